This is an optimization exercise on Yosys and OpenROAD, whose aim is small area, not a production implementation.
Only simulation tests tie the RTL to the original design; equivalence was not proved.
Order is by start time. A run may have started before the one above it ended, and the first run may already hold edits.
The series may have gaps, and a smaller design here may also do less where the tests do not look.
Power is estimated from default activity; no workload was simulated.

`design.v`:
```
module synchroniser (
	input clk,
	input rst,
	input in_data,
	output reg sync_data
);
	reg half_sync_data;
	always @(posedge clk) begin
		if (rst) begin
			half_sync_data <= 1'b0;
			sync_data <= 1'b0;
		end else begin
			half_sync_data <= in_data;
			sync_data <= half_sync_data;
		end
	end
endmodule 
module counter #(parameter n=1)
	(input clk, rst, reset_counter, in, output reg [n-1:0] out);
	always @(posedge clk) begin
		if (rst || reset_counter) out <= 0;
		else if (in) out <= out + 1'b1;
	end
endmodule 
`default_nettype none
module timer #(
	parameter CLK_PERIOD_ns = 20,  
	parameter TIMER_PERIOD_ms = 25,  
	parameter TIMER_PERIOD_us = 25_000,  
	parameter TIMER_PERIOD_ns = 25_000_000,  
	parameter TIMER_PERIOD_TYPE = "ms"
)
(
	input wire clk,
	input wire rst,
	input wire enable,
	input wire resetn,
	input wire sync_resetn,
	input wire start,
	output wire done
);
	localparam TIMER_PERIOD = get_timer_period(TIMER_PERIOD_TYPE);
	localparam MULTIPLIER = get_multiplier(TIMER_PERIOD_TYPE);
	localparam MAX_COUNT = (TIMER_PERIOD * MULTIPLIER / CLK_PERIOD_ns);  
	localparam
	IDLE = 0,
	COUNTING_DOWN = 1,
	STOPPED = 2;
	timer_base #(
		.MAX_COUNT(MAX_COUNT)
	)
	timer_inst (
		.clk(clk),
		.rst(rst),
		.enable(enable),
		.resetn(resetn),
		.sync_resetn(sync_resetn),
		.start(start),
		.done(done)
	);
	function [31:0] get_timer_period(
		input [15:0] type_str
		);
		case (type_str)
			"ms" : get_timer_period = TIMER_PERIOD_ms;
			"us" : get_timer_period = TIMER_PERIOD_us;
			"ns" : get_timer_period = TIMER_PERIOD_ns;
		default : get_timer_period = TIMER_PERIOD_ms;
		endcase
	endfunction
	function [31:0] get_multiplier(
		input [15:0] type_str
	);	
		case (type_str)
			"ms" : get_multiplier = 1_000_000;
			"us" : get_multiplier = 1_000;
			"ns" : get_multiplier = 1;
			default : get_multiplier = 1_000_000;
		endcase
	endfunction
endmodule
module timer_base #(
	parameter MAX_COUNT = 10
)
(
	input  wire clk,
	input  wire rst,
	input  wire enable,
	input  wire resetn,
	input  wire sync_resetn,
	input  wire start,
	output reg done
);
	localparam COUNTER_BITS = $clog2(MAX_COUNT);  
	localparam
		IDLE          = 2'b00,
		COUNTING_DOWN = 2'b01,
		STOPPED       = 2'b10;
	reg [1:0] state;
	reg [COUNTER_BITS : 0 ] count;
	always @(posedge clk) begin
		if (rst) begin
			state <= IDLE;
			count <= MAX_COUNT-1'b1;
		end
		else if (!resetn) begin
			state <= IDLE;
			count <= MAX_COUNT;
		end
		else if (enable) begin
			if (!sync_resetn) begin
				state <= IDLE;
				count <= MAX_COUNT - 1'b1;
			end else begin
				case (state)
					IDLE:
						if (start)
							state <= COUNTING_DOWN;
						else
							state <= IDLE;
					COUNTING_DOWN:
						if (count == 0)
							state <= STOPPED;
						else
							state <= COUNTING_DOWN;
					STOPPED:
						if (start)
							state <= COUNTING_DOWN;
						else
							state <= IDLE;
					default:
						state <= IDLE;
				endcase
				if (state == COUNTING_DOWN)
					count <= count - 1'b1;
				else if (state == STOPPED)
					count <= MAX_COUNT - 2'd2;  
				else
					count <= MAX_COUNT - 1'b1;
			end
		end
	end
	always@(*) done = (state == STOPPED);
endmodule
module debounce #(
	parameter CLK_PERIOD_ns = 20,
	parameter DEBOUNCE_TIME_ns = 30_000_000
)
(
	input wire clk,
	input wire rst,
	input wire enable,
	input wire resetn,
	input wire sig_i,
	output wire sig_o
);
	localparam TIMER_ADJUST = DEBOUNCE_TIME_ns + CLK_PERIOD_ns;  
	localparam ZERO_OFF = 2'b00, ZERO_ON = 2'b10; 
	localparam ONE_OFF = 2'b01, ONE_ON = 2'b11;
	wire sync_i;
	synchroniser sync(.clk(clk), .rst(rst), .in_data(sig_i), .sync_data(sync_i));
	reg [1:0] state;
	reg [1:0] next_state;
	wire timer_resetn;
	wire timer_start;
	wire done;
	always @(*)
		case(state)  
			ZERO_OFF : next_state = done ? ZERO_ON : (sync_i ? ONE_ON : ZERO_OFF);
			ZERO_ON  : next_state = sync_i ? ONE_OFF : ZERO_ON;
			ONE_OFF  : next_state = done ? ONE_ON : (sync_i ? ONE_OFF : ZERO_ON);
			ONE_ON   : next_state = sync_i ? ONE_ON : ZERO_OFF;
			default  : next_state = ZERO_ON;
		endcase
	always @(posedge clk) begin
		if (rst || !resetn) begin
			state <= ZERO_ON;
		end 
		else begin
			if (enable) begin
				state <= next_state;
			end
		end
	end
	assign timer_resetn = !((state == ZERO_ON) || (state == ONE_ON));
	assign timer_start = !done && ((state == ZERO_OFF) || (state == ONE_OFF));
	assign sig_o = (state == ZERO_OFF) || (state == ONE_ON);  
	timer #(
		.CLK_PERIOD_ns(CLK_PERIOD_ns),
		.TIMER_PERIOD_TYPE("ns"),
		.TIMER_PERIOD_ns(TIMER_ADJUST)
	)
	timer_inst (
		.clk(clk),
		.rst(rst),
		.enable(enable),
		.resetn(resetn),
		.sync_resetn(timer_resetn),
		.start(timer_start),
		.done(done)
	);
endmodule 
module falling_edge_detector #(
	parameter DEBOUNCE_TIME_ns = 30_000_000,
	parameter HOLD_TIME_ns = 1_500_000_000
) 
(input clk, rst, in, output out_press, hold_indicator);
	wire deb_in;
	debounce #(.DEBOUNCE_TIME_ns(DEBOUNCE_TIME_ns))
		deb(.clk(clk), .rst(rst), .enable(1'b1), .resetn(1'b1), .sig_i(in), .sig_o(deb_in));
	reg prev_press;  
	always @(posedge clk)
		if (rst) prev_press <= 1'b0;
		else prev_press <= deb_in;
	wire done_hold;
	timer #(
		.TIMER_PERIOD_TYPE("ns"),
		.TIMER_PERIOD_ns(HOLD_TIME_ns)
	)
	timer_hold(
		.clk(clk),
		.rst(rst),
		.enable(1'b1),
		.resetn(1'b1),
		.sync_resetn(deb_in),
		.start(deb_in),
		.done(done_hold)
	);
	reg hold_sig;  
	always @(posedge clk) begin
		if (rst) hold_sig <= 1'b0;
		else begin
		if (done_hold) hold_sig <= done_hold;
		if (out_press) hold_sig <= 1'b0;
		end
	end
	assign hold_indicator = hold_sig;
	assign out_press = (prev_press && !deb_in);
endmodule 
module enable_gen #(
	parameter ENABLE_CNT = 10
)
(
	input wire clk,
	input wire rst,
	input wire reset,
	input wire mode,
	output wire enable_out
);
	localparam size = $clog2(ENABLE_CNT) + 1;  
	wire [size-1:0] num_count;
	wire out_slow = (num_count == ENABLE_CNT);
	wire reset_counter = out_slow || !(reset);
	counter #(.n(size)) count(.clk(clk), .rst(rst), .reset_counter(reset_counter), .in(1'b1), .out(num_count));
	assign enable_out = mode ? 1'b1 : out_slow;
endmodule 
`default_nettype none
module instruction_splitter (
	input  wire [31:0] insruction,
	output wire [2:0]  command_group,
	output wire [2:0]  command,
	output wire        arg_type_1,
	output wire [7:0]  arg_1,
	output wire        arg_type_2,
	output wire [7:0]  arg_2,
	output wire [7:0]  address
);
	assign command_group	= insruction [31:29];
	assign command			= insruction [28:26];
	assign arg_type_1		= insruction    [25];
	assign arg_1			= insruction [24:17];
	assign arg_type_2		= insruction    [16];
	assign arg_2			= insruction  [15:8]; 
	assign address			= insruction   [7:0];
endmodule 
`default_nettype none
module controller (
	input wire [2:0] command_group,
	input wire [2:0] command,
	output reg [3:0] alu_op,
	output reg branch_select,
	output reg write_enable,
	output reg is_atc
);
	always @(*)
		case (command_group)
			3'b000 : begin
				write_enable = 1'b0;
				branch_select = 1'b0;
				is_atc = 1'b0;
				alu_op = 4'b0000;
			end
			3'b011 : begin
				write_enable = 1'b1;
				branch_select = 1'b0;
				is_atc = 1'b0;
				case (command)
					3'b000: alu_op = 4'b0000;
					3'b001: alu_op = 4'b0001;
					3'b010: alu_op = 4'b0010;
					default: alu_op = 4'b0000;
				endcase
			end
			3'b001 : begin
				write_enable = 1'b0;
				branch_select = 1'b1;
				is_atc = 1'b0;
				case (command)
					3'b000: alu_op = 4'b0011;
					3'b010 : alu_op = 4'b0100 ;
					3'b100: alu_op = 4'b0101;
					3'b101: alu_op = 4'b0110;
					3'b110: alu_op = 4'b0111;
					3'b111: alu_op = 4'b1000;
					default: alu_op = 4'b0000;
				endcase
			end
			3'b100 : begin
				write_enable = 1'b1;
				branch_select = 1'b0;
				is_atc = 1'b0;
				case (command)
					3'b000: alu_op = 4'b1001;
					3'b001: alu_op = 4'b1010;
					3'b010: alu_op = 4'b1011;
					3'b011: alu_op = 4'b1100;
					3'b100: alu_op = 4'b1101;
					3'b101 : alu_op = 4'b1110 ;
					3'b110: alu_op = 4'b1111;
					default: alu_op = 4'b0000;
				endcase
			end
			3'b010 : begin
				write_enable = 1'b0;
				branch_select = 1'b0;
				alu_op = 4'b0000;
				is_atc = 1'b1;
			end
			default: begin
				write_enable = 1'b0;
				branch_select = 1'b0;
				is_atc = 1'b0;
				alu_op = 4'b0000;
			end
		endcase
endmodule 
`default_nettype none
module alu (
	input wire [7:0] operand_a,
	input wire [7:0] operand_b,
	input wire [3:0] alu_op,
	output reg [7:0] result,
	output reg arithmetic_overflow,
	output reg shift_overflow
);
	wire [8:0] shift_left = {operand_a, 1'b0};
	wire [8:0] shift_right = {1'b0, operand_a};
	wire [8:0] unsigned_add = operand_a + operand_b;
	wire signed [8:0] signed_add = $signed(operand_a) + $signed(operand_b);
	wire [15:0] unsigned_mul = operand_a * operand_b;
	wire signed [15:0] signed_mul = $signed(operand_a) * $signed(operand_b);	
	always @(*)
		case (alu_op)
			4'b0000 : result = operand_a; 										  	 
			4'b0001 : result = shift_left[7:0]; 								  	 
			4'b0010 : result = shift_right[8:1]; 								  	 
			4'b0011	: result = 1'd1; 												  	 
			4'b0100 	: result = operand_a == operand_b; 						  	 
			4'b0101	: result = operand_a <  operand_b; 						  	 
			4'b0110	: result = $signed(operand_a) <  $signed(operand_b); 	 
			4'b0111	: result = operand_a <=  operand_b; 					  	 
			4'b1000	: result = $signed(operand_a) <= $signed(operand_b);	 
			4'b1001 : result = unsigned_add[7:0]; 								 
			4'b1010 : result = signed_add[7:0]; 									 
			4'b1011 : result = unsigned_mul[7:0]; 								 
			4'b1100 : result = signed_mul[7:0];  									 
			4'b1101 : result = operand_a & operand_b;							 
			4'b1110  : result = operand_a | operand_b; 							 
			4'b1111 : result = operand_a ^ operand_b; 							 
			default  : result = operand_a; 											 
		endcase
	always @(*) begin
		case (alu_op)
			4'b0001 : shift_overflow = shift_left[8];
			4'b0010 : shift_overflow = shift_right[0];
			default  : shift_overflow = 1'b0;
		endcase
	end
	always @(*) begin
		case (alu_op)
			4'b1001 : arithmetic_overflow = unsigned_add > 255;
			4'b1010 : arithmetic_overflow = signed_add > 127 || signed_add < -128;
			4'b1011 : arithmetic_overflow = unsigned_mul > 255;
			4'b1100 : arithmetic_overflow = signed_mul > 127 || signed_mul < -128;
			default  : arithmetic_overflow = 1'b0;
		endcase
	end
endmodule
`default_nettype none
module register_file (
	input wire clk,
	input wire rst,
	input wire enable,
	input wire resetn,
	input wire non_signed,
	input  wire [4:0] a_addr,
	output wire [7:0] a_data_out,
	input  wire [4:0] b_addr,
	input  wire [7:0] b_data_in,
	input  wire       b_wr_enable,
	output wire [7:0] b_data_out,
	input  wire [7:0] flag_inputs,
	input  wire is_atc,
	input  wire [2:0] atc_bit,
	output wire atc_out,
	input  wire [7:0] reg_din,
	output wire [7:0] reg_gout,
	output wire [7:0] reg_dout,
	output wire [7:0] reg_flag
);
	reg [7:0] reg_arr [0:31];
	assign a_data_out = reg_arr[a_addr];
	assign b_data_out = reg_arr[b_addr];
	assign atc_out = is_atc ? reg_arr[8'd31][atc_bit] : 1'b0;
	always @(posedge clk) begin : write_block
		integer i;
		if (rst || !resetn)
			for (i = 0; i < 32; i = i + 1)
				reg_arr[i] <= 0;
		else begin
			if (enable && b_wr_enable)
				reg_arr[b_addr] <= b_data_in;
			if (enable && is_atc)
				reg_arr[8'd31][atc_bit] <= 1'b0;
			for (i = 0; i < 7; i = i + 1)
				if (flag_inputs[i])
					reg_arr[8'd31][i] <= 1'b1;
			reg_arr[8'd28] <= reg_din;
			if (reg_arr[8'd29][7])
				reg_arr[8'd29][5] <= non_signed;
			if 		(reg_arr[8'd5] != 8'b1111_1111) reg_arr[8'd5] <= reg_arr[8'd5] + 1'b1;
			else if 	(reg_arr[8'd5] == 8'b1111_1111)	reg_arr[8'd5] <= 8'b0;
		end
	end
	assign reg_gout = reg_arr[8'd29];
	assign reg_dout = reg_arr[8'd30];
	assign reg_flag = reg_arr[8'd31];
endmodule
`default_nettype none
module instruction_pointer (
	input wire clk, rst, resetn, enable, 
	input wire alu_result, branch_select, atc_out,
	input wire non_signed,
	input wire dval,
	input wire [3:0] gpi,
	input wire 		  gpi_hold,
	input wire [7:0] address,
	output reg [7:0] instruction_pointer
);
	always @(posedge clk)
		if (rst || !resetn)
			instruction_pointer <= 8'd0;
		else if (enable && alu_result && branch_select)
			instruction_pointer <= address;
		else if (enable && atc_out)
			instruction_pointer <= address;
		else if (dval && gpi_hold)
			instruction_pointer <= 8'd90;
		else if (enable)
			instruction_pointer <= instruction_pointer + 1'b1;
		else
			instruction_pointer <= instruction_pointer;
endmodule 
`default_nettype none
module cpu (
	input wire clk,
	input wire rst,
	input wire enable,
	input wire resetn,
	input  wire [31:0] instruction,
	output wire [7:0] instruction_pointer,
	input wire [7:0] din,
	input wire [3:0] gpi,
	input wire 		  gpi_hold,
	output wire [7:0] reg_dout,
	output wire [7:0] reg_gout,
	output wire [7:0] reg_flag,
	output reg  		non_signed
);
	wire [2:0] command_group;
	wire [2:0] command;
	wire       arg_type_1;
	wire [7:0] arg_1;
	wire       arg_type_2;
	wire [7:0] arg_2;
	wire [7:0] address;
	instruction_splitter split(
		.insruction(instruction),
		.command_group(command_group),
		.command(command),
		.arg_type_1(arg_type_1),
		.arg_1(arg_1),
		.arg_type_2(arg_type_2),
		.arg_2(arg_2),
		.address(address)
	);
	wire [3:0] alu_op;
	wire branch_select;
	wire write_enable;
	wire is_atc;
	wire write_reg_enable = write_enable && (arg_type_2 == 1'b1);
	wire atc_out;
	wire [7:0] a_data_out;
	wire [7:0] b_data_out;	
	wire [7:0] operand_a = (arg_type_1 == 1'b1) ? a_data_out : arg_1;
	wire [7:0] operand_b = (arg_type_2 == 1'b1) ? b_data_out : arg_2;
	wire [7:0] alu_result;
	wire shift_overflow;
	wire arithmetic_overflow;	
	reg [7:0] flag_inputs;
	always @(*)
		flag_inputs = {2'b0, (shift_overflow), (arithmetic_overflow), gpi};
	always @(posedge clk) 
		if (rst || !resetn) non_signed <= 1'b0;
		else if (gpi_hold && gpi[1])
			non_signed <= !non_signed;
	controller control(
		.command_group(command_group),
		.command(command),
		.alu_op(alu_op),
		.branch_select(branch_select),
		.write_enable(write_enable),
		.is_atc(is_atc)
	);
	alu logic_calc(
		.operand_a(operand_a),
		.operand_b(operand_b),
		.alu_op(alu_op),
		.result(alu_result),
		.shift_overflow(shift_overflow),
		.arithmetic_overflow(arithmetic_overflow)
	);
	register_file register(
		.clk(clk), .rst(rst), .enable(enable), .resetn(resetn), 
		.non_signed(non_signed),
		.a_addr(arg_1), 
		.a_data_out(a_data_out),
		.b_addr(arg_2),
		.b_data_in(alu_result),
		.b_wr_enable(write_reg_enable),
		.b_data_out(b_data_out),
		.flag_inputs(flag_inputs),
		.is_atc(is_atc),
		.atc_bit(command),
		.atc_out(atc_out),
		.reg_din(din),
		.reg_gout(reg_gout),
		.reg_dout(reg_dout),
		.reg_flag(reg_flag)
	);
	instruction_pointer instruct(
		.clk(clk), .rst(rst), .enable(enable), .resetn(resetn), 
		.alu_result(alu_result), 
		.branch_select(branch_select), 
		.atc_out(atc_out),
		.non_signed(non_signed),
		.dval(reg_gout[7]),
		.gpi(gpi),
		.gpi_hold(gpi_hold),
		.address(address),
		.instruction_pointer(instruction_pointer)
	);
endmodule 
`default_nettype none
module instruction_memory (
	input wire [7:0] 	address,
	input 				non_signed,
	output reg [31:0] instruction
);
	always @(*)
		case (address)
			0  : instruction = set(8'd29, 0);
			1  : instruction = set(8'd4, 0);
			2  : instruction = set(8'd31, 0);
			3  : instruction = set(8'd30, 0);
			4  : instruction = set(8'd28, 0);
			5  : instruction = jmp(8'd6);
			6  : instruction = set(8'd29, 128);
			7  : instruction = acc(3'b000, 1'b1, 8'd4, 8'd29);
			8  : instruction = 32'd0;  
			9  : instruction = jmp(8'd84);
			10 : instruction = set(8'd29, 0);
			11 : instruction = mov(3'b000, 1'b1, 8'd28, 8'd30);
			12 : instruction = mov(3'b000, 1'b1, 8'd2, 8'd3);
			13 : instruction = mov(3'b000, 1'b1, 8'd1, 8'd2);
			14 : instruction = mov(3'b000, 1'b1, 8'd0, 8'd1);
			15 : instruction = mov(3'b000, 1'b1, 8'd30, 8'd0);
			16 : instruction = atc(3'd5, 8'd17);
			17 : instruction = {3'b001, 3'b010, 1'b1, 8'd4, 1'b0, 8'd8, 8'd23};
			18 : instruction = {3'b001, 3'b010, 1'b1, 8'd4, 1'b0, 8'd0, 8'd21};
			19 : instruction = mov(3'b001, 1'b1, 8'd4, 8'd4);
			20 : instruction = jmp(8'd6);
			21 : instruction = set(8'd4, 8'b0000_0001);
			22 : instruction = jmp(8'd6);
			23 : instruction = acc(3'b000, 1'b0, 8'b0010_0000, 8'd31);
			24 : instruction = jmp(8'd6);
			25 : instruction = set(8'd29, 0);
			26 : instruction = atc(3'd5, 8'd27);
			27 : instruction = mov(3'b000, 1'b1,  8'd1, 8'd0);
			28 : instruction = mov(3'b000, 1'b1,  8'd2, 8'd1);
			29 : instruction = mov(3'b000, 1'b1,  8'd3, 8'd2);
			30 : instruction = mov(3'b000, 1'b1,  8'd0, 8'd30);
			31 : instruction = mov(3'b010, 1'b1, 8'd4, 8'd4);
			32 : instruction = {3'b001, 3'b010, 1'b1, 8'd4, 1'b0, 8'd0, 8'd34};
			33 : instruction = jmp(8'd6);
			34 : instruction = set(8'd30, 0);
			35 : instruction = jmp(8'd6);
			36 : instruction = set(8'd29, 0);
			37 : instruction = {3'b001, 3'b110, 1'b1, 8'd4, 1'b0, 8'd1, 8'd6};
			38 : instruction = set(8'd31, 0);
			39 : instruction = acc(3'b001, 1'b1, 8'd0, 8'd1);
			40 : instruction = jmp(8'd27);
			41 : instruction = set(8'd29, 0);
			42 : instruction = set(8'd31, 0);
			43 : instruction = {3'b001, 3'b110, 1'b1, 8'd4, 1'b0, 8'd1, 8'd46};
			44 : instruction = acc(3'b011, 1'b1, 8'd0, 8'd1);
			45 : instruction = jmp(8'd27);
			46 : instruction = set(8'd0, 0);
			47 : instruction = set(8'd30, 0);
			48 : instruction = jmp(8'd6);
			49 : instruction = set(8'd29, 0);
			50 : instruction = {3'b001, 3'b110, 1'b1, 8'd4, 1'b0, 8'd1, 8'd6};
			51 : instruction = set(8'd31, 0);
			52 : instruction = acc(3'b000, 1'b1, 8'd0, 8'd1);
			53 : instruction = jmp(8'd27);
			54 : instruction = set(8'd29, 0);
			55 : instruction = set(8'd31, 0);
			56 : instruction = {3'b001, 3'b110, 1'b1, 8'd4, 1'b0, 8'd1, 8'd59};
			57 : instruction = acc(3'b010, 1'b1, 8'd0, 8'd1);
			58 : instruction = jmp(8'd27);
			59 : instruction = set(8'd0, 0);
			60 : instruction = set(8'd30, 0);
			61 : instruction = jmp(8'd6);
			62 : instruction = set(8'd29, 0);
			63 : instruction = mov(3'b000, 1'b1, 8'd5, 8'd30);
			64 : instruction = jmp(8'd10 + 8'd2);
			65 : instruction = set(8'd29, 0);
			66 : instruction = {3'b001, 3'b110, 1'b1, 8'd4, 1'b0, 8'd1, 8'd6};
			67 : instruction = mov(3'b000, 1'b1, 8'd0, 8'd30);
			68 : instruction = mov(3'b000, 1'b1, 8'd1, 8'd0);
			69 : instruction = mov(3'b000, 1'b1, 8'd2, 8'd1);
			70 : instruction = mov(3'b000, 1'b1, 8'd3, 8'd2);
			71 : instruction = {3'b001, 3'b010, 1'b0, 8'b0000_0100, 1'b1, 8'd4, 8'd75};
			72 : instruction = {3'b001, 3'b010, 1'b0, 8'b0000_1000, 1'b1, 8'd4, 8'd77};
			73 : instruction = mov(3'b000, 1'b1, 8'd30, 8'd1);
			74 : instruction = jmp(8'd78);
			75 : instruction = mov(3'b000, 1'b1, 8'd30, 8'd2);
			76 : instruction = jmp(8'd78);
			77 : instruction = mov(3'b000, 1'b1, 8'd30, 8'd3);
			78 : instruction = mov(3'b000, 1'b1, 8'd0, 8'd30);
			79 : instruction = atc(3'd5, 8'd80);
			80 : instruction = jmp(8'd6);
			81 : instruction = set(8'd29, 0);
			82 : instruction = set(8'd31, 0);
			83 : instruction = jmp(8'd6);
			84 : instruction = 32'd0;
			85 : instruction = atc(3'd3, 8'd10);
			86 : instruction = atc(3'd2, 8'd25 );
			87 : 	if (!non_signed)		instruction = atc(3'd1, 8'd36);
					else					instruction = atc(3'd1, 8'd49);
			88 : 	if (!non_signed)		instruction = atc(3'd0, 8'd41);
					else					instruction = atc(3'd0, 8'd54);
			89 : instruction = jmp(8'd84);
			90 : instruction = 32'd0;
			91 : instruction = atc(3'd3, 8'd62);
			92 : instruction = atc(3'd2, 8'd65);
			93 : instruction = atc(3'd1, 8'd84);
			94 : instruction = atc(3'd0, 8'd81);
			95 : instruction = jmp(8'd90);
			default : instruction = jmp(8'd6);
		endcase
		function [31:0] mov;
			input [2:0] op;
			input arg1_type;
			input [7:0] arg1;
			input [7:0] reg_num;
			mov = {3'b011, op, arg1_type, arg1, 1'b1, reg_num, 8'd0};
		endfunction
		function [31:0] set;
			input [7:0] reg_num;
			input [7:0] value;
			set = {3'b011, 3'b000, 1'b0, value, 1'b1, reg_num, 8'd0};
		endfunction
		function [31:0] jmp;
			input [7:0] addr;
			jmp = {3'b001, 3'b000, 9'd0, 9'd0, addr};
		endfunction
		function [31:0] atc;
			input [2:0] atc_bit;
			input [7:0] addr;
			atc = {3'b010, atc_bit, 9'd0, 9'd0, addr};
		endfunction
		function [31:0] acc;
			input [2:0] op;
			input num_type;
			input [7:0] num;
			input [7:0] reg_num;
			acc = {3'b100, op, num_type, num, 1'b1, reg_num, 8'd0};
		endfunction
endmodule 
`default_nettype none
module soc #(
	parameter DEBOUNCE_TIME_ns = 30_000_000,  
	parameter HOLD_TIME_ns = 1_500_000_000,
	parameter ENABLE_CNT = 2**23
)
(
    input   wire        clk,
    input   wire        rst,
    input   wire        resetn,  
    input   wire        turbo_mode,
    input   wire [3:0]  gpi,
    output  wire [5:0]  gpo,
    input   wire [7:0]  din,
    output  wire [7:0]  dout,
    output  wire        dval, 
    output  wire [3:0]  debug,
    output  wire [7:0]  ip,
	 output  wire        non_signed
);
	wire [31:0] instruction;
	wire [7:0] gout;
	wire [7:0] flag;
	wire [7:0] dsync;
	genvar i_SW;
	generate
		for (i_SW=0; i_SW<8; i_SW=i_SW+1) begin:SW_loop
			synchroniser sync_SW(.clk(clk), .rst(rst), .in_data(din[i_SW]), .sync_data(dsync[i_SW]));
		end
	endgenerate
	wire deb_resetn;
	debounce #(.DEBOUNCE_TIME_ns(DEBOUNCE_TIME_ns)) 
		deb_reset(.clk(clk), .rst(rst), .enable(1'b1), .resetn(1'b1), .sig_i(resetn), .sig_o(deb_resetn));
	wire deb_turbo_mode;
	debounce #(.DEBOUNCE_TIME_ns(DEBOUNCE_TIME_ns)) 
		deb_turb(.clk(clk), .rst(rst), .enable(1'b1), .resetn(deb_resetn), .sig_i(turbo_mode), .sig_o(deb_turbo_mode));
	wire [3:0] gpi_sync;
	wire [3:0] gpi_fall;
	wire [3:0] hold_indicator;
	wire		  gpi_hold = (hold_indicator != 4'd0);
	genvar i_KEY;
	generate
		for (i_KEY=0; i_KEY<4; i_KEY=i_KEY+1) begin:KEY_loop
			synchroniser sync_KEY(.clk(clk), .rst(rst), .in_data(gpi[i_KEY]), .sync_data(gpi_sync[i_KEY]));
			falling_edge_detector #(.DEBOUNCE_TIME_ns(DEBOUNCE_TIME_ns), .HOLD_TIME_ns(HOLD_TIME_ns))
				fall(.clk(clk), .rst(rst), 
					.in(gpi_sync[i_KEY]), 
					.out_press(gpi_fall[i_KEY]), 
					.hold_indicator(hold_indicator[i_KEY])
				);
		end
	endgenerate
	wire enabler;
	enable_gen #(ENABLE_CNT) 
	enable(.clk(clk), .rst(rst), .reset(deb_resetn), .mode(deb_turbo_mode), .enable_out(enabler));	
	reg [7:0] din_reg;
	always @(posedge clk)
		if (rst || !deb_resetn)
			din_reg <= 8'd0;
		else if (gpi_fall[3] && gout[7])
			din_reg <= dsync;
	instruction_memory rom (
		.address(ip), 
		.instruction(instruction),
		.non_signed(non_signed)
	);
	cpu core (
		.clk(clk),
		.rst(rst),
		.enable(enabler),
		.resetn(deb_resetn),
		.instruction(instruction),
		.din(din_reg),
		.gpi(gpi_fall),
		.gpi_hold(gpi_hold),
		.reg_flag(flag),
		.instruction_pointer(ip),
		.reg_dout(dout),
		.reg_gout(gout),
		.non_signed(non_signed)
	);
	assign dval = gout[7];
	assign debug[3] = enabler;
	assign debug[2] = flag[3'd5];
	assign debug[1] = flag[3'd4];
	assign debug[0] = gpi_hold;
	assign gpo[5:0] = gout[5:0];
endmodule 
`default_nettype none
module SSeg
(
	input  wire	[3:0] 	bin, 
	input  wire				neg, 
	input  wire			enable, 
	output reg	[6:0] 	segs
);
	always @(*)
		if (enable) begin
			if (neg) segs = 7'b011_1111;
			else begin
				case (bin)
					4'd0	: segs = 7'b100_0000;
					4'd1	: segs = 7'b111_1001;
					4'd2	: segs = 7'b010_0100;
					4'd3	: segs = 7'b011_0000;
					4'd4	: segs = 7'b001_1001;
					4'd5	: segs = 7'b001_0010;
					4'd6	: segs = 7'b000_0010;
					4'd7	: segs = 7'b111_1000;
					4'd8	: segs = 7'b000_0000;
					4'd9	: segs = 7'b001_1000;
					4'd10	: segs = 7'b000_1000;
					4'd11	: segs = 7'b000_0011;
					4'd12	: segs = 7'b100_0110;
					4'd13	: segs = 7'b010_0001;
					4'd14	: segs = 7'b000_0110;
					4'd15	: segs = 7'b000_1110;
				endcase
			end
		end
		else segs = 7'b111_1111;
endmodule 
module snum_to_sseg
(
	input [7:0] x, 
	input neg, enable_in, 
	output reg [7:0] xo, 
	output eno, 
	output [6:0] segs
);
	wire [3:0] digit = x % 4'd10;
	wire n_sign = neg && !x;
	assign eno = !((!neg && x<10) || (neg && n_sign)) && enable_in;  
	always @(*)
		xo = x / 4'd10;
	SSeg converter(.bin(digit), .neg(n_sign), .enable(enable_in), .segs(segs));
endmodule 
module disp_decimal (
	input signed [7:0] value,
	input enable,
	input non_signed,
	output [6:0] disp_dec0,
	output [6:0] disp_dec1,
	output [6:0] disp_dec2,
	output [6:0] disp_dec3
);
	wire [7:0] x_val = non_signed ? value : $signed(value);
	wire neg = x_val[7] && !non_signed;
	wire [7:0] x0 = neg ? -x_val : x_val;
	wire [7:0] x1, x2, x3;  
	wire en1, en2, en3;  
	snum_to_sseg digit0 (
		.x(x0),
		.neg(neg), .enable_in(enable),
		.xo(x1),
		.eno(en1),
		.segs(disp_dec0)
	);
	snum_to_sseg digit1 (
		.x(x1),
		.neg(neg), .enable_in(en1),
		.xo(x2),
		.eno(en2),
		.segs(disp_dec1)
	);
	snum_to_sseg digit2 (
		.x(x2),
		.neg(neg), .enable_in(en2),
		.xo(x3),
		.eno(en3),
		.segs(disp_dec2)
	);
	snum_to_sseg digit3 (
		.x(x3),
		.neg(neg), .enable_in(en3),
		.xo(),
		.eno(),
		.segs(disp_dec3)
	);
endmodule 
module disp_hex
(
	input wire [7:0] instruct_pointer,
	output wire [6:0] disp_hex0,
	output wire [6:0] disp_hex1
);
	SSeg hex_dig0(.bin(instruct_pointer[3:0]), .neg(1'b0), .enable(1'b1), .segs(disp_hex0));
	SSeg hex_dig1(.bin(instruct_pointer[7:4]), .neg(1'b0), .enable(1'b1), .segs(disp_hex1));
endmodule 
`default_nettype none
module top (
	input	wire		CLOCK_50,
	input	wire		rst,
    input 	wire [9:0] 	SW,         
    input 	wire [3:0] 	KEY,        
    output 	wire [9:0] 	LEDR,      
    output 	wire [6:0] 	HEX0,      
    output 	wire [6:0] 	HEX1,
    output 	wire [6:0] 	HEX2,
    output 	wire [6:0] 	HEX3,
    output 	wire [6:0] 	HEX4,
    output 	wire [6:0] 	HEX5
);
	wire [7:0] soc_d_out;
	wire 		  soc_d_val;
	wire [7:0] soc_ip;
	wire 		  non_signed;
	soc #(
		.DEBOUNCE_TIME_ns(1280),
		.HOLD_TIME_ns(20480),
		.ENABLE_CNT(32)
	) system_on_chip (
		.clk(CLOCK_50), 
		.rst(rst),
		.resetn(~SW[9]), 
		.turbo_mode(SW[8]), 
		.gpi(~KEY[3:0]), 
		.gpo(LEDR[5:0]), 
		.din(SW[7:0]), 
		.debug(LEDR[9:6]),
		.dout(soc_d_out),
		.dval(soc_d_val),
		.ip(soc_ip),
		.non_signed(non_signed)
	);
	disp_decimal dec (
		.value(soc_d_out),
		.enable(soc_d_val),
		.non_signed(non_signed),
		.disp_dec0(HEX0),
		.disp_dec1(HEX1),
		.disp_dec2(HEX2),
		.disp_dec3(HEX3)
	);
	disp_hex hex (
		.instruct_pointer(soc_ip),
		.disp_hex0(HEX4),
		.disp_hex1(HEX5)
	);
endmodule 
```
`run.sh`:
```
#!/bin/bash
# synth_recipe.tcl (not shown) runs the flow's synth.tcl, then flattens the netlist and writes it again
# the make line also repeats each setting of config.mk as NAME=value (left out here)
make -C /OpenROAD-flow-scripts/flow DESIGN_CONFIG=/design/flow/config.mk WORK_HOME=/design/flow/orfs CLKGATE_MAP_FILE= SYNTH_SCRIPT=/design/flow/synth_recipe.tcl finish
```
`config.mk`:
```
export PLATFORM = sky130hd
export DESIGN_NAME = top
export DESIGN_NICKNAME = top
export VERILOG_FILES = /design/flow/design.v
export SDC_FILE = /design/flow/constraint.sdc
export NUM_CORES = 4
export LEC_CHECK = 0
export CAP_MARGIN = 20
export CORE_MARGIN = 2
export CORE_UTILIZATION = 40
export SLEW_MARGIN = 20
```
`constraint.sdc`:
```
create_clock -name core_clock -period 12.0 [get_ports {CLOCK_50}]
set_input_delay 2.4000 -clock core_clock [delete_from_list [all_inputs] [get_ports {CLOCK_50}]]
set_output_delay 2.4000 -clock core_clock [all_outputs]
set_load 0.01 [all_outputs]
```
==> flow_summary.html, run 1 <==
<table>
<tr><th>Metric</th><th>Value</th></tr>
<tr><th colspan="2">Outcome</th></tr>
<tr><td>Status</td><td>complete, no violations</td></tr>
<tr><th colspan="2">Power</th></tr>
<tr><td>Leakage power of the design</td><td>between 10 and 15 nW</td></tr>
<tr><td>Worst-case vdd ir drop</td><td>~110 uV</td></tr>
<tr><td>Final Total Pwr</td><td>roughly 3.4 mW</td></tr>
<tr><td>Pwr Density</td><td>111 nW/um^2</td></tr>
<tr><th colspan="2">Cells and area</th></tr>
<tr><td>Area of all placed cells without fillers</td><td>~31,000 sq um</td></tr>
<tr><td>Share of layout cells above drive strength 1</td><td>5.60%</td></tr>
<tr><td>Largest register FFs</td><td>around 190</td></tr>
<tr><td>Final #Nets</td><td>around 3,700</td></tr>
<tr><td>Biggest registers after layout</td><td>system_on_chip.core.register.reg_arr x186, system_on_chip.KEY_loop.fall.timer_hold.timer_inst.count x44, system_on_chip.KEY_loop.fall.deb.timer_inst.timer_inst.count x32</td></tr>
<tr><td>Register bank with the most flops</td><td>system_on_chip.core.register.reg_arr</td></tr>
<tr><td>Core Util, Final</td><td>44.6%</td></tr>
<tr><td>Post-route insts no fill</td><td>4,388</td></tr>
<tr><td>Layout Area Growth over Synthesis</td><td>10.9%</td></tr>
<tr><td>Antenna diode count</td><td>0</td></tr>
<tr><th colspan="2">Worst setup path</th></tr>
<tr><td>Max FO, Critical Path</td><td>12</td></tr>
<tr><td>Crit. End Element</td><td>output pin</td></tr>
<tr><td>Cells on worst reg2reg path</td><td>35</td></tr>
<tr><td>Worst Path Class, Setup</td><td>reg -&gt; out</td></tr>
<tr><td>Endpoint arrival time on the critical path</td><td>8.42 ns</td></tr>
<tr><td>Critical path required time</td><td>9.60 ns</td></tr>
<tr><td>Launching element type of the critical path</td><td>flop</td></tr>
<tr><th colspan="2">Logic synthesis</th></tr>
<tr><td>Number of unique standard cell types used by synthesis</td><td>between 100 and 150</td></tr>
<tr><td>Cells after Synth</td><td>3,371</td></tr>
<tr><td>Largest cells by area after synthesis</td><td>edfxtp_1 (19%), dfxtp_1 (15%), nand2_1 (7.6%)</td></tr>
<tr><td>Seq/Total Area, Yosys</td><td>34.3%</td></tr>
<tr><td>Largest area contributor in the netlist</td><td>edfxtp_1</td></tr>
<tr><td>Post-synth EDFFs</td><td>roughly 180</td></tr>
<tr><td>Async set-or-reset flop fraction in the synthesized netlist</td><td>0%</td></tr>
<tr><td>Synth Cell Area</td><td>28,000 sq um</td></tr>
<tr><td>Top cell type's share of synthesized area</td><td>19.1%</td></tr>
<tr><td>Post-synthesis average cell area</td><td>8.31 sq um</td></tr>
<tr><td>Yosys reg bits</td><td>~400</td></tr>
<tr><td>Primary FF master, synth</td><td>dfxtp_1</td></tr>
<tr><td>Most frequent cell after synthesis</td><td>nand2_1</td></tr>
<tr><td>YS warnings</td><td>18</td></tr>
<tr><td>Most common library cells after synthesis</td><td>nand2_1 (565), inv_1 (324), nor2_1 (293)</td></tr>
<tr><th colspan="2">Global route</th></tr>
<tr><td>Overflow left after global routing</td><td>0</td></tr>
<tr><td>Wire length of the first global-routing pass</td><td>about 130,000 um</td></tr>
<tr><td>Largest net degree at the start of global routing</td><td>77</td></tr>
<tr><td>Antenna violations before repair</td><td>2</td></tr>
<tr><td>Overall routing resource usage</td><td>22.1%</td></tr>
<tr><td>Vias in the first global route</td><td>around 23,000</td></tr>
<tr><th colspan="2">Floorplan</th></tr>
<tr><td>Die ar.</td><td>approximately 72,000 sq um</td></tr>
<tr><td>Number of core rows</td><td>97</td></tr>
<tr><td>Io pins</td><td>just under 70</td></tr>
<tr><td>Initial core utilization</td><td>between 40% and 50%</td></tr>
<tr><td>Chip Width</td><td>269 um</td></tr>
<tr><td>Core Region</td><td>69,700 sq um</td></tr>
<tr><td>Die H</td><td>around 270 um</td></tr>
<tr><th colspan="2">Placed design</th></tr>
<tr><td>Placer Congestion</td><td>around 0.95</td></tr>
<tr><td>Post-placement cell count</td><td>between 4,000 and 5,000</td></tr>
<tr><td>Buffers added on ports</td><td>61</td></tr>
<tr><td>Dpl cell area</td><td>29,700 sq um</td></tr>
<tr><td>Dpl hpwl</td><td>57,800 um</td></tr>
<tr><td>Worst slack after detailed placement</td><td>around 1.5 ns</td></tr>
<tr><th colspan="2">Clocking</th></tr>
<tr><td>Insertion delay to the later sink of the worst-skew pair</td><td>around 0.59 ns</td></tr>
<tr><td>TritonCTS sink count</td><td>between 300 and 400</td></tr>
<tr><td>Hold buffers post-CTS</td><td>0</td></tr>
<tr><td>CTS tree</td><td>built</td></tr>
<tr><td>Max Root-Sink Buffers</td><td>3</td></tr>
<tr><td>Total of cells resized after clock tree synthesis</td><td>0</td></tr>
<tr><td>Buffers inserted during post-CTS setup optimization</td><td>0</td></tr>
<tr><td>H-tree depth</td><td>2</td></tr>
<tr><td>Inserted Clock Buffers</td><td>44</td></tr>
<tr><td>Clock tree root driver cell</td><td>clkbuf_16</td></tr>
<tr><td>Clock input transition at the sequential cells of the worst setup and hold paths</td><td>0.06 ns</td></tr>
<tr><th colspan="2">Routing</th></tr>
<tr><td>Total via count in the routed design</td><td>between 20,000 and 25,000</td></tr>
<tr><td>ANT nets after route</td><td>0</td></tr>
<tr><td>Drt first pass iters</td><td>8</td></tr>
<tr><td>Routed wire per std cell</td><td>around 18 um</td></tr>
<tr><td>Number of DRC violations after detailed-routing iteration 0</td><td>about 2,000</td></tr>
<tr><td>DRC violations left</td><td>0</td></tr>
<tr><td>Post-Route WL</td><td>roughly 80,000 um</td></tr>
<tr><td>Vias per cell</td><td>roughly 5.5</td></tr>
<tr><th colspan="2">STA</th></tr>
<tr><td>Final worst path period need</td><td>between 10 and 15 ns</td></tr>
<tr><td>Worst hold margin</td><td>~0.43 ns</td></tr>
<tr><td>Final Hold Viols</td><td>0</td></tr>
<tr><td>Worst Setup Slack, final</td><td>between 1 and 1.5 ns</td></tr>
<tr><td>Achievable frequency</td><td>0.0924 GHz</td></tr>
<tr><td>Count of final max-slew check failures</td><td>0</td></tr>
<tr><td>Final worst-path cycle share</td><td>90.2%</td></tr>
<tr><td>Post-route setup TNS</td><td>0 ns</td></tr>
<tr><td>Final setup violation count</td><td>0</td></tr>
<tr><td>Worst-case headroom to the max-slew limit</td><td>a little over an eighth</td></tr>
<tr><td>Measured slew at the worst slew-check pin</td><td>about 1.3 ns</td></tr>
<tr><td>RSZ-0062 raised after global routing</td><td>false</td></tr>
<tr><td>Clk_skew</td><td>about 0.027 ns</td></tr>
<tr><th colspan="2">Min path</th></tr>
<tr><td>Path class of the lowest-slack min-delay path</td><td>reg -&gt; reg</td></tr>
<tr><td>Cells on Worst Hold Path</td><td>1</td></tr>
<tr><th colspan="2">Run</th></tr>
<tr><td>Max-cap violations</td><td>0</td></tr>
</table>
## layout by cell type, fill, tap and decap left out, drive strengths merged, types with 15 or more instances in the layout
cell / n
nand2: 566
inv: 329
nor2: 293
dfxtp: 213
edfxtp: 178
ha: 163
nand3: 134
o21ai: 133
a21oi: 131
conb: 96
fa: 87
xnor2: 69
nor2b: 65
clkbuf: 63
nor3: 62
clkdlybuf4s50: 60
buf: 56
and3: 54
a311oi: 45
nor4: 45
o22ai: 40
xor2: 39
mux2i: 35
nand2b: 32
a31oi: 30
and2: 29
a211oi: 25
or3: 24
o21a: 20
o211ai: 18
nand3b: 18
or4: 18
nor4b: 18
o221ai: 17
nor3b: 17
a21o: 15
## cell families (layout without fill, tap and decap cells)
| group | count (synthesis) | after routing | synth area share, % |
|---|---|---|---|
| simple gates | 1422 | 1422 | 24.2 |
| compound gates | 612 | 612 | 14.9 |
| buf+inv | 540 | 523 | 7.96 |
| flops | 391 | 391 | 34.3 |
| fa+ha+maj | 250 | 250 | 13.5 |
| xor+xnor | 108 | 108 | 3.40 |
| mux | 46 | 46 | 1.75 |
| other cells | 2 | 96 | 0.0268 |
## critical path, cell delays in order (launching register included)
cell	delay [ns]
edfxtp_1	0.55
inv_1	0.25
ha_1	0.30
nor3b_2	0.54
a21oi_1	0.16
xnor2_1	0.37
inv_1	0.17
ha_1	0.43
nand2_1	0.07
a2bb2oi_1	0.62
a211oi_1	0.13
nor2b_1	0.58
xnor2_1	0.26
ha_1	0.29
a31oi_2	0.41
xnor2_1	0.31
nand2_1	0.13
a21boi_2	0.48
xor2_1	0.34
ha_1	0.36
mux2_2	0.25
o221ai_1	0.11
o21ai_1	0.18
clkdlybuf4s50_1	0.56
## worst paths after layout
check | slack [ns] | startpoint | to
max | 1.18 | system_on_chip.core.register.reg_arr[30][0] | HEX0[3]
min | 0.43 | system_on_chip.KEY_loop[1].sync_KEY.sync_data | flop
max reg2reg | 1.35 | flop | system_on_chip.core.register.reg_arr[31][4]
min reg2reg | 0.43 | system_on_chip.KEY_loop[1].sync_KEY.sync_data | flop
## final cells by class
cell class | count | area, sq um
Clock inverter | 16 | 170
Tap cell | 940 | 1180
Clock buffer | 63 | 1250
Timing Repair Buffer | 116 | 1040
Inverter | 328 | 1230
Multi-Input combinational cell | 2534 | 16600
Sequential cell | 391 | 9610
Fill cell | 6997 | 38600
## power by group
group	switching (mW)	leakage [nW]	internal (mW)
clock	0.558	0.693	0.774
combinational	0.365	8.14	0.226
sequential	0.0499	3.70	1.47
total	0.973	12.5	2.47
## layer usage
| metal | vias up | GRT usage, % | routed length [um] |
|---|---|---|---|
| met1 | 11300 | 30.1 | 35000 |
| li1 | 11600 | - | - |
| met4 | 2 | 8.47 | 3130 |
| met2 | 885 | 35.7 | 35800 |
| met3 | 192 | 2.76 | 5540 |
| met5 | - | 0 | 20 |
==> run 2: changes to the inputs <==
==> design.v (replaced) <==
`default_nettype none
module debounce (
	input  wire clk,
	input  wire rst,
	input  wire in,
	output reg  v
);
	reg [6:0] c;
	always @(posedge clk)
		if (rst) begin
			v <= 1'b0;
			c <= 7'd0;
		end else if (c == 7'd0) begin
			if (in != v) c <= 7'd1;
		end else if (c == 7'd67) begin
			v <= ~v;
			c <= 7'd0;
		end else if (in == v)
			c <= 7'd0;
		else
			c <= c + 7'd1;
endmodule
module keyhold (
	input  wire clk,
	input  wire rst,
	input  wire v,
	output wire press,
	output wire hold
);
	reg [10:0] h;
	always @(posedge clk)
		if (rst || !v) h <= 11'd0;
		else if (h != 11'd1026) h <= h + 11'd1;
	assign press = (h != 11'd0) && !v;
	assign hold  = (h == 11'd1026);
endmodule
`default_nettype none
module sseg7 (input wire [3:0] d, output reg [6:0] s);
	always @(*)
		case (d)
			4'd0 : s = 7'b100_0000;
			4'd1 : s = 7'b111_1001;
			4'd2 : s = 7'b010_0100;
			4'd3 : s = 7'b011_0000;
			4'd4 : s = 7'b001_1001;
			4'd5 : s = 7'b001_0010;
			4'd6 : s = 7'b000_0010;
			4'd7 : s = 7'b111_1000;
			4'd8 : s = 7'b000_0000;
			4'd9 : s = 7'b001_1000;
			4'd10: s = 7'b000_1000;
			4'd11: s = 7'b000_0011;
			4'd12: s = 7'b100_0110;
			4'd13: s = 7'b010_0001;
			4'd14: s = 7'b000_0110;
			default: s = 7'b000_1110;
		endcase
endmodule
module disp_decimal (
	input  wire [7:0] value,
	input  wire       enable,
	input  wire       non_signed,
	output wire [6:0] disp_dec0,
	output wire [6:0] disp_dec1,
	output wire [6:0] disp_dec2,
	output wire [6:0] disp_dec3
);
	wire       neg = value[7] && !non_signed;
	wire [7:0] mag = neg ? -value : value;
	wire [3:0] u = mag % 8'd10;
	wire [3:0] t = (mag / 8'd10) % 8'd10;
	wire [3:0] hd = mag / 8'd100;
	wire ge10  = mag >= 8'd10;
	wire ge100 = mag >= 8'd100;
	wire [6:0] su, st, sh;
	sseg7 e0 (.d(u),  .s(su));
	sseg7 e1 (.d(t),  .s(st));
	sseg7 e2 (.d(hd), .s(sh));
	localparam [6:0] BLANK = 7'b111_1111, MINUS = 7'b011_1111;
	assign disp_dec0 = !enable ? BLANK : su;
	assign disp_dec1 = !enable ? BLANK : neg ? (ge10 ? st : MINUS) : (ge10 ? st : BLANK);
	assign disp_dec2 = !enable ? BLANK : neg ? (ge100 ? sh : ge10 ? MINUS : BLANK) : (ge100 ? sh : BLANK);
	assign disp_dec3 = (enable && neg && ge100) ? MINUS : BLANK;
endmodule
`default_nettype none
module top (
	input	wire		CLOCK_50,
	input	wire		rst,
	input 	wire [9:0] 	SW,
	input 	wire [3:0] 	KEY,
	output 	wire [9:0] 	LEDR,
	output 	wire [6:0] 	HEX0,
	output 	wire [6:0] 	HEX1,
	output 	wire [6:0] 	HEX2,
	output 	wire [6:0] 	HEX3,
	output 	wire [6:0] 	HEX4,
	output 	wire [6:0] 	HEX5
);
	wire clk = CLOCK_50;
	reg [7:0] sw_s1, sw_s2;
	always @(posedge clk) begin
		sw_s1 <= SW[7:0];
		sw_s2 <= sw_s1;
	end
	reg [3:0] k1, k2, k3, k4;
	always @(posedge clk)
		if (rst) begin
			k1 <= 4'd0; k2 <= 4'd0; k3 <= 4'd0; k4 <= 4'd0;
		end else begin
			k1 <= ~KEY; k2 <= k1; k3 <= k2; k4 <= k3;
		end
	reg r9a, r9b, t8a, t8b;
	always @(posedge clk)
		if (rst) begin
			r9a <= 1'b0; r9b <= 1'b0; t8a <= 1'b0; t8b <= 1'b0;
		end else begin
			r9a <= ~SW[9]; r9b <= r9a; t8a <= SW[8]; t8b <= t8a;
		end
	wire dresetn;           
	wire turbo;
	debounce deb_r (.clk(clk), .rst(rst), .in(r9b), .v(dresetn));
	wire crst = rst || !dresetn;
	debounce deb_t (.clk(clk), .rst(crst), .in(t8b), .v(turbo));
	wire [3:0] kv, fall, hold;
	genvar i;
	generate
		for (i = 0; i < 4; i = i + 1) begin : key
			debounce deb (.clk(clk), .rst(rst), .in(k4[i]), .v(kv[i]));
			keyhold  kh  (.clk(clk), .rst(rst), .v(kv[i]), .press(fall[i]), .hold(hold[i]));
		end
	endgenerate
	wire hold_any = |hold;
	reg [5:0] ecnt;
	wire eslow = (ecnt == 6'd32);
	always @(posedge clk)
		if (crst || eslow) ecnt <= 6'd0;
		else ecnt <= ecnt + 6'd1;
	wire en = turbo || eslow;
	reg [6:0] ip;
	reg [7:0] r0, r1, r2, r3, dout, rnd, dinp, dreg;
	reg [3:0] size;        
	reg [5:0] flag;        
	reg       gout7, gout5, g7, ns;
	wire [8:0]  sum  = r0 + r1;
	wire        uadd_ovf = sum[8];
	wire        sadd_ovf = (r0[7] == r1[7]) && (sum[7] != r0[7]);
	wire [15:0] prod = r0 * r1;
	wire        umul_ovf = |prod[15:8];
	wire [7:0]  shi  = prod[15:8] - (r0[7] ? r1 : 8'd0) - (r1[7] ? r0 : 8'd0);
	wire        smul_ovf = (shi != {8{prod[7]}});
	wire aovf = (ip == 7'd39 && sadd_ovf) || (ip == 7'd52 && uadd_ovf) ||
	            (ip == 7'd44 && smul_ovf) || (ip == 7'd57 && umul_ovf);
	wire sovf = (ip == 7'd31) && size[0];
	wire sz_le1 = (size[3:1] == 3'd0);
	wire sz_0   = (size == 4'd0);
	reg       jt;           
	reg [6:0] tgt;
	reg       atc;          
	reg [2:0] abit;
	always @(*) begin
		jt = 1'b0; tgt = 7'd6; atc = 1'b0; abit = 3'd0;
		case (ip)
			7'd5 : begin jt = 1'b1; tgt = 7'd6; end
			7'd9 : begin jt = 1'b1; tgt = 7'd84; end
			7'd16: begin atc = 1'b1; abit = 3'd5; jt = flag[5]; tgt = 7'd17; end
			7'd17: begin jt = size[3]; tgt = 7'd23; end
			7'd18: begin jt = sz_0; tgt = 7'd21; end
			7'd20, 7'd22, 7'd24, 7'd33, 7'd35, 7'd61, 7'd80, 7'd83:
			       begin jt = 1'b1; tgt = 7'd6; end
			7'd26: begin atc = 1'b1; abit = 3'd5; jt = flag[5]; tgt = 7'd27; end
			7'd32: begin jt = sz_0; tgt = 7'd34; end
			7'd37, 7'd50, 7'd66: begin jt = sz_le1; tgt = 7'd6; end
			7'd40, 7'd45, 7'd53, 7'd58: begin jt = 1'b1; tgt = 7'd27; end
			7'd43: begin jt = sz_le1; tgt = 7'd46; end
			7'd48: begin jt = 1'b1; tgt = 7'd6; end
			7'd56: begin jt = sz_le1; tgt = 7'd59; end
			7'd64: begin jt = 1'b1; tgt = 7'd12; end
			7'd71: begin jt = size[2]; tgt = 7'd75; end
			7'd72: begin jt = size[3]; tgt = 7'd77; end
			7'd74, 7'd76: begin jt = 1'b1; tgt = 7'd78; end
			7'd79: begin atc = 1'b1; abit = 3'd5; jt = flag[5]; tgt = 7'd80; end
			7'd85: begin atc = 1'b1; abit = 3'd3; jt = flag[3]; tgt = 7'd10; end
			7'd86: begin atc = 1'b1; abit = 3'd2; jt = flag[2]; tgt = 7'd25; end
			7'd87: begin atc = 1'b1; abit = 3'd1; jt = flag[1]; tgt = ns ? 7'd49 : 7'd36; end
			7'd88: begin atc = 1'b1; abit = 3'd0; jt = flag[0]; tgt = ns ? 7'd54 : 7'd41; end
			7'd89: begin jt = 1'b1; tgt = 7'd84; end
			7'd91: begin atc = 1'b1; abit = 3'd3; jt = flag[3]; tgt = 7'd62; end
			7'd92: begin atc = 1'b1; abit = 3'd2; jt = flag[2]; tgt = 7'd65; end
			7'd93: begin atc = 1'b1; abit = 3'd1; jt = flag[1]; tgt = 7'd84; end
			7'd94: begin atc = 1'b1; abit = 3'd0; jt = flag[0]; tgt = 7'd81; end
			7'd95: begin jt = 1'b1; tgt = 7'd90; end
			default: ;
		endcase
	end
	always @(posedge clk)
		if (crst) ip <= 7'd0;
		else if (en && jt) ip <= tgt;
		else if (gout7 && hold_any) ip <= 7'd90;
		else if (en) ip <= ip + 7'd1;
	always @(posedge clk)
		if (crst) begin
			r0 <= 8'd0; r1 <= 8'd0; r2 <= 8'd0; r3 <= 8'd0;
			dout <= 8'd0; size <= 4'd0;
		end else if (en)
			case (ip)
				7'd1 : size <= 4'd0;
				7'd3, 7'd34, 7'd47, 7'd60: dout <= 8'd0;
				7'd11: dout <= dinp;
				7'd12: r3 <= r2;
				7'd13: r2 <= r1;
				7'd14: r1 <= r0;
				7'd15: r0 <= dout;
				7'd19: size <= {size[2:0], 1'b0};
				7'd21: size <= 4'd1;
				7'd27, 7'd68: r0 <= r1;
				7'd28, 7'd69: r1 <= r2;
				7'd29, 7'd70: r2 <= r3;
				7'd30, 7'd67, 7'd78: dout <= r0;
				7'd31: size <= {1'b0, size[3:1]};
				7'd39, 7'd52: r1 <= sum[7:0];
				7'd44, 7'd57: r1 <= prod[7:0];
				7'd46, 7'd59: r0 <= 8'd0;
				7'd63: dout <= rnd;
				7'd73: r1 <= dout;
				7'd75: r2 <= dout;
				7'd77: r3 <= dout;
				default: ;
			endcase
	reg [5:0] flag_n;
	always @(*) begin
		flag_n = flag;
		if (en) begin
			case (ip)
				7'd2, 7'd38, 7'd42, 7'd51, 7'd55, 7'd82: flag_n = 6'd0;
				7'd23: flag_n[5] = ~flag[5];
				default: ;
			endcase
			if (atc) flag_n[abit] = 1'b0;
		end
		flag_n = flag_n | {sovf, aovf, fall};
	end
	always @(posedge clk)
		if (crst) flag <= 6'd0;
		else flag <= flag_n;
	wire gclr = en && (ip == 7'd0 || ip == 7'd10 || ip == 7'd25 || ip == 7'd36 ||
	                   ip == 7'd41 || ip == 7'd49 || ip == 7'd54 || ip == 7'd62 ||
	                   ip == 7'd65 || ip == 7'd81);
	wire gset = en && (ip == 7'd6);
	always @(posedge clk)
		if (crst) begin
			gout7 <= 1'b0; gout5 <= 1'b0; g7 <= 1'b0;
		end else begin
			if (gclr || gset) begin
				gout7 <= gset; g7 <= 1'b0; gout5 <= 1'b0;
			end
			if (en && ip == 7'd7) g7 <= 1'b1;
			if (gout7) gout5 <= ns;
		end
	always @(posedge clk)
		if (crst) begin
			rnd <= 8'd0; dinp <= 8'd0; dreg <= 8'd0; ns <= 1'b0;
		end else begin
			rnd  <= rnd + 8'd1;
			dinp <= dreg;
			if (fall[3] && gout7) dreg <= sw_s2;
			if (hold_any && fall[1]) ns <= ~ns;
		end
	assign LEDR[5:0] = {gout5, 1'b0, size & {4{g7}}};
	assign LEDR[6] = hold_any;
	assign LEDR[7] = flag[4];
	assign LEDR[8] = flag[5];
	assign LEDR[9] = en;
	disp_decimal dec (
		.value(dout), .enable(gout7), .non_signed(ns),
		.disp_dec0(HEX0), .disp_dec1(HEX1), .disp_dec2(HEX2), .disp_dec3(HEX3)
	);
	sseg7 hx0 (.d(ip[3:0]), .s(HEX4));
	sseg7 hx1 (.d({1'b0, ip[6:4]}), .s(HEX5));
endmodule
==> run 2 against run 1 <==
Net effect:
- still clean on timing, DRC and antenna
- core utilization rose by 0.49 points
- register-to-register slack improved by 3.7 ns
- global-route usage fell by 2.8 points
- synthesized area fell by 42%
- die area fell by 41%
- critical path type unchanged
- largest cell class unchanged
==> flow_summary.html, run 2 <==
<table>
<tr><th>Metric</th><th>Value</th></tr>
<tr><th colspan="2">Logic synthesis</th></tr>
<tr><td>Largest area contributor in the netlist</td><td>dfxtp_1</td></tr>
<tr><td>Cells after Synth</td><td>1,994 (-41%)</td></tr>
<tr><td>Post-synthesis average cell area</td><td>8.16 sq um (-1.9%)</td></tr>
<tr><td>Synth Cell Area</td><td>16,300 sq um (-42%)</td></tr>
<tr><td>Top cell type's share of synthesized area</td><td>28.7% (+9.6 points)</td></tr>
<tr><td>Post-synth EDFFs</td><td>0 (-100%)</td></tr>
<tr><td>Primary FF master, synth</td><td>dfxtp_1</td></tr>
<tr><td>Async set-or-reset flop fraction in the synthesized netlist</td><td>0% (unchanged)</td></tr>
<tr><td>YS warnings</td><td>4 (-14)</td></tr>
<tr><td>Yosys reg bits</td><td>233 (-40%)</td></tr>
<tr><td>Largest cells by area after synthesis</td><td>dfxtp_1 (29%), ha_1 (9.0%), nor2_1 (6.2%)</td></tr>
<tr><td>Seq/Total Area, Yosys</td><td>28.7% (-5.6 points)</td></tr>
<tr><td>Number of unique standard cell types used by synthesis</td><td>102 (-8.9%)</td></tr>
<tr><td>Most frequent cell after synthesis</td><td>nor2_1</td></tr>
<tr><td>Most common library cells after synthesis</td><td>nor2_1 (267), dfxtp_1 (233), inv_1 (147)</td></tr>
<tr><th colspan="2">Routing</th></tr>
<tr><td>ANT nets after route</td><td>0 (unchanged)</td></tr>
<tr><td>Vias per cell</td><td>5.53 (+0.94%)</td></tr>
<tr><td>Routed wire per std cell</td><td>16.1 um (-11%)</td></tr>
<tr><td>DRC violations left</td><td>0 (unchanged)</td></tr>
<tr><td>Number of DRC violations after detailed-routing iteration 0</td><td>1,008 (-50%)</td></tr>
<tr><td>Drt first pass iters</td><td>7 (-1)</td></tr>
<tr><td>Post-Route WL</td><td>41,000 um (-49%)</td></tr>
<tr><td>Total via count in the routed design</td><td>14,000 (-42%)</td></tr>
<tr><th colspan="2">Clocking</th></tr>
<tr><td>H-tree depth</td><td>1 (-1)</td></tr>
<tr><td>Inserted Clock Buffers</td><td>26 (-41%)</td></tr>
<tr><td>TritonCTS sink count</td><td>233 (-40%)</td></tr>
<tr><td>CTS tree</td><td>built</td></tr>
<tr><td>Clock input transition at the sequential cells of the worst setup and hold paths</td><td>0.06 ns (about the same)</td></tr>
<tr><td>Insertion delay to the later sink of the worst-skew pair</td><td>0.55 ns (-0.04 ns)</td></tr>
<tr><td>Clock tree root driver cell</td><td>clkbuf_16</td></tr>
<tr><td>Total of cells resized after clock tree synthesis</td><td>0 (unchanged)</td></tr>
<tr><td>Hold buffers post-CTS</td><td>0 (unchanged)</td></tr>
<tr><td>Buffers inserted during post-CTS setup optimization</td><td>0 (unchanged)</td></tr>
<tr><td>Max Root-Sink Buffers</td><td>3 (unchanged)</td></tr>
<tr><th colspan="2">Global route</th></tr>
<tr><td>Met3 capacity usage during global routing</td><td>2.60% (-0.16 points)</td></tr>
<tr><td>Largest net degree at the start of global routing</td><td>70 (-9.1%)</td></tr>
<tr><td>Vias in the first global route</td><td>13,200 (-43%)</td></tr>
<tr><td>Met1 Usage GRT</td><td>26.6% (-3.5 points)</td></tr>
<tr><td>Overall routing resource usage</td><td>19.2% (-2.8 points)</td></tr>
<tr><td>Met2 Usage GRT</td><td>31.2% (-4.5 points)</td></tr>
<tr><td>Wire length of the first global-routing pass</td><td>67,400 um (-47%)</td></tr>
<tr><td>Antenna violations before repair</td><td>0 (-2)</td></tr>
<tr><td>Top Usage Layer GRT</td><td>met2</td></tr>
<tr><td>Overflow left after global routing</td><td>0 (unchanged)</td></tr>
<tr><th colspan="2">STA</th></tr>
<tr><td>Worst Setup Slack, final</td><td>2.26 ns (+1.08 ns)</td></tr>
<tr><td>Final worst path period need</td><td>9.74 ns (-1.08 ns)</td></tr>
<tr><td>Worst-case headroom to the max-slew limit</td><td>30.8% (+18 points)</td></tr>
<tr><td>Count of final max-slew check failures</td><td>0 (unchanged)</td></tr>
<tr><td>RSZ-0062 raised after global routing</td><td>false</td></tr>
<tr><td>Measured slew at the worst slew-check pin</td><td>1.04 ns (-0.251 ns)</td></tr>
<tr><td>Worst hold margin</td><td>0.326 ns (-0.109 ns)</td></tr>
<tr><td>Achievable frequency</td><td>0.103 GHz (+11%)</td></tr>
<tr><td>Post-route setup TNS</td><td>0 ns (unchanged)</td></tr>
<tr><td>Final Hold Viols</td><td>0 (unchanged)</td></tr>
<tr><td>Clk_skew</td><td>0.0260 ns (-0.00116 ns)</td></tr>
<tr><td>Final worst-path cycle share</td><td>81.2% (-9.0 points)</td></tr>
<tr><td>Final setup violation count</td><td>0 (unchanged)</td></tr>
<tr><th colspan="2">Cells and area</th></tr>
<tr><td>Final #Nets</td><td>2,174 (-41%)</td></tr>
<tr><td>Biggest registers after layout</td><td>key.kh.h x44, key.deb.c x28</td></tr>
<tr><td>Layout Area Growth over Synthesis</td><td>10.7%</td></tr>
<tr><td>Largest register FFs</td><td>44 (-76%)</td></tr>
<tr><td>Leading cell types in the layout, fill and taps excluded</td><td>nor2_1 (265), dfxtp_1 (233), inv_1 (147), nand2_1 (125), ha_1 (117)</td></tr>
<tr><td>Commonest non-fill, non-tap cell in the layout</td><td>nor2_1</td></tr>
<tr><td>Antenna diode count</td><td>0 (unchanged)</td></tr>
<tr><td>Register bank with the most flops</td><td>key.kh.h</td></tr>
<tr><td>Post-route insts no fill</td><td>2,540 (-42%)</td></tr>
<tr><td>Share of layout cells above drive strength 1</td><td>5.56% (-0.039 points)</td></tr>
<tr><th colspan="2">Floorplan</th></tr>
<tr><td>Die ar.</td><td>42,300 sq um (-41%)</td></tr>
<tr><td>Io pins</td><td>68 (unchanged)</td></tr>
<tr><td>Initial core utilization</td><td>40.7% (+0.52 points)</td></tr>
<tr><td>Die H</td><td>206 um (-23%)</td></tr>
<tr><td>Core Region</td><td>39,900 sq um (-43%)</td></tr>
<tr><td>Chip Width</td><td>206 um (-23%)</td></tr>
<tr><td>Number of core rows</td><td>73 (-25%)</td></tr>
<tr><th colspan="2">Outcome</th></tr>
<tr><td>Status</td><td>complete, no violations</td></tr>
<tr><th colspan="2">Worst setup path</th></tr>
<tr><td>Launching element type of the critical path</td><td>flop</td></tr>
<tr><td>Max FO, Critical Path</td><td>13 (+1)</td></tr>
<tr><td>Crit. End Element</td><td>output pin</td></tr>
<tr><td>Critical path required time</td><td>9.60 ns (about the same)</td></tr>
<tr><td>Worst Path Class, Setup</td><td>reg -&gt; out</td></tr>
<tr><td>Endpoint arrival time on the critical path</td><td>7.34 ns (-1.08 ns)</td></tr>
<tr><th colspan="2">Placed design</th></tr>
<tr><td>Post-placement cell count</td><td>2,494 (-42%)</td></tr>
<tr><td>Dpl hpwl</td><td>29,700 um (-49%)</td></tr>
<tr><td>Placer Congestion</td><td>0.944 (-1.1%)</td></tr>
<tr><td>Worst slack after detailed placement</td><td>2.86 ns (+1.38 ns)</td></tr>
<tr><td>Buffers added on ports</td><td>59 (-3.3%)</td></tr>
<tr><th colspan="2">Run</th></tr>
<tr><td>Max-cap violations</td><td>0 (unchanged)</td></tr>
<tr><th colspan="2">Min path</th></tr>
<tr><td>Path class of the lowest-slack min-delay path</td><td>reg -&gt; reg</td></tr>
</table>
[run 2: changes by cell type after synthesis, moves of 36 or more]
cell      change
ha_1         -46
and2_1       +39
nand2_1     -440
fa_1         -43
clkbuf_1     -56
o21ai_0      -54
nand3_1      -71
edfxtp_1    -178
inv_1       -177
nor2b_1      -36
[run 2: through the flow]
stage	area, sq um	util, %
2_1_floorplan	16300	-
4_1_cts	18000	45.1
5_1_grt	18000	45.1
3_3_place_gp	17100	42.9
6_report	18000	45.1
3_5_place_dp	17100	42.9
[run 2: cell families after synthesis]
group | after synthesis | synth area share (%)
xor gates and xnor gates | 119 | 6.59
AOI/OAI and AO/OA | 423 | 18.0
buffers and inverters | 261 | 6.84
adders and majority gates | 162 | 14.5
DFF | 233 | 28.7
muxes | 37 | 2.30
and+or+nand+nor | 757 | 23.1
other | 2 | 0.0462
[run 2: area by class of cell]
| cell class | count | area, sq um |
|---|---|---|
| Fill cell | 3961 | 21900 |
| Multi-Input combinational cell | 1506 | 10500 |
| Sequential cell | 233 | 4660 |
| Clock buffer | 34 | 731 |
| Timing Repair Buffer | 76 | 718 |
| Tap cell | 525 | 657 |
| Inverter | 154 | 581 |
| Clock inverter | 12 | 135 |
[run 2: path summary, 6_finish.rpt]
path	depth (start not counted)	to	slack, ns	start
worst max-delay path	24	HEX1[0]	2.26	dout[0]
worst max register to register	27	flag[4]	5.05	r0[1]
worst min register to register	0	sw_s2[7]	0.33	sw_s1[7]
worst min-delay path	0	sw_s2[7]	0.33	sw_s1[7]
[run 2: critical path, cell delays in order (launching register included)]
cell,delay [ns]
dfxtp_1,0.64
inv_1,0.30
ha_1,0.33
nor4b_4,0.16
a22o_1,0.26
or2_4,0.34
ha_1,0.47
nor2_1,0.12
a32oi_4,0.32
nand2_2,0.15
inv_2,0.14
o211ai_1,0.19
o21ai_0,0.27
and4_1,0.46
nand2_1,0.12
o21ai_0,0.14
and3_1,0.17
a21oi_1,0.04
ha_1,0.22
nand2_1,0.06
o32ai_1,0.10
a211oi_2,0.64
mux2_2,0.41
a22oi_1,0.18
clkdlybuf4s50_1,0.56
[run 2: per-layer routing]
metal / up-vias / wire length (um)
li1: 6940 / -
met1: 6648 / 18900
met2: 375 / 18800
met3: 72 / 2270
met4: 0 / 971
met5: - / 0
Power of run 2 is not shown: the default activity estimate is doubtful for this run.
==> run 3: changes to the inputs <==
--- a/design.v
+++ b/design.v
@@ -5,56 +5,45 @@
 	input  wire in,
 	output reg  v
 );
-	reg [6:0] c;
-	always @(posedge clk)
-		if (rst) begin
-			v <= 1'b0;
-			c <= 7'd0;
-		end else if (c == 7'd0) begin
-			if (in != v) c <= 7'd1;
-		end else if (c == 7'd67) begin
-			v <= ~v;
-			c <= 7'd0;
-		end else if (in == v)
-			c <= 7'd0;
-		else
-			c <= c + 7'd1;
+	reg  [6:0] c;
+	wire       done = c[5] & c[4] & c[3] & c[1];    
+	wire       run  = !rst && (in != v) && !done;
+	always @(posedge clk) begin
+		c <= run ? {c[5:0], ~(c[6] ^ c[0])} : 7'd0;
+		v <= !rst && (v ^ done);
+	end
 endmodule
 module keyhold (
 	input  wire clk,
 	input  wire rst,
 	input  wire v,
 	output wire press,
-	output wire hold
-);
-	reg [10:0] h;
-	always @(posedge clk)
-		if (rst || !v) h <= 11'd0;
-		else if (h != 11'd1026) h <= h + 11'd1;
-	assign press = (h != 11'd0) && !v;
-	assign hold  = (h == 11'd1026);
+	output reg  hold
+);
+	reg  [10:0] h;
+	reg         prev;
+	wire        on  = !rst && v;
+	wire        hit = h[10] & h[8] & h[6] & h[5] & h[3] & h[2] & h[1] & h[0];  
+	always @(posedge clk) begin
+		h    <= on ? {h[9:0], ~(h[10] ^ h[8])} : 11'd0;
+		prev <= on;
+		hold <= on && (hold || hit);
+	end
+	assign press = prev && !v;
 endmodule
 `default_nettype none
-module sseg7 (input wire [3:0] d, output reg [6:0] s);
-	always @(*)
-		case (d)
-			4'd0 : s = 7'b100_0000;
-			4'd1 : s = 7'b111_1001;
-			4'd2 : s = 7'b010_0100;
-			4'd3 : s = 7'b011_0000;
-			4'd4 : s = 7'b001_1001;
-			4'd5 : s = 7'b001_0010;
-			4'd6 : s = 7'b000_0010;
-			4'd7 : s = 7'b111_1000;
-			4'd8 : s = 7'b000_0000;
-			4'd9 : s = 7'b001_1000;
-			4'd10: s = 7'b000_1000;
-			4'd11: s = 7'b000_0011;
-			4'd12: s = 7'b100_0110;
-			4'd13: s = 7'b010_0001;
-			4'd14: s = 7'b000_0110;
-			default: s = 7'b000_1110;
-		endcase
+module sseg7 (input wire [3:0] d, output wire [6:0] s);
+	wire [15:0] oh = 16'd1 << d;
+	assign s[0] = |(oh & 16'h2812);
+	assign s[1] = |(oh & 16'hd860);
+	assign s[2] = |(oh & 16'hd004);
+	assign s[3] = |(oh & 16'h8692);
+	assign s[4] = |(oh & 16'h02ba);
+	assign s[5] = |(oh & 16'h208e);
+	assign s[6] = |(oh & 16'h1083);
+endmodule
+module add3(input wire [3:0] i, output wire [3:0] o);
+  assign o = (i >= 4'd5) ? i + 4'd3 : i;
 endmodule
 module disp_decimal (
 	input  wire [7:0] value,
@@ -67,19 +56,27 @@
 );
 	wire       neg = value[7] && !non_signed;
 	wire [7:0] mag = neg ? -value : value;
-	wire [3:0] u = mag % 8'd10;
-	wire [3:0] t = (mag / 8'd10) % 8'd10;
-	wire [3:0] hd = mag / 8'd100;
-	wire ge10  = mag >= 8'd10;
-	wire ge100 = mag >= 8'd100;
+	wire [3:0] a1,a2,a3,a4,a5,a6,a7;
+	add3 m1(.i({1'b0,mag[7:5]}), .o(a1));
+	add3 m2(.i({a1[2:0],mag[4]}), .o(a2));
+	add3 m3(.i({a2[2:0],mag[3]}), .o(a3));
+	add3 m4(.i({a3[2:0],mag[2]}), .o(a4));
+	add3 m5(.i({a4[2:0],mag[1]}), .o(a5));
+	add3 m6(.i({1'b0,a1[3],a2[3],a3[3]}), .o(a6));
+	add3 m7(.i({a6[2:0],a4[3]}), .o(a7));
+	wire [3:0] u = {a5[2:0], mag[0]};
+	wire [3:0] t = {a7[2:0], a5[3]};
+	wire [1:0] hd = {a6[3], a7[3]};
+	wire ge10  = |hd || |t;
+	wire ge100 = |hd;
 	wire [6:0] su, st, sh;
 	sseg7 e0 (.d(u),  .s(su));
 	sseg7 e1 (.d(t),  .s(st));
-	sseg7 e2 (.d(hd), .s(sh));
+	assign sh = hd[1] ? 7'b010_0100 : 7'b111_1001;
 	localparam [6:0] BLANK = 7'b111_1111, MINUS = 7'b011_1111;
 	assign disp_dec0 = !enable ? BLANK : su;
-	assign disp_dec1 = !enable ? BLANK : neg ? (ge10 ? st : MINUS) : (ge10 ? st : BLANK);
-	assign disp_dec2 = !enable ? BLANK : neg ? (ge100 ? sh : ge10 ? MINUS : BLANK) : (ge100 ? sh : BLANK);
+	assign disp_dec1 = !enable ? BLANK : (ge10 ? st : neg ? MINUS : BLANK);
+	assign disp_dec2 = !enable ? BLANK : ge100 ? sh : (neg && ge10) ? MINUS : BLANK;
 	assign disp_dec3 = (enable && neg && ge100) ? MINUS : BLANK;
 endmodule
 `default_nettype none
@@ -131,10 +128,10 @@
 	endgenerate
 	wire hold_any = |hold;
 	reg [5:0] ecnt;
-	wire eslow = (ecnt == 6'd32);
+	wire eslow = ecnt[3] & ecnt[2] & ecnt[1];
 	always @(posedge clk)
 		if (crst || eslow) ecnt <= 6'd0;
-		else ecnt <= ecnt + 6'd1;
+		else ecnt <= {ecnt[4:0], ~(ecnt[5] ^ ecnt[0])};
 	wire en = turbo || eslow;
 	reg [6:0] ip;
 	reg [7:0] r0, r1, r2, r3, dout, rnd, dinp, dreg;
==> run 3 against run 2 <==
Net effect:
- sequential share of layout area up 3.8 points
- design area shrank 15%
- still clean on timing, DRC and antenna
- routed wire length is 16% lower
- register-to-register slack lost 0.81 ns
- worst hold slack better by 0.0012 ns
==> flow_summary.html, run 3 <==
<table>
<tr><th>Metric</th><th>Value</th></tr>
<tr><th colspan="2">Worst setup path</th></tr>
<tr><td>Crit. End Element</td><td>output pin</td></tr>
<tr><td>Launching element type of the critical path</td><td>flop</td></tr>
<tr><td>Max FO, Critical Path</td><td>15 (+2)</td></tr>
<tr><td>Critical Path Start</td><td>dout[0]</td></tr>
<tr><td>Critical path required time</td><td>9.60 ns (about the same)</td></tr>
<tr><td>Critical R2R Launch</td><td>r0[2]</td></tr>
<tr><td>Worst Path Class, Setup</td><td>reg -&gt; out</td></tr>
<tr><td>Endpoint arrival time on the critical path</td><td>8.71 ns (+1.37 ns)</td></tr>
<tr><th colspan="2">Global route</th></tr>
<tr><td>Vias in the first global route</td><td>10,900 (-17%)</td></tr>
<tr><td>Largest net degree at the start of global routing</td><td>77 (+10%)</td></tr>
<tr><td>Antenna violations before repair</td><td>0 (unchanged)</td></tr>
<tr><td>Wire length of the first global-routing pass</td><td>56,500 um (-16%)</td></tr>
<tr><td>Overall routing resource usage</td><td>19.0% (-0.22 points)</td></tr>
<tr><td>Overflow left after global routing</td><td>0 (unchanged)</td></tr>
<tr><th colspan="2">Logic synthesis</th></tr>
<tr><td>Post-synth EDFFs</td><td>0 (unchanged)</td></tr>
<tr><td>Primary FF master, synth</td><td>dfxtp_1</td></tr>
<tr><td>Most frequent cell after synthesis</td><td>dfxtp_1</td></tr>
<tr><td>Most common library cells after synthesis</td><td>dfxtp_1 (227), nor2_1 (154), and2_1 (136)</td></tr>
<tr><td>Largest cells by area after synthesis</td><td>dfxtp_1 (33%), ha_1 (6.7%), fa_1 (6.4%)</td></tr>
<tr><td>Synth Cell Area</td><td>13,800 sq um (-15%)</td></tr>
<tr><td>Largest area contributor in the netlist</td><td>dfxtp_1</td></tr>
<tr><td>Seq/Total Area, Yosys</td><td>33.0% (+4.3 points)</td></tr>
<tr><td>Yosys reg bits</td><td>227 (-2.6%)</td></tr>
<tr><td>Cells after Synth</td><td>1,608 (-19%)</td></tr>
<tr><td>Async set-or-reset flop fraction in the synthesized netlist</td><td>0% (unchanged)</td></tr>
<tr><td>Number of unique standard cell types used by synthesis</td><td>99 (-2.9%)</td></tr>
<tr><td>Post-synthesis average cell area</td><td>8.57 sq um (+5.0%)</td></tr>
<tr><td>YS warnings</td><td>3 (-1)</td></tr>
<tr><td>Top cell type's share of synthesized area</td><td>33.0% (+4.3 points)</td></tr>
<tr><th colspan="2">Clocking</th></tr>
<tr><td>Clock tree root driver cell</td><td>clkbuf_16</td></tr>
<tr><td>Clock input transition at the sequential cells of the worst setup and hold paths</td><td>0.06 ns (about the same)</td></tr>
<tr><td>Buffers inserted during post-CTS setup optimization</td><td>0 (unchanged)</td></tr>
<tr><td>CTS tree</td><td>built</td></tr>
<tr><td>H-tree depth</td><td>1 (unchanged)</td></tr>
<tr><td>Total of cells resized after clock tree synthesis</td><td>0 (unchanged)</td></tr>
<tr><td>Inserted Clock Buffers</td><td>24 (-7.7%)</td></tr>
<tr><td>Max Root-Sink Buffers</td><td>3 (unchanged)</td></tr>
<tr><td>TritonCTS sink count</td><td>227 (-2.6%)</td></tr>
<tr><td>Hold buffers post-CTS</td><td>0 (unchanged)</td></tr>
<tr><td>Insertion delay to the later sink of the worst-skew pair</td><td>0.52 ns (-0.03 ns)</td></tr>
<tr><th colspan="2">Floorplan</th></tr>
<tr><td>Chip Width</td><td>190 um (-7.8%)</td></tr>
<tr><td>Initial core utilization</td><td>40.9% (+0.13 points)</td></tr>
<tr><td>Core Region</td><td>33,700 sq um (-16%)</td></tr>
<tr><td>Number of core rows</td><td>67 (-8.2%)</td></tr>
<tr><td>Die ar.</td><td>35,900 sq um (-15%)</td></tr>
<tr><td>Io pins</td><td>68 (unchanged)</td></tr>
<tr><td>Die H</td><td>190 um (-7.8%)</td></tr>
<tr><th colspan="2">STA</th></tr>
<tr><td>Final worst path period need</td><td>11.11 ns (+1.37 ns)</td></tr>
<tr><td>Final setup violation count</td><td>0 (unchanged)</td></tr>
<tr><td>Achievable frequency</td><td>0.0900 GHz (-12%)</td></tr>
<tr><td>RSZ-0062 raised after global routing</td><td>false</td></tr>
<tr><td>Clk_skew</td><td>0.0175 ns (-0.00853 ns)</td></tr>
<tr><td>Post-route setup TNS</td><td>0 ns (unchanged)</td></tr>
<tr><td>Final worst-path cycle share</td><td>92.6% (+11 points)</td></tr>
<tr><td>Measured slew at the worst slew-check pin</td><td>1.02 ns (-0.0128 ns)</td></tr>
<tr><td>Final Hold Viols</td><td>0 (unchanged)</td></tr>
<tr><td>Worst-case headroom to the max-slew limit</td><td>31.7% (+0.85 points)</td></tr>
<tr><td>Count of final max-slew check failures</td><td>0 (unchanged)</td></tr>
<tr><th colspan="2">Placed design</th></tr>
<tr><td>Buffers added on ports</td><td>59 (unchanged)</td></tr>
<tr><td>Dpl hpwl</td><td>24,700 um (-17%)</td></tr>
<tr><td>Placer Congestion</td><td>0.931 (-1.4%)</td></tr>
<tr><th colspan="2">Min path</th></tr>
<tr><td>Launch point of the worst hold path</td><td>sw_s1[2]</td></tr>
<tr><td>Path class of the lowest-slack min-delay path</td><td>reg -&gt; reg</td></tr>
<tr><th colspan="2">Routing</th></tr>
<tr><td>Number of DRC violations after detailed-routing iteration 0</td><td>971 (-3.7%)</td></tr>
<tr><td>Routed wire per std cell</td><td>16.7 um (+3.3%)</td></tr>
<tr><td>ANT nets after route</td><td>0 (unchanged)</td></tr>
<tr><td>Total via count in the routed design</td><td>11,300 (-19%)</td></tr>
<tr><td>DRC violations left</td><td>0 (unchanged)</td></tr>
<tr><td>Vias per cell</td><td>5.49 (-0.57%)</td></tr>
<tr><td>Post-Route WL</td><td>34,400 um (-16%)</td></tr>
<tr><td>Drt first pass iters</td><td>6 (-1)</td></tr>
<tr><th colspan="2">Cells and area</th></tr>
<tr><td>Leading cell types in the layout, fill and taps excluded</td><td>dfxtp_1 (227), nor2_1 (153), and2_1 (136), nand2_1 (116), inv_1 (98)</td></tr>
<tr><td>Commonest non-fill, non-tap cell in the layout</td><td>dfxtp_1</td></tr>
<tr><td>Biggest registers after layout</td><td>key.kh.h x44, key.deb.c x28</td></tr>
<tr><td>Final #Nets</td><td>1,738 (-20%)</td></tr>
<tr><td>Antenna diode count</td><td>0 (unchanged)</td></tr>
<tr><td>Largest register FFs</td><td>44 (unchanged)</td></tr>
<tr><td>Share of layout cells above drive strength 1</td><td>5.32% (-0.24 points)</td></tr>
<tr><td>Register bank with the most flops</td><td>key.kh.h</td></tr>
<tr><td>Layout Area Growth over Synthesis</td><td>11.2%</td></tr>
<tr><th colspan="2">Outcome</th></tr>
<tr><td>Status</td><td>complete, no violations</td></tr>
<tr><th colspan="2">Run</th></tr>
<tr><td>Max-cap violations</td><td>0 (unchanged)</td></tr>
</table>
[run 3: cell count changes in the layout (fill, tap and decap cells not counted), sizes merged, moves of 12 or more]
cell,change
a21oi,-21
inv,-53
o211ai,-12
and3,-27
o21ai,-27
nand3,-30
xor2,-24
and2,+71
ha,-43
xnor2,-34
nand2,-12
nor2,-115
[run 3: path summary, 6_finish.rpt]
check / end / slack [ns] / cells after the start
worst max-delay path: HEX1[3] / 0.89 / 27
worst min register to register: sw_s2[2] / 0.33 / 0
worst min-delay path: sw_s2[2] / 0.33 / 0
worst max register to register: flag[4] / 4.24 / 29
[run 3: cell type report]
class	instances	area (sq um)
tap	448	561
multi-input combinational	1180	8410
clock inverter	6	73.8
timing repair buffer	70	673
inverter	101	379
fill	3317	18400
sequential	227	4540
clock buffer	33	674
[run 3: layer usage]
metal  part of all wire (%)  track usage [%]
met1                     46             26.4
met2                     44             30.5
met3                    6.7             3.12
met4                    2.4             5.34
met5                      0                0
[run 3: logic make-up after synthesis]
family | Yosys count | share of synthesized area (%)
AOI/OAI and AO/OA | 358 | 18.2
xor gates and xnor gates | 61 | 4.03
DFF | 227 | 33.0
other | 2 | 0.0545
muxes | 32 | 2.48
and+or+nand+nor | 602 | 22.8
adders and majority gates | 119 | 13.2
buffers and inverters | 207 | 6.29
[run 3: critical path: stages, from the launching register on]
cell             delay, ns
dfxtp_1               0.64
clkinv_1              0.40
ha_1                  0.32
nor3b_2               0.19
a22oi_1               0.29
nand2_1               0.17
a21oi_1               0.21
ha_1                  0.30
nor2b_1               0.22
a211o_1               0.20
a21oi_1               0.10
a31oi_2               0.34
ha_1                  0.27
nand2b_1              0.16
or4_1                 0.51
o311ai_0              0.14
a211oi_2              0.14
ha_1                  0.24
nand2b_1              0.21
and2_1                0.22
mux2i_4               0.26
ha_1                  0.32
or2_2                 0.30
o221ai_1              0.81
nand2b_1              0.23
mux2_1                0.35
nand4_1               0.09
clkdlybuf4s50_1       0.54
[run 3: metrics by stage]
step / utilization [%] / hold WS [ns] / worst slack, ns / area (sq um) / instances
floorplan: - / 0.310 / 3.52 / 13800 / 1614
global placement: 43.2 / 0.313 / 1.85 / 14600 / 2026
detailed placement: 43.2 / 0.315 / 1.49 / 14600 / 2026
CTS: 45.4 / 0.328 / 0.905 / 15300 / 2065
global route: 45.4 / 0.335 / 0.263 / 15300 / 2065
finish: 45.4 / 0.327 / 0.892 / 15300 / 2065
Power of run 3 is not shown: the default activity estimate is doubtful for this run.
==> run 4: changes to the inputs <==
==> flow/run.sh (new file) <==
#!/bin/bash
# Own layout flow: the standard synthesis, then the combinational logic of
# its netlist re-mapped by ABC for area (registers untouched: same cells, same
# names), then the standard layout from floorplan to finish.
set -euo pipefail
WORK=$(pwd)
R=$WORK/orfs/results/$FLOW_PLATFORM/top/base
YOSYS=$FLOW_HOME/../tools/install/yosys/bin/yosys

bash standard.sh synth > $WORK/flow_synth.log 2>&1
cp $R/1_2_yosys.v $WORK/std_synth.v
RESYN_IN=$WORK/std_synth.v RESYN_OUT=$WORK/resynth.v \
RESYN_LIB=$FLOW_HOME/platforms/$FLOW_PLATFORM/lib/sky130_fd_sc_hd__tt_025C_1v80.lib \
RESYN_SCRIPT=$WORK/flow/abc.script \
	$YOSYS -c $WORK/flow/resynth.tcl > $WORK/flow_resynth.log 2>&1
cp $WORK/resynth.v $R/1_2_yosys.v
rm -f $R/1_synth.odb $R/1_synth.sdc
bash standard.sh > $WORK/flow_layout.log 2>&1
==> flow/abc.script (new file) <==
strash
ifraig
dc2
dch -f
map -a
strash
dch -f
amap
==> flow/resynth.tcl (new file) <==
set lib $::env(RESYN_LIB)
yosys read_liberty -ignore_miss_func -ignore_miss_dir $lib
yosys read_verilog $::env(RESYN_IN)
yosys hierarchy -top top
# keep the registers as they are; dissolve every other cell into logic
yosys setattr -mod -set keep_hierarchy 1 sky130_fd_sc_hd__df*
yosys flatten
yosys opt -purge
yosys abc -liberty $lib -script $::env(RESYN_SCRIPT) -dont_use *probe* -dont_use *lpflow* -dont_use *clkbuf* -dont_use *clkinv* -dont_use *dly*
yosys opt_clean -purge
yosys hilomap -singleton -hicell sky130_fd_sc_hd__conb_1 HI -locell sky130_fd_sc_hd__conb_1 LO
yosys insbuf -buf sky130_fd_sc_hd__buf_4 A X
yosys splitnets
yosys opt_clean -purge
yosys rename -enumerate
yosys select top
yosys tee -o $::env(RESYN_OUT).stat stat -liberty $lib
yosys write_verilog -noattr -noexpr -nohex -nodec -selected $::env(RESYN_OUT)
==> standard.sh (new file) <==
#!/bin/bash
# synth_recipe.tcl (not shown) runs the flow's synth.tcl, then flattens the netlist and writes it again
# the make line also repeats each setting of config.mk as NAME=value (left out here)
make -C /OpenROAD-flow-scripts/flow DESIGN_CONFIG=/design/flow/config.mk WORK_HOME=/design/flow/orfs CLKGATE_MAP_FILE= SYNTH_SCRIPT=/design/flow/synth_recipe.tcl "${@:-finish}"
removed: run.sh
==> run 4 against run 3 <==
Net effect:
- still clean
- clock skew shrank 0.0049 ns
- critical path depth shrank 5
- non-clock buffer count up 1
- synthesized cell count grew 5.0%
- worst hold slack worse by 0.0030 ns
- critical path type unchanged
- largest cell class unchanged
==> flow_summary.html, run 4 <==
<table>
<tr><th>Metric</th><th>Value</th></tr>
<tr><th colspan="2">Global route</th></tr>
<tr><td>Overall routing resource usage</td><td>23.3% (+4.3 points)</td></tr>
<tr><td>Largest net degree at the start of global routing</td><td>65 (-16%)</td></tr>
<tr><td>Overflow left after global routing</td><td>0 (unchanged)</td></tr>
<tr><td>Vias in the first global route</td><td>11,300 (+3.6%)</td></tr>
<tr><td>Wire length of the first global-routing pass</td><td>58,500 um (+3.4%)</td></tr>
<tr><td>Antenna violations before repair</td><td>0 (unchanged)</td></tr>
<tr><th colspan="2">Worst setup path</th></tr>
<tr><td>Crit-path max cell delay</td><td>0.66 ns (-0.15 ns)</td></tr>
<tr><td>Endpoint arrival time on the critical path</td><td>6.49 ns (-2.22 ns)</td></tr>
<tr><td>Critical R2R Launch</td><td>r1[3]</td></tr>
<tr><td>Critical path's slowest cell</td><td>a2111oi_0</td></tr>
<tr><td>Top delay family on crit path</td><td>compound AO/OA/AOI/OAI gates</td></tr>
<tr><td>Worst Path Class, Setup</td><td>reg -&gt; out</td></tr>
<tr><td>Reg2reg end</td><td>flag[4]</td></tr>
<tr><td>Worst path buffer plus inverter count</td><td>5 (+3)</td></tr>
<tr><td>Crit-path cells</td><td>inv_1 -&gt; nor2_1 -&gt; inv_1 -&gt; nor2_1 -&gt; nor2_1 -&gt; a21oi_1 -&gt; inv_1 -&gt; nor2_1 -&gt; inv_1 -&gt; a221oi_1 -&gt; nor2_1 -&gt; o21ai_0 -&gt; nand2_1 -&gt; a22oi_1 -&gt; o21ai_0 -&gt; nor2_1 -&gt; nor4_1 -&gt; a2111oi_0 -&gt; nand2_1 -&gt; o21ai_0 -&gt; o21bai_1 -&gt; clkdlybuf4s50_1</td></tr>
<tr><td>Crit. End Element</td><td>output pin</td></tr>
<tr><td>Reg2reg setup slack</td><td>4.87 ns (+0.63 ns)</td></tr>
<tr><td>CP endpoint</td><td>HEX0[0]</td></tr>
<tr><td>Critical path required time</td><td>9.60 ns (about the same)</td></tr>
<tr><td>Launching element type of the critical path</td><td>flop</td></tr>
<tr><td>Logic depth of the worst setup path including buffers</td><td>22 (-19%)</td></tr>
<tr><td>Cell repeated most along the worst path</td><td>nor2_1</td></tr>
<tr><td>Critical Path Start</td><td>dout[7]</td></tr>
<tr><td>Cells on worst reg2reg path</td><td>41 (+41%)</td></tr>
<tr><td>Max FO, Critical Path</td><td>8 (-7)</td></tr>
<tr><th colspan="2">Routing</th></tr>
<tr><td>Total via count in the routed design</td><td>12,100 (+6.8%)</td></tr>
<tr><td>Drt first pass iters</td><td>6 (unchanged)</td></tr>
<tr><td>ANT nets after route</td><td>0 (unchanged)</td></tr>
<tr><td>DRC violations left</td><td>0 (unchanged)</td></tr>
<tr><td>Routed wire per std cell</td><td>16.7 um (+0.37%)</td></tr>
<tr><td>Post-Route WL</td><td>36,500 um (+6.0%)</td></tr>
<tr><td>Number of DRC violations after detailed-routing iteration 0</td><td>981 (+1.0%)</td></tr>
<tr><td>Vias per cell</td><td>5.55 (+1.1%)</td></tr>
<tr><th colspan="2">Floorplan</th></tr>
<tr><td>Number of core rows</td><td>62 (-7.5%)</td></tr>
<tr><td>Core Region</td><td>28,800 sq um (-15%)</td></tr>
<tr><td>Initial core utilization</td><td>40.8% (-0.048 points)</td></tr>
<tr><td>Die H</td><td>175 um (-7.5%)</td></tr>
<tr><td>Chip Width</td><td>175 um (-7.5%)</td></tr>
<tr><td>Die ar.</td><td>30,800 sq um (-14%)</td></tr>
<tr><td>Io pins</td><td>68 (unchanged)</td></tr>
<tr><th colspan="2">Cells and area</th></tr>
<tr><td>Largest register FFs</td><td>44 (unchanged)</td></tr>
<tr><td>Final #Nets</td><td>1,795 (+3.3%)</td></tr>
<tr><td>Leading cell types in the layout, fill and taps excluded</td><td>nor2_1 (442), dfxtp_1 (227), inv_1 (190), nand2_1 (138), o21ai_0 (128)</td></tr>
<tr><td>Commonest non-fill, non-tap cell in the layout</td><td>nor2_1</td></tr>
<tr><td>Register bank with the most flops</td><td>key.kh.h</td></tr>
<tr><td>Biggest registers after layout</td><td>key.kh.h x44, key.deb.c x28</td></tr>
<tr><td>Layout Area Growth over Synthesis</td><td>16.8%</td></tr>
<tr><td>Antenna diode count</td><td>0 (unchanged)</td></tr>
<tr><td>Share of layout cells above drive strength 1</td><td>3.06% (-2.3 points)</td></tr>
<tr><th colspan="2">STA</th></tr>
<tr><td>Post-route setup TNS</td><td>0 ns (unchanged)</td></tr>
<tr><td>RSZ-0062 raised after global routing</td><td>false</td></tr>
<tr><td>Final worst-path cycle share</td><td>74.1% (-18 points)</td></tr>
<tr><td>Clk_skew</td><td>0.0126 ns (-0.00490 ns)</td></tr>
<tr><td>Final worst path period need</td><td>8.89 ns (-2.22 ns)</td></tr>
<tr><td>Final setup violation count</td><td>0 (unchanged)</td></tr>
<tr><td>Achievable frequency</td><td>0.112 GHz (+25%)</td></tr>
<tr><td>Measured slew at the worst slew-check pin</td><td>1.05 ns (+0.0207 ns)</td></tr>
<tr><td>Count of final max-slew check failures</td><td>0 (unchanged)</td></tr>
<tr><td>Worst-case headroom to the max-slew limit</td><td>29.6% (-2.1 points)</td></tr>
<tr><td>Final Hold Viols</td><td>0 (unchanged)</td></tr>
<tr><th colspan="2">Clocking</th></tr>
<tr><td>H-tree depth</td><td>1 (unchanged)</td></tr>
<tr><td>Max Root-Sink Buffers</td><td>3 (unchanged)</td></tr>
<tr><td>Total of cells resized after clock tree synthesis</td><td>0 (unchanged)</td></tr>
<tr><td>Clock input transition at the sequential cells of the worst setup and hold paths</td><td>0.06 ns (about the same)</td></tr>
<tr><td>TritonCTS sink count</td><td>227 (unchanged)</td></tr>
<tr><td>Buffers inserted during post-CTS setup optimization</td><td>0 (unchanged)</td></tr>
<tr><td>Inserted Clock Buffers</td><td>25 (+4.2%)</td></tr>
<tr><td>Hold buffers post-CTS</td><td>0 (unchanged)</td></tr>
<tr><td>CTS tree</td><td>built</td></tr>
<tr><td>Insertion delay to the later sink of the worst-skew pair</td><td>0.53 ns (about the same)</td></tr>
<tr><td>Clock tree root driver cell</td><td>clkbuf_16</td></tr>
<tr><th colspan="2">Min path</th></tr>
<tr><td>Path class of the lowest-slack min-delay path</td><td>reg -&gt; reg</td></tr>
<tr><th colspan="2">Logic synthesis</th></tr>
<tr><td>Synth Cell Area</td><td>11,700 sq um (-15%)</td></tr>
<tr><td>YS warnings</td><td>3 (unchanged)</td></tr>
<tr><td>Cells after Synth</td><td>1,688 (+5.0%)</td></tr>
<tr><td>Post-synthesis average cell area</td><td>6.96 sq um (-19%)</td></tr>
<tr><th colspan="2">Placed design</th></tr>
<tr><td>Dpl hpwl</td><td>27,600 um (+12%)</td></tr>
<tr><td>Placer Congestion</td><td>0.972 (+4.5%)</td></tr>
<tr><td>Buffers added on ports</td><td>59 (unchanged)</td></tr>
<tr><th colspan="2">Run</th></tr>
<tr><td>Max-cap violations</td><td>0 (unchanged)</td></tr>
<tr><th colspan="2">Outcome</th></tr>
<tr><td>Status</td><td>complete, no violations</td></tr>
</table>
## run 4: final cells by class
type / count / area (sq um)
Fill cell: 2931 / 15100
Tap cell: 384 / 480
Timing Repair Buffer: 71 / 681
Multi-Input combinational cell: 1263 / 6420
Clock buffer: 34 / 709
Clock inverter: 11 / 166
Inverter: 191 / 717
Sequential cell: 227 / 4540
## run 4: per-layer routing
metal	global-route usage (%)	up-vias	wire length, um
met5	0	-	0
met4	8.06	0	1200
met3	4.07	95	2760
met2	38.2	472	16300
met1	30.9	5487	16200
li1	-	6059	-
## run 4: how the worst min path moves through the flow
stage              from        to  slack, ns  cells past startpoint
6_report       sw_s1[0]  sw_s2[0]       0.32                      0
5_1_grt        sw_s1[0]  sw_s2[0]       0.33                      0
4_1_cts        sw_s1[0]  sw_s2[0]       0.32                      0
3_5_place_dp   sw_s1[0]  sw_s2[0]       0.31                      0
3_3_place_gp   sw_s1[7]  sw_s2[7]       0.31                      0
2_1_floorplan  sw_s1[0]  sw_s2[0]       0.31                      0
## run 4: metrics by stage
stage / hold slack [ns] / cells / setup slack (ns) / util (%) / instance area [sq um]
global placement: 0.312 / 2136 / 4.04 / 44.6 / 12800
CTS: 0.324 / 2181 / 3.18 / 47.7 / 13700
finish: 0.324 / 2181 / 3.11 / 47.7 / 13700
detailed placement: 0.312 / 2136 / 3.79 / 44.6 / 12800
floorplan: 0.310 / 1694 / 5.24 / - / 11800
global route: 0.329 / 2181 / 2.51 / 47.7 / 13700
## run 4: worst reg2reg max path: cells and delay by family (launching register included)
kind	cells	cell delay, ns
AOI/OAI and AO/OA	17	3.32
and+or+nand+nor	22	2.86
DFF	1	0.50
buffers and inverters	2	0.34
Power of run 4 is not shown: the default activity estimate is doubtful for this run.
==> run 5: changes to the inputs <==
--- a/design.v
+++ b/design.v
@@ -3,11 +3,13 @@
 	input  wire clk,
 	input  wire rst,
 	input  wire in,
-	output reg  v
+	output reg  v,
+	output wire rel         
 );
 	reg  [6:0] c;
 	wire       done = c[5] & c[4] & c[3] & c[1];    
 	wire       run  = !rst && (in != v) && !done;
+	assign rel = run && v;
 	always @(posedge clk) begin
 		c <= run ? {c[5:0], ~(c[6] ^ c[0])} : 7'd0;
 		v <= !rst && (v ^ done);
@@ -94,11 +96,6 @@
 	output 	wire [6:0] 	HEX5
 );
 	wire clk = CLOCK_50;
-	reg [7:0] sw_s1, sw_s2;
-	always @(posedge clk) begin
-		sw_s1 <= SW[7:0];
-		sw_s2 <= sw_s1;
-	end
 	reg [3:0] k1, k2, k3, k4;
 	always @(posedge clk)
 		if (rst) begin
@@ -115,14 +112,14 @@
 		end
 	wire dresetn;           
 	wire turbo;
-	debounce deb_r (.clk(clk), .rst(rst), .in(r9b), .v(dresetn));
+	debounce deb_r (.clk(clk), .rst(rst), .in(r9b), .v(dresetn), .rel());
 	wire crst = rst || !dresetn;
-	debounce deb_t (.clk(clk), .rst(crst), .in(t8b), .v(turbo));
-	wire [3:0] kv, fall, hold;
+	debounce deb_t (.clk(clk), .rst(crst), .in(t8b), .v(turbo), .rel());
+	wire [3:0] kv, fall, hold, krel;
 	genvar i;
 	generate
 		for (i = 0; i < 4; i = i + 1) begin : key
-			debounce deb (.clk(clk), .rst(rst), .in(k4[i]), .v(kv[i]));
+			debounce deb (.clk(clk), .rst(rst), .in(k4[i]), .v(kv[i]), .rel(krel[i]));
 			keyhold  kh  (.clk(clk), .rst(rst), .v(kv[i]), .press(fall[i]), .hold(hold[i]));
 		end
 	endgenerate
@@ -134,17 +131,46 @@
 		else ecnt <= {ecnt[4:0], ~(ecnt[5] ^ ecnt[0])};
 	wire en = turbo || eslow;
 	reg [6:0] ip;
-	reg [7:0] r0, r1, r2, r3, dout, rnd, dinp, dreg;
+	reg [7:0] r0, r1, r2, r3, dout, rnd, dinp, swz;
+	reg       dld;
 	reg [3:0] size;        
 	reg [5:0] flag;        
 	reg       gout7, gout5, g7, ns;
+	always @(posedge clk)
+		if (krel[3]) swz <= SW[7:0];
 	wire [8:0]  sum  = r0 + r1;
 	wire        uadd_ovf = sum[8];
 	wire        sadd_ovf = (r0[7] == r1[7]) && (sum[7] != r0[7]);
-	wire [15:0] prod = r0 * r1;
-	wire        umul_ovf = |prod[15:8];
-	wire [7:0]  shi  = prod[15:8] - (r0[7] ? r1 : 8'd0) - (r1[7] ? r0 : 8'd0);
-	wire        smul_ovf = (shi != {8{prod[7]}});
+	reg  [7:0] mh, ml;
+	reg  [3:0] mst;
+	reg        muo;
+	wire       mwr = en && (ip == 7'd14 || ip == 7'd15 || ip == 7'd27 || ip == 7'd28 ||
+	                        ip == 7'd39 || ip == 7'd44 || ip == 7'd46 || ip == 7'd52 ||
+	                        ip == 7'd57 || ip == 7'd59 || ip == 7'd68 || ip == 7'd69 ||
+	                        ip == 7'd73);
+	wire       mshift = !mst[3];
+	wire       mcor   = mst[3] && !mst[1];        
+	wire       mbit   = r1[mst[2:0]];
+	wire       selA   = mshift ? mbit : (mst[0] ? r1[7] : 1'b0);
+	wire       selB   = !mshift && !mst[0] && r0[7];
+	wire [7:0] maddend = {8{!mshift}} ^ ({8{selA}} & r0 | {8{selB}} & r1);
+	wire [8:0] madd   = {1'b0, mh} + {1'b0, maddend} + {8'd0, !mshift};
+	always @(posedge clk)
+		if (crst || mwr) begin
+			mst <= 4'd0;
+			mh  <= 8'd0;
+		end else if (mshift) begin
+			mst <= mst + 4'd1;
+			mh  <= madd[8:1];
+			ml  <= {madd[0], ml[7:1]};
+		end else if (mcor) begin
+			mst <= mst + 4'd1;
+			mh  <= madd[7:0];
+			if (!mst[0]) muo <= (mh != 8'd0);
+		end
+	wire [7:0] prod_lo  = ml;
+	wire       umul_ovf = muo;
+	wire       smul_ovf = (mh != {8{ml[7]}});
 	wire aovf = (ip == 7'd39 && sadd_ovf) || (ip == 7'd52 && uadd_ovf) ||
 	            (ip == 7'd44 && smul_ovf) || (ip == 7'd57 && umul_ovf);
 	wire sovf = (ip == 7'd31) && size[0];
@@ -215,7 +241,7 @@
 				7'd30, 7'd67, 7'd78: dout <= r0;
 				7'd31: size <= {1'b0, size[3:1]};
 				7'd39, 7'd52: r1 <= sum[7:0];
-				7'd44, 7'd57: r1 <= prod[7:0];
+				7'd44, 7'd57: r1 <= prod_lo;
 				7'd46, 7'd59: r0 <= 8'd0;
 				7'd63: dout <= rnd;
 				7'd73: r1 <= dout;
@@ -255,11 +281,11 @@
 		end
 	always @(posedge clk)
 		if (crst) begin
-			rnd <= 8'd0; dinp <= 8'd0; dreg <= 8'd0; ns <= 1'b0;
+			rnd <= 8'd0; dinp <= 8'd0; dld <= 1'b0; ns <= 1'b0;
 		end else begin
 			rnd  <= rnd + 8'd1;
-			dinp <= dreg;
-			if (fall[3] && gout7) dreg <= sw_s2;
+			dld  <= fall[3] && gout7;
+			if (dld) dinp <= swz;
 			if (hold_any && fall[1]) ns <= ~ns;
 		end
 	assign LEDR[5:0] = {gout5, 1'b0, size & {4{g7}}};
==> flow/abc.script (replaced) <==
strash
&get -n
&deepsyn -T 60
&put
dch -f
amap
==> flow/resynth.tcl (replaced) <==
set lib $::env(RESYN_LIB)
yosys read_liberty -ignore_miss_func -ignore_miss_dir $lib
yosys read_verilog $::env(RESYN_IN)
yosys hierarchy -top top
# keep the registers as they are; dissolve every other cell into logic
yosys setattr -mod -set keep_hierarchy 1 sky130_fd_sc_hd__df* sky130_fd_sc_hd__edf* sky130_fd_sc_hd__sdf* sky130_fd_sc_hd__sedf* sky130_fd_sc_hd__dl*
yosys flatten
yosys opt -purge
yosys abc -liberty $lib -script $::env(RESYN_SCRIPT) -dont_use *probe* -dont_use *lpflow* -dont_use *clkbuf* -dont_use *clkinv* -dont_use *dly*
yosys opt_clean -purge
yosys hilomap -hicell sky130_fd_sc_hd__conb_1 HI -locell sky130_fd_sc_hd__conb_1 LO
yosys insbuf -buf sky130_fd_sc_hd__buf_1 A X
yosys splitnets
yosys opt_clean -purge
yosys rename -enumerate
yosys select top
yosys tee -o $::env(RESYN_OUT).stat stat -liberty $lib
yosys write_verilog -noattr -noexpr -nohex -nodec -selected $::env(RESYN_OUT)
==> run 5 against run 4 <==
Net effect:
- routed wire length decreased by 20%
- die area decreased by 14%
- highest routed layer unchanged
- worst hold slack improved by 0.11 ns
- still clean
- design area decreased by 13%
- fmax increased by 10%
- first-iteration DRC count decreased by 11%
==> flow_summary.html, run 5 <==
<table>
<tr><th>Metric</th><th>Value</th></tr>
<tr><th colspan="2">Clocking</th></tr>
<tr><td>Inserted Clock Buffers</td><td>25 (unchanged)</td></tr>
<tr><td>H-tree depth</td><td>1 (unchanged)</td></tr>
<tr><td>Hold buffers post-CTS</td><td>0 (unchanged)</td></tr>
<tr><td>Clock tree root driver cell</td><td>clkbuf_16</td></tr>
<tr><td>Clock input transition at the sequential cells of the worst setup and hold paths</td><td>0.06 ns (about the same)</td></tr>
<tr><td>CTS tree</td><td>built</td></tr>
<tr><td>TritonCTS sink count</td><td>233 (+2.6%)</td></tr>
<tr><td>Total of cells resized after clock tree synthesis</td><td>0 (unchanged)</td></tr>
<tr><td>Buffers inserted during post-CTS setup optimization</td><td>0 (unchanged)</td></tr>
<tr><td>Insertion delay to the later sink of the worst-skew pair</td><td>0.52 ns (about the same)</td></tr>
<tr><td>Max Root-Sink Buffers</td><td>3 (unchanged)</td></tr>
<tr><th colspan="2">STA</th></tr>
<tr><td>Measured slew at the worst slew-check pin</td><td>1.09 ns (+0.0419 ns)</td></tr>
<tr><td>Post-route setup TNS</td><td>0 ns (unchanged)</td></tr>
<tr><td>Final setup violation count</td><td>0 (unchanged)</td></tr>
<tr><td>Final Hold Viols</td><td>0 (unchanged)</td></tr>
<tr><td>Worst-case headroom to the max-slew limit</td><td>26.7% (-2.8 points)</td></tr>
<tr><td>Final worst path period need</td><td>8.06 ns (-0.833 ns)</td></tr>
<tr><td>Final worst-path cycle share</td><td>67.1% (-6.9 points)</td></tr>
<tr><td>Count of final max-slew check failures</td><td>0 (unchanged)</td></tr>
<tr><td>RSZ-0062 raised after global routing</td><td>false</td></tr>
<tr><td>Clk_skew</td><td>0.0213 ns (+0.00866 ns)</td></tr>
<tr><td>Achievable frequency</td><td>0.124 GHz (+10%)</td></tr>
<tr><th colspan="2">Floorplan</th></tr>
<tr><td>Die ar.</td><td>26,500 sq um (-14%)</td></tr>
<tr><td>Initial core utilization</td><td>40.4% (-0.44 points)</td></tr>
<tr><td>Io pins</td><td>68 (unchanged)</td></tr>
<tr><td>Die H</td><td>163 um (-7.2%)</td></tr>
<tr><td>Chip Width</td><td>163 um (-7.2%)</td></tr>
<tr><td>Core Region</td><td>25,000 sq um (-13%)</td></tr>
<tr><td>Number of core rows</td><td>58 (-6.5%)</td></tr>
<tr><th colspan="2">Cells and area</th></tr>
<tr><td>Biggest registers after layout</td><td>key.kh.h x44, key.deb.c x28</td></tr>
<tr><td>Register bank with the most flops</td><td>key.kh.h</td></tr>
<tr><td>Layout Area Growth over Synthesis</td><td>18.9%</td></tr>
<tr><td>Share of layout cells above drive strength 1</td><td>3.92% (+0.86 points)</td></tr>
<tr><td>Leading cell types in the layout, fill and taps excluded</td><td>nor2_1 (262), dfxtp_1 (216), inv_1 (181), o21ai_0 (100), nand2_1 (74)</td></tr>
<tr><td>Fill cell count</td><td>2,500 (-15%)</td></tr>
<tr><td>Combined flip-flop and latch cell area</td><td>4830 sq um (+6.4%)</td></tr>
<tr><td>Largest register FFs</td><td>44 (unchanged)</td></tr>
<tr><td>Commonest non-fill, non-tap cell in the layout</td><td>nor2_1</td></tr>
<tr><td>Antenna diode count</td><td>0 (unchanged)</td></tr>
<tr><td>Final #Nets</td><td>1,377 (-23%)</td></tr>
<tr><td>Combined area of the multi-input logic cells</td><td>4520 sq um (-30%)</td></tr>
<tr><th colspan="2">Routing</th></tr>
<tr><td>Number of DRC violations after detailed-routing iteration 0</td><td>877 (-11%)</td></tr>
<tr><td>Vias per cell</td><td>5.50 (-0.91%)</td></tr>
<tr><td>DRC violations left</td><td>0 (unchanged)</td></tr>
<tr><td>Post-Route WL</td><td>29,100 um (-20%)</td></tr>
<tr><td>Routed wire per std cell</td><td>17.0 um (+1.9%)</td></tr>
<tr><td>Total via count in the routed design</td><td>9,400 (-22%)</td></tr>
<tr><td>ANT nets after route</td><td>0 (unchanged)</td></tr>
<tr><td>Drt first pass iters</td><td>8 (+2)</td></tr>
<tr><th colspan="2">Worst setup path</th></tr>
<tr><td>Critical path required time</td><td>9.60 ns (about the same)</td></tr>
<tr><td>Endpoint arrival time on the critical path</td><td>5.66 ns (-0.83 ns)</td></tr>
<tr><td>Crit. End Element</td><td>output pin</td></tr>
<tr><td>Worst Path Class, Setup</td><td>reg -&gt; out</td></tr>
<tr><td>Launching element type of the critical path</td><td>flop</td></tr>
<tr><td>Max FO, Critical Path</td><td>7 (-1)</td></tr>
<tr><th colspan="2">Logic synthesis</th></tr>
<tr><td>Synth Cell Area</td><td>10,100 sq um (-14%)</td></tr>
<tr><td>Post-synthesis average cell area</td><td>7.91 sq um (+14%)</td></tr>
<tr><td>YS warnings</td><td>3 (unchanged)</td></tr>
<tr><td>Cells after Synth</td><td>1,275 (-24%)</td></tr>
<tr><th colspan="2">Global route</th></tr>
<tr><td>Wire length of the first global-routing pass</td><td>46,700 um (-20%)</td></tr>
<tr><td>Vias in the first global route</td><td>8,730 (-23%)</td></tr>
<tr><td>Overflow left after global routing</td><td>0 (unchanged)</td></tr>
<tr><td>Largest net degree at the start of global routing</td><td>43 (-34%)</td></tr>
<tr><td>Met3 capacity usage during global routing</td><td>3.06% (-1.0 points)</td></tr>
<tr><td>Met2 Usage GRT</td><td>34.4% (-3.8 points)</td></tr>
<tr><td>Antenna violations before repair</td><td>0 (unchanged)</td></tr>
<tr><td>Met1 Usage GRT</td><td>30.6% (-0.24 points)</td></tr>
<tr><td>Top Usage Layer GRT</td><td>met2</td></tr>
<tr><td>Overall routing resource usage</td><td>21.8% (-1.5 points)</td></tr>
<tr><th colspan="2">Outcome</th></tr>
<tr><td>Status</td><td>complete, no violations</td></tr>
<tr><th colspan="2">Placed design</th></tr>
<tr><td>Dpl hpwl</td><td>21,500 um (-22%)</td></tr>
<tr><td>Buffers added on ports</td><td>59 (unchanged)</td></tr>
<tr><td>Placer Congestion</td><td>0.966 (-0.66%)</td></tr>
<tr><th colspan="2">Run</th></tr>
<tr><td>Max-cap violations</td><td>0 (unchanged)</td></tr>
<tr><th colspan="2">Min path</th></tr>
<tr><td>Path class of the lowest-slack min-delay path</td><td>reg -&gt; reg</td></tr>
</table>
run 5: critical path: stages, from the launching register on:
cell,delay [ns]
dfxtp_1,0.34
inv_1,0.20
nor2_1,0.10
inv_1,0.16
nor2_1,0.07
a21oi_1,0.21
a21oi_1,0.11
a31oi_1,0.14
o21ai_0,0.23
inv_1,0.23
nor2_1,0.07
a21oi_1,0.22
inv_1,0.09
nor3_1,0.25
nor2_1,0.13
inv_1,0.15
o22ai_1,0.11
nor2_1,0.11
a21oi_1,0.06
a221oi_1,0.58
inv_1,0.24
nor2_1,0.17
or2_0,0.20
nand2_1,0.10
nand3_1,0.11
a21boi_0,0.18
clkdlybuf4s50_1,0.55
run 5: stage by stage:
step / worst slack (ns) / cell area [sq um] / cells / util (%) / hold slack [ns]
6_report: 3.94 / 12000 / 1708 / 48.0 / 0.430
5_1_grt: 3.36 / 12000 / 1708 / 48.0 / 0.448
4_1_cts: 3.97 / 12000 / 1708 / 48.0 / 0.434
2_1_floorplan: 5.65 / 10100 / 1275 / - / 0.413
3_5_place_dp: 4.56 / 11100 / 1664 / 44.6 / 0.421
3_3_place_gp: 4.66 / 11100 / 1664 / 44.6 / 0.417
run 5: final cells by class:
class,instances,share of cell area [%]
Sequential cell,233,40.3
Tap cell,330,3.44
Inverter,181,5.67
Clock inverter,9,0.918
Multi-Input combinational cell,848,37.7
Timing Repair Buffer,72,5.74
Clock buffer,35,6.21
run 5: final timing paths:
path | start | end | slack, ns | cells past startpoint
worst min-delay path | r9a | r9b | 0.43 | 1
worst min register to register | r9a | r9b | 0.43 | 1
worst max-delay path | ns | HEX0[0] | 3.94 | 26
worst max register to register | ip[1] | mh[7] | 6.80 | 13
run 5: metal layers:
layer | up-vias | share of wire [%]
met5 | - | 0
met4 | 0 | 3.2
met3 | 77 | 7.1
met2 | 384 | 43
met1 | 4302 | 46
li1 | 4637 | -
Power of run 5 is not shown: the default activity estimate is doubtful for this run.
==> run 6: changes to the inputs <==
--- a/design.v
+++ b/design.v
@@ -106,10 +106,13 @@
 	reg r9a, r9b, t8a, t8b;
 	always @(posedge clk)
 		if (rst) begin
-			r9a <= 1'b0; r9b <= 1'b0; t8a <= 1'b0; t8b <= 1'b0;
+			r9a <= 1'b0; r9b <= 1'b0;
 		end else begin
-			r9a <= ~SW[9]; r9b <= r9a; t8a <= SW[8]; t8b <= t8a;
+			r9a <= ~SW[9]; r9b <= r9a;
 		end
+	always @(posedge clk) begin
+		t8a <= SW[8]; t8b <= t8a;
+	end
 	wire dresetn;           
 	wire turbo;
 	debounce deb_r (.clk(clk), .rst(rst), .in(r9b), .v(dresetn), .rel());
@@ -223,7 +226,6 @@
 	always @(posedge clk)
 		if (crst) begin
 			r0 <= 8'd0; r1 <= 8'd0; r2 <= 8'd0; r3 <= 8'd0;
-			dout <= 8'd0; size <= 4'd0;
 		end else if (en)
 			case (ip)
 				7'd1 : size <= 4'd0;
==> flow/run.sh (replaced) <==
#!/bin/bash
# Own layout flow: the standard synthesis; then the combinational logic of
# its netlist re-mapped by ABC for area, with every register kept as it is
# (same cell, same name); then the standard layout from floorplan to
# finish, with a clock tree of smaller buffers. If the re-mapped netlist cannot
# be proven equal to the standard one, the standard netlist is laid out.
set -euo pipefail
WORK=$(pwd)
R=$WORK/orfs/results/$FLOW_PLATFORM/top/base
YOSYS=$FLOW_HOME/../tools/install/yosys/bin/yosys
export RESYN_LIB=$FLOW_HOME/platforms/$FLOW_PLATFORM/lib/sky130_fd_sc_hd__tt_025C_1v80.lib
export RESYN_MAP=$WORK/cellmap.v

bash standard.sh synth > $WORK/flow_synth.log 2>&1
cp $R/1_2_yosys.v $WORK/std_synth.v

# Three ABC runs with different seeds; the smallest netlist that is proven
# equal to the standard one is laid out.
python3 $WORK/flow/genmap.py $RESYN_LIB $RESYN_MAP > $WORK/flow_genmap.log 2>&1 || true
resyn() {
	local k=$1
	RESYN_IN=$WORK/std_synth.v RESYN_OUT=$WORK/resynth$k.raw.v RESYN_SCRIPT=$WORK/flow/abc$k.script \
		$YOSYS -c $WORK/flow/resynth.tcl > $WORK/flow_resynth$k.log 2>&1 &&
	python3 $WORK/flow/fixports.py $WORK/resynth$k.raw.v $WORK/resynth$k.v > $WORK/flow_fixports$k.log 2>&1 &&
	EQ_GOLD=$WORK/std_synth.v EQ_GATE=$WORK/resynth$k.v \
		$YOSYS -c $WORK/flow/eqv.tcl > $WORK/flow_equiv$k.log 2>&1 &&
	grep "Chip area" $WORK/resynth$k.raw.v.stat | awk '{print $NF}' > $WORK/resynth$k.area
}
for k in 0 1 2; do resyn $k & done
wait || true
best=""; bestarea=""
for k in 0 1 2; do
	if [[ -s $WORK/resynth$k.area ]]; then
		a=$(cat $WORK/resynth$k.area)
		if [[ -z "$best" ]] || python3 -c "import sys; sys.exit(0 if $a < $bestarea else 1)"; then
			best=$k; bestarea=$a
		fi
	fi
done
if [[ -n "$best" ]]; then
	echo "using re-mapped netlist $best, area $bestarea" > $WORK/flow_choice.log
	cp $WORK/resynth$best.v $R/1_2_yosys.v
	rm -f $R/1_synth.odb $R/1_synth.sdc
else
	echo "re-mapping failed; using the standard netlist" > $WORK/flow_choice.log
fi

# Clock tree of clkbuf_4 without dummy loads; the port buffers that the
# standard flow adds are buf_1 cells (the resizer upsizes them if needed).
CTS="CTS_ARGS=$(cat $WORK/flow/cts_args)"
BUFP="BUFFER_PORTS_ARGS=-inputs -outputs -buffer_cell sky130_fd_sc_hd__buf_1"
bash standard.sh "$CTS" "$BUFP" finish > $WORK/flow_layout.log 2>&1
==> flow/abc0.script (new file) <==
strash
&get -n
&deepsyn -T 60 -S 1
&put
dch -f
amap
==> flow/abc1.script (new file) <==
strash
&get -n
&deepsyn -T 60 -S 8
&put
dch -f
amap
==> flow/abc2.script (new file) <==
strash
&get -n
&deepsyn -T 60 -S 15
&put
dch -f
amap
==> flow/cts_args (new file) <==
-sink_clustering_enable -repair_clock_nets -buf_list sky130_fd_sc_hd__clkbuf_4 -root_buf sky130_fd_sc_hd__clkbuf_4 -dont_use_dummy_load
==> flow/eqv.tcl (new file) <==
# Prove the re-mapped netlist equal to the standard one (same registers).
set lib $::env(RESYN_LIB)
yosys read_liberty -ignore_miss_func -ignore_miss_dir $lib
yosys read_verilog $::env(EQ_GOLD)
yosys rename top gold
yosys read_verilog $::env(EQ_GATE)
yosys rename top gate
yosys hierarchy -check
yosys flatten
yosys opt_clean
yosys equiv_make gold gate eq
yosys hierarchy -top eq
yosys equiv_simple -seq 2
yosys equiv_induct -seq 2
yosys equiv_status -assert
==> flow/fixports.py (new file) <==
# Connect output ports straight to their drivers in a Yosys-written netlist:
# "assign PORT = {...};" lines become net renames, buffers (a net that drives
# several port bits) and tie cells (constant port bits).
import re, sys
src, dst = sys.argv[1], sys.argv[2]
txt = open(src).read()
m = re.search(r'module\s+top\s*\((.*?)\);', txt, re.S)
widths = {}
for d in re.finditer(r'^\s*(input|output)\s+(?:\[(\d+):(\d+)\]\s+)?(\w+)\s*;', txt, re.M):
    hi = int(d.group(2)) if d.group(2) else 0
    widths[d.group(4)] = (d.group(1), hi)
def items(rhs):
    rhs = rhs.strip()
    if rhs.startswith('{'):
        rhs = rhs[1:-1]
    out = []
    for it in [x.strip() for x in rhs.split(',')]:
        c = re.fullmatch(r"(\d+)'([bh])([0-9a-fA-F]+)", it)
        if c:
            n = int(c.group(1)); v = int(c.group(3), 2 if c.group(2) == 'b' else 16)
            out += [("const", (v >> k) & 1) for k in reversed(range(n))]
        else:
            out.append(("net", it))
    return out
renames = {}; extra = []; k = 0
def bitname(port, i, hi):
    return f"{port}[{i}]" if hi > 0 or widths[port][1] > 0 else port
lines = []
for line in txt.split('\n'):
    a = re.fullmatch(r'\s*assign\s+(\w+)\s*=\s*(.+?)\s*;\s*', line)
    if not a:
        lines.append(line); continue
    port, rhs = a.group(1), a.group(2)
    assert port in widths and widths[port][0] == 'output', line
    hi = widths[port][1]
    its = items(rhs)
    assert len(its) == hi + 1, line
    for pos, (kind, v) in enumerate(its):
        bit = bitname(port, hi - pos, hi)
        k += 1
        if kind == 'const':
            pin = 'HI' if v else 'LO'
            extra.append(f"  sky130_fd_sc_hd__conb_1 tieport_{k} (.{pin}({bit}));")
        elif re.fullmatch(r'_\d+_', v) and v not in renames:
            renames[v] = bit
        else:
            extra.append(f"  sky130_fd_sc_hd__buf_1 portbuf_{k} (.A({renames.get(v, v)}), .X({bit}));")
body = '\n'.join(lines)
for old, new in renames.items():
    body = re.sub(r'^\s*wire\s+' + re.escape(old) + r'\s*;\s*\n', '', body, flags=re.M)
    body = re.sub(r'(?<![\w\\$])' + re.escape(old) + r'(?!\w)', new, body)
body = body.replace('endmodule', '\n'.join(extra) + '\nendmodule', 1)
assert 'assign' not in body
assert not re.search(r"\(\s*\d+'[bh][01]+\s*\)", body), 'constant pin connection left'
open(dst, 'w').write(body)
print('renamed', len(renames), 'extra cells', len(extra))
==> flow/genmap.py (new file) <==
# Write a Yosys techmap file giving every combinational cell of the liberty
# file its logic function: genmap.py LIB OUT
import re,sys
lib=open(sys.argv[1]).read()
cells=re.split(r'\n\s*cell\s*\(\s*"?',lib)[1:]
out=[]
for c in cells:
    name=re.match(r'([\w]+)',c).group(1)
    if re.search(r'\b(ff|latch|statetable)\s*\(',c): continue
    pins=[]
    for m in re.finditer(r'\n\s*pin\s*\(\s*"?(\w+)"?\s*\)\s*\{',c):
        body=c[m.end():]
        # find end of pin group by brace matching
        depth=1;i=0
        while depth>0:
            if body[i]=='{':depth+=1
            elif body[i]=='}':depth-=1
            i+=1
        body=body[:i]
        d=re.search(r'direction\s*:\s*"?(\w+)"?',body)
        f=re.search(r'\bfunction\s*:\s*"([^"]*)"',body)
        tri=re.search(r'three_state',body)
        pins.append((m.group(1),d.group(1) if d else None,f.group(1) if f else None,bool(tri)))
    outs=[p for p in pins if p[1]=='output']
    ins=[p for p in pins if p[1]=='input']
    if not outs or any(p[2] is None or p[3] for p in outs): continue
    if 'lpflow' in name or 'probe' in name: continue
    def conv(e):
        e=e.replace('!','~').replace('+','|')
        e=re.sub(r"(\w+)'",r"~\1",e)
        return e
    ports=[p[0] for p in ins]+[p[0] for p in outs]
    s=f"module {name}({', '.join(ports)});\n"
    for p in ins: s+=f"  input {p[0]};\n"
    for p in outs: s+=f"  output {p[0]};\n  assign {p[0]} = {conv(p[2])};\n"
    s+="endmodule\n"
    out.append(s)
open(sys.argv[2],'w').write('\n'.join(out))
print(len(out))
==> flow/resynth.tcl (replaced) <==
set lib $::env(RESYN_LIB)
yosys read_liberty -lib -ignore_miss_dir $lib
yosys read_verilog $::env(RESYN_IN)
yosys hierarchy -top top
# every combinational cell becomes plain logic; registers stay as they are
yosys techmap -map $::env(RESYN_MAP)
yosys techmap
yosys opt -purge
yosys abc -liberty $lib -script $::env(RESYN_SCRIPT) -dont_use *probe* -dont_use *lpflow* -dont_use *clkbuf* -dont_use *clkinv* -dont_use *dly*
yosys rename -enumerate
yosys opt_clean -purge
yosys splitnets
yosys opt_clean -purge
yosys rename -enumerate
yosys tee -o $::env(RESYN_OUT).stat stat -liberty $lib
yosys write_verilog -noattr -noexpr -nohex -nodec $::env(RESYN_OUT)
removed: flow/abc.script
==> run 6 against run 5 <==
Net effect:
- register-to-register slack worse by 0.12 ns
- synthesized area up 0.52%
- first-iteration DRC count up 11%
- fmax down 4.1%
- sequential share of layout area up 3.4 points
- global-route usage up 0.68 points
- non-clock buffer count up 2
- count of clock-buffer cells in the layout up 25
- routed wire length up 3.0%
- critical endpoint is now HEX0[2]
- largest cell class unchanged
- highest routed layer unchanged
==> flow_summary.html, run 6 <==
<table>
<tr><th>Metric</th><th>Value</th></tr>
<tr><th colspan="2">Worst setup path</th></tr>
<tr><td>Critical path required time</td><td>9.60 ns (about the same)</td></tr>
<tr><td>Cell repeated most along the worst path</td><td>inv_1</td></tr>
<tr><td>Worst path buffer plus inverter count</td><td>9 (+2)</td></tr>
<tr><td>Worst Path Class, Setup</td><td>reg -&gt; out</td></tr>
<tr><td>Crit. End Element</td><td>output pin</td></tr>
<tr><td>Max FO, Critical Path</td><td>10 (+3)</td></tr>
<tr><td>Endpoint arrival time on the critical path</td><td>6.00 ns (+0.34 ns)</td></tr>
<tr><td>Top delay family on crit path</td><td>compound AO/OA/AOI/OAI gates</td></tr>
<tr><td>Critical path's slowest cell</td><td>edfxtp_1</td></tr>
<tr><td>Launching element type of the critical path</td><td>flop</td></tr>
<tr><td>Crit-path max cell delay</td><td>0.61 ns (+0.03 ns)</td></tr>
<tr><th colspan="2">Routing</th></tr>
<tr><td>DRC violations left</td><td>0 (unchanged)</td></tr>
<tr><td>Vias per cell</td><td>5.57 (+1.2%)</td></tr>
<tr><td>Routed wire per std cell</td><td>17.3 um (+1.8%)</td></tr>
<tr><td>Drt first pass iters</td><td>8 (unchanged)</td></tr>
<tr><td>Post-Route WL</td><td>29,900 um (+3.0%)</td></tr>
<tr><td>ANT nets after route</td><td>0 (unchanged)</td></tr>
<tr><td>Number of DRC violations after detailed-routing iteration 0</td><td>977 (+11%)</td></tr>
<tr><td>Total via count in the routed design</td><td>9,624 (+2.4%)</td></tr>
<tr><th colspan="2">Floorplan</th></tr>
<tr><td>Die H</td><td>163 um (+0.25%)</td></tr>
<tr><td>Number of core rows</td><td>58 (unchanged)</td></tr>
<tr><td>Core Region</td><td>25,000 sq um (+0.29%)</td></tr>
<tr><td>Initial core utilization</td><td>40.5% (+0.093 points)</td></tr>
<tr><td>Die ar.</td><td>26,600 sq um (+0.51%)</td></tr>
<tr><td>Io pins</td><td>68 (unchanged)</td></tr>
<tr><td>Chip Width</td><td>163 um (+0.25%)</td></tr>
<tr><th colspan="2">Cells and area</th></tr>
<tr><td>Fill cell count</td><td>2,599 (+4.0%)</td></tr>
<tr><td>Layout Area Growth over Synthesis</td><td>11.8%</td></tr>
<tr><td>Commonest non-fill, non-tap cell in the layout</td><td>nor2_1</td></tr>
<tr><td>Core Util, Final</td><td>45.2% (-2.8 points)</td></tr>
<tr><td>Leading cell types in the layout, fill and taps excluded</td><td>nor2_1 (256), dfxtp_1 (204), inv_1 (192), nand2_1 (93), o21ai_0 (84)</td></tr>
<tr><td>Share of layout cells above drive strength 1</td><td>5.37% (+1.4 points)</td></tr>
<tr><td>Final #Nets</td><td>1,415 (+2.8%)</td></tr>
<tr><td>Largest register FFs</td><td>44 (unchanged)</td></tr>
<tr><td>Register bank with the most flops</td><td>key.kh.h</td></tr>
<tr><td>Biggest registers after layout</td><td>key.kh.h x44, key.deb.c x28</td></tr>
<tr><th colspan="2">Global route</th></tr>
<tr><td>Vias in the first global route</td><td>9,010 (+3.2%)</td></tr>
<tr><td>Overflow left after global routing</td><td>0 (unchanged)</td></tr>
<tr><td>Overall routing resource usage</td><td>22.5% (+0.68 points)</td></tr>
<tr><td>Antenna violations before repair</td><td>1 (+1)</td></tr>
<tr><td>Wire length of the first global-routing pass</td><td>47,200 um (+1.2%)</td></tr>
<tr><td>Largest net degree at the start of global routing</td><td>47 (+9.3%)</td></tr>
<tr><th colspan="2">Clocking</th></tr>
<tr><td>H-tree depth</td><td>2 (+1)</td></tr>
<tr><td>Clock tree root driver cell</td><td>clkbuf_4</td></tr>
<tr><td>Insertion delay to the later sink of the worst-skew pair</td><td>0.71 ns (+0.19 ns)</td></tr>
<tr><td>Max Root-Sink Buffers</td><td>3 (unchanged)</td></tr>
<tr><td>Inserted Clock Buffers</td><td>60 (+140%)</td></tr>
<tr><td>TritonCTS sink count</td><td>233 (unchanged)</td></tr>
<tr><td>Hold buffers post-CTS</td><td>0 (unchanged)</td></tr>
<tr><td>Clock input transition at the sequential cells of the worst setup and hold paths</td><td>0.06 ns (about the same)</td></tr>
<tr><td>Total of cells resized after clock tree synthesis</td><td>0 (unchanged)</td></tr>
<tr><td>CTS tree</td><td>built</td></tr>
<tr><td>Buffers inserted during post-CTS setup optimization</td><td>0 (unchanged)</td></tr>
<tr><th colspan="2">Outcome</th></tr>
<tr><td>Status</td><td>complete, no violations</td></tr>
<tr><th colspan="2">Logic synthesis</th></tr>
<tr><td>Post-synthesis average cell area</td><td>8.01 sq um (+1.3%)</td></tr>
<tr><td>Cells after Synth</td><td>1,265 (-0.78%)</td></tr>
<tr><td>YS warnings</td><td>3 (unchanged)</td></tr>
<tr><td>Synth Cell Area</td><td>10,100 sq um (+0.52%)</td></tr>
<tr><th colspan="2">Placed design</th></tr>
<tr><td>Placer Congestion</td><td>0.936 (-3.1%)</td></tr>
<tr><td>Worst slack after detailed placement</td><td>4.35 ns (-0.207 ns)</td></tr>
<tr><td>Dpl hpwl</td><td>22,000 um (+2.2%)</td></tr>
<tr><td>Buffers added on ports</td><td>59 (unchanged)</td></tr>
<tr><th colspan="2">STA</th></tr>
<tr><td>Post-route setup TNS</td><td>0 ns (unchanged)</td></tr>
<tr><td>Final setup violation count</td><td>0 (unchanged)</td></tr>
<tr><td>Measured slew at the worst slew-check pin</td><td>1.11 ns (+0.0219 ns)</td></tr>
<tr><td>Worst Setup Slack, final</td><td>3.60 ns (-0.341 ns)</td></tr>
<tr><td>Final worst-path cycle share</td><td>70.0% (+2.8 points)</td></tr>
<tr><td>Clk_skew</td><td>0.122 ns (+0.101 ns)</td></tr>
<tr><td>Final worst path period need</td><td>8.40 ns (+0.341 ns)</td></tr>
<tr><td>Achievable frequency</td><td>0.119 GHz (-4.1%)</td></tr>
<tr><td>RSZ-0062 raised after global routing</td><td>false</td></tr>
<tr><td>Worst-case headroom to the max-slew limit</td><td>25.7% (-1.0 points)</td></tr>
<tr><td>Count of final max-slew check failures</td><td>0 (unchanged)</td></tr>
<tr><td>Final Hold Viols</td><td>0 (unchanged)</td></tr>
<tr><th colspan="2">Min path</th></tr>
<tr><td>Path class of the lowest-slack min-delay path</td><td>reg -&gt; reg</td></tr>
<tr><th colspan="2">Run</th></tr>
<tr><td>Max-cap violations</td><td>0 (unchanged)</td></tr>
</table>
## run 6: worst paths after layout
kind	slack, ns	endpoint	from	depth (start not counted)
worst max-delay path	3.60	HEX0[2]	dout[7]	28
worst min-delay path	0.31	t8b	t8a	0
worst min register to register	0.31	t8b	t8a	0
worst max register to register	6.68	mh[4]	ip[2]	16
## run 6: routing by layer
layer	part of all wire, %	GRT usage [%]	wire (um)
met4	3.8	10.4	1130
met1	44	30.2	13200
met5	0	0	0
met2	44	34.4	13100
met3	8.5	4.90	2530
## run 6: metrics by stage
| step | hold slack (ns) | std cells | instance area, sq um |
|---|---|---|---|
| 4_1_cts | 0.312 | 1727 | 11300 |
| 6_report | 0.309 | 1728 | 11300 |
| 3_5_place_dp | 0.313 | 1667 | 10900 |
| 2_1_floorplan | 0.310 | 1265 | 10100 |
| 3_3_place_gp | 0.315 | 1667 | 10900 |
| 5_1_grt | 0.314 | 1728 | 11300 |
## run 6: layout make-up
class | count | area (sq um) | area share (%)
flip-flops and latches | 233 | 4950 | 43.7
well taps | 330 | 413 | 3.65
repair buffers | 74 | 334 | 2.95
diodes | 1 | 2.50 | 0.0221
inverters | 192 | 721 | 6.36
multi-input cells | 838 | 4450 | 39.3
clock buffers | 60 | 450 | 3.98
## run 6: worst register-to-register path, stage by stage, from the launching register on
cell and delay, ns:
dfxtp_1 0.46, inv_1 0.38, nor2_1 0.16, inv_1 0.32, nor2_1 0.15, inv_1 0.16, o22ai_1 0.09, buf_4 0.18
nor4_1 0.55, inv_1 0.33, o21ai_0 0.49, inv_1 0.11, nor2_1 0.26, inv_1 0.15, nor2_1 0.76, inv_1 0.34
o221ai_1 0.29
Power of run 6 is not shown: the default activity estimate is doubtful for this run.
==> run 7: changes to the inputs <==
--- a/design.v
+++ b/design.v
@@ -224,9 +224,7 @@
 		else if (gout7 && hold_any) ip <= 7'd90;
 		else if (en) ip <= ip + 7'd1;
 	always @(posedge clk)
-		if (crst) begin
-			r0 <= 8'd0; r1 <= 8'd0; r2 <= 8'd0; r3 <= 8'd0;
-		end else if (en)
+		if (en)
 			case (ip)
 				7'd1 : size <= 4'd0;
 				7'd3, 7'd34, 7'd47, 7'd60: dout <= 8'd0;
@@ -264,9 +262,11 @@
 		end
 		flag_n = flag_n | {sovf, aovf, fall};
 	end
-	always @(posedge clk)
-		if (crst) flag <= 6'd0;
-		else flag <= flag_n;
+	always @(posedge clk) begin
+		if (crst) flag[5:4] <= 2'd0;
+		else flag[5:4] <= flag_n[5:4];
+		flag[3:0] <= flag_n[3:0];
+	end
 	wire gclr = en && (ip == 7'd0 || ip == 7'd10 || ip == 7'd25 || ip == 7'd36 ||
 	                   ip == 7'd41 || ip == 7'd49 || ip == 7'd54 || ip == 7'd62 ||
 	                   ip == 7'd65 || ip == 7'd81);
--- a/flow/run.sh
+++ b/flow/run.sh
@@ -45,7 +45,8 @@
 	echo "re-mapping failed; using the standard netlist" > $WORK/flow_choice.log
 fi
 
-# Clock tree of clkbuf_4 without dummy loads; the port buffers that the
+# Clock tree of clkbuf_4 in clusters of at most 8 registers, without dummy
+# loads; the port buffers that the
 # standard flow adds are buf_1 cells (the resizer upsizes them if needed).
 CTS="CTS_ARGS=$(cat $WORK/flow/cts_args)"
 BUFP="BUFFER_PORTS_ARGS=-inputs -outputs -buffer_cell sky130_fd_sc_hd__buf_1"
==> flow/cts_args (replaced) <==
-sink_clustering_enable -repair_clock_nets -buf_list sky130_fd_sc_hd__clkbuf_4 -root_buf sky130_fd_sc_hd__clkbuf_4 -sink_clustering_size 8 -sink_clustering_max_diameter 50 -dont_use_dummy_load
==> run 7 against run 6 <==
Net effect:
- routed wire length shrank 9.8%
- synthesized cell count fell by 7.0%
- global-route usage shrank 2.1 points
- core utilization fell by 0.91 points
- register-to-register slack better by 0.10 ns
- clock skew down 0.022 ns
- sequential cell count did not move
- first-iteration DRC count shrank 12%
- synthesized area fell by 0.64%
- sequential share of layout area is 3.9 points higher
- critical path depth grew 1
- critical endpoint is now HEX1[0]
- largest cell class unchanged
==> flow_summary.html, run 7 <==
<table>
<tr><th>Metric</th><th>Value</th></tr>
<tr><th colspan="2">Placed design</th></tr>
<tr><td>Placer Congestion</td><td>0.987 (+5.5%)</td></tr>
<tr><td>Buffers added on ports</td><td>59 (unchanged)</td></tr>
<tr><td>Dpl hpwl</td><td>20,000 um (-9.0%)</td></tr>
<tr><th colspan="2">Logic synthesis</th></tr>
<tr><td>Cells after Synth</td><td>1,177 (-7.0%)</td></tr>
<tr><td>Post-synthesis average cell area</td><td>8.56 sq um (+6.8%)</td></tr>
<tr><td>Synth Cell Area</td><td>10,100 sq um (-0.64%)</td></tr>
<tr><td>YS warnings</td><td>3 (unchanged)</td></tr>
<tr><th colspan="2">Global route</th></tr>
<tr><td>Antenna violations before repair</td><td>1 (unchanged)</td></tr>
<tr><td>Largest net degree at the start of global routing</td><td>46 (-2.1%)</td></tr>
<tr><td>Overall routing resource usage</td><td>20.4% (-2.1 points)</td></tr>
<tr><td>Vias in the first global route</td><td>8,403 (-6.7%)</td></tr>
<tr><td>Overflow left after global routing</td><td>0 (unchanged)</td></tr>
<tr><td>Wire length of the first global-routing pass</td><td>43,500 um (-7.9%)</td></tr>
<tr><th colspan="2">Cells and area</th></tr>
<tr><td>Biggest registers after layout</td><td>key.kh.h x44, key.deb.c x28</td></tr>
<tr><td>Fill cell count</td><td>2,609 (+0.38%)</td></tr>
<tr><td>Final #Nets</td><td>1,300 (-8.1%)</td></tr>
<tr><td>Register bank with the most flops</td><td>key.kh.h</td></tr>
<tr><td>Leading cell types in the layout, fill and taps excluded</td><td>nor2_1 (244), dfxtp_1 (172), inv_1 (164), nand2_1 (94), edfxtp_1 (61)</td></tr>
<tr><td>Largest register FFs</td><td>44 (unchanged)</td></tr>
<tr><td>Commonest non-fill, non-tap cell in the layout</td><td>nor2_1</td></tr>
<tr><td>Share of layout cells above drive strength 1</td><td>3.90% (-1.5 points)</td></tr>
<tr><td>Layout Area Growth over Synthesis</td><td>9.90%</td></tr>
<tr><th colspan="2">Routing</th></tr>
<tr><td>ANT nets after route</td><td>0 (unchanged)</td></tr>
<tr><td>Number of DRC violations after detailed-routing iteration 0</td><td>855 (-12%)</td></tr>
<tr><td>Vias per cell</td><td>5.53 (-0.68%)</td></tr>
<tr><td>Drt first pass iters</td><td>6 (-2)</td></tr>
<tr><td>DRC violations left</td><td>0 (unchanged)</td></tr>
<tr><td>Routed wire per std cell</td><td>16.8 um (-3.3%)</td></tr>
<tr><td>Post-Route WL</td><td>27,000 um (-9.8%)</td></tr>
<tr><td>Total via count in the routed design</td><td>8,922 (-7.3%)</td></tr>
<tr><th colspan="2">Floorplan</th></tr>
<tr><td>Core Region</td><td>25,000 sq um (-0.29%)</td></tr>
<tr><td>Die H</td><td>163 um (-0.31%)</td></tr>
<tr><td>Io pins</td><td>68 (unchanged)</td></tr>
<tr><td>Number of core rows</td><td>58 (unchanged)</td></tr>
<tr><td>Chip Width</td><td>163 um (-0.31%)</td></tr>
<tr><td>Die ar.</td><td>26,500 sq um (-0.62%)</td></tr>
<tr><td>Initial core utilization</td><td>40.3% (-0.14 points)</td></tr>
<tr><th colspan="2">Clocking</th></tr>
<tr><td>Clock tree root driver cell</td><td>clkbuf_4</td></tr>
<tr><td>Total of cells resized after clock tree synthesis</td><td>0 (unchanged)</td></tr>
<tr><td>Max Root-Sink Buffers</td><td>3 (unchanged)</td></tr>
<tr><td>Clock input transition at the sequential cells of the worst setup and hold paths</td><td>0.09 ns (+0.03 ns)</td></tr>
<tr><td>Insertion delay to the later sink of the worst-skew pair</td><td>0.65 ns (-0.06 ns)</td></tr>
<tr><td>H-tree depth</td><td>2 (unchanged)</td></tr>
<tr><td>Inserted Clock Buffers</td><td>37 (-38%)</td></tr>
<tr><td>Hold buffers post-CTS</td><td>0 (unchanged)</td></tr>
<tr><td>TritonCTS sink count</td><td>233 (unchanged)</td></tr>
<tr><td>CTS tree</td><td>built</td></tr>
<tr><td>Buffers inserted during post-CTS setup optimization</td><td>0 (unchanged)</td></tr>
<tr><th colspan="2">Worst setup path</th></tr>
<tr><td>Launching element type of the critical path</td><td>flop</td></tr>
<tr><td>Crit. End Element</td><td>output pin</td></tr>
<tr><td>Critical path required time</td><td>9.60 ns (about the same)</td></tr>
<tr><td>Critical path's slowest cell</td><td>o31ai_1</td></tr>
<tr><td>Worst Path Class, Setup</td><td>reg -&gt; out</td></tr>
<tr><td>Max FO, Critical Path</td><td>6 (-4)</td></tr>
<tr><td>Endpoint arrival time on the critical path</td><td>7.14 ns (+1.14 ns)</td></tr>
<tr><td>Crit-path max cell delay</td><td>0.55 ns (-0.06 ns)</td></tr>
<tr><th colspan="2">STA</th></tr>
<tr><td>Post-route setup TNS</td><td>0 ns (unchanged)</td></tr>
<tr><td>Measured slew at the worst slew-check pin</td><td>1.03 ns (-0.0812 ns)</td></tr>
<tr><td>RSZ-0062 raised after global routing</td><td>false</td></tr>
<tr><td>Final setup violation count</td><td>0 (unchanged)</td></tr>
<tr><td>Worst-case headroom to the max-slew limit</td><td>30.8% (+5.1 points)</td></tr>
<tr><td>Final worst path period need</td><td>9.54 ns (+1.14 ns)</td></tr>
<tr><td>Count of final max-slew check failures</td><td>0 (unchanged)</td></tr>
<tr><td>Final worst-path cycle share</td><td>79.5% (+9.5 points)</td></tr>
<tr><td>Achievable frequency</td><td>0.105 GHz (-12%)</td></tr>
<tr><td>Clk_skew</td><td>0.101 ns (-0.0216 ns)</td></tr>
<tr><td>Final Hold Viols</td><td>0 (unchanged)</td></tr>
<tr><th colspan="2">Outcome</th></tr>
<tr><td>Status</td><td>complete, no violations</td></tr>
<tr><th colspan="2">Run</th></tr>
<tr><td>Max-cap violations</td><td>0 (unchanged)</td></tr>
<tr><th colspan="2">Min path</th></tr>
<tr><td>Path class of the lowest-slack min-delay path</td><td>reg -&gt; reg</td></tr>
</table>
-- run 7: worst max-delay path: cells and delay by family (launching register included) --
kind / cells / cell delay, ns
and+or+nand+nor: 4 / 0.80
buffers and inverters: 8 / 0.92
AOI/OAI and AO/OA: 17 / 4.42
DFF: 1 / 0.39
-- run 7: metal layers --
metal	share of wire (%)	vias to the layer above	global-route usage (%)
met2	45	350	32.5
met4	2.4	0	7.16
li1	-	4365	-
met3	7.4	56	3.31
met5	0	-	0
met1	45	4151	28.2
-- run 7: final timing paths --
check | from | end | slack (ns) | cells past startpoint
max | dout[7] | HEX1[0] | 2.46 | 29
min | t8a | t8b | 0.35 | 0
max reg2reg | ip[1] | mh[6] | 6.78 | 17
min reg2reg | t8a | t8b | 0.35 | 0
-- run 7: layout make-up --
class / instances / area (sq um) / share of cell area (%)
Clock buffer: 37 / 278 / 2.51
Antenna cell: 1 / 2.50 / 0.0226
Inverter: 164 / 616 / 5.56
Tap cell: 330 / 413 / 3.73
Multi-Input combinational cell: 778 / 4180 / 37.8
Timing Repair Buffer: 70 / 304 / 2.75
Sequential cell: 233 / 5280 / 47.7
-- run 7: per-stage QoR --
step | cell area (sq um) | worst slack [ns] | hold slack, ns | util [%] | cells
floorplan | 10100 | 4.34 | 0.310 | - | 1177
finish | 11100 | 2.46 | 0.346 | 44.3 | 1613
CTS | 11100 | 2.59 | 0.353 | 44.3 | 1612
global route | 11100 | 1.72 | 0.371 | 44.3 | 1613
global placement | 10800 | 3.44 | 0.313 | 43.2 | 1575
detailed placement | 10800 | 3.29 | 0.314 | 43.2 | 1575
Power of run 7 is not shown: the default activity estimate is doubtful for this run.
==> run 8: changes to the inputs <==
--- a/config.mk
+++ b/config.mk
@@ -8,4 +8,5 @@
 export CAP_MARGIN = 20
 export CORE_MARGIN = 2
 export CORE_UTILIZATION = 40
+export GPL_TIMING_DRIVEN = 0
 export SLEW_MARGIN = 20
==> run 8 against run 7 <==
Net effect:
- count of clock-buffer cells in the layout stayed put
- critical path type unchanged
- cell count is 0.74% higher
- fmax is 14% higher
==> flow_summary.html, run 8 <==
<table>
<tr><th>Metric</th><th>Value</th></tr>
<tr><th colspan="2">Outcome</th></tr>
<tr><td>Status</td><td>complete, no violations</td></tr>
<tr><th colspan="2">Routing</th></tr>
<tr><td>Number of DRC violations after detailed-routing iteration 0</td><td>663 (-22%)</td></tr>
<tr><td>Post-Route WL</td><td>26,700 um (-1.0%)</td></tr>
<tr><td>DRC violations left</td><td>0 (unchanged)</td></tr>
<tr><td>Vias per cell</td><td>5.43 (-1.9%)</td></tr>
<tr><td>Routed wire per std cell</td><td>16.5 um (-1.8%)</td></tr>
<tr><td>ANT nets after route</td><td>0 (unchanged)</td></tr>
<tr><td>Drt first pass iters</td><td>7 (+1)</td></tr>
<tr><td>Total via count in the routed design</td><td>8,822 (-1.1%)</td></tr>
<tr><th colspan="2">Worst setup path</th></tr>
<tr><td>Crit. End Element</td><td>output pin</td></tr>
<tr><td>Worst Path Class, Setup</td><td>reg -&gt; out</td></tr>
<tr><td>Launching element type of the critical path</td><td>flop</td></tr>
<tr><td>Critical path required time</td><td>9.60 ns (about the same)</td></tr>
<tr><td>Critical path's slowest cell</td><td>edfxtp_1</td></tr>
<tr><td>Crit-path max cell delay</td><td>0.56 ns (about the same)</td></tr>
<tr><td>Endpoint arrival time on the critical path</td><td>5.99 ns (-1.15 ns)</td></tr>
<tr><td>Top delay family on crit path</td><td>compound AO/OA/AOI/OAI gates</td></tr>
<tr><td>Max FO, Critical Path</td><td>10 (+4)</td></tr>
<tr><td>Cell repeated most along the worst path</td><td>inv_1</td></tr>
<tr><td>Worst path buffer plus inverter count</td><td>7 (-1)</td></tr>
<tr><th colspan="2">Cells and area</th></tr>
<tr><td>Core Util, Final</td><td>44.2% (-0.14 points)</td></tr>
<tr><td>Layout Area Growth over Synthesis</td><td>9.69%</td></tr>
<tr><td>Share of layout cells above drive strength 1</td><td>3.48% (-0.42 points)</td></tr>
<tr><td>Commonest non-fill, non-tap cell in the layout</td><td>nor2_1</td></tr>
<tr><td>Register bank with the most flops</td><td>key.kh.h</td></tr>
<tr><td>Leading cell types in the layout, fill and taps excluded</td><td>nor2_1 (239), inv_1 (172), dfxtp_1 (172), nand2_1 (91), o21ai_0 (87)</td></tr>
<tr><td>Biggest registers after layout</td><td>key.kh.h x44, key.deb.c x28</td></tr>
<tr><td>Largest register FFs</td><td>44 (unchanged)</td></tr>
<tr><td>Final #Nets</td><td>1,312 (+0.92%)</td></tr>
<tr><th colspan="2">Logic synthesis</th></tr>
<tr><td>YS warnings</td><td>3 (unchanged)</td></tr>
<tr><td>Cells after Synth</td><td>1,195 (+1.5%)</td></tr>
<tr><td>Post-synthesis average cell area</td><td>8.42 sq um (-1.6%)</td></tr>
<tr><td>Synth Cell Area</td><td>10,100 sq um (-0.12%)</td></tr>
<tr><th colspan="2">STA</th></tr>
<tr><td>Post-route setup TNS</td><td>0 ns (unchanged)</td></tr>
<tr><td>Count of final max-slew check failures</td><td>0 (unchanged)</td></tr>
<tr><td>Worst Setup Slack, final</td><td>3.61 ns (+1.15 ns)</td></tr>
<tr><td>RSZ-0062 raised after global routing</td><td>false</td></tr>
<tr><td>Final worst path period need</td><td>8.39 ns (-1.15 ns)</td></tr>
<tr><td>Final worst-path cycle share</td><td>70.0% (-9.5 points)</td></tr>
<tr><td>Final Hold Viols</td><td>0 (unchanged)</td></tr>
<tr><td>Measured slew at the worst slew-check pin</td><td>0.961 ns (-0.0668 ns)</td></tr>
<tr><td>Final setup violation count</td><td>0 (unchanged)</td></tr>
<tr><td>Clk_skew</td><td>0.0774 ns (-0.0232 ns)</td></tr>
<tr><td>Worst-case headroom to the max-slew limit</td><td>35.2% (+4.4 points)</td></tr>
<tr><td>Achievable frequency</td><td>0.119 GHz (+14%)</td></tr>
<tr><th colspan="2">Global route</th></tr>
<tr><td>Vias in the first global route</td><td>8,406 (+0.036%)</td></tr>
<tr><td>Wire length of the first global-routing pass</td><td>43,000 um (-1.3%)</td></tr>
<tr><td>Overflow left after global routing</td><td>0 (unchanged)</td></tr>
<tr><td>Antenna violations before repair</td><td>1 (unchanged)</td></tr>
<tr><td>Overall routing resource usage</td><td>20.3% (-0.061 points)</td></tr>
<tr><td>Largest net degree at the start of global routing</td><td>46 (unchanged)</td></tr>
<tr><th colspan="2">Floorplan</th></tr>
<tr><td>Initial core utilization</td><td>40.3% (-0.050 points)</td></tr>
<tr><td>Io pins</td><td>68 (unchanged)</td></tr>
<tr><td>Number of core rows</td><td>58 (unchanged)</td></tr>
<tr><td>Core Region</td><td>25,000 sq um (unchanged)</td></tr>
<tr><td>Die H</td><td>163 um (about the same)</td></tr>
<tr><td>Chip Width</td><td>163 um (about the same)</td></tr>
<tr><td>Die ar.</td><td>26,400 sq um (-0.12%)</td></tr>
<tr><th colspan="2">Clocking</th></tr>
<tr><td>Clock tree root driver cell</td><td>clkbuf_4</td></tr>
<tr><td>TritonCTS sink count</td><td>233 (unchanged)</td></tr>
<tr><td>Inserted Clock Buffers</td><td>37 (unchanged)</td></tr>
<tr><td>Clock input transition at the sequential cells of the worst setup and hold paths</td><td>0.08 ns (about the same)</td></tr>
<tr><td>Max Root-Sink Buffers</td><td>3 (unchanged)</td></tr>
<tr><td>Hold buffers post-CTS</td><td>0 (unchanged)</td></tr>
<tr><td>CTS tree</td><td>built</td></tr>
<tr><td>Buffers inserted during post-CTS setup optimization</td><td>0 (unchanged)</td></tr>
<tr><td>Total of cells resized after clock tree synthesis</td><td>0 (unchanged)</td></tr>
<tr><td>H-tree depth</td><td>2 (unchanged)</td></tr>
<tr><td>Insertion delay to the later sink of the worst-skew pair</td><td>0.65 ns (about the same)</td></tr>
<tr><th colspan="2">Run</th></tr>
<tr><td>Max-cap violations</td><td>0 (unchanged)</td></tr>
<tr><th colspan="2">Placed design</th></tr>
<tr><td>Placer Congestion</td><td>0.972 (-1.6%)</td></tr>
<tr><td>Worst slack after detailed placement</td><td>4.26 ns (+0.976 ns)</td></tr>
<tr><td>Dpl hpwl</td><td>19,500 um (-2.5%)</td></tr>
<tr><td>Buffers added on ports</td><td>59 (unchanged)</td></tr>
<tr><th colspan="2">Min path</th></tr>
<tr><td>Path class of the lowest-slack min-delay path</td><td>reg -&gt; reg</td></tr>
</table>
run 8: area by class of cell:
cell class                      count  area [sq um]
Inverter                          172           646
Tap cell                          330           413
Fill cell                        2585         13900
Timing Repair Buffer               62           265
Sequential cell                   233          5280
Antenna cell                        1          2.50
Multi-Input combinational cell    788          4150
Clock buffer                       37           278
Buffer                              2          7.51
run 8: layer usage:
metal / vias to the layer above / part of all wire [%] / GRT usage (%)
li1: 4378 / - / -
met4: 0 / 3.5 / 8.41
met1: 4094 / 45 / 26.5
met5: - / 0 / 0
met3: 74 / 6.2 / 4.23
met2: 276 / 45 / 33.0
run 8: through the flow:
| step | std cells | area, sq um | hold slack [ns] |
|---|---|---|---|
| detailed placement | 1586 | 10700 | 0.324 |
| global route | 1625 | 11000 | 0.351 |
| finish | 1625 | 11000 | 0.345 |
| global placement | 1584 | 10700 | 0.313 |
| floorplan | 1195 | 10100 | 0.310 |
| CTS | 1623 | 11000 | 0.336 |
run 8: worst paths after layout:
check	startpoint	to	slack, ns	cells after the start
setup reg to reg	ip[0]	mh[7]	6.78	20
setup / recovery	dout[7]	HEX0[6]	3.61	26
hold reg to reg	t8a	t8b	0.35	0
hold / removal	t8a	t8b	0.35	0
Power of run 8 is not shown: the default activity estimate is doubtful for this run.
==> run 9: changes to the inputs <==
--- a/flow/run.sh
+++ b/flow/run.sh
@@ -14,8 +14,8 @@
 bash standard.sh synth > $WORK/flow_synth.log 2>&1
 cp $R/1_2_yosys.v $WORK/std_synth.v
 
-# Three ABC runs with different seeds; the smallest netlist that is proven
-# equal to the standard one is laid out.
+# Eight ABC runs (different seeds and mappings, four at a time); the smallest
+# netlist that is proven equal to the standard one is laid out.
 python3 $WORK/flow/genmap.py $RESYN_LIB $RESYN_MAP > $WORK/flow_genmap.log 2>&1 || true
 resyn() {
 	local k=$1
@@ -26,10 +26,12 @@
 		$YOSYS -c $WORK/flow/eqv.tcl > $WORK/flow_equiv$k.log 2>&1 &&
 	grep "Chip area" $WORK/resynth$k.raw.v.stat | awk '{print $NF}' > $WORK/resynth$k.area
 }
-for k in 0 1 2; do resyn $k & done
+for k in 0 1 2 3; do resyn $k & done
+wait || true
+for k in 4 5 6 7; do resyn $k & done
 wait || true
 best=""; bestarea=""
-for k in 0 1 2; do
+for k in 0 1 2 3 4 5 6 7; do
 	if [[ -s $WORK/resynth$k.area ]]; then
 		a=$(cat $WORK/resynth$k.area)
 		if [[ -z "$best" ]] || python3 -c "import sys; sys.exit(0 if $a < $bestarea else 1)"; then
==> flow/abc1.script (replaced) <==
strash
&get -n
&deepsyn -T 60 -S 12
&put
dch -f
amap
strash
dch -f
amap
==> flow/abc2.script (replaced) <==
strash
&get -n
&deepsyn -T 60 -S 23
&put
dch -f
amap
==> flow/abc3.script (new file) <==
strash
&get -n
&deepsyn -T 60 -S 34
&put
dch -f
amap
strash
dch -f
amap
==> flow/abc4.script (new file) <==
strash
&get -n
&deepsyn -T 60 -S 45
&put
dch -f
amap
==> flow/abc5.script (new file) <==
strash
&get -n
&deepsyn -T 60 -S 56
&put
dch -f
amap
strash
dch -f
amap
==> flow/abc6.script (new file) <==
strash
&get -n
&deepsyn -T 60 -S 67
&put
dch -f
amap
==> flow/abc7.script (new file) <==
strash
&get -n
&deepsyn -T 60 -S 78
&put
dch -f
amap
strash
dch -f
amap
==> run 9 against run 8 <==
Net effect:
- still clean on timing, DRC and antenna
- via count increased by 0.61%
- synthesized cell count decreased by 2.6%
- count of clock-buffer cells in the layout unchanged
- routed wire length decreased by 1.8%
- sequential cell count unchanged
- fmax decreased by 6.5%
- global-route usage decreased by 0.55 points
- worst hold slack got worse by 0.015 ns
- die area decreased by 0.16%
- worst setup slack got worse by 0.58 ns
- largest cell class unchanged
==> flow_summary.html, run 9 <==
<table>
<tr><th>Metric</th><th>Value</th></tr>
<tr><th colspan="2">Routing</th></tr>
<tr><td>Vias per cell</td><td>5.59 (+3.0%)</td></tr>
<tr><td>ANT nets after route</td><td>0 (unchanged)</td></tr>
<tr><td>DRC violations left</td><td>0 (unchanged)</td></tr>
<tr><td>Routed wire per std cell</td><td>16.5 um (+0.50%)</td></tr>
<tr><td>Drt first pass iters</td><td>7 (unchanged)</td></tr>
<tr><td>Post-Route WL</td><td>26,300 um (-1.8%)</td></tr>
<tr><td>Number of DRC violations after detailed-routing iteration 0</td><td>1,044 (+57%)</td></tr>
<tr><td>Total via count in the routed design</td><td>8,876 (+0.61%)</td></tr>
<tr><th colspan="2">Floorplan</th></tr>
<tr><td>Io pins</td><td>68 (unchanged)</td></tr>
<tr><td>Number of core rows</td><td>57 (-1.7%)</td></tr>
<tr><td>Core Region</td><td>24,500 sq um (-2.0%)</td></tr>
<tr><td>Die ar.</td><td>26,400 sq um (-0.16%)</td></tr>
<tr><td>Die H</td><td>162 um (about the same)</td></tr>
<tr><td>Initial core utilization</td><td>41.0% (+0.76 points)</td></tr>
<tr><td>Chip Width</td><td>162 um (about the same)</td></tr>
<tr><th colspan="2">STA</th></tr>
<tr><td>Final setup violation count</td><td>0 (unchanged)</td></tr>
<tr><td>Final Hold Viols</td><td>0 (unchanged)</td></tr>
<tr><td>Worst-case headroom to the max-slew limit</td><td>25.5% (-9.8 points)</td></tr>
<tr><td>RSZ-0062 raised after global routing</td><td>false</td></tr>
<tr><td>Final worst-path cycle share</td><td>74.8% (+4.9 points)</td></tr>
<tr><td>Achievable frequency</td><td>0.111 GHz (-6.5%)</td></tr>
<tr><td>Count of final max-slew check failures</td><td>0 (unchanged)</td></tr>
<tr><td>Final worst path period need</td><td>8.98 ns (+0.584 ns)</td></tr>
<tr><td>Clk_skew</td><td>0.0711 ns (-0.00627 ns)</td></tr>
<tr><td>Measured slew at the worst slew-check pin</td><td>1.11 ns (+0.153 ns)</td></tr>
<tr><td>Post-route setup TNS</td><td>0 ns (unchanged)</td></tr>
<tr><th colspan="2">Logic synthesis</th></tr>
<tr><td>YS warnings</td><td>3 (unchanged)</td></tr>
<tr><td>Synth Cell Area</td><td>10,000 sq um (-0.16%)</td></tr>
<tr><td>Post-synthesis average cell area</td><td>8.63 sq um (+2.5%)</td></tr>
<tr><td>Cells after Synth</td><td>1,164 (-2.6%)</td></tr>
<tr><th colspan="2">Worst setup path</th></tr>
<tr><td>Crit-path cells</td><td>inv_1 -&gt; nor3_1 -&gt; a21oi_1 -&gt; o22ai_1 -&gt; nor2_1 -&gt; nor2_1 -&gt; nand2_1 -&gt; o21ai_0 -&gt; inv_1 -&gt; o221ai_1 -&gt; o21ai_0 -&gt; inv_1 -&gt; a22oi_1 -&gt; a22oi_1 -&gt; o221ai_1 -&gt; nand2_1 -&gt; nand2_1 -&gt; o21ai_0 -&gt; nand2_1 -&gt; nor2_1 -&gt; nor3_1 -&gt; o22ai_1 -&gt; nor2b_1 -&gt; buf_1</td></tr>
<tr><td>Cell repeated most along the worst path</td><td>nand2_1</td></tr>
<tr><td>Top delay family on crit path</td><td>compound AO/OA/AOI/OAI gates</td></tr>
<tr><td>Reg2reg setup slack</td><td>6.32 ns (-0.46 ns)</td></tr>
<tr><td>Max FO, Critical Path</td><td>9 (-1)</td></tr>
<tr><td>Cells on worst reg2reg path</td><td>18 (-10%)</td></tr>
<tr><td>Crit-path max cell delay</td><td>0.61 ns (+0.05 ns)</td></tr>
<tr><td>Critical R2R Launch</td><td>ip[2]</td></tr>
<tr><td>Worst path buffer plus inverter count</td><td>4 (-3)</td></tr>
<tr><td>Endpoint arrival time on the critical path</td><td>6.58 ns (+0.59 ns)</td></tr>
<tr><td>Worst Path Class, Setup</td><td>reg -&gt; out</td></tr>
<tr><td>Critical path required time</td><td>9.60 ns (about the same)</td></tr>
<tr><td>Critical path's slowest cell</td><td>dfxtp_1</td></tr>
<tr><td>Launching element type of the critical path</td><td>flop</td></tr>
<tr><td>Crit. End Element</td><td>output pin</td></tr>
<tr><td>Reg2reg end</td><td>mh[4]</td></tr>
<tr><th colspan="2">Clocking</th></tr>
<tr><td>Clock input transition at the sequential cells of the worst setup and hold paths</td><td>0.08 ns (about the same)</td></tr>
<tr><td>H-tree depth</td><td>2 (unchanged)</td></tr>
<tr><td>Insertion delay to the later sink of the worst-skew pair</td><td>0.62 ns (-0.03 ns)</td></tr>
<tr><td>Clock tree root driver cell</td><td>clkbuf_4</td></tr>
<tr><td>Buffers inserted during post-CTS setup optimization</td><td>0 (unchanged)</td></tr>
<tr><td>CTS tree</td><td>built</td></tr>
<tr><td>Total of cells resized after clock tree synthesis</td><td>0 (unchanged)</td></tr>
<tr><td>Max Root-Sink Buffers</td><td>3 (unchanged)</td></tr>
<tr><td>TritonCTS sink count</td><td>233 (unchanged)</td></tr>
<tr><td>Inserted Clock Buffers</td><td>37 (unchanged)</td></tr>
<tr><td>Hold buffers post-CTS</td><td>0 (unchanged)</td></tr>
<tr><th colspan="2">Cells and area</th></tr>
<tr><td>Final #Nets</td><td>1,280 (-2.4%)</td></tr>
<tr><td>Fill cell count</td><td>2,389 (-7.6%)</td></tr>
<tr><td>Combined flip-flop and latch cell area</td><td>5280 sq um (unchanged)</td></tr>
<tr><td>Biggest registers after layout</td><td>key.kh.h x44, key.deb.c x28</td></tr>
<tr><td>Leading cell types in the layout, fill and taps excluded</td><td>nor2_1 (218), dfxtp_1 (172), inv_1 (162), nand2_1 (88), edfxtp_1 (61)</td></tr>
<tr><td>Combined area of the multi-input logic cells</td><td>4160 sq um (+0.39%)</td></tr>
<tr><td>Register bank with the most flops</td><td>key.kh.h</td></tr>
<tr><td>Commonest non-fill, non-tap cell in the layout</td><td>nor2_1</td></tr>
<tr><td>Share of layout cells above drive strength 1</td><td>3.33% (-0.15 points)</td></tr>
<tr><td>Layout Area Growth over Synthesis</td><td>9.52%</td></tr>
<tr><td>Largest register FFs</td><td>44 (unchanged)</td></tr>
<tr><th colspan="2">Placed design</th></tr>
<tr><td>Buffers added on ports</td><td>59 (unchanged)</td></tr>
<tr><td>Placer Congestion</td><td>0.982 (+1.1%)</td></tr>
<tr><td>Dpl hpwl</td><td>19,100 um (-2.3%)</td></tr>
<tr><th colspan="2">Outcome</th></tr>
<tr><td>Status</td><td>complete, no violations</td></tr>
<tr><th colspan="2">Global route</th></tr>
<tr><td>Overall routing resource usage</td><td>19.8% (-0.55 points)</td></tr>
<tr><td>Antenna violations before repair</td><td>1 (unchanged)</td></tr>
<tr><td>Vias in the first global route</td><td>8,264 (-1.7%)</td></tr>
<tr><td>Largest net degree at the start of global routing</td><td>46 (unchanged)</td></tr>
<tr><td>Wire length of the first global-routing pass</td><td>42,200 um (-1.8%)</td></tr>
<tr><td>Overflow left after global routing</td><td>0 (unchanged)</td></tr>
<tr><th colspan="2">Min path</th></tr>
<tr><td>Endpoint, Worst Hold</td><td>t8b</td></tr>
<tr><td>Cells on Worst Hold Path</td><td>0 (unchanged)</td></tr>
<tr><td>Launch point of the worst hold path</td><td>t8a</td></tr>
<tr><td>Path class of the lowest-slack min-delay path</td><td>reg -&gt; reg</td></tr>
<tr><th colspan="2">Run</th></tr>
<tr><td>Max-cap violations</td><td>0 (unchanged)</td></tr>
</table>
==> run 9: worst max path at each step <==
stage	start	endpoint	slack (ns)	cells after the start
after floorplan	dout[1]	HEX0[2]	4.78	24
after global placement	ns	HEX0[2]	3.69	22
after detailed placement	ns	HEX0[2]	3.76	22
after CTS	ns	HEX0[2]	3.03	22
after global routing	ns	HEX0[2]	2.22	24
final	ns	HEX0[2]	3.02	24
==> run 9: cell type report <==
class                   count  share of cell area, %
flip-flops and latches    233                   48.0
multi-input cells         766                   37.8
inverters                 163                   5.56
well taps                 324                   3.69
clock buffers              37                   2.53
repair buffers             61                   2.32
plain buffers               2                 0.0683
diodes                      1                 0.0228
==> run 9: metrics by stage <==
step	hold WS (ns)	cells	utilization, %	setup WS, ns	instance area, sq um
global route	0.338	1587	45.0	2.22	11000
finish	0.330	1587	45.0	3.02	11000
CTS	0.335	1584	44.7	3.03	10900
detailed placement	0.316	1547	43.6	3.76	10700
global placement	0.316	1547	43.6	3.69	10700
floorplan	0.310	1164	-	4.78	10000
==> run 9: metal layers <==
metal  GRT usage (%)  part of all wire (%)
met1            26.5                    45
met2            30.4                    43
met3            4.00                   7.5
met4            9.90                   4.5
met5               0                     0
Power of run 9 is not shown: the default activity estimate is doubtful for this run.

port drivers added, routing unchanged:
The results above use ideal ports. As a check the final layouts listed here were re-extracted and re-timed, cells and wires unchanged.
Step 1 assumes that a clkbuf_16 drives the clock port and a buf_2 every other input.
Step 2 moves the port delays by t, midway between the first and last clock arrival at a register: inputs arrive t later, outputs are due t later. That takes back most of the time a late clock gives input paths.
Slacks: ideal ports / drivers / drivers and shift; pairs: ideal ports / drivers.
run | t, ns | slack for setup (ns) | hold slack, ns | clock arrival spread, ns
run 1 | 0.629 | 1.176 / 1.119 / 1.345 | 0.434 / 0.434 / 0.434 | 0.028 / 0.028
run 2 | 0.590 | 2.259 / 2.208 / 2.798 | 0.326 / 0.326 / 0.326 | 0.026 / 0.026
run 3 | 0.559 | 0.892 / 0.846 / 1.405 | 0.327 / 0.327 / 0.327 | 0.019 / 0.019
run 4 | 0.573 | 3.109 / 3.062 / 3.636 | 0.324 / 0.324 / 0.324 | 0.018 / 0.017
run 5 | 0.560 | 3.942 / 3.895 / 4.456 | 0.430 / 0.430 / 0.430 | 0.022 / 0.021
run 6 | 0.694 | 3.601 / 3.562 / 4.255 | 0.309 / 0.309 / 0.309 | 0.122 / 0.123
run 7 | 0.639 | 2.460 / 2.418 / 3.057 | 0.346 / 0.346 / 0.346 | 0.100 / 0.100
run 8 | 0.649 | 3.605 / 3.566 / 4.215 | 0.345 / 0.345 / 0.345 | 0.078 / 0.077
run 9 | 0.622 | 3.021 / 2.984 / 3.606 | 0.330 / 0.330 / 0.330 | 0.072 / 0.072
After both steps setup and hold are still met in every run listed.
